This is an optimization exercise on Yosys and OpenROAD, whose aim is small area, not a production implementation. At most, simulation tests tie the RTL to the original design; equivalence was not proved. Order is by start time. A run may have started before the one above it ended, and the first run may already hold edits. Not every run is shown, and edits may drop behaviour that the tests do not exercise. For runs 2 to 5 and 9, only the layout was checked, not whether the RTL still works.

===== flow/design.v =====
`timescale 1 ns / 1 ns
module alu_avr(
               alu_data_r_in, 
               alu_data_d_in, 
	       alu_c_flag_in, 
	       alu_z_flag_in, 
	       idc_add, 
	       idc_adc, 
	       idc_adiw, 
	       idc_sub, 
	       idc_subi, 
	       idc_sbc, 
	       idc_sbci, 
	       idc_sbiw, 
	       adiw_st, 
	       sbiw_st, 
	       idc_and, 
	       idc_andi, 
	       idc_or, 
	       idc_ori, 
	       idc_eor, 
	       idc_com, 
	       idc_neg, 
	       idc_inc, 
	       idc_dec, 
	       idc_cp, 
	       idc_cpc, 
	       idc_cpi, 
	       idc_cpse, 
	       idc_lsr, 
	       idc_ror, 
	       idc_asr, 
	       idc_swap, 
	       alu_data_out, 
	       alu_c_flag_out, 
	       alu_z_flag_out, 
	       alu_n_flag_out, 
	       alu_v_flag_out, 
	       alu_s_flag_out, 
	       alu_h_flag_out
	       );
   input [7:0]  alu_data_r_in;
   input [7:0]  alu_data_d_in;
   input        alu_c_flag_in;
   input        alu_z_flag_in;
   input        idc_add;
   input        idc_adc;
   input        idc_adiw;
   input        idc_sub;
   input        idc_subi;
   input        idc_sbc;
   input        idc_sbci;
   input        idc_sbiw;
   input        adiw_st;
   input        sbiw_st;
   input        idc_and;
   input        idc_andi;
   input        idc_or;
   input        idc_ori;
   input        idc_eor;
   input        idc_com;
   input        idc_neg;
   input        idc_inc;
   input        idc_dec;
   input        idc_cp;
   input        idc_cpc;
   input        idc_cpi;
   input        idc_cpse;
   input        idc_lsr;
   input        idc_ror;
   input        idc_asr;
   input        idc_swap;
   output [7:0] alu_data_out;
   output       alu_c_flag_out;
   output       alu_z_flag_out;
   output       alu_n_flag_out;
   output       alu_v_flag_out;
   output       alu_s_flag_out;
   output       alu_h_flag_out;
   wire [7:0]   alu_data_out_int;
   wire         alu_z_flag_out_int;
   wire         alu_c_flag_in_int;		 
   wire         alu_n_flag_out_int;
   wire         alu_v_flag_out_int;
   wire         alu_c_flag_out_int;
   wire         adder_nadd_sub;		 
   wire         adder_v_flag_out;
   wire [8:0]   adder_carry;
   wire [8:0]   adder_d_in;
   wire [8:0]   adder_r_in;
   wire [8:0]   adder_out;
   wire [8:0]   neg_op_carry;
   wire [8:0]   neg_op_out;
   wire [7:0]   incdec_op_carry;
   wire [7:0]   incdec_op_out;
   wire [7:0]   com_op_out;
   wire [7:0]   and_op_out;
   wire [7:0]   or_op_out;
   wire [7:0]   eor_op_out;
   wire [7:0]   right_shift_out;
   wire [7:0]   swap_out;
   assign adder_nadd_sub = (idc_sub | idc_subi | idc_sbc | idc_sbci | idc_sbiw | sbiw_st | idc_cp | idc_cpc | idc_cpi | idc_cpse);		 
   assign alu_c_flag_in_int = alu_c_flag_in & (idc_adc | adiw_st | idc_sbc | idc_sbci | sbiw_st | idc_cpc | idc_ror);
   assign alu_z_flag_out = (alu_z_flag_out_int & (~(adiw_st | sbiw_st | idc_cpc | idc_sbc | idc_sbci))) | ((alu_z_flag_in & alu_z_flag_out_int) & (adiw_st | sbiw_st)) | (alu_z_flag_in & alu_z_flag_out_int & (idc_cpc | idc_sbc | idc_sbci));		 
   assign alu_n_flag_out = alu_n_flag_out_int;
   assign alu_v_flag_out = alu_v_flag_out_int;
   assign alu_c_flag_out = alu_c_flag_out_int;
   assign alu_data_out = alu_data_out_int;
   assign adder_d_in = {1'b0, alu_data_d_in};
   assign adder_r_in = {1'b0, alu_data_r_in};
   assign adder_out[0]     = adder_d_in[0] ^ adder_r_in[0] ^ alu_c_flag_in_int;
   assign adder_carry[0]   = ((adder_d_in[0] ^ adder_nadd_sub) & adder_r_in[0]) | (((adder_d_in[0] ^ adder_nadd_sub) | adder_r_in[0]) & alu_c_flag_in_int);
   assign adder_out[8:1]   = adder_d_in[8:1] ^ adder_r_in[8:1] ^ adder_carry[7:0];
   assign adder_carry[8:1] = ((adder_d_in[8:1] ^ {8{adder_nadd_sub}}) & adder_r_in[8:1]) | (((adder_d_in[8:1] ^ {8{adder_nadd_sub}}) | adder_r_in[8:1]) & adder_carry[7:0]);
      assign adder_v_flag_out = (((adder_d_in[7] & adder_r_in[7] & (~adder_out[7])) | ((~adder_d_in[7]) & (~adder_r_in[7]) & adder_out[7])) & (~adder_nadd_sub)) | (((adder_d_in[7] & (~adder_r_in[7]) & (~adder_out[7])) | ((~adder_d_in[7]) & adder_r_in[7] & adder_out[7])) & adder_nadd_sub);		 
      assign neg_op_out[0]     = alu_data_d_in[0];
      assign neg_op_carry[0]   = ~alu_data_d_in[0];
      assign neg_op_out[7:1]   = (~alu_data_d_in[7:1]) ^ neg_op_carry[6:0];
      assign neg_op_carry[7:1] = (~alu_data_d_in[7:1]) & neg_op_carry[6:0];
         assign neg_op_out[8]   = ~neg_op_carry[7];
         assign neg_op_carry[8] = neg_op_carry[7];		 
         assign incdec_op_out[0]     = ~alu_data_d_in[0];
         assign incdec_op_carry[0]   = alu_data_d_in[0] ^ idc_dec;
         assign incdec_op_out[7:1]   = alu_data_d_in[7:1] ^ incdec_op_carry[6:0];
         assign incdec_op_carry[7:1] = (alu_data_d_in[7:1] ^ {7{idc_dec}}) & incdec_op_carry[6:0];
            assign com_op_out = (~alu_data_d_in);
            assign and_op_out = alu_data_d_in & alu_data_r_in;
            assign or_op_out = alu_data_d_in | alu_data_r_in;
            assign eor_op_out = alu_data_d_in ^ alu_data_r_in;
            assign right_shift_out[7] = (idc_ror & alu_c_flag_in_int) | (idc_asr & alu_data_d_in[7]);		 
	    assign right_shift_out[6:0] = alu_data_d_in[7:1];
                  assign swap_out = {alu_data_d_in[3:0] , alu_data_d_in[7:4]};		     
assign alu_data_out_int[7:0] = (adder_out[7:0]       & {8{(idc_add | idc_adc | (idc_adiw | adiw_st) | idc_sub | idc_subi | idc_sbc | idc_sbci | (idc_sbiw | sbiw_st) | idc_cpse | idc_cp | idc_cpc | idc_cpi)}}) | 
                               (neg_op_out[7:0]      & {8{idc_neg}}) |                           
			       (incdec_op_out[7:0]   & {8{(idc_inc | idc_dec)}}) | 	         
			       (com_op_out[7:0]      & {8{idc_com}}) |  		         
			       (and_op_out[7:0]      & {8{(idc_and | idc_andi)}}) | 	         
			       (or_op_out[7:0]       & {8{(idc_or | idc_ori)}}) | 	         
			       (eor_op_out[7:0]      & {8{idc_eor}}) |  		         
			       (right_shift_out[7:0] & {8{(idc_lsr | idc_ror | idc_asr)}}) |     
			       (swap_out[7:0]        & {8{idc_swap}});			         
 assign alu_h_flag_out = (adder_carry[3] & (idc_add | idc_adc | idc_sub | idc_subi | idc_sbc | idc_sbci | idc_cp | idc_cpc | idc_cpi)) | ((~neg_op_carry[3]) & idc_neg);	  
 assign alu_s_flag_out = alu_n_flag_out_int ^ alu_v_flag_out_int;
 assign alu_v_flag_out_int = (adder_v_flag_out & (idc_add | idc_adc | idc_sub | idc_subi | idc_sbc | idc_sbci | adiw_st | sbiw_st | idc_cp | idc_cpi | idc_cpc)) | ((alu_data_d_in[7] & neg_op_carry[6]) & idc_neg) | ((~alu_data_d_in[7]) & incdec_op_carry[6] & idc_inc) | (alu_data_d_in[7] & incdec_op_carry[6] & idc_dec) | ((alu_n_flag_out_int ^ alu_c_flag_out_int) & (idc_lsr | idc_ror | idc_asr));		  
 assign alu_n_flag_out_int = alu_data_out_int[7];
 assign alu_z_flag_out_int = ~(|alu_data_out_int);
 assign alu_c_flag_out_int = (adder_out[8] & (idc_add | idc_adc | (idc_adiw | adiw_st) | idc_sub | idc_subi | idc_sbc | idc_sbci | (idc_sbiw | sbiw_st) | idc_cp | idc_cpc | idc_cpi)) | ((~alu_z_flag_out_int) & idc_neg) | (alu_data_d_in[0] & (idc_lsr | idc_ror | idc_asr)) | idc_com;		  
endmodule  
`timescale 1 ns / 1 ns
module reg_file(
                cp2, 
		cp2en, 
		ireset, 
		reg_rd_in, 
		reg_rd_out, 
		reg_rd_adr, 
		reg_rr_out, 
		reg_rr_adr, 
		reg_rd_wr, 
		post_inc, 
		pre_dec, 
		reg_h_wr, 
		reg_h_out, 
		reg_h_adr, 
		reg_z_out, 
		w_op, 
		reg_rd_hb_in, 
		reg_rr_hb_out, 
		spm_out
		);
   parameter     use_rst = 1;  
   input         cp2;
   input         cp2en;
   input         ireset;
   input [7:0]   reg_rd_in;
   output [7:0]  reg_rd_out;
   input [4:0]   reg_rd_adr;
   output [7:0]  reg_rr_out;
   input [4:0]   reg_rr_adr;
   input         reg_rd_wr;
   input         post_inc;		 
   input         pre_dec;		 
   input         reg_h_wr;
   output [15:0] reg_h_out;
   input [2:0]   reg_h_adr;		 
   output [15:0] reg_z_out;		 
   input         w_op;
   input [7:0]   reg_rd_hb_in;
   output [7:0]  reg_rr_hb_out;
   output [15:0] spm_out;
   reg [7:0]     gprf_current[0:31];
   reg [7:0]     gprf_next[0:31];
   wire [15:0]   reg_h_in;
   wire [15:0]   sg_adr16_postinc;
   wire [15:0]   sg_adr16_predec;
   reg [15:0]    sg_tmp_h_data;
   localparam LP_GPRF_VECT_LEN = 8*32;
   reg [LP_GPRF_VECT_LEN-1:0]     gprf_current_vect;
   reg [LP_GPRF_VECT_LEN-1:0]     gprf_next_vect;   
   always@*
   begin : vec_array_cnv
   integer i;
   integer j;
   reg[7:0] tmp_rg_v2a;
   reg[7:0] tmp_rg_a2v;
    for(i = 0;i < 32;i = i + 1) begin
     tmp_rg_a2v = gprf_next[i];
     for(j = 0;j < 8;j = j + 1) begin
      gprf_next_vect[i*8+j] = tmp_rg_a2v[j];
      tmp_rg_v2a[j] = gprf_current_vect[i*8+j];
     end
      gprf_current[i] = tmp_rg_v2a; 
    end
   end  
   generate
    if (!use_rst)
     begin : impl_no_rst
      always @(posedge cp2)
      begin: gprf_seq
            gprf_current_vect <= gprf_next_vect;   
         end  
      end  
      else  
      begin : impl_rst
         always @(posedge cp2 or negedge ireset)
         begin: gprf_seq
            if (!ireset)
             gprf_current_vect <= {LP_GPRF_VECT_LEN{1'b0}};   
            else 
             gprf_current_vect <= gprf_next_vect;   
            end  
         end  
    endgenerate
         assign sg_adr16_postinc = sg_tmp_h_data + 1;		 
         assign sg_adr16_predec  = sg_tmp_h_data - 1;		 
         assign reg_h_out = ((pre_dec)) ? sg_adr16_predec : 		 
                            sg_tmp_h_data;		 
         assign reg_h_in = ((post_inc)) ? sg_adr16_postinc : 		 
                           sg_adr16_predec;		 
         always @(*)
         begin: hi_regs_mux_comb
            sg_tmp_h_data = {16{1'b0}};
            case (reg_h_adr)
               3'b001 :		 
                  sg_tmp_h_data = {gprf_current[27], gprf_current[26]};
               3'b010 :		 
                  sg_tmp_h_data = {gprf_current[29], gprf_current[28]};
               3'b100 :		 
                  sg_tmp_h_data = {gprf_current[31], gprf_current[30]};
               default :
                  sg_tmp_h_data = {16{1'b0}};
            endcase
            end  
            always @(*)
            begin: gprf_comb
               integer       i;
               for(i = 0; i < 32; i = i + 1) gprf_next[i] = gprf_current[i];		 
               if (cp2en)		 
               begin
                  if (reg_rd_wr)		 
                  begin
                     for (i = 0; i < 32; i = i + 1)
                        if ( reg_rd_adr == i[4:0])
                           gprf_next[i] = reg_rd_in;
                     if (w_op)		 
                        for (i = 0; i < 32; i = i + 1)
                         if ((reg_rd_adr[4:0] + 5'd1) == i[4:0])    
                              gprf_next[i] = reg_rd_hb_in;
                  end
                  else if (reg_h_wr)		 
                     case (reg_h_adr)
                        3'b001 :		 
                           begin
                              gprf_next[26] = reg_h_in[7:0];
                              gprf_next[27] = reg_h_in[15:8];
                           end
                        3'b010 :		 
                           begin
                              gprf_next[28] = reg_h_in[7:0];
                              gprf_next[29] = reg_h_in[15:8];
                           end
                        3'b100 :		 
                           begin
                              gprf_next[30] = reg_h_in[7:0];
                              gprf_next[31] = reg_h_in[15:8];
                           end
                        default : ;  
                     endcase
               end
               end   
               assign reg_rd_out = gprf_current[reg_rd_adr];
               assign reg_rr_out = gprf_current[reg_rr_adr];
               assign reg_z_out = {gprf_current[31], gprf_current[30]};
	       wire[4:0] reg_rr_hb_idx = (reg_rr_adr + 1);  
               assign reg_rr_hb_out = gprf_current[reg_rr_hb_idx];		 
               assign spm_out = {gprf_current[1], gprf_current[0]};
endmodule  
`timescale 1 ns / 1 ns
module io_reg_file(
                   cp2, 
		   cp2en, 
		   ireset, 
		   adr, 
		   iowe, 
		   dbusout, 
		   sreg_fl_in, 
		   sreg_out, 
		   sreg_fl_wr_en, 
		   spl_out, 
		   sph_out, 
		   sp_ndown_up, 
		   sp_en, 
		   rampz_out, 
		   eind_out
		   );
   parameter             pc22b = 0;
   parameter             eind_width = 1;
   parameter             rampz_width = 1;
   input                 cp2;
   input                 cp2en;
   input                 ireset;
   input [5:0]           adr;
   input                 iowe;
   input [7:0]           dbusout;
   input [7:0]           sreg_fl_in;
   output [7:0]          sreg_out;
   input [7:0]           sreg_fl_wr_en;		 
   output [7:0]          spl_out;
   output [7:0]          sph_out;
   input                 sp_ndown_up;		 
   input                 sp_en;		 
   output reg [7:0]      rampz_out;
   output [7:0]          eind_out;
   reg    [7:0]          eind_out;  
   reg [7:0]             spl_current;
   reg [7:0]             spl_next;
   reg [7:0]             sph_current;
   reg [7:0]             sph_next;
   reg [7:0]             sreg_current;
   reg [7:0]             sreg_next;
   reg [rampz_width-1:0] rampz_current;
   reg [rampz_width-1:0] rampz_next;
   reg [eind_width-1:0]  eind_current;
   reg [eind_width-1:0]  eind_next;
   wire [15:0]           sp_res;
parameter P_SPL_Address   = 6'h3D;  
parameter P_SPH_Address   = 6'h3E;  
parameter P_SREG_Address  = 6'h3F;  
parameter P_RAMPZ_Address = 6'h3B;  
parameter P_EIND_Address  = 6'h3C;  
   assign sp_res = (!sp_ndown_up) ? (({sph_current, spl_current}) - 16'd1) :    
                                    (({sph_current, spl_current}) + 16'd1);     
   always @(cp2en or adr or iowe or dbusout or sreg_fl_in or sreg_fl_wr_en or sp_res or sp_en or spl_current or sph_current or 
            sreg_current or rampz_current)
   begin: next_regs_comb
      integer               i;
      spl_next   = spl_current;
      sph_next   = sph_current;
      sreg_next  = sreg_current;
      rampz_next = rampz_current;
      if (cp2en)		 
      begin
         if (iowe)		 
         begin
            if (adr == P_SPL_Address)
               spl_next = dbusout;		 
            if (adr == P_SPH_Address)
               sph_next = dbusout;		 
         end
         else if (sp_en)		 
         begin
            spl_next = sp_res[7:0];
            sph_next = sp_res[15:8];
         end
         if (iowe)		 
         begin
            if (adr == P_SREG_Address)
               sreg_next = dbusout;		 
         end
         else 
	 begin
            for (i = 0; i < 8; i = i + 1)
             if (sreg_fl_wr_en[i])
                  sreg_next[i] = sreg_fl_in[i];
         end 
         if (iowe && adr == P_RAMPZ_Address)		 
            rampz_next = dbusout[rampz_width-1:0];
      end
      end  
      generate
        if (!pc22b)
         begin : no_eind
	  always @(*)  
           eind_out = {8{1'b0}};
         end
        else   
        begin : eind_is_impl
         always @(cp2en or adr or iowe or dbusout or eind_current)
          begin: next_eind_comb
           eind_next = eind_current;
           if (iowe && adr == P_EIND_Address)		 
            eind_next = dbusout[eind_width-1:0];
           end  
          always @(posedge cp2 or negedge ireset)
           begin: eind_seq
            if (!ireset)	    
             eind_current <= {eind_width{1'b0}};
            else	    
             eind_current <= eind_next;
            end  
           always @(eind_current)
            begin: eind_gen_comb
             integer i;
	     eind_out = {8{1'b0}};
             for (i = 0; i < 8; i = i + 1)
              if (i < eind_width)
               eind_out[i] = eind_current[i];
             end  
           end  
        endgenerate
  always @(posedge cp2 or negedge ireset)
  begin: regs_seq
     if (!ireset)	    
     begin
	spl_current   <= {8{1'b0}};
	sph_current   <= {8{1'b0}};
	sreg_current  <= {8{1'b0}};
	rampz_current <= {rampz_width{1'b0}};
     end
     else	    
     begin
	spl_current   <= spl_next;
	sph_current   <= sph_next;
	sreg_current  <= sreg_next;
	rampz_current <= rampz_next;
     end
     end  
     assign spl_out  = spl_current;
     assign sph_out  = sph_current;
     assign sreg_out = sreg_current;
     always @(rampz_current)
     begin: rampz_gen_comb
      integer i;
      rampz_out = {8{1'b0}};  
      for (i = 0; i < rampz_width; i = i + 1)
       rampz_out[i] = rampz_current[i];
     end  
endmodule  
`timescale 1 ns / 1 ns
module AluREG (
   input  wire       cp2,
   input  wire       cp2en,
   input  wire       ireset,
   input  wire [4:0] reg_rd_adr,
   input  wire [4:0] reg_rr_adr,
   input  wire       reg_rd_wr,
   input  wire [7:0] sreg_fl_wr_en,
   input  wire       idc_add,
   input  wire       idc_adc,
   input  wire       idc_adiw,
   input  wire       idc_sub,
   input  wire       idc_subi,
   input  wire       idc_sbc,
   input  wire       idc_sbci,
   input  wire       idc_sbiw,
   input  wire       adiw_st,
   input  wire       sbiw_st,
   input  wire       idc_and,
   input  wire       idc_andi,
   input  wire       idc_or,
   input  wire       idc_ori,
   input  wire       idc_eor,
   input  wire       idc_com,
   input  wire       idc_neg,
   input  wire       idc_inc,
   input  wire       idc_dec,
   input  wire       idc_cp,
   input  wire       idc_cpc,
   input  wire       idc_cpi,
   input  wire       idc_cpse,
   input  wire       idc_lsr,
   input  wire       idc_ror,
   input  wire       idc_asr,
   input  wire       idc_swap,
   input  wire       mc,
   input  wire       mz,
   output wire [7:0] alu_data_out,
   output wire [7:0] sreg_out
);
   parameter use_rst     = 1;
   parameter pc22b       = 0;
   parameter eind_width  = 1;
   parameter rampz_width = 1;
   wire [7:0]  reg_rd_out;
   wire [7:0]  reg_rr_out;
   wire [15:0] reg_h_out;
   wire [15:0] reg_z_out;
   wire [7:0]  reg_rr_hb_out;
   wire [15:0] spm_out;
   wire [7:0]  spl_out;
   wire [7:0]  sph_out;
   wire [7:0]  rampz_out;
   wire [7:0]  eind_out;
   wire        alu_c_flag_out;
   wire        alu_z_flag_out;
   wire        alu_n_flag_out;
   wire        alu_v_flag_out;
   wire        alu_s_flag_out;
   wire        alu_h_flag_out;
   reg_file #(.use_rst(use_rst))
   GPRF_Inst (.cp2           (cp2),
              .cp2en         (cp2en),
              .ireset        (ireset),
              .reg_rd_in     (alu_data_out),
              .reg_rd_out    (reg_rd_out),
              .reg_rd_adr    (reg_rd_adr),
              .reg_rr_out    (reg_rr_out),
              .reg_rr_adr    (reg_rr_adr),
              .reg_rd_wr     (reg_rd_wr),
              .post_inc      (1'b0),
              .pre_dec       (1'b0),
              .reg_h_wr      (1'b0),
              .reg_h_out     (reg_h_out),
              .reg_h_adr     (3'b000),
              .reg_z_out     (reg_z_out),
              .w_op          (1'b0),
              .reg_rd_hb_in  (8'h00),
              .reg_rr_hb_out (reg_rr_hb_out),
              .spm_out       (spm_out));
   io_reg_file #(.pc22b       (pc22b),
                 .eind_width  (eind_width),
                 .rampz_width (rampz_width))
   IORegs_Inst (.cp2           (cp2),
                .cp2en         (cp2en),
                .ireset        (ireset),
                .adr           (6'h00),
                .iowe          (1'b0),
                .dbusout       (8'h00),
                .sreg_fl_in    ({mz, mc, alu_h_flag_out, alu_s_flag_out, alu_v_flag_out,
                                 alu_n_flag_out, alu_z_flag_out, alu_c_flag_out}),
                .sreg_out      (sreg_out),
                .sreg_fl_wr_en (sreg_fl_wr_en),
                .spl_out       (spl_out),
                .sph_out       (sph_out),
                .sp_ndown_up   (1'b0),
                .sp_en         (1'b0),
                .rampz_out     (rampz_out),
                .eind_out      (eind_out));
   alu_avr
   ALU_Inst (.alu_data_r_in  (reg_rr_out),
             .alu_data_d_in  (reg_rd_out),
             .alu_c_flag_in  (sreg_out[0]),
             .alu_z_flag_in  (sreg_out[1]),
             .idc_add        (idc_add),
             .idc_adc        (idc_adc),
             .idc_adiw       (idc_adiw),
             .idc_sub        (idc_sub),
             .idc_subi       (idc_subi),
             .idc_sbc        (idc_sbc),
             .idc_sbci       (idc_sbci),
             .idc_sbiw       (idc_sbiw),
             .adiw_st        (adiw_st),
             .sbiw_st        (sbiw_st),
             .idc_and        (idc_and),
             .idc_andi       (idc_andi),
             .idc_or         (idc_or),
             .idc_ori        (idc_ori),
             .idc_eor        (idc_eor),
             .idc_com        (idc_com),
             .idc_neg        (idc_neg),
             .idc_inc        (idc_inc),
             .idc_dec        (idc_dec),
             .idc_cp         (idc_cp),
             .idc_cpc        (idc_cpc),
             .idc_cpi        (idc_cpi),
             .idc_cpse       (idc_cpse),
             .idc_lsr        (idc_lsr),
             .idc_ror        (idc_ror),
             .idc_asr        (idc_asr),
             .idc_swap       (idc_swap),
             .alu_data_out   (alu_data_out),
             .alu_c_flag_out (alu_c_flag_out),
             .alu_z_flag_out (alu_z_flag_out),
             .alu_n_flag_out (alu_n_flag_out),
             .alu_v_flag_out (alu_v_flag_out),
             .alu_s_flag_out (alu_s_flag_out),
             .alu_h_flag_out (alu_h_flag_out));
endmodule  

===== flow/run.sh =====
#!/bin/bash
# synth_recipe.tcl (not shown) runs the flow's synth.tcl, then flattens the netlist and writes it again
# the make line also repeats each setting of config.mk as NAME=value (left out here)
make -C /OpenROAD-flow-scripts/flow DESIGN_CONFIG=/design/flow/config.mk WORK_HOME=/design/flow/orfs CLKGATE_MAP_FILE= SYNTH_SCRIPT=/design/flow/synth_recipe.tcl finish

===== flow/config.mk =====
export PLATFORM = sky130hd
export DESIGN_NAME = AluREG
export DESIGN_NICKNAME = AluREG
export VERILOG_FILES = /design/flow/design.v
export SDC_FILE = /design/flow/constraint.sdc
export NUM_CORES = 4
export LEC_CHECK = 0
export CAP_MARGIN = 20
export CORE_MARGIN = 2
export CORE_UTILIZATION = 40
export SETUP_SLACK_MARGIN = 0.3
export SLEW_MARGIN = 20

===== flow/constraint.sdc =====
create_clock -name core_clock -period 7.2 [get_ports {cp2}]
set_input_delay 1.4400 -clock core_clock [delete_from_list [all_inputs] [get_ports {cp2}]]
set_output_delay 1.4400 -clock core_clock [all_outputs]
set_load 0.01 [all_outputs]

==> qor.csv, run 1 <==
stage,metric,value,unit
grt,GRT Total Usage,0.4186,
routing,Post-DRT Antenna Nets,0,
synthesis,asr flop ratio synth,1.000,
synthesis,top-area cell type share of the netlist area,0.4173,
worst_setup_path,R2R cell count,24,
synthesis,Post-Synth XOR/XNOR Area,0.009958,
worst_setup_path,slack of the worst reg-to-reg path,1.94,ns
grt,vias in the first global route,17100,
placed_design,dpl cells,2668,
worst_hold_path,Hold Crit Start,IORegs_Inst.sreg_current[7],
worst_setup_path,Crit path buffers/inverters,14,
routing,drt drc,0,
cts,TritonCTS Buffers,29,
die,Ports,67,
synthesis,Post-Synth Adder-Cell Area,0.02268,
synthesis,post-synthesis cell type count,94,
worst_hold_path,Worst Hold Class,reg2reg,
cts,Clock Tree Root,clkbuf_16,
worst_setup_path,CP top delay family,buffers and inverters,
die,initial core utilization,0.4077,
worst_setup_path,highest cell delay on the worst timing path,0.41,ns
cts,Max H-tree Level,1,
synthesis,syn avg cell area,8.498,sq um
finish,area grow syn2layout,39.56,%
synthesis,largest cells by area after synthesis,"dfrtp_1, a21oi_1, nor2_1",
timing,final hold viol count,0,
worst_setup_path,CP Data Required Time,5.76,ns
finish,antenna diode instance count,0,
timing,Worst Skew,0.01761,ns
worst_setup_path,Crit Path Class,in2out,
timing,min cycle time layout,6.886,ns
synthesis,Cells after Synth,1863,
synthesis,post-synthesis mux area share,0.02869,
finish,fin cells,2787,
cts,Sink Count,264,
synthesis,dominant synthesized flop cell,dfrtp_1,
routing,per-cell routed wire length,31.36,um
synthesis,simple logic cell fraction of the synthesized area,0.2265,
die,DIE WIDTH,202.9,um
timing,Setup TNS,0,ns
worst_hold_path,Hold Path Stages,1,
worst_setup_path,"most used cell, CP",buf_4,
finish,Final #Nets,2325,
routing,drt first pass iters,8,
run_status,status,timing/DRC/antenna clean,
grt,largest net degree at the start of global routing,174,
worst_setup_path,Worst R2R End,IORegs_Inst.sreg_current[4],
finish,fin util,0.5690,
die,Die Footprint,41190,sq um
timing,Relative slew margins,0.2424,
synthesis,most frequent cells after synthesis,"dfrtp_1, nor2_1, a21oi_1",
synthesis,complex-gate fraction of the synthesized area,0.2441,
job,Max-cap violations,0,
worst_setup_path,CP max FO,8,
synthesis,Syn Std Cell Area,15830,sq um
worst_setup_path,Worst Path Arrival,5.45,ns
worst_setup_path,FF-to-FF Start,GPRF_Inst.gprf_current_vect[208],
cts,Longest Clk Path Bufs,3,
die,Std-Cell Rows,72,
worst_setup_path,CP startpoint kind,input port,
synthesis,largest family of logic cells by synthesized area,compound AO/OA/AOI/OAI gates,
routing,routed wire length,87400,um
placed_design,DP Wirelength,67690,um
worst_setup_path,critical path's slowest cell,o32a_1,
synthesis,register area share after synthesis,0.4173,
grt,GRT overflow,0,
grt,global-route wire length before repair,123400,um
worst_setup_path,Setup crit end kind,output pin,
synthesis,"EDFF count, synth",0,
synthesis,Ys Warns,4,
cts,# hold bufs at CTS,0,
synthesis,"area leader, netlist",dfrtp_1,
routing,DRT iter0 DRCs,2319,
placed_design,port buffer count,66,
cts,clock slew at reported path FFs,0.06,ns
cts,clk latency of the worst-skew pair,0.60,ns
grt,initial antenna violation count,6,
cts,CTS tree,yes,
placed_design,placer congestion estimate,1.070,
routing,via count,17990,
finish,fraction of layout cells with a size suffix above 1,0.3067,
timing,Final setup viols,0,
worst_hold_path,Hold EP,IORegs_Inst.sreg_current[7],
die,core region area,38830,sq um
timing,fmax,145.2,MHz
synthesis,post-synthesis register bit count,264,
timing,unrepaired setup endpoints after global routing,yes,
timing,pins over their slew limit,0,
routing,vias per cell,6.454,
timing,Final Cycle Share,0.9564,
die,Die Y,202.9,um
timing,Worst-Margin Slew,1.133,ns
per-layer routing:
| layer | vias up | routed length, um | GRT usage |
|---|---|---|---|
| met4 | 4 | 5009 | 0.1903 |
| met5 | - | 20 | 0 |
| met1 | 8830 | 36550 | 0.5984 |
| li1 | 7621 | - | - |
| met2 | 1241 | 35990 | 0.6051 |
| met3 | 290 | 9821 | 0.08989 |
through the flow:
step                cell area [sq um]  hold slack, ns  worst slack, ns
finish                          22090          0.5127           0.3139
global route                    22090          0.5371           0.1147
CTS                             21470          0.5155           0.2311
detailed placement              19570          0.5015          -0.7499
global placement                19570          0.4864          -0.7046
floorplan                       15840          0.4595           0.3602
how the worst max path moves through the flow:
stage,from,to,slack (ns),depth (start not counted)
2_1_floorplan,reg_rd_adr[2],alu_data_out[6],0.36,24
3_3_place_gp,reg_rd_adr[0],alu_data_out[6],-0.70,24
3_5_place_dp,reg_rd_adr[0],alu_data_out[6],-0.75,25
4_1_cts,reg_rd_adr[1],alu_data_out[6],0.23,24
5_1_grt,reg_rd_adr[3],alu_data_out[6],0.11,25
6_report,reg_rd_adr[4],alu_data_out[7],0.31,27
cells in the final DEF (no fill, tap or decap), types with 8 or more instances in the layout:
| cell | synthesis | final |
|---|---|---|
| a21oi_1 | 212 | 205 |
| a221oi_1 | 20 | 13 |
| a221oi_2 | 2 | 9 |
| a222oi_1 | 10 | 10 |
| a22o_1 | 17 | 17 |
| a22oi_1 | 83 | 81 |
| a31oi_1 | 18 | 16 |
| a32oi_1 | 14 | 14 |
| and2_1 | 13 | 9 |
| and3_1 | 45 | 35 |
| and3_4 | 0 | 9 |
| buf_12 | 0 | 15 |
| buf_4 | 7 | 389 |
| buf_6 | 8 | 23 |
| clkbuf_16 | 0 | 29 |
| clkdlybuf4s50_1 | 0 | 47 |
| dfrtp_1 | 264 | 264 |
| ha_1 | 27 | 21 |
| inv_1 | 30 | 27 |
| mux2_2 | 10 | 10 |
| mux2i_1 | 33 | 32 |
| nand2_1 | 157 | 155 |
| nand3_1 | 60 | 59 |
| nand3b_1 | 16 | 16 |
| nand4_1 | 36 | 36 |
| nor2_1 | 264 | 241 |
| nor2_2 | 6 | 16 |
| nor2_4 | 1 | 14 |
| nor2b_1 | 10 | 9 |
| nor3_1 | 60 | 25 |
| nor3_2 | 3 | 29 |
| nor3_4 | 0 | 9 |
| nor3b_1 | 12 | 8 |
| o211ai_1 | 9 | 9 |
| o21ai_0 | 107 | 104 |
| xnor2_1 | 17 | 16 |
final cells by class:
type                       count  area, sq um
fill                        3545        16730
multi-input combinational   1421         9463
sequential                   264         6606
timing repair buffer         497         4249
clock buffer                  38        789.5
tap                          518        648.1
clock inverter                15        207.7
inverter                      34        130.1
state kept, by name, summed over array words and instances (netlist names):
name                         cells
GPRF_Inst.gprf_current_vect    256
IORegs_Inst.sreg_current         8
what timing repair did:
action	in CTS	in global routing
endpoints found under the setup margin	8	8
resized for setup	170	97
buffers inserted	31	30
pin swaps	42	36
cloned	4	1
hold endpoints to repair	0	0
logic make-up after synthesis:
logic type / count (synthesis)
mux: 44
simple gates: 741
flops: 264
buf+inv: 178
xor+xnor: 18
compound gates: 589
fa+ha+maj: 29
Power of run 1 is not shown: the default activity estimate is doubtful for this run.
==> inputs of run 2 (changes only) <==
==> flow/design.v (replaced) <==
`timescale 1 ns / 1 ns
module alu_avr (
   input  wire [7:0] alu_data_r_in,
   input  wire [7:0] alu_data_d_in,
   input  wire       alu_c_flag_in,
   input  wire       alu_z_flag_in,
   input  wire       idc_add,
   input  wire       idc_adc,
   input  wire       idc_adiw,
   input  wire       idc_sub,
   input  wire       idc_subi,
   input  wire       idc_sbc,
   input  wire       idc_sbci,
   input  wire       idc_sbiw,
   input  wire       adiw_st,
   input  wire       sbiw_st,
   input  wire       idc_and,
   input  wire       idc_andi,
   input  wire       idc_or,
   input  wire       idc_ori,
   input  wire       idc_eor,
   input  wire       idc_com,
   input  wire       idc_neg,
   input  wire       idc_inc,
   input  wire       idc_dec,
   input  wire       idc_cp,
   input  wire       idc_cpc,
   input  wire       idc_cpi,
   input  wire       idc_cpse,
   input  wire       idc_lsr,
   input  wire       idc_ror,
   input  wire       idc_asr,
   input  wire       idc_swap,
   output wire [7:0] alu_data_out,
   output wire       alu_c_flag_out,
   output wire       alu_z_flag_out,
   output wire       alu_n_flag_out,
   output wire       alu_v_flag_out,
   output wire       alu_s_flag_out,
   output wire       alu_h_flag_out
);
   wire [7:0] x = alu_data_d_in;
   wire [7:0] y = alu_data_r_in;
   wire op_hflag = idc_add | idc_adc | idc_sub | idc_subi | idc_sbc | idc_sbci |
                   idc_cp | idc_cpc | idc_cpi | idc_neg;
   wire op_vflag = idc_add | idc_adc | idc_sub | idc_subi | idc_sbc | idc_sbci |
                   adiw_st | sbiw_st | idc_cp | idc_cpi | idc_cpc |
                   idc_neg | idc_inc | idc_dec;
   wire op_cflag = idc_add | idc_adc | idc_adiw | adiw_st | idc_sub | idc_subi |
                   idc_sbc | idc_sbci | idc_sbiw | sbiw_st | idc_cp | idc_cpc |
                   idc_cpi | idc_neg;
   wire op_adder = op_cflag | idc_cpse | idc_inc | idc_dec | idc_com;
   wire op_sub   = idc_sub | idc_subi | idc_sbc | idc_sbci | idc_sbiw | sbiw_st |
                   idc_cp | idc_cpc | idc_cpi | idc_cpse | idc_neg | idc_com | idc_dec;
   wire op_cin   = idc_adc | adiw_st | idc_sbc | idc_sbci | sbiw_st | idc_cpc;
   wire op_zkeep = adiw_st | sbiw_st | idc_cpc | idc_sbc | idc_sbci;
   wire op_shift = idc_lsr | idc_ror | idc_asr;
   wire op_and   = idc_and | idc_andi;
   wire op_or    = idc_or | idc_ori;
   wire cin = (alu_c_flag_in & op_cin) | idc_inc | idc_dec | idc_com;
   wire [7:0] xs = x ^ {8{op_sub}};
   wire [7:0] gen = xs & y;
   wire [7:0] prp = xs | y;
   wire [7:0] c;
   assign c[0] = gen[0] | (prp[0] & cin);
   genvar k;
   generate
      for (k = 1; k < 8; k = k + 1) begin : cy
         assign c[k] = gen[k] | (prp[k] & c[k-1]);
      end
   endgenerate
   wire [7:0] sum = x ^ y ^ {c[6:0], cin};
   wire       v_add = (xs[7] ~^ y[7]) & (sum[7] ^ x[7]);
   wire [7:0] shr = {(idc_ror & alu_c_flag_in) | (idc_asr & x[7]), x[7:1]};
   wire [7:0] res = (sum & {8{op_adder}}) |
                    ((x & y) & {8{op_and}}) |
                    ((x | y) & {8{op_or}}) |
                    ((x ^ y) & {8{idc_eor}}) |
                    (shr & {8{op_shift}}) |
                    ({x[3:0], x[7:4]} & {8{idc_swap}});
   wire zero = ~(|res);
   assign alu_data_out   = res;
   assign alu_n_flag_out = res[7];
   assign alu_z_flag_out = zero & (~op_zkeep | alu_z_flag_in);
   assign alu_h_flag_out = c[3] & op_hflag;
   assign alu_c_flag_out = (c[7] & op_cflag) | (x[0] & op_shift) | idc_com;
   assign alu_v_flag_out = (v_add & op_vflag) | ((res[7] ^ x[0]) & op_shift);
   assign alu_s_flag_out = alu_n_flag_out ^ alu_v_flag_out;
endmodule  
`timescale 1 ns / 1 ns
module reg_file (
   input  wire       cp2,
   input  wire       cp2en,
   input  wire       ireset,
   input  wire [7:0] reg_rd_in,
   input  wire [4:0] reg_rd_adr,
   input  wire       reg_rd_wr,
   input  wire       rd_en,
   output reg  [7:0] reg_rd_out,
   input  wire [4:0] reg_rr_adr,
   input  wire       rr_en,
   output reg  [7:0] reg_rr_out
);
   reg  [255:0] gprf;
   wire [31:0]  rd_dec, rr_dec;
   wire         wr = cp2en & reg_rd_wr;
   genvar g;
   generate
      for (g = 0; g < 32; g = g + 1) begin : gpr
         assign rd_dec[g] = (reg_rd_adr == g);
         assign rr_dec[g] = rr_en & (reg_rr_adr == g);
         always @(posedge cp2 or negedge ireset)
            if (!ireset)
               gprf[g*8 +: 8] <= 8'h00;
            else if (wr & rd_dec[g])
               gprf[g*8 +: 8] <= reg_rd_in;
      end
   endgenerate
   always @(*) begin : rd_mux
      integer i;
      reg_rd_out = 8'h00;
      reg_rr_out = 8'h00;
      for (i = 0; i < 32; i = i + 1) begin
         reg_rd_out = reg_rd_out | (gprf[i*8 +: 8] & {8{rd_en & rd_dec[i]}});
         reg_rr_out = reg_rr_out | (gprf[i*8 +: 8] & {8{rr_dec[i]}});
      end
   end
endmodule  
`timescale 1 ns / 1 ns
module io_reg_file (
   input  wire       cp2,
   input  wire       cp2en,
   input  wire       ireset,
   input  wire [7:0] sreg_fl_in,
   input  wire [7:0] sreg_fl_wr_en,
   output reg  [7:0] sreg_out
);
   genvar g;
   generate
      for (g = 0; g < 8; g = g + 1) begin : fl
         always @(posedge cp2 or negedge ireset)
            if (!ireset)
               sreg_out[g] <= 1'b0;
            else if (cp2en && sreg_fl_wr_en[g])
               sreg_out[g] <= sreg_fl_in[g];
      end
   endgenerate
endmodule  
`timescale 1 ns / 1 ns
module AluREG (
   input  wire       cp2,
   input  wire       cp2en,
   input  wire       ireset,
   input  wire [4:0] reg_rd_adr,
   input  wire [4:0] reg_rr_adr,
   input  wire       reg_rd_wr,
   input  wire [7:0] sreg_fl_wr_en,
   input  wire       idc_add,
   input  wire       idc_adc,
   input  wire       idc_adiw,
   input  wire       idc_sub,
   input  wire       idc_subi,
   input  wire       idc_sbc,
   input  wire       idc_sbci,
   input  wire       idc_sbiw,
   input  wire       adiw_st,
   input  wire       sbiw_st,
   input  wire       idc_and,
   input  wire       idc_andi,
   input  wire       idc_or,
   input  wire       idc_ori,
   input  wire       idc_eor,
   input  wire       idc_com,
   input  wire       idc_neg,
   input  wire       idc_inc,
   input  wire       idc_dec,
   input  wire       idc_cp,
   input  wire       idc_cpc,
   input  wire       idc_cpi,
   input  wire       idc_cpse,
   input  wire       idc_lsr,
   input  wire       idc_ror,
   input  wire       idc_asr,
   input  wire       idc_swap,
   input  wire       mc,
   input  wire       mz,
   output wire [7:0] alu_data_out,
   output wire [7:0] sreg_out
);
   wire [7:0] reg_rd_out;
   wire [7:0] reg_rr_out;
   wire       alu_c_flag_out;
   wire       alu_z_flag_out;
   wire       alu_n_flag_out;
   wire       alu_v_flag_out;
   wire       alu_s_flag_out;
   wire       alu_h_flag_out;
   wire       neg_com = idc_neg | idc_com;
   wire       rd_en   = ~neg_com;
   wire       rr_en   = ~(idc_inc | idc_dec);
   wire [4:0] rr_adr  = neg_com ? reg_rd_adr : reg_rr_adr;
   reg_file GPRF_Inst (
      .cp2        (cp2),
      .cp2en      (cp2en),
      .ireset     (ireset),
      .reg_rd_in  (alu_data_out),
      .reg_rd_adr (reg_rd_adr),
      .reg_rd_wr  (reg_rd_wr),
      .rd_en      (rd_en),
      .reg_rd_out (reg_rd_out),
      .reg_rr_adr (rr_adr),
      .rr_en      (rr_en),
      .reg_rr_out (reg_rr_out));
   io_reg_file IORegs_Inst (
      .cp2           (cp2),
      .cp2en         (cp2en),
      .ireset        (ireset),
      .sreg_fl_in    ({mz, mc, alu_h_flag_out, alu_s_flag_out, alu_v_flag_out,
                       alu_n_flag_out, alu_z_flag_out, alu_c_flag_out}),
      .sreg_fl_wr_en (sreg_fl_wr_en),
      .sreg_out      (sreg_out));
   alu_avr ALU_Inst (
      .alu_data_r_in  (reg_rr_out),
      .alu_data_d_in  (reg_rd_out),
      .alu_c_flag_in  (sreg_out[0]),
      .alu_z_flag_in  (sreg_out[1]),
      .idc_add        (idc_add),
      .idc_adc        (idc_adc),
      .idc_adiw       (idc_adiw),
      .idc_sub        (idc_sub),
      .idc_subi       (idc_subi),
      .idc_sbc        (idc_sbc),
      .idc_sbci       (idc_sbci),
      .idc_sbiw       (idc_sbiw),
      .adiw_st        (adiw_st),
      .sbiw_st        (sbiw_st),
      .idc_and        (idc_and),
      .idc_andi       (idc_andi),
      .idc_or         (idc_or),
      .idc_ori        (idc_ori),
      .idc_eor        (idc_eor),
      .idc_com        (idc_com),
      .idc_neg        (idc_neg),
      .idc_inc        (idc_inc),
      .idc_dec        (idc_dec),
      .idc_cp         (idc_cp),
      .idc_cpc        (idc_cpc),
      .idc_cpi        (idc_cpi),
      .idc_cpse       (idc_cpse),
      .idc_lsr        (idc_lsr),
      .idc_ror        (idc_ror),
      .idc_asr        (idc_asr),
      .idc_swap       (idc_swap),
      .alu_data_out   (alu_data_out),
      .alu_c_flag_out (alu_c_flag_out),
      .alu_z_flag_out (alu_z_flag_out),
      .alu_n_flag_out (alu_n_flag_out),
      .alu_v_flag_out (alu_v_flag_out),
      .alu_s_flag_out (alu_s_flag_out),
      .alu_h_flag_out (alu_h_flag_out));
endmodule  
==> qor.csv, run 2 <==
stage,metric,value,unit,change
timing,Worst Skew,0.01058,ns,-0.007036 ns
timing,fmax,141.6,MHz,-2.5%
synthesis,post-synthesis mux area share,0.06565,,+0.03696
cts,Longest Clk Path Bufs,3,,unchanged
job,Max-cap violations,0,,unchanged
worst_setup_path,critical path's slowest cell,and2_1,,
routing,per-cell routed wire length,30.29,um,-3.4%
finish,biggest regs,"GPRF_Inst.gprf (256), IORegs_Inst.sreg_out (8)",,
routing,vias per cell,6.292,,-2.5%
grt,largest net degree at the start of global routing,161,,-7.5%
worst_setup_path,CP max FO,10,,+2
synthesis,register area share after synthesis,0.4360,,+0.01875
timing,Final setup viols,0,,unchanged
timing,Final Cycle Share,0.9805,,+0.02412
worst_setup_path,CP startpoint kind,input port,,
routing,routed wire length,77750,um,-11%
placed_design,dpl cell area,18920,sq um,-3.3%
grt,GRT overflow,0,,unchanged
worst_setup_path,CP top delay family,compound AO/OA/AOI/OAI gates,,
routing,Post-DRT Antenna Nets,0,,unchanged
finish,fin cells,2567,,-7.9%
synthesis,"area leader, netlist",dfrtp_1,,
finish,"commonest non-fill, non-tap cell in the layout",buf_4,,
synthesis,complex-gate fraction of the synthesized area,0.2468,,+0.002788
cts,CTS tree,yes,,
synthesis,top-area cell type share of the netlist area,0.4360,,+0.01875
placed_design,DP Wirelength,60490,um,-11%
cts,Sink Count,264,,unchanged
worst_setup_path,Crit path buffers/inverters,7,,-7
synthesis,most common cell in the netlist,nor2_1,,
worst_setup_path,"most used cell, CP",buf_4,,
finish,fraction of layout cells with a size suffix above 1,0.2904,,-0.01637
grt,GRT Total Usage,0.3981,,-0.02048
cts,Clock Tree Root,clkbuf_16,,
run_status,status,timing/DRC/antenna clean,,
timing,hold slack final,0.4903,ns,-0.02237 ns
finish,most frequent cells in the layout,"buf_4, nor2_1, dfrtp_1",,
cts,TritonCTS Buffers,30,,+3.4%
synthesis,dominant synthesized flop cell,dfrtp_1,,
cts,clk latency of the worst-skew pair,0.58,ns,-0.02 ns
finish,antenna diode instance count,0,,unchanged
grt,initial antenna violation count,0,,-6
grt,vias in the first global route,15520,,-9.3%
synthesis,post-synthesis cell type count,88,,-6.4%
worst_setup_path,CP Cell Sequence,"buf_6, buf_4, nor3_1, and2_1, a32o_1, o21ai_1, o211ai_1, buf_4, inv_1, a211o_1, a31oi_4, o221ai_4, o211ai_1, buf_4, nand4_1, xor2_2, a221oi_4, inv_1, buf_2",,
routing,DRT iter0 DRCs,2084,,-10%
synthesis,largest family of logic cells by synthesized area,compound AO/OA/AOI/OAI gates,,
die,Die Y,198.6,um,-2.1%
worst_setup_path,R2R cell count,18,,-25%
finish,fin area,20480,sq um,-7.3%
synthesis,Ys Warns,2,,-2
timing,Relative slew margins,0.2854,,+0.04304
worst_setup_path,slack of the worst reg-to-reg path,2.11,ns,+0.17 ns
die,DIE WIDTH,198.6,um,-2.1%
worst_setup_path,WP depth,19,,-30%
cts,clock slew at reported path FFs,0.06,ns,about the same
worst_setup_path,Worst Path Arrival,5.62,ns,+0.17 ns
synthesis,"EDFF count, synth",0,,unchanged
cts,Max H-tree Level,1,,unchanged
finish,max reg flops,256,,unchanged
synthesis,asr flop ratio synth,1.000,,unchanged
routing,via count,16150,,-10%
worst_hold_path,Worst Hold Class,reg2reg,,
synthesis,largest cells by area after synthesis,"dfrtp_1, a21oi_1, nor2_1",,
placed_design,dpl cells,2493,,-6.6%
synthesis,simple logic cell fraction of the synthesized area,0.1784,,-0.04813
finish,Final #Nets,2102,,-9.6%
cts,# hold bufs at CTS,0,,unchanged
die,Die Footprint,39450,sq um,-4.2%
synthesis,Syn Std Cell Area,15150,sq um,-4.3%
placed_design,port buffer count,66,,unchanged
worst_setup_path,highest cell delay on the worst timing path,0.55,ns,+0.14 ns
die,initial core utilization,0.4041,,-0.003595
timing,pins over their slew limit,0,,unchanged
timing,min cycle time layout,7.060,ns,+0.1737 ns
routing,drt first pass iters,8,,unchanged
die,core region area,37490,sq um,-3.4%
finish,Reg with most FFs,GPRF_Inst.gprf,,
worst_setup_path,Crit Path Class,in2out,,
worst_setup_path,Setup crit end kind,output pin,,
die,Ports,67,,unchanged
placed_design,placer congestion estimate,1.039,,-2.8%
synthesis,post-synthesis register bit count,264,,unchanged
finish,Filler cells,3502,,-1.2%
synthesis,Post-Synth Adder-Cell Area,0.01693,,-0.005753
die,Std-Cell Rows,71,,-1.4%
routing,drt drc,0,,unchanged
worst_hold_path,Hold Path Stages,2,,+1
finish,area grow syn2layout,35.15,%,
worst_setup_path,CP Data Required Time,5.76,ns,about the same
grt,global-route wire length before repair,112000,um,-9.2%
synthesis,Cells after Synth,1682,,-9.7%
timing,Worst-Margin Slew,1.071,ns,-0.06203 ns
timing,final hold viol count,0,,unchanged
synthesis,Post-Synth XOR/XNOR Area,0.009249,,-0.0007088
synthesis,syn avg cell area,9.008,sq um,+6.0%
synthesis,most frequent cells after synthesis,"nor2_1, dfrtp_1, a21oi_1",,
timing,unrepaired setup endpoints after global routing,yes,,
## run 2: cell count changes after synthesis, moves of 11 or more
cell       delta
a2111oi_0    -11
a22oi_1      +21
and3_1       -27
buf_2        -13
mux2_2       +43
nand2_1      -61
nand3_1      -21
nand3b_1     -13
nor2_1       +17
nor3_1       -32
o21ai_0      -53
o22ai_1      +14
## run 2: metrics by stage
stage	worst slack [ns]	utilization	TNS, ns
2_1_floorplan	0.3218	-	0
3_3_place_gp	-1.089	0.5046	-4.770
3_5_place_dp	-1.173	0.5046	-5.308
4_1_cts	0.1715	0.5417	0
5_1_grt	-0.002122	0.5462	-0.002122
6_report	0.1402	0.5462	0
## run 2: path summary, 6_finish.rpt
path | to | start
hold / removal | IORegs_Inst.sreg_out[5] | IORegs_Inst.sreg_out[5]
setup reg to reg | IORegs_Inst.sreg_out[1] | GPRF_Inst.gprf[72]
setup / recovery | alu_data_out[6] | reg_rd_adr[0]
max in group asynchronous | GPRF_Inst.gprf[204] | ireset
hold reg to reg | IORegs_Inst.sreg_out[5] | IORegs_Inst.sreg_out[5]
min in group asynchronous | GPRF_Inst.gprf[41] | ireset
## run 2: timing repair
| action | in CTS | in global routing |
|---|---|---|
| gates resized for setup | 102 | 39 |
| pin swaps | 19 | 22 |
| setup buffers | 11 | 7 |
| setup endpoints to repair | 8 | 6 |
| hold endpoints to repair | 0 | 0 |
| cloned | 1 | 0 |
## run 2: kinds of logic after synthesis
kind of cell,Yosys count
adder cells (fa/ha/maj),21
AND/OR/NAND/NOR,576
flip-flops,264
multiplexers,84
buffers and inverters,160
XOR/XNOR,16
AO/OA/AOI/OAI,561
## run 2: tightest hold or removal path, cell delays in order, from the launching register on
cell	delay, ns
dfrtp_1	0.35
nand2_1	0.05
o31ai_1	0.06
## run 2: layer usage
layer,GRT usage,up-vias,share of wire,routed length [um]
met1,0.5784,8027,0.44,34030
met3,0.08664,171,0.10,8000
met2,0.5958,985,0.43,33050
met5,0,-,0,0
li1,-,6969,-,-
met4,0.1106,0,0.034,2671
## run 2: final cells by class
class | count | area (sq um) | area share
Multi-Input combinational cell | 1258 | 8312 | 0.4059
Sequential cell | 264 | 6606 | 0.3226
Timing Repair Buffer | 447 | 3834 | 0.1872
Clock buffer | 42 | 835.8 | 0.04082
Tap cell | 511 | 639.4 | 0.03123
Inverter | 32 | 125.1 | 0.006111
Clock inverter | 13 | 123.9 | 0.006050
Power of run 2 is not shown: the default activity estimate is doubtful for this run.
==> inputs of run 3 (changes only) <==
--- a/flow/config.mk
+++ b/flow/config.mk
@@ -8,5 +8,7 @@
 export CAP_MARGIN = 20
 export CORE_MARGIN = 2
-export CORE_UTILIZATION = 40
-export SETUP_SLACK_MARGIN = 0.3
+export CORE_UTILIZATION = 60
+export CTS_BUF_LIST = sky130_fd_sc_hd__clkbuf_4
+export GPL_TIMING_DRIVEN = 0
+export SETUP_SLACK_MARGIN = 0
 export SLEW_MARGIN = 20
==> qor.csv, run 3 <==
stage,metric,value,unit,change
synthesis,"EDFF count, synth",0,,unchanged
placed_design,port buffer count,61,,-7.6%
cts,Clock Tree Root,clkbuf_4,,
die,Die Y,162.9,um,-18%
run_status,first error,[ERROR GRT-0232] Routing congestion too high. Check the congestion heatmap in the GUI.,,
grt,GRT Total Usage,0.7163,,
synthesis,Syn Std Cell Area,15150,sq um,unchanged
timing,worst_ep grt,alu_data_out[6],,
cts,Sink Count,264,,unchanged
placed_design,dpl cell area,16320,sq um,-14%
die,initial core utilization,0.6069,,+0.2028
die,DIE WIDTH,162.9,um,-18%
run_status,status,stopped before the end,,
synthesis,register area share after synthesis,0.4360,,unchanged
placed_design,pre-CTS setup slack,-2.153,ns,-0.9805 ns
placed_design,placer congestion estimate,1.175,,+13%
die,Std-Cell Rows,58,,-18%
grt,largest net degree at the start of global routing,109,,
cts,TritonCTS Buffers,69,,+130%
synthesis,post-synthesis register bit count,264,,unchanged
synthesis,"area leader, netlist",dfrtp_1,,
timing,Worst EP Category,top-level output,,
synthesis,Cells after Synth,1682,,unchanged
synthesis,most common cell in the netlist,nor2_1,,
synthesis,asr flop ratio synth,1.000,,unchanged
cts,Longest Clk Path Bufs,3,,unchanged
synthesis,top-area cell type share of the netlist area,0.4360,,unchanged
synthesis,syn avg cell area,9.008,sq um,unchanged
cts,# hold bufs at CTS,0,,unchanged
die,Ports,67,,unchanged
synthesis,post-synthesis cell type count,88,,unchanged
placed_design,DP Wirelength,55590,um,-8.1%
synthesis,most frequent cells after synthesis,"nor2_1, dfrtp_1, a21oi_1",,
cts,Max H-tree Level,3,,+2
synthesis,dominant synthesized flop cell,dfrtp_1,,
synthesis,largest cells by area after synthesis,"dfrtp_1, a21oi_1, nor2_1",,
run_status,stage where the run ended,global routing (5_1_grt),,
synthesis,Ys Warns,2,,unchanged
grt,GRT overflow,31,,
-- run 3: cell counts after synthesis --
Identical to the previous run, type by type.
-- run 3: metrics by stage --
stage	util	hold slack (ns)	cells
after CTS	0.7576	0.5156	2288
after detailed placement	0.6536	0.5000	2079
after global placement	0.6479	0.4679	2073
after floorplan	-	0.4586	1682
-- run 3: layer usage --
metal | GRT usage | GRT overflow
met4 | 0.6279 | 16
met1 | 0.7446 | 0
met3 | 0.5651 | 1
met2 | 0.8800 | 14
met5 | 0.3314 | 0
-- run 3: cells by family after synthesis --
kind of cell	after synthesis	share of synthesized area
fa+ha+maj	21	0.01693
mux	84	0.06565
flops	264	0.4360
xor+xnor	16	0.009249
buf+inv	160	0.04691
compound gates	561	0.2468
simple gates	576	0.1784
-- run 3: worst min-delay path by stage --
stage	startpoint	to	slack, ns	cells after the start
CTS	IORegs_Inst.sreg_out[6]	IORegs_Inst.sreg_out[6]	0.52	1
detailed placement	IORegs_Inst.sreg_out[6]	IORegs_Inst.sreg_out[6]	0.50	1
global placement	IORegs_Inst.sreg_out[5]	IORegs_Inst.sreg_out[5]	0.47	2
floorplan	GPRF_Inst.gprf[88]	GPRF_Inst.gprf[88]	0.46	2
-- run 3: what timing repair did --
item,CTS
gates resized for setup,278
endpoints found under the setup margin,8
buffers inserted,101
endpoints found under the hold margin,0
pin swaps,54
cloned,2
==> inputs of run 4 (changes only) <==
--- a/flow/design.v
+++ b/flow/design.v
@@ -42,4 +42,6 @@
    wire [7:0] x = alu_data_d_in;
    wire [7:0] y = alu_data_r_in;
+   wire op_subr  = idc_sub | idc_subi | idc_sbc | idc_sbci | idc_sbiw | sbiw_st |
+                   idc_cp | idc_cpc | idc_cpi | idc_cpse;
    wire op_hflag = idc_add | idc_adc | idc_sub | idc_subi | idc_sbc | idc_sbci |
                    idc_cp | idc_cpc | idc_cpi | idc_neg;
@@ -51,6 +53,4 @@
                    idc_cpi | idc_neg;
    wire op_adder = op_cflag | idc_cpse | idc_inc | idc_dec | idc_com;
-   wire op_sub   = idc_sub | idc_subi | idc_sbc | idc_sbci | idc_sbiw | sbiw_st |
-                   idc_cp | idc_cpc | idc_cpi | idc_cpse | idc_neg | idc_com | idc_dec;
    wire op_cin   = idc_adc | adiw_st | idc_sbc | idc_sbci | sbiw_st | idc_cpc;
    wire op_zkeep = adiw_st | sbiw_st | idc_cpc | idc_sbc | idc_sbci;
@@ -58,10 +58,14 @@
    wire op_and   = idc_and | idc_andi;
    wire op_or    = idc_or | idc_ori;
-   wire cin = (alu_c_flag_in & op_cin) | idc_inc | idc_dec | idc_com;
-   wire [7:0] xs = x ^ {8{op_sub}};
-   wire [7:0] gen = xs & y;
-   wire [7:0] prp = xs | y;
-   wire [7:0] c;
-   assign c[0] = gen[0] | (prp[0] & cin);
+   wire inv_a  = idc_neg | idc_com;             
+   wire inv_b  = op_subr | idc_dec;             
+   wire borrow = op_subr | idc_neg;             
+   wire ci     = ((alu_c_flag_in & op_cin) ^ op_subr) | idc_neg | idc_inc;
+   wire [7:0] a   = x ^ {8{inv_a}};
+   wire [7:0] b   = y ^ {8{inv_b}};
+   wire [7:0] gen = a & b;
+   wire [7:0] prp = a ^ b;
+   wire [7:0] c;                                 
+   assign c[0] = gen[0] | (prp[0] & ci);
    genvar k;
    generate
@@ -70,11 +74,11 @@
       end
    endgenerate
-   wire [7:0] sum = x ^ y ^ {c[6:0], cin};
-   wire       v_add = (xs[7] ~^ y[7]) & (sum[7] ^ x[7]);
+   wire [7:0] sum = prp ^ {c[6:0], ci};
+   wire       v_add = (a[7] ~^ b[7]) & (sum[7] ^ a[7]);
    wire [7:0] shr = {(idc_ror & alu_c_flag_in) | (idc_asr & x[7]), x[7:1]};
    wire [7:0] res = (sum & {8{op_adder}}) |
-                    ((x & y) & {8{op_and}}) |
-                    ((x | y) & {8{op_or}}) |
-                    ((x ^ y) & {8{idc_eor}}) |
+                    (gen & {8{op_and}}) |
+                    ((gen | prp) & {8{op_or}}) |
+                    (prp & {8{idc_eor}}) |
                     (shr & {8{op_shift}}) |
                     ({x[3:0], x[7:4]} & {8{idc_swap}});
@@ -83,6 +87,6 @@
    assign alu_n_flag_out = res[7];
    assign alu_z_flag_out = zero & (~op_zkeep | alu_z_flag_in);
-   assign alu_h_flag_out = c[3] & op_hflag;
-   assign alu_c_flag_out = (c[7] & op_cflag) | (x[0] & op_shift) | idc_com;
+   assign alu_h_flag_out = (c[3] ^ borrow) & op_hflag;
+   assign alu_c_flag_out = ((c[7] ^ borrow) & op_cflag) | (x[0] & op_shift) | idc_com;
    assign alu_v_flag_out = (v_add & op_vflag) | ((res[7] ^ x[0]) & op_shift);
    assign alu_s_flag_out = alu_n_flag_out ^ alu_v_flag_out;
@@ -96,33 +100,66 @@
    input  wire [4:0] reg_rd_adr,
    input  wire       reg_rd_wr,
-   input  wire       rd_en,
-   output reg  [7:0] reg_rd_out,
+   output wire [7:0] reg_rd_out,
    input  wire [4:0] reg_rr_adr,
    input  wire       rr_en,
-   output reg  [7:0] reg_rr_out
+   output wire [7:0] reg_rr_out
 );
    reg  [255:0] gprf;
-   wire [31:0]  rd_dec, rr_dec;
-   wire         wr = cp2en & reg_rd_wr;
+   reg  [31:0]  valid;
+   wire [31:0]  we, rd_sel, rr_sel;
+   rf_dec     wr_dec (.adr(reg_rd_adr), .en(cp2en & reg_rd_wr), .sel(we));
+   rf_dec_vld rd_dec (.adr(reg_rd_adr), .en(1'b1),  .vld(valid), .sel(rd_sel));
+   rf_dec_vld rr_dec (.adr(reg_rr_adr), .en(rr_en), .vld(valid), .sel(rr_sel));
+   rf_rd_mux  rd_mux (.data(gprf), .sel(rd_sel), .q(reg_rd_out));
+   rf_rd_mux  rr_mux (.data(gprf), .sel(rr_sel), .q(reg_rr_out));
    genvar g;
    generate
       for (g = 0; g < 32; g = g + 1) begin : gpr
-         assign rd_dec[g] = (reg_rd_adr == g);
-         assign rr_dec[g] = rr_en & (reg_rr_adr == g);
          always @(posedge cp2 or negedge ireset)
             if (!ireset)
-               gprf[g*8 +: 8] <= 8'h00;
-            else if (wr & rd_dec[g])
+               valid[g] <= 1'b0;
+            else if (we[g])
+               valid[g] <= 1'b1;
+         always @(posedge cp2)
+            if (we[g])
                gprf[g*8 +: 8] <= reg_rd_in;
       end
    endgenerate
-   always @(*) begin : rd_mux
+endmodule  
+module rf_dec (
+   input  wire [4:0]  adr,
+   input  wire        en,
+   output wire [31:0] sel
+);
+   genvar g;
+   generate
+      for (g = 0; g < 32; g = g + 1) begin : d
+         assign sel[g] = en & (adr == g);
+      end
+   endgenerate
+endmodule  
+module rf_dec_vld (
+   input  wire [4:0]  adr,
+   input  wire        en,
+   input  wire [31:0] vld,
+   output wire [31:0] sel
+);
+   genvar g;
+   generate
+      for (g = 0; g < 32; g = g + 1) begin : d
+         assign sel[g] = en & vld[g] & (adr == g);
+      end
+   endgenerate
+endmodule  
+module rf_rd_mux (
+   input  wire [255:0] data,
+   input  wire [31:0]  sel,
+   output reg  [7:0]   q
+);
+   always @(*) begin : ao
       integer i;
-      reg_rd_out = 8'h00;
-      reg_rr_out = 8'h00;
-      for (i = 0; i < 32; i = i + 1) begin
-         reg_rd_out = reg_rd_out | (gprf[i*8 +: 8] & {8{rd_en & rd_dec[i]}});
-         reg_rr_out = reg_rr_out | (gprf[i*8 +: 8] & {8{rr_dec[i]}});
-      end
+      q = 8'h00;
+      for (i = 0; i < 32; i = i + 1)
+         q = q | (data[i*8 +: 8] & {8{sel[i]}});
    end
 endmodule  
@@ -196,8 +233,5 @@
    wire       alu_s_flag_out;
    wire       alu_h_flag_out;
-   wire       neg_com = idc_neg | idc_com;
-   wire       rd_en   = ~neg_com;
-   wire       rr_en   = ~(idc_inc | idc_dec);
-   wire [4:0] rr_adr  = neg_com ? reg_rd_adr : reg_rr_adr;
+   wire       rr_en = ~(idc_neg | idc_com | idc_inc | idc_dec);
    reg_file GPRF_Inst (
       .cp2        (cp2),
@@ -207,7 +241,6 @@
       .reg_rd_adr (reg_rd_adr),
       .reg_rd_wr  (reg_rd_wr),
-      .rd_en      (rd_en),
       .reg_rd_out (reg_rd_out),
-      .reg_rr_adr (rr_adr),
+      .reg_rr_adr (reg_rr_adr),
       .rr_en      (rr_en),
       .reg_rr_out (reg_rr_out));
--- a/flow/config.mk
+++ b/flow/config.mk
@@ -8,7 +8,7 @@
 export CAP_MARGIN = 20
 export CORE_MARGIN = 2
-export CORE_UTILIZATION = 60
+export CORE_UTILIZATION = 50
 export CTS_BUF_LIST = sky130_fd_sc_hd__clkbuf_4
-export GPL_TIMING_DRIVEN = 0
 export SETUP_SLACK_MARGIN = 0
 export SLEW_MARGIN = 20
+export SYNTH_HIERARCHICAL = 1
==> qor.csv, run 4 <==
stage,metric,value,unit,change
synthesis,Ys Warns,9,,+7
cts,Clock Tree Root,clkbuf_4,,
routing,drt first pass iters,6,,
routing,vias per cell,6.400,,
worst_setup_path,FF-to-FF Start,GPRF_Inst.valid[2],,
timing,Relative slew margins,0.2629,,
cts,clock slew at reported path FFs,0.07,ns,
placed_design,port buffer count,66,,+8.2%
synthesis,"EDFF count, synth",256,,+256
cts,clk latency of the worst-skew pair,0.74,ns,
synthesis,top-area cell type share of the netlist area,0.5538,,+0.1177
timing,unrepaired setup endpoints after global routing,yes,,
routing,drt drc,0,,
synthesis,Syn Std Cell Area,13880,sq um,-8.4%
synthesis,"area leader, netlist",edfxtp_1,,
synthesis,Cells after Synth,1015,,-40%
timing,min cycle time layout,8.237,ns,
routing,per-cell routed wire length,27.43,um,
synthesis,register area share after synthesis,0.6259,,+0.1898
worst_setup_path,Worst Path Arrival,6.80,ns,
synthesis,most frequent cells after synthesis,"a22oi_1, edfxtp_1, nand4_1",,
synthesis,syn avg cell area,13.68,sq um,+52%
synthesis,largest cells by area after synthesis,"edfxtp_1, a22oi_1, dfrtp_1",,
timing,Worst-Margin Slew,1.102,ns,
run_status,SO Viols,negative setup slack,,
timing,Final setup viols,5,,
grt,GRT Total Usage,0.3287,,
placed_design,DP Wirelength,33810,um,-39%
worst_hold_path,Hold Crit Start,GPRF_Inst.valid[28],,
worst_setup_path,CP max FO,5,,
die,initial core utilization,0.5122,,-0.09467
worst_setup_path,R2R cell count,22,,
timing,fmax,121.4,MHz,
cts,CTS tree,yes,,
worst_hold_path,Hold Path Stages,1,,
finish,fin cells,1722,,
grt,GRT overflow,0,,
grt,initial antenna violation count,5,,
placed_design,pre-CTS setup slack,-1.968,ns,+0.1860 ns
finish,most frequent cells in the layout,"edfxtp_1, a22oi_1, buf_4",,
synthesis,dominant synthesized flop cell,edfxtp_1,,
worst_hold_path,Worst Hold Class,reg2reg,,
finish,biggest regs,"GPRF_Inst.gprf (256), GPRF_Inst.valid (32), IORegs_Inst.sreg_out (8)",,
synthesis,most common cell in the netlist,a22oi_1,,
worst_hold_path,Hold EP,GPRF_Inst.valid[28],,
routing,DRT iter0 DRCs,1331,,
die,Die Footprint,29110,sq um,
finish,Reg with most FFs,GPRF_Inst.gprf,,
timing,pins over their slew limit,0,,
job,Max-cap violations,0,,
timing,Final Cycle Share,1.144,,
grt,largest net degree at the start of global routing,41,,
run_status,status,finished with violations,,
synthesis,post-synthesis register bit count,296,,+12%
routing,via count,11020,,
die,Std-Cell Rows,60,,+3.4%
worst_setup_path,Setup crit end kind,output pin,,
die,Ports,67,,unchanged
finish,area grow syn2layout,26.37,%,
die,core region area,27100,sq um,
timing,Worst Skew,0.05097,ns,
finish,"commonest non-fill, non-tap cell in the layout",edfxtp_1,,
worst_setup_path,slack of the worst reg-to-reg path,0.81,ns,
routing,Post-DRT Antenna Nets,0,,
placed_design,dpl cells,1560,,-25%
finish,fin util,0.6473,,
die,DIE WIDTH,170.6,um,+4.7%
routing,routed wire length,47240,um,
worst_setup_path,CP startpoint kind,input port,,
finish,max reg flops,256,,
finish,Final #Nets,1359,,
cts,TritonCTS Buffers,77,,+12%
worst_setup_path,Worst R2R End,IORegs_Inst.sreg_out[1],,
worst_setup_path,Crit Path Class,in2out,,
finish,fraction of layout cells with a size suffix above 1,0.3249,,
cts,Sink Count,296,,+12%
cts,# hold bufs at CTS,0,,unchanged
grt,vias in the first global route,10870,,
placed_design,placer congestion estimate,0.9263,,-21%
worst_setup_path,CP Data Required Time,5.76,ns,
cts,Max H-tree Level,3,,unchanged
timing,PnR worst setup slack,-1.037,ns,
synthesis,post-synthesis cell type count,55,,-38%
synthesis,asr flop ratio synth,0.1351,,-0.8649
timing,hold slack final,0.4750,ns,
timing,final hold viol count,0,,
die,Die Y,170.6,um,+4.7%
cts,Longest Clk Path Bufs,3,,unchanged
grt,global-route wire length before repair,68610,um,
[run 4: changes by cell type after synthesis, sizes merged, moves of 47 or more]
cell,delta
edfxtp,+256
nand2,-85
o21ai,-47
dfrtp,-224
clkbuf,-58
a21oi,-219
a22oi,+158
nor2,-242
[run 4: logic make-up (layout without fill, tap and decap cells)]
group,after synthesis,after routing,share of synthesized area
AO/OA/AOI/OAI,293,293,0.1591
AND/OR/NAND/NOR,279,279,0.1298
multiplexers,9,9,0.009374
flip-flops,296,296,0.6259
XOR/XNOR,21,21,0.01325
adder cells (fa/ha/maj),24,24,0.02596
other,1,10,0.0002701
buffers and inverters,92,418,0.03641
[run 4: repair_timing]
item	in CTS	in global routing
endpoints found under the setup margin	10	8
gates resized for setup	143	10
gates cloned	2	0
pin swaps	42	21
buffers inserted	14	2
[run 4: per-layer routing]
layer | track usage | vias up | wire length, um
met5 | 0 | - | 39
met4 | 0.1579 | 6 | 2399
met3 | 0.08374 | 134 | 4666
met2 | 0.5080 | 662 | 21260
met1 | 0.4360 | 5469 | 18870
li1 | - | 4750 | -
[run 4: area by class of cell]
class / instances / area (sq um)
fillers: 2087 / 9558
flip-flops and latches: 296 / 8688
well taps: 372 / 465.4
clock inverters: 32 / 178.9
diodes: 2 / 5.005
inverters: 19 / 73.82
clock buffers: 111 / 833.3
repair buffers: 256 / 2160
multi-input cells: 634 / 5139
[run 4: per-module statistics from Yosys (local to each module, per instance)]
module | times used | flops+latches | cells inside
alu_avr | 1 | 0 | 132
io_reg_file | 1 | 8 | 25
rf_dec_vld | 2 | 0 | 44
AluREG | 1 | 0 | 1
rf_dec | 1 | 0 | 47
reg_file | 1 | 288 | 322
rf_rd_mux | 2 | 0 | 200
[run 4: worst max path at each step]
| stage | from | end | cells past startpoint |
|---|---|---|---|
| after floorplan | reg_rd_adr[2] | alu_data_out[7] | 21 |
| after global placement | reg_rr_adr[0] | alu_data_out[7] | 22 |
| after detailed placement | reg_rr_adr[1] | alu_data_out[7] | 22 |
| after CTS | idc_inc | alu_data_out[7] | 23 |
| after global routing | idc_com | alu_data_out[7] | 23 |
| final | reg_rd_adr[1] | alu_data_out[7] | 22 |
[run 4: worst max-delay path, stage by stage]
cell and delay (ns):
clkdlybuf4s15_2 0.27, nor2_1 0.11, buf_4 0.17, and3_1 0.22, a22oi_2 0.20, nand4_1 0.14, or4_4 0.60, xnor2_4 0.17
inv_2 0.07, fa_2 0.38, fa_2 0.35, fa_2 0.36, fa_2 0.39, fa_2 0.35, fa_2 0.36, fa_2 0.35
inv_2 0.06, fa_1 0.42, inv_1 0.08, o21ba_4 0.16, inv_4 0.03, buf_6 0.11
[run 4: per-stage QoR]
stage	cell area, sq um	TNS (ns)
6_report	17540	-2.779
5_1_grt	17540	-3.590
4_1_cts	17480	-2.907
3_5_place_dp	16120	-44.28
3_3_place_gp	16120	-45.13
2_1_floorplan	14080	-2.129
Power of run 4 is not shown: the default activity estimate is doubtful for this run.
==> inputs of run 5 (changes only) <==
--- a/flow/config.mk
+++ b/flow/config.mk
@@ -8,7 +8,6 @@
 export CAP_MARGIN = 20
 export CORE_MARGIN = 2
-export CORE_UTILIZATION = 50
-export CTS_BUF_LIST = sky130_fd_sc_hd__clkbuf_4
-export SETUP_SLACK_MARGIN = 0
+export CORE_UTILIZATION = 40
+export SETUP_SLACK_MARGIN = 0.3
 export SLEW_MARGIN = 20
 export SYNTH_HIERARCHICAL = 1
==> qor.csv, run 5 <==
stage,metric,value,unit,change
routing,routed wire length,47750,um,+1.1%
cts,Clock Tree Root,clkbuf_16,,
worst_setup_path,critical path's slowest cell,or4_4,,
grt,vias in the first global route,10940,,+0.62%
worst_setup_path,CP Data Required Time,5.76,ns,about the same
routing,DRT iter0 DRCs,1483,,+11%
die,core region area,34370,sq um,+27%
job,Max-cap violations,0,,unchanged
synthesis,most frequent cells after synthesis,"a22oi_1, edfxtp_1, nand4_1",,
synthesis,asr flop ratio synth,0.1351,,unchanged
finish,Filler cells,2918,,+40%
routing,vias per cell,6.194,,-3.2%
routing,via count,10750,,-2.4%
synthesis,most common cell in the netlist,a22oi_1,,
run_status,SO Viols,negative setup slack,,
synthesis,post-synthesis cell type count,55,,unchanged
timing,final hold viol count,0,,unchanged
timing,Relative slew margins,0.2629,,about the same
worst_setup_path,CP max FO,5,,unchanged
finish,area grow syn2layout,29.30,%,
cts,Longest Clk Path Bufs,3,,unchanged
worst_setup_path,CP startpoint kind,input port,,
die,Ports,67,,unchanged
die,Die Footprint,36210,sq um,+24%
worst_setup_path,CP Cell Sequence,"buf_8, buf_6, buf_6, and4b_2, and3_4, a22oi_2, nand4_1, or4_4, xnor2_4, inv_2, fa_2, fa_2, fa_2, fa_2, fa_2, fa_2, fa_2, inv_2, fa_1, inv_1, o21ba_4, inv_4, buf_6",,
grt,largest net degree at the start of global routing,41,,unchanged
grt,GRT overflow,0,,unchanged
run_status,status,finished with violations,,
timing,unrepaired setup endpoints after global routing,yes,,
timing,PnR worst setup slack,-1.077,ns,-0.04002 ns
worst_hold_path,Worst Hold Class,reg2reg,,
worst_setup_path,slack of the worst reg-to-reg path,0.58,ns,-0.23 ns
placed_design,port buffer count,66,,unchanged
die,DIE WIDTH,190.3,um,+12%
finish,"commonest non-fill, non-tap cell in the layout",edfxtp_1,,
timing,Worst-Margin Slew,1.102,ns,+0.000001550 ns
finish,max reg flops,256,,unchanged
cts,TritonCTS Buffers,31,,-60%
routing,Post-DRT Antenna Nets,0,,unchanged
worst_hold_path,Hold Path Stages,1,,unchanged
cts,Sink Count,296,,unchanged
cts,clk latency of the worst-skew pair,0.59,ns,-0.15 ns
routing,drt first pass iters,5,,-1
worst_setup_path,Crit Path Class,in2out,,
timing,Worst Skew,0.02819,ns,-0.02277 ns
timing,Setup TNS,-2.580,ns,+0.1987 ns
worst_hold_path,Hold EP,GPRF_Inst.valid[29],,
finish,biggest regs,"GPRF_Inst.gprf (256), GPRF_Inst.valid (32), IORegs_Inst.sreg_out (8)",,
worst_setup_path,Worst Path Arrival,6.84,ns,+0.04 ns
placed_design,placer congestion estimate,0.9181,,-0.89%
worst_setup_path,"most used cell, CP",fa_2,,
timing,Final setup viols,4,,-1
routing,per-cell routed wire length,27.50,um,+0.26%
placed_design,DP Wirelength,33820,um,about the same
die,initial core utilization,0.4039,,-0.1084
cts,CTS tree,yes,,
finish,antenna diode instance count,0,,-2
die,Std-Cell Rows,68,,+13%
grt,initial antenna violation count,1,,-4
synthesis,register area share after synthesis,0.6259,,unchanged
synthesis,"area leader, netlist",edfxtp_1,,
timing,pins over their slew limit,0,,unchanged
finish,Final #Nets,1332,,-2.0%
synthesis,syn avg cell area,13.68,sq um,unchanged
grt,GRT Total Usage,0.2617,,-0.06702
synthesis,top-area cell type share of the netlist area,0.5538,,unchanged
finish,fraction of layout cells with a size suffix above 1,0.3091,,-0.01579
routing,drt drc,0,,unchanged
synthesis,"EDFF count, synth",256,,unchanged
worst_setup_path,Setup crit end kind,output pin,,
cts,# hold bufs at CTS,0,,unchanged
timing,Final Cycle Share,1.150,,+0.005558
finish,Reg with most FFs,GPRF_Inst.gprf,,
worst_hold_path,Hold Crit Start,GPRF_Inst.valid[29],,
die,Die Y,190.3,um,+12%
worst_setup_path,highest cell delay on the worst timing path,0.60,ns,about the same
worst_setup_path,Worst R2R End,IORegs_Inst.sreg_out[1],,
synthesis,dominant synthesized flop cell,edfxtp_1,,
synthesis,Ys Warns,9,,unchanged
synthesis,Cells after Synth,1015,,unchanged
synthesis,post-synthesis register bit count,296,,unchanged
cts,Max H-tree Level,1,,-2
synthesis,Syn Std Cell Area,13880,sq um,unchanged
cts,clock slew at reported path FFs,0.07,ns,about the same
synthesis,largest cells by area after synthesis,"edfxtp_1, a22oi_1, dfrtp_1",,
timing,fmax,120.8,MHz,-0.48%
worst_setup_path,FF-to-FF Start,GPRF_Inst.valid[24],,
worst_setup_path,R2R cell count,25,,+14%
placed_design,pre-CTS setup slack,-1.983,ns,-0.01530 ns
timing,min cycle time layout,8.277,ns,+0.04002 ns
grt,global-route wire length before repair,70060,um,+2.1%
finish,most frequent cells in the layout,"edfxtp_1, a22oi_1, buf_4",,
## run 5: cell counts after synthesis
No cell type changed its count.
## run 5: layout make-up
type,instances,area [sq um],area share
inverter,19,73.82,0.004113
sequential,296,8688,0.4840
multi-input combinational,634,5214,0.2905
tap,455,569.3,0.03172
clock buffer,36,794.5,0.04426
timing repair buffer,275,2344,0.1306
clock inverter,21,266.5,0.01485
## run 5: timing repair
item,in CTS,in global routing
pin swaps,51,20
hold endpoints to repair,0,0
gates cloned,3,3
buffers inserted,14,7
setup endpoints to repair,76,42
resized for setup,165,25
## run 5: worst max-delay path by stage
stage	start	endpoint	depth (start not counted)
after CTS	reg_rd_adr[3]	alu_data_out[7]	22
final	reg_rd_adr[2]	alu_data_out[7]	23
after floorplan	reg_rd_adr[2]	alu_data_out[7]	21
after global placement	idc_com	alu_data_out[7]	22
after detailed placement	reg_rr_adr[2]	alu_data_out[7]	21
after global routing	reg_rd_adr[2]	alu_data_out[7]	23
## run 5: layer usage
| layer | global-route usage | vias to the layer above | part of all wire |
|---|---|---|---|
| met1 | 0.3505 | 5373 | 0.41 |
| met4 | 0.09600 | 2 | 0.041 |
| met3 | 0.05521 | 118 | 0.092 |
| met2 | 0.4206 | 619 | 0.46 |
| li1 | - | 4641 | - |
| met5 | 0 | - | 0.00027 |
## run 5: cell families after synthesis
| kind of cell | Yosys count | synth area share |
|---|---|---|
| adders and majority gates | 24 | 0.02596 |
| xor gates and xnor gates | 21 | 0.01325 |
| muxes | 9 | 0.009374 |
| buffers and inverters | 92 | 0.03641 |
| and+or+nand+nor | 279 | 0.1298 |
| DFF | 296 | 0.6259 |
| other | 1 | 0.0002701 |
| AOI/OAI and AO/OA | 293 | 0.1591 |
## run 5: per-stage QoR
step | cells | area [sq um] | hold WS, ns | util
floorplan | 1022 | 14090 | 0.4393 | -
global placement | 1652 | 16270 | 0.4535 | 0.4735
detailed placement | 1652 | 16270 | 0.4595 | 0.4735
CTS | 1726 | 17730 | 0.4773 | 0.5159
global route | 1736 | 17950 | 0.5069 | 0.5222
finish | 1736 | 17950 | 0.4798 | 0.5222
## run 5: critical path: cells and delay by family
kind | cells | cell delay, ns
compound gates | 2 | 0.33
xor+xnor | 1 | 0.17
buf+inv | 8 | 0.70
fa+ha+maj | 8 | 2.97
simple gates | 4 | 1.21
## run 5: modules after synthesis (local to each module, per instance)
| module | times used | flip-flops and latches | cells |
|---|---|---|---|
| AluREG | 1 | 0 | 1 |
| alu_avr | 1 | 0 | 132 |
| io_reg_file | 1 | 8 | 25 |
| reg_file | 1 | 288 | 322 |
| rf_dec | 1 | 0 | 47 |
| rf_dec_vld | 2 | 0 | 44 |
| rf_rd_mux | 2 | 0 | 200 |
Power of run 5 is not shown: the default activity estimate is doubtful for this run.
==> inputs of run 6 (changes only) <==
--- a/flow/design.v
+++ b/flow/design.v
@@ -66,12 +66,11 @@
    wire [7:0] gen = a & b;
    wire [7:0] prp = a ^ b;
-   wire [7:0] c;                                 
-   assign c[0] = gen[0] | (prp[0] & ci);
-   genvar k;
-   generate
-      for (k = 1; k < 8; k = k + 1) begin : cy
-         assign c[k] = gen[k] | (prp[k] & c[k-1]);
-      end
-   endgenerate
+   wire [7:0] g0 = {gen[7:1], gen[0] | (prp[0] & ci)};
+   wire [7:0] p0 = prp;
+   wire [7:0] g1 = g0 | ({p0[7:1], 1'b0} & {g0[6:0], 1'b0});
+   wire [7:0] p1 = {p0[7:1] & p0[6:0], p0[0]};
+   wire [7:0] g2 = g1 | ({p1[7:2], 2'b0} & {g1[5:0], 2'b0});
+   wire [7:0] p2 = {p1[7:2] & p1[5:0], p1[1:0]};
+   wire [7:0] c  = g2 | ({p2[7:4], 4'b0} & {g2[3:0], 4'b0});
    wire [7:0] sum = prp ^ {c[6:0], ci};
    wire       v_add = (a[7] ~^ b[7]) & (sum[7] ^ a[7]);
==> qor.csv, run 6 <==
stage,metric,value,unit,change
synthesis,dominant synthesized flop cell,edfxtp_1,,
synthesis,register area share after synthesis,0.6212,,-0.004647
worst_setup_path,CP Data Required Time,5.76,ns,about the same
routing,wire length on met3,3264,um,-26%
routing,routed wire length,47950,um,+0.43%
worst_setup_path,R2R cell count,16,,-36%
routing,via count,10790,,+0.33%
placed_design,port buffer count,66,,unchanged
finish,most frequent cells in the layout,"edfxtp_1, a22oi_1, buf_4",,
grt,largest net degree at the start of global routing,41,,unchanged
run_status,status,timing/DRC/antenna clean,,
worst_setup_path,Crit Path Class,in2out,,
cts,# hold bufs at CTS,0,,unchanged
cts,Sink Count,296,,unchanged
synthesis,largest cells by area after synthesis,"edfxtp_1, a22oi_1, dfrtp_1",,
finish,Final #Nets,1340,,+0.60%
worst_setup_path,CP max FO,7,,+2
timing,pins over their slew limit,0,,unchanged
cts,CTS tree,yes,,
timing,fmax,147.0,MHz,+22%
placed_design,placer congestion estimate,1.030,,+12%
finish,fin cells,1750,,+0.81%
timing,final hold viol count,0,,unchanged
worst_setup_path,Setup crit end kind,output pin,,
worst_hold_path,Worst Hold Class,reg2reg,,
synthesis,most frequent cells after synthesis,"a22oi_1, edfxtp_1, nand4_1",,
timing,Worst Skew,0.01892,ns,-0.009275 ns
synthesis,post-synthesis register bit count,296,,unchanged
synthesis,most common cell in the netlist,a22oi_1,,
die,Std-Cell Rows,68,,unchanged
timing,unrepaired setup endpoints after global routing,no,,
cts,Clock Tree Root,clkbuf_16,,
grt,GRT overflow,0,,unchanged
routing,Top Layer Used,met4,,
routing,drt drc,0,,unchanged
cts,TritonCTS Buffers,35,,+13%
finish,area grow syn2layout,30.76,%,
synthesis,Syn Std Cell Area,13990,sq um,+0.75%
timing,min cycle time layout,6.803,ns,-1.474 ns
synthesis,Ys Warns,9,,unchanged
grt,GRT Total Usage,0.2656,,+0.003947
finish,biggest regs,"GPRF_Inst.gprf (256), GPRF_Inst.valid (32), IORegs_Inst.sreg_out (8)",,
die,Die Y,191.0,um,+0.37%
routing,Post-DRT Antenna Nets,0,,unchanged
synthesis,top-area cell type share of the netlist area,0.5497,,-0.004112
timing,Final setup viols,0,,-4
placed_design,dpl cells,1677,,+1.5%
routing,met1 wire length,19630,um,+0.46%
routing,per-cell routed wire length,27.40,um,-0.37%
die,Die Footprint,36480,sq um,+0.73%
routing,metal2 WL,22760,um,+4.2%
die,core region area,34460,sq um,+0.25%
finish,Reg with most FFs,GPRF_Inst.gprf,,
timing,Final Cycle Share,0.9448,,-0.2047
die,Ports,67,,unchanged
cts,Longest Clk Path Bufs,3,,unchanged
worst_hold_path,Hold Path Stages,1,,unchanged
finish,fin util,0.5307,,+0.008515
synthesis,"area leader, netlist",edfxtp_1,,
finish,"commonest non-fill, non-tap cell in the layout",edfxtp_1,,
grt,vias in the first global route,11090,,+1.4%
synthesis,post-synthesis cell type count,62,,+13%
synthesis,asr flop ratio synth,0.1351,,unchanged
worst_setup_path,Worst Path Arrival,5.36,ns,-1.48 ns
cts,clock slew at reported path FFs,0.06,ns,about the same
finish,max reg flops,256,,unchanged
synthesis,Cells after Synth,1047,,+3.2%
synthesis,"EDFF count, synth",256,,unchanged
routing,vias per cell,6.165,,-0.48%
cts,clk latency of the worst-skew pair,0.53,ns,-0.06 ns
finish,fraction of layout cells with a size suffix above 1,0.3236,,+0.01442
grt,initial antenna violation count,1,,unchanged
routing,drt first pass iters,8,,+3
timing,Worst-Margin Slew,1.093,ns,-0.008870 ns
die,DIE WIDTH,191.0,um,+0.37%
finish,antenna diode instance count,0,,unchanged
placed_design,DP Wirelength,34820,um,+3.0%
finish,Filler cells,2911,,-0.24%
synthesis,syn avg cell area,13.36,sq um,-2.3%
job,Max-cap violations,0,,unchanged
grt,global-route wire length before repair,70890,um,+1.2%
cts,Max H-tree Level,2,,+1
routing,DRT iter0 DRCs,1081,,-27%
timing,Relative slew margins,0.2688,,+0.005935
die,initial core utilization,0.4059,,+0.002017
worst_setup_path,CP startpoint kind,input port,,
## run 6: cell count changes after synthesis, moves of 3 or more
| cell | previous run | this run |
|---|---|---|
| a22o_1 | 3 | 0 |
| a21o_1 | 1 | 7 |
| a222oi_1 | 0 | 3 |
| xor2_1 | 1 | 6 |
| nor2_1 | 41 | 51 |
| fa_1 | 8 | 2 |
| a221o_1 | 1 | 4 |
| a21oi_1 | 1 | 6 |
| a221oi_1 | 7 | 0 |
## run 6: repair_timing
item | 4_1_cts | 5_1_grt
buffers inserted | 9 | 0
endpoints found under the setup margin | 8 | 8
resized for setup | 145 | 82
pin swaps | 55 | 47
gates cloned | 3 | 0
## run 6: layout make-up
cell class / count / area [sq um] / area share
flip-flops and latches: 296 / 8688 / 0.4751
multi-input cells: 666 / 5579 / 0.3051
clock buffers: 53 / 1046 / 0.05720
clock inverters: 8 / 117.6 / 0.006431
well taps: 455 / 569.3 / 0.03113
repair buffers: 253 / 2213 / 0.1210
inverters: 19 / 73.82 / 0.004037
## run 6: worst paths after layout
path,startpoint,to,slack [ns]
max in group asynchronous,ireset,GPRF_Inst.valid[11],5.72
min in group asynchronous,ireset,IORegs_Inst.sreg_out[5],1.02
min,GPRF_Inst.valid[3],GPRF_Inst.valid[3],0.48
max reg2reg,GPRF_Inst.valid[9],IORegs_Inst.sreg_out[4],2.41
min reg2reg,GPRF_Inst.valid[3],GPRF_Inst.valid[3],0.48
max,reg_rd_adr[2],alu_data_out[7],0.40
## run 6: metal layers
metal / global-route usage / up-vias
met3: 0.04388 / 122
met2: 0.4352 / 523
met5: 0 / -
met1: 0.3458 / 5427
li1: - / 4716
met4: 0.1216 / 0
## run 6: cell families (layout without fill, tap and decap cells)
family | Yosys count | count (layout) | share of synthesized area
flops | 296 | 296 | 0.6212
simple gates | 299 | 299 | 0.1343
buf+inv | 92 | 333 | 0.03659
fa+ha+maj | 18 | 18 | 0.01718
compound gates | 307 | 307 | 0.1652
mux | 10 | 10 | 0.01020
other cells | 1 | 8 | 0.0002681
xor+xnor | 24 | 24 | 0.01503
## run 6: per-module statistics from Yosys (local to each module, per instance)
module,cell area (sq um),times used
rf_dec,234.0,1
rf_dec_vld,314.1,2
rf_rd_mux,1420,2
AluREG,12.51,1
io_reg_file,361.6,1
reg_file,8698,1
alu_avr,1211,1
## run 6: worst max-delay path: stages
cell      delay (ns)
clkbuf_2        0.13
buf_6           0.13
and4bb_2        0.28
and3_1          0.20
buf_4           0.17
a22oi_1         0.32
nand4_1         0.31
or4_4           0.57
xnor2_1         0.16
ha_1            0.21
or2_1           0.24
or4_4           0.43
o32a_4          0.21
a31oi_4         0.30
inv_4           0.10
buf_6           0.13
## run 6: per-stage QoR
stage	setup TNS, ns	area (sq um)	setup WS (ns)	hold slack [ns]
after detailed placement	-2.593	16320	-0.5905	0.4614
after global routing	0	18290	0.3305	0.4985
after floorplan	0	14010	0.5394	0.4393
after global placement	-2.548	16320	-0.5414	0.4534
final	0	18290	0.3974	0.4765
after CTS	0	18070	0.3129	0.4742
Power of run 6 is not shown: the default activity estimate is doubtful for this run.
==> inputs of run 7 (changes only) <==
--- a/flow/design.v
+++ b/flow/design.v
@@ -64,13 +64,7 @@
    wire [7:0] a   = x ^ {8{inv_a}};
    wire [7:0] b   = y ^ {8{inv_b}};
-   wire [7:0] gen = a & b;
-   wire [7:0] prp = a ^ b;
-   wire [7:0] g0 = {gen[7:1], gen[0] | (prp[0] & ci)};
-   wire [7:0] p0 = prp;
-   wire [7:0] g1 = g0 | ({p0[7:1], 1'b0} & {g0[6:0], 1'b0});
-   wire [7:0] p1 = {p0[7:1] & p0[6:0], p0[0]};
-   wire [7:0] g2 = g1 | ({p1[7:2], 2'b0} & {g1[5:0], 2'b0});
-   wire [7:0] p2 = {p1[7:2] & p1[5:0], p1[1:0]};
-   wire [7:0] c  = g2 | ({p2[7:4], 4'b0} & {g2[3:0], 4'b0});
+   wire [7:0] gen, prp, c;                       
+   alu_pg  u_pg  (.a(a), .b(b), .g(gen), .p(prp));
+   alu_cla u_cla (.g(gen), .p(prp), .ci(ci), .c(c));
    wire [7:0] sum = prp ^ {c[6:0], ci};
    wire       v_add = (a[7] ~^ b[7]) & (sum[7] ^ a[7]);
@@ -91,4 +85,26 @@
    assign alu_s_flag_out = alu_n_flag_out ^ alu_v_flag_out;
 endmodule  
+module alu_pg (
+   input  wire [7:0] a,
+   input  wire [7:0] b,
+   output wire [7:0] g,
+   output wire [7:0] p
+);
+   assign g = a & b;
+   assign p = a ^ b;
+endmodule  
+module alu_cla (
+   input  wire [7:0] g,
+   input  wire [7:0] p,
+   input  wire       ci,
+   output wire [7:0] c
+);
+   wire [7:0] g0 = {g[7:1], g[0] | (p[0] & ci)};
+   wire [7:0] g1 = g0 | ({p[7:1], 1'b0} & {g0[6:0], 1'b0});
+   wire [7:0] p1 = {p[7:1] & p[6:0], p[0]};
+   wire [7:0] g2 = g1 | ({p1[7:2], 2'b0} & {g1[5:0], 2'b0});
+   wire [7:0] p2 = {p1[7:2] & p1[5:0], p1[1:0]};
+   assign c = g2 | ({p2[7:4], 4'b0} & {g2[3:0], 4'b0});
+endmodule  
 `timescale 1 ns / 1 ns
 module reg_file (
@@ -107,7 +123,12 @@
    reg  [31:0]  valid;
    wire [31:0]  we, rd_sel, rr_sel;
-   rf_dec     wr_dec (.adr(reg_rd_adr), .en(cp2en & reg_rd_wr), .sel(we));
-   rf_dec_vld rd_dec (.adr(reg_rd_adr), .en(1'b1),  .vld(valid), .sel(rd_sel));
-   rf_dec_vld rr_dec (.adr(reg_rr_adr), .en(rr_en), .vld(valid), .sel(rr_sel));
+   wire [3:0] rd_lo, rd_lo_n, rr_lo;
+   wire [7:0] rd_hi, wr_hi_n, rr_hi;
+   rf_pre2    rd_pre_lo  (.a(reg_rd_adr[1:0]), .y(rd_lo));
+   rf_pre2_n  rd_pre_lon (.a(reg_rd_adr[1:0]), .y_n(rd_lo_n));
+   rf_pre3    rd_pre_hi  (.a(reg_rd_adr[4:2]), .y(rd_hi));
+   rf_pre3e_n wr_pre_hin (.a(reg_rd_adr[4:2]), .en(cp2en & reg_rd_wr), .y_n(wr_hi_n));
+   rf_pre2    rr_pre_lo  (.a(reg_rr_adr[1:0]), .y(rr_lo));
+   rf_pre3e   rr_pre_hi  (.a(reg_rr_adr[4:2]), .en(rr_en), .y(rr_hi));
    rf_rd_mux  rd_mux (.data(gprf), .sel(rd_sel), .q(reg_rd_out));
    rf_rd_mux  rr_mux (.data(gprf), .sel(rr_sel), .q(reg_rr_out));
@@ -115,4 +136,7 @@
    generate
       for (g = 0; g < 32; g = g + 1) begin : gpr
+         rf_nor2 we_g (.a(rd_lo_n[g % 4]), .b(wr_hi_n[g / 4]), .y(we[g]));
+         rf_and3 rd_g (.a(rd_lo[g % 4]), .b(rd_hi[g / 4]), .c(valid[g]), .y(rd_sel[g]));
+         rf_and3 rr_g (.a(rr_lo[g % 4]), .b(rr_hi[g / 4]), .c(valid[g]), .y(rr_sel[g]));
          always @(posedge cp2 or negedge ireset)
             if (!ireset)
@@ -126,41 +150,78 @@
    endgenerate
 endmodule  
-module rf_dec (
-   input  wire [4:0]  adr,
-   input  wire        en,
-   output wire [31:0] sel
-);
-   genvar g;
+module rf_pre2 (input wire [1:0] a, output wire [3:0] y);
+   assign y = {a[1] & a[0], a[1] & ~a[0], ~a[1] & a[0], ~a[1] & ~a[0]};
+endmodule
+module rf_pre2_n (input wire [1:0] a, output wire [3:0] y_n);
+   assign y_n = ~{a[1] & a[0], a[1] & ~a[0], ~a[1] & a[0], ~a[1] & ~a[0]};
+endmodule
+module rf_pre3 (input wire [2:0] a, output wire [7:0] y);
+   genvar k;
    generate
-      for (g = 0; g < 32; g = g + 1) begin : d
-         assign sel[g] = en & (adr == g);
+      for (k = 0; k < 8; k = k + 1) begin : d
+         assign y[k] = (a == k);
       end
    endgenerate
-endmodule  
-module rf_dec_vld (
-   input  wire [4:0]  adr,
-   input  wire        en,
-   input  wire [31:0] vld,
-   output wire [31:0] sel
-);
-   genvar g;
+endmodule
+module rf_pre3e (input wire [2:0] a, input wire en, output wire [7:0] y);
+   genvar k;
    generate
-      for (g = 0; g < 32; g = g + 1) begin : d
-         assign sel[g] = en & vld[g] & (adr == g);
+      for (k = 0; k < 8; k = k + 1) begin : d
+         assign y[k] = en & (a == k);
       end
    endgenerate
-endmodule  
+endmodule
+module rf_pre3e_n (input wire [2:0] a, input wire en, output wire [7:0] y_n);
+   genvar k;
+   generate
+      for (k = 0; k < 8; k = k + 1) begin : d
+         assign y_n[k] = ~(en & (a == k));
+      end
+   endgenerate
+endmodule
 module rf_rd_mux (
    input  wire [255:0] data,
    input  wire [31:0]  sel,
-   output reg  [7:0]   q
+   output wire [7:0]   q
 );
-   always @(*) begin : ao
-      integer i;
-      q = 8'h00;
-      for (i = 0; i < 32; i = i + 1)
-         q = q | (data[i*8 +: 8] & {8{sel[i]}});
-   end
+   genvar b, k;
+   generate
+      for (b = 0; b < 8; b = b + 1) begin : bit_
+         wire [10:0] t;
+         wire [2:0]  p;
+         for (k = 0; k < 10; k = k + 1) begin : ao3
+            rf_a222oi u (.a1(data[(3*k)*8+b]),   .a2(sel[3*k]),
+                         .b1(data[(3*k+1)*8+b]), .b2(sel[3*k+1]),
+                         .c1(data[(3*k+2)*8+b]), .c2(sel[3*k+2]), .y(t[k]));
+         end
+         rf_a22oi  u30 (.a1(data[30*8+b]), .a2(sel[30]), .b1(data[31*8+b]), .b2(sel[31]), .y(t[10]));
+         rf_nand4  n0  (.a(t[0]), .b(t[1]), .c(t[2]), .d(t[3]), .y(p[0]));
+         rf_nand4  n1  (.a(t[4]), .b(t[5]), .c(t[6]), .d(t[7]), .y(p[1]));
+         rf_nand3  n2  (.a(t[8]), .b(t[9]), .c(t[10]), .y(p[2]));
+         rf_or3    o   (.a(p[0]), .b(p[1]), .c(p[2]), .y(q[b]));
+      end
+   endgenerate
 endmodule  
+module rf_a222oi (input wire a1, a2, b1, b2, c1, c2, output wire y);
+   assign y = ~((a1 & a2) | (b1 & b2) | (c1 & c2));
+endmodule
+module rf_a22oi (input wire a1, a2, b1, b2, output wire y);
+   assign y = ~((a1 & a2) | (b1 & b2));
+endmodule
+module rf_nand4 (input wire a, b, c, d, output wire y);
+   assign y = ~(a & b & c & d);
+endmodule
+module rf_nand3 (input wire a, b, c, output wire y);
+   assign y = ~(a & b & c);
+endmodule
+module rf_or3 (input wire a, b, c, output wire y);
+   assign y = a | b | c;
+endmodule
+module rf_and3 (input wire a, b, c, output wire y);
+   assign y = a & b & c;
+endmodule
+module rf_nor2 (input wire a, b, output wire y);
+   assign y = ~(a | b);
+endmodule
 `timescale 1 ns / 1 ns
 module io_reg_file (
==> flow/flow/run.sh (new file) <==
#!/bin/bash
# Standard ORFS layout (standard.sh) with two changes:
#  - ports are buffered with buf_2 instead of the default delay-cell buffer;
#  - clock tree synthesis without dummy loads.
# make's full output goes to run_make.log in the work folder; ORFS writes each
# step's log under orfs/logs/.
set -euo pipefail
bash standard.sh \
  "BUFFER_PORTS_ARGS=-buffer_cell sky130_fd_sc_hd__buf_2" \
  "CTS_ARGS=-sink_clustering_enable -repair_clock_nets -dont_use_dummy_load -sink_clustering_size 20 -sink_clustering_max_diameter 80 -buf_list sky130_fd_sc_hd__clkbuf_16" \
  finish > run_make.log 2>&1
==> flow/standard.sh (new file) <==
#!/bin/bash
# synth_recipe.tcl (not shown) runs the flow's synth.tcl, then flattens the netlist and writes it again
# the make line also repeats each setting of config.mk as NAME=value (left out here)
make -C /OpenROAD-flow-scripts/flow DESIGN_CONFIG=/design/flow/config.mk WORK_HOME=/design/flow/orfs CLKGATE_MAP_FILE= SYNTH_SCRIPT=/design/flow/synth_recipe.tcl "${@:-finish}"
--- a/flow/config.mk
+++ b/flow/config.mk
@@ -8,6 +8,9 @@
 export CAP_MARGIN = 20
 export CORE_MARGIN = 2
-export CORE_UTILIZATION = 40
-export SETUP_SLACK_MARGIN = 0.3
+export CORE_UTILIZATION = 50
+export CTS_BUF_LIST = sky130_fd_sc_hd__clkbuf_16
+export CTS_CLUSTER_DIAMETER = 80
+export CTS_CLUSTER_SIZE = 20
+export SETUP_SLACK_MARGIN = 0.1
 export SLEW_MARGIN = 20
 export SYNTH_HIERARCHICAL = 1
removed: flow/run.sh
==> qor.csv, run 7 <==
stage,metric,value,unit,change
finish,antenna diode instance count,0,,unchanged
worst_hold_path,Worst Hold Class,reg2reg,,
synthesis,most common cell in the netlist,edfxtp_1,,
cts,Sink Count,296,,unchanged
synthesis,Syn Std Cell Area,13200,sq um,-5.6%
timing,Relative slew margins,0.2328,,-0.03601
cts,clock slew at reported path FFs,0.08,ns,+0.02 ns
die,Std-Cell Rows,59,,-13%
timing,final hold viol count,0,,unchanged
finish,Filler cells,2108,,-28%
cts,TritonCTS Buffers,19,,-46%
synthesis,"EDFF count, synth",256,,unchanged
finish,Final #Nets,1055,,-21%
cts,Clock Tree Root,clkbuf_16,,
routing,drt first pass iters,14,,+6
synthesis,Ys Warns,8,,-1
worst_setup_path,CP startpoint kind,input port,,
timing,Final setup viols,0,,unchanged
routing,via count,10160,,-5.8%
timing,Worst Skew,0.04261,ns,+0.02369 ns
routing,drt drc,0,,unchanged
cts,clk latency of the worst-skew pair,0.54,ns,about the same
synthesis,asr flop ratio synth,0.1351,,unchanged
placed_design,port buffer count,66,,unchanged
worst_setup_path,CP max FO,8,,+1
cts,Longest Clk Path Bufs,3,,unchanged
worst_setup_path,Crit Path Class,in2out,,
die,Die Footprint,27710,sq um,-24%
finish,most frequent cells in the layout,"edfxtp_1, a222oi_1, buf_2",,
timing,unrepaired setup endpoints after global routing,yes,,
finish,Reg with most FFs,GPRF_Inst.gprf,,
timing,min cycle time layout,7.068,ns,+0.2649 ns
finish,area grow syn2layout,12.10,%,
synthesis,top-area cell type share of the netlist area,0.5825,,+0.03288
grt,met2 Usage GRT,0.4951,,+0.05995
routing,routed wire length,44330,um,-7.5%
grt,grt peak-use layer,met2,,
worst_setup_path,Setup crit end kind,output pin,,
finish,max reg flops,256,,unchanged
placed_design,DP Wirelength,31700,um,-9.0%
grt,GR Layer Usage met1,0.4511,,+0.1054
cts,Max H-tree Level,1,,-1
job,Max-cap violations,0,,unchanged
grt,global-route wire length before repair,63900,um,-9.9%
die,core region area,25980,sq um,-25%
synthesis,syn avg cell area,15.12,sq um,+13%
worst_setup_path,Worst Path Arrival,5.63,ns,+0.27 ns
routing,DRT iter0 DRCs,2480,,+130%
grt,largest net degree at the start of global routing,41,,unchanged
routing,Post-DRT Antenna Nets,0,,unchanged
synthesis,complex-gate fraction of the synthesized area,0.1672,,+0.001921
finish,Reg area,8688,sq um,unchanged
grt,GRT overflow,0,,unchanged
grt,initial antenna violation count,1,,unchanged
synthesis,most frequent cells after synthesis,"edfxtp_1, a222oi_1, and3_1",,
synthesis,Post-Synth XOR/XNOR Area,0.01517,,+0.0001407
synthesis,largest family of logic cells by synthesized area,compound AO/OA/AOI/OAI gates,,
grt,vias in the first global route,9519,,-14%
die,initial core utilization,0.5078,,+0.1020
cts,CTS tree,yes,,
placed_design,placer congestion estimate,0.9892,,-3.9%
synthesis,simple logic cell fraction of the synthesized area,0.1367,,+0.002440
timing,Worst-Margin Slew,1.148,ns,+0.05569 ns
synthesis,post-synthesis mux area share,0.01071,,+0.0005153
synthesis,Post-Synth Adder-Cell Area,0.007585,,-0.009592
die,DIE WIDTH,166.5,um,-13%
routing,vias per cell,7.646,,+24%
finish,fraction of layout cells with a size suffix above 1,0.2042,,-0.1193
die,Ports,67,,unchanged
synthesis,"area leader, netlist",edfxtp_1,,
worst_setup_path,CP Data Required Time,5.76,ns,about the same
synthesis,post-synthesis register bit count,296,,unchanged
timing,pins over their slew limit,0,,unchanged
grt,GRT Total Usage,0.3105,,+0.04486
finish,biggest regs,"GPRF_Inst.gprf (256), GPRF_Inst.valid (32), IORegs_Inst.sreg_out (8)",,
grt,M3 GR Usage,0.04563,,+0.001750
routing,per-cell routed wire length,33.36,um,+22%
timing,Final Cycle Share,0.9816,,+0.03679
timing,fmax,141.5,MHz,-3.7%
finish,multi-input logic area,4543,sq um,-19%
synthesis,register area share after synthesis,0.6584,,+0.03717
timing,Setup TNS,0,ns,unchanged
cts,# hold bufs at CTS,0,,unchanged
finish,fin util,0.5693,,+0.03857
synthesis,dominant synthesized flop cell,edfxtp_1,,
synthesis,largest cells by area after synthesis,"edfxtp_1, a222oi_1, dfrtp_1",,
run_status,status,timing/DRC/antenna clean,,
die,Die Y,166.5,um,-13%
finish,"commonest non-fill, non-tap cell in the layout",edfxtp_1,,
synthesis,post-synthesis cell type count,70,,+13%
synthesis,Cells after Synth,873,,-17%
run 7: cell count changes after synthesis, sizes merged, moves of 18 or more:
cell | before | now
nand4 | 66 | 36
a22oi | 262 | 22
a222oi | 3 | 163
nand3 | 2 | 21
clkbuf | 22 | 4
or3 | 4 | 22
buf | 51 | 3
run 7: worst paths after layout:
path                                           from                 endpoint  slack, ns  depth (start not counted)
worst max register to register   GPRF_Inst.valid[9]  IORegs_Inst.sreg_out[1]       2.01                         16
worst max-delay path                        idc_neg          alu_data_out[5]       0.13                         17
worst min-delay path            GPRF_Inst.valid[28]      GPRF_Inst.valid[28]       0.48                          1
max in group asynchronous                    ireset      GPRF_Inst.valid[24]       5.82                          1
worst min register to register  GPRF_Inst.valid[28]      GPRF_Inst.valid[28]       0.48                          1
min in group asynchronous                    ireset  IORegs_Inst.sreg_out[5]       0.94                          1
run 7: Yosys stat by module, one instance, submodules excluded, a selection:
module | flip-flops and latches | cells | area, sq um
rf_pre2_n | 0 | 4 | 22.52
alu_cla | 0 | 16 | 118.9
rf_pre3e_n | 0 | 8 | 76.32
rf_or3 | 0 | 1 | 6.256
io_reg_file | 8 | 25 | 361.6
alu_avr | 0 | 130 | 893.4
rf_nand3 | 0 | 1 | 5.005
rf_and3 | 0 | 1 | 6.256
AluREG | 0 | 1 | 12.51
rf_nor2 | 0 | 1 | 3.754
rf_pre3e | 0 | 8 | 96.34
rf_pre3 | 0 | 8 | 65.06
rf_a22oi | 0 | 1 | 12.51
run 7: metrics by stage:
step	cell area [sq um]	cells	worst slack, ns	hold WS, ns
floorplan	13200	873	0.1113	0.4417
global placement	14190	1304	0.08517	0.4583
detailed placement	14190	1304	0.03478	0.4606
CTS	14690	1323	0.1042	0.4812
global route	14790	1329	0.09551	0.5017
finish	14790	1329	0.1325	0.4806
run 7: cell type report:
cell class,count,share of cell area
Inverter,3,0.0007612
Timing Repair Buffer,109,0.04432
Tap cell,335,0.02833
Sequential cell,296,0.5873
Clock buffer,19,0.03214
Multi-Input combinational cell,567,0.3071
run 7: worst max-delay path, stage by stage:
cell and delay, ns:
buf_2 0.15, nor4_2 0.06, buf_4 0.17, and4bb_2 0.28, and3_2 0.26, a222oi_1 0.53, nand4_1 0.32, or3_1 0.43
xor2_1 0.17, ha_1 0.37, a21oi_2 0.21, nand2_1 0.12, a21o_1 0.20, a31o_2 0.26, xnor2_1 0.15, o21bai_2 0.30
buf_2 0.19
run 7: timing repair:
item	CTS	global route
setup endpoints to repair	2	4
pin swaps	2	17
buffers inserted	0	6
resized for setup	3	19
gates cloned	0	0
run 7: layer usage:
metal | part of all wire | vias up
li1 | - | 4155
met1 | 0.39 | 5085
met2 | 0.46 | 825
met3 | 0.12 | 96
met4 | 0.030 | 0
met5 | 0 | -
run 7: kinds of logic (layout without fill, tap and decap cells):
logic type	count (synthesis)	after routing
DFF	296	296
buffers and inverters	10	131
AOI/OAI and AO/OA	231	231
and+or+nand+nor	296	296
muxes	10	10
adders and majority gates	8	8
xor gates and xnor gates	22	22
Power of run 7 is not shown: the default activity estimate is doubtful for this run.
==> inputs of run 8 (changes only) <==
--- a/flow/design.v
+++ b/flow/design.v
@@ -122,19 +122,20 @@
    reg  [255:0] gprf;
    reg  [31:0]  valid;
-   wire [31:0]  we, rd_sel, rr_sel;
-   wire [3:0] rd_lo, rd_lo_n, rr_lo;
-   wire [7:0] rd_hi, wr_hi_n, rr_hi;
+   wire [31:0]  we_n, rd_sel, rr_sel;
+   wire [3:0] rd_lo, rr_lo;
+   wire [7:0] rd_hi, wr_hi, rr_hi;
    rf_pre2    rd_pre_lo  (.a(reg_rd_adr[1:0]), .y(rd_lo));
-   rf_pre2_n  rd_pre_lon (.a(reg_rd_adr[1:0]), .y_n(rd_lo_n));
    rf_pre3    rd_pre_hi  (.a(reg_rd_adr[4:2]), .y(rd_hi));
-   rf_pre3e_n wr_pre_hin (.a(reg_rd_adr[4:2]), .en(cp2en & reg_rd_wr), .y_n(wr_hi_n));
+   rf_pre3e   wr_pre_hi  (.a(reg_rd_adr[4:2]), .en(cp2en & reg_rd_wr), .y(wr_hi));
    rf_pre2    rr_pre_lo  (.a(reg_rr_adr[1:0]), .y(rr_lo));
    rf_pre3e   rr_pre_hi  (.a(reg_rr_adr[4:2]), .en(rr_en), .y(rr_hi));
    rf_rd_mux  rd_mux (.data(gprf), .sel(rd_sel), .q(reg_rd_out));
    rf_rd_mux  rr_mux (.data(gprf), .sel(rr_sel), .q(reg_rr_out));
-   genvar g;
+   wire [255:0] gprf_d;
+   wire [7:0]   din_n = ~reg_rd_in;
+   genvar g, b;
    generate
       for (g = 0; g < 32; g = g + 1) begin : gpr
-         rf_nor2 we_g (.a(rd_lo_n[g % 4]), .b(wr_hi_n[g / 4]), .y(we[g]));
+         rf_nand2 we_g (.a(rd_lo[g % 4]), .b(wr_hi[g / 4]), .y(we_n[g]));
          rf_and3 rd_g (.a(rd_lo[g % 4]), .b(rd_hi[g / 4]), .c(valid[g]), .y(rd_sel[g]));
          rf_and3 rr_g (.a(rr_lo[g % 4]), .b(rr_hi[g / 4]), .c(valid[g]), .y(rr_sel[g]));
@@ -142,9 +143,13 @@
             if (!ireset)
                valid[g] <= 1'b0;
-            else if (we[g])
+            else if (!we_n[g])
                valid[g] <= 1'b1;
+         for (b = 0; b < 8; b = b + 1) begin : bit_
+            wire hold_n;
+            rf_nand2 h_g (.a(gprf[g*8+b]), .b(we_n[g]), .y(hold_n));
+            rf_o21ai d_g (.a1(we_n[g]), .a2(din_n[b]), .b1(hold_n), .y(gprf_d[g*8+b]));
+         end
          always @(posedge cp2)
-            if (we[g])
-               gprf[g*8 +: 8] <= reg_rd_in;
+            gprf[g*8 +: 8] <= gprf_d[g*8 +: 8];
       end
    endgenerate
@@ -153,7 +158,4 @@
    assign y = {a[1] & a[0], a[1] & ~a[0], ~a[1] & a[0], ~a[1] & ~a[0]};
 endmodule
-module rf_pre2_n (input wire [1:0] a, output wire [3:0] y_n);
-   assign y_n = ~{a[1] & a[0], a[1] & ~a[0], ~a[1] & a[0], ~a[1] & ~a[0]};
-endmodule
 module rf_pre3 (input wire [2:0] a, output wire [7:0] y);
    genvar k;
@@ -172,12 +174,4 @@
    endgenerate
 endmodule
-module rf_pre3e_n (input wire [2:0] a, input wire en, output wire [7:0] y_n);
-   genvar k;
-   generate
-      for (k = 0; k < 8; k = k + 1) begin : d
-         assign y_n[k] = ~(en & (a == k));
-      end
-   endgenerate
-endmodule
 module rf_rd_mux (
    input  wire [255:0] data,
@@ -221,6 +215,9 @@
    assign y = a & b & c;
 endmodule
-module rf_nor2 (input wire a, b, output wire y);
-   assign y = ~(a | b);
+module rf_o21ai (input wire a1, a2, b1, output wire y);
+   assign y = ~((a1 | a2) & b1);
+endmodule
+module rf_nand2 (input wire a, b, output wire y);
+   assign y = ~(a & b);
 endmodule
 `timescale 1 ns / 1 ns
==> qor.csv, run 8 <==
stage,metric,value,unit,change
run_status,status,timing/DRC/antenna clean,,
grt,initial antenna violation count,1,,unchanged
worst_setup_path,CP max FO,16,,+8
routing,via count,12260,,+21%
routing,routed wire length,45420,um,+2.5%
grt,largest net degree at the start of global routing,41,,unchanged
synthesis,post-synthesis cell type count,68,,-2.9%
finish,Reg with most FFs,GPRF_Inst.gprf,,
synthesis,Syn Std Cell Area,12900,sq um,-2.2%
finish,Final #Nets,1562,,+48%
grt,GRT overflow,0,,unchanged
timing,unrepaired setup endpoints after global routing,no,,
finish,fraction of layout cells with a size suffix above 1,0.1259,,-0.07831
grt,GRT Total Usage,0.3303,,+0.01979
routing,vias per cell,6.694,,-12%
routing,drt drc,0,,unchanged
synthesis,post-synthesis register bit count,296,,unchanged
synthesis,most common cell in the netlist,nand2_1,,
synthesis,most frequent cells after synthesis,"nand2_1, dfxtp_1, o21ai_1",,
finish,fin cells,1831,,+38%
die,initial core utilization,0.5109,,+0.003101
cts,TritonCTS Buffers,19,,unchanged
cts,Longest Clk Path Bufs,3,,unchanged
timing,PnR worst setup slack,0.2178,ns,+0.08534 ns
synthesis,syn avg cell area,9.290,sq um,-39%
placed_design,DP Wirelength,32210,um,+1.6%
worst_setup_path,CP Data Required Time,5.76,ns,about the same
routing,drt first pass iters,14,,unchanged
placed_design,port buffer count,66,,unchanged
worst_setup_path,slack of the worst reg-to-reg path,2.24,ns,+0.23 ns
placed_design,pre-CTS setup slack,0.2613,ns,+0.2265 ns
placed_design,dpl cells,1811,,+39%
cts,clk latency of the worst-skew pair,0.54,ns,about the same
synthesis,Cells after Synth,1389,,+59%
synthesis,"area leader, netlist",dfxtp_1,,
timing,Final Cycle Share,0.9697,,-0.01185
die,DIE WIDTH,164.6,um,-1.1%
die,core region area,25250,sq um,-2.8%
cts,# hold bufs at CTS,0,,unchanged
worst_setup_path,highest cell delay on the worst timing path,0.60,ns,+0.07 ns
cts,Sink Count,296,,unchanged
finish,Filler cells,2369,,+12%
finish,most frequent cells in the layout,"nand2_1, dfxtp_1, o21ai_1",,
synthesis,largest cells by area after synthesis,"dfxtp_1, a222oi_1, o21ai_1",,
timing,pins over their slew limit,0,,unchanged
worst_setup_path,Crit Path Class,in2out,,
die,Die Footprint,27110,sq um,-2.2%
die,Ports,67,,unchanged
worst_setup_path,Worst Path Arrival,5.54,ns,-0.09 ns
routing,per-cell routed wire length,24.81,um,-26%
finish,"commonest non-fill, non-tap cell in the layout",nand2_1,,
die,Std-Cell Rows,58,,-1.7%
finish,max reg flops,256,,unchanged
timing,min cycle time layout,6.982,ns,-0.08534 ns
synthesis,asr flop ratio synth,0.1351,,unchanged
worst_setup_path,critical path's slowest cell,a222oi_1,,
routing,DRT iter0 DRCs,1846,,-26%
grt,vias in the first global route,11140,,+17%
grt,global-route wire length before repair,68110,um,+6.6%
cts,Max H-tree Level,1,,unchanged
cts,Clock Tree Root,clkbuf_16,,
synthesis,top-area cell type share of the netlist area,0.3972,,-0.1854
finish,antenna diode instance count,0,,unchanged
cts,clock slew at reported path FFs,0.08,ns,about the same
synthesis,register area share after synthesis,0.4747,,-0.1836
timing,Relative slew margins,0.1850,,-0.04782
finish,biggest regs,"GPRF_Inst.gprf (256), GPRF_Inst.valid (32), IORegs_Inst.sreg_out (8)",,
timing,Final setup viols,0,,unchanged
finish,area grow syn2layout,11.63,%,
job,Max-cap violations,0,,unchanged
timing,Worst-Margin Slew,1.220,ns,+0.07159 ns
routing,Post-DRT Antenna Nets,0,,unchanged
die,Die Y,164.6,um,-1.1%
timing,Worst Skew,0.05530,ns,+0.01269 ns
worst_setup_path,"most used cell, CP",buf_2,,
cts,CTS tree,yes,,
worst_setup_path,CP startpoint kind,input port,,
synthesis,dominant synthesized flop cell,dfxtp_1,,
worst_setup_path,CP Cell Sequence,"buf_2, and2_2, and3_1, a222oi_1, nand4_1, or3_1, xnor2_1, ha_1, and4_1, a211oi_2, nand2b_2, a21o_2, xor2_2, a21oi_2, inv_1, buf_2",,
timing,final hold viol count,0,,unchanged
worst_setup_path,Setup crit end kind,output pin,,
synthesis,Ys Warns,8,,unchanged
worst_hold_path,Worst Hold Class,reg2reg,,
placed_design,placer congestion estimate,0.9835,,-0.58%
timing,fmax,143.2,MHz,+1.2%
synthesis,"EDFF count, synth",0,,-100%
[run 8: what timing repair did]
item	CTS	global route
buffers inserted	0	1
endpoints found under the setup margin	0	2
gates resized for setup	0	7
[run 8: cell type report]
type                    instances  area [sq um]  share of cell area
repair buffers                100         625.6             0.04343
inverters                      11         41.29            0.002867
multi-input cells            1075          6723              0.4667
flip-flops and latches        296          6126              0.4253
well taps                     330         412.9             0.02867
clock buffers                  19         475.5             0.03301
[run 8: per-module statistics from Yosys (local to each module, per instance), excerpt]
| module | flops+latches | cells inside | area, sq um |
|---|---|---|---|
| reg_file | 288 | 329 | 6162 |
| io_reg_file | 8 | 25 | 361.6 |
| rf_pre3e | 0 | 8 | 96.34 |
| rf_a22oi | 0 | 1 | 12.51 |
| rf_and3 | 0 | 1 | 6.256 |
| rf_nand2 | 0 | 1 | 3.754 |
[run 8: per-stage QoR]
step	utilization	hold WS, ns	TNS [ns]	cell area, sq um
global placement	0.5495	0.4579	-0.2539	13880
CTS	0.5687	0.4761	0	14360
global route	0.5704	0.4906	0	14400
finish	0.5704	0.4751	0	14400
detailed placement	0.5498	0.4602	0	13890
floorplan	-	0.4427	0	12900
[run 8: metal layers]
layer / vias to the layer above / track usage / share of wire
met4: 2 / 0.1146 / 0.038
met5: - / 0 / 0.00018
met2: 709 / 0.4874 / 0.41
met3: 101 / 0.06554 / 0.10
li1: 5720 / - / -
met1: 5725 / 0.4809 / 0.45
[run 8: kinds of logic (layout without fill, tap and decap cells)]
kind of cell	count (synthesis)	count (layout)	share of synthesized area
flip-flops	296	296	0.4747
adder cells (fa/ha/maj)	8	8	0.007758
AND/OR/NAND/NOR	548	548	0.2141
multiplexers	10	10	0.01096
buffers and inverters	18	130	0.006690
XOR/XNOR	22	22	0.01551
AO/OA/AOI/OAI	487	487	0.2702
[run 8: path summary, 6_finish.rpt]
path,startpoint,end,cells past startpoint
max,reg_rd_adr[0],alu_data_out[7],16
min,GPRF_Inst.gprf[206],GPRF_Inst.gprf[206],2
max reg2reg,GPRF_Inst.valid[9],IORegs_Inst.sreg_out[1],16
min reg2reg,GPRF_Inst.gprf[206],GPRF_Inst.gprf[206],2
max in group asynchronous,ireset,IORegs_Inst.sreg_out[1],2
min in group asynchronous,ireset,GPRF_Inst.valid[30],2
[run 8: worst max-delay path: cells and delay by family]
family / cells / cell delay (ns)
AOI/OAI and AO/OA: 4 / 1.24
adders and majority gates: 1 / 0.32
and+or+nand+nor: 6 / 1.82
xor gates and xnor gates: 2 / 0.36
buffers and inverters: 3 / 0.35
Power of run 8 is not shown: the default activity estimate is doubtful for this run.
==> inputs of run 9 (changes only) <==
--- a/flow/design.v
+++ b/flow/design.v
@@ -230,12 +230,17 @@
    output reg  [7:0] sreg_out
 );
+   wire [7:0] fl_n = ~sreg_fl_in;
+   wire [7:0] en_n, hold_n, d;
    genvar g;
    generate
       for (g = 0; g < 8; g = g + 1) begin : fl
+         rf_nand2 en_g (.a(cp2en), .b(sreg_fl_wr_en[g]), .y(en_n[g]));
+         rf_nand2 h_g  (.a(sreg_out[g]), .b(en_n[g]), .y(hold_n[g]));
+         rf_o21ai d_g  (.a1(en_n[g]), .a2(fl_n[g]), .b1(hold_n[g]), .y(d[g]));
          always @(posedge cp2 or negedge ireset)
             if (!ireset)
                sreg_out[g] <= 1'b0;
-            else if (cp2en && sreg_fl_wr_en[g])
-               sreg_out[g] <= sreg_fl_in[g];
+            else
+               sreg_out[g] <= d[g];
       end
    endgenerate
==> flow/flow/run.sh (replaced) <==
#!/bin/bash
# Standard ORFS layout (standard.sh) with two changes:
#  - ports are buffered with buf_1 instead of the default delay-cell buffer;
#  - clock tree synthesis without dummy loads.
# make's full output goes to run_make.log in the work folder; ORFS writes each
# step's log under orfs/logs/.
set -euo pipefail
bash standard.sh \
  "BUFFER_PORTS_ARGS=-buffer_cell sky130_fd_sc_hd__buf_1" \
  "CTS_ARGS=-sink_clustering_enable -repair_clock_nets -dont_use_dummy_load -sink_clustering_size 30 -sink_clustering_max_diameter 120 -buf_list sky130_fd_sc_hd__clkbuf_16" \
  finish > run_make.log 2>&1
--- a/flow/config.mk
+++ b/flow/config.mk
@@ -8,5 +8,5 @@
 export CAP_MARGIN = 20
 export CORE_MARGIN = 2
-export CORE_UTILIZATION = 50
+export CORE_UTILIZATION = 45
 export CTS_BUF_LIST = sky130_fd_sc_hd__clkbuf_16
 export CTS_CLUSTER_DIAMETER = 80
==> qor.csv, run 9 <==
stage,metric,value,unit,change
worst_setup_path,Worst Path Arrival,5.52,ns,-0.02 ns
grt,global-route wire length before repair,70080,um,+2.9%
worst_setup_path,CP max FO,11,,-5
synthesis,Cells after Synth,1404,,+1.1%
synthesis,Syn Std Cell Area,12870,sq um,-0.24%
timing,Relative slew margins,0.3701,,+0.1851
routing,per-cell routed wire length,24.54,um,-1.1%
worst_setup_path,slack of the worst reg-to-reg path,2.58,ns,+0.34 ns
finish,biggest regs,"GPRF_Inst.gprf (256), GPRF_Inst.valid (32), IORegs_Inst.sreg_out (8)",,
routing,DRT iter0 DRCs,2239,,+21%
finish,Reg with most FFs,GPRF_Inst.gprf,,
synthesis,register area share after synthesis,0.4759,,+0.001154
cts,Max H-tree Level,1,,unchanged
synthesis,dominant synthesized flop cell,dfxtp_1,,
cts,# hold bufs at CTS,0,,unchanged
finish,max reg flops,256,,unchanged
finish,Final #Nets,1582,,+1.3%
synthesis,most common cell in the netlist,nand2_1,,
cts,clk latency of the worst-skew pair,0.53,ns,about the same
worst_setup_path,Crit Path Class,in2out,,
cts,TritonCTS Buffers,13,,-6
timing,fmax,143.6,MHz,+0.26%
worst_setup_path,CP startpoint kind,input port,,
die,Die Footprint,29970,sq um,+11%
cts,Longest Clk Path Bufs,3,,unchanged
routing,Top Layer Used,met5,,
die,Die Y,173.1,um,+5.2%
synthesis,asr flop ratio synth,0.1351,,unchanged
cts,CTS tree,yes,,
die,core region area,28010,sq um,+11%
worst_hold_path,Hold Path Stages,2,,unchanged
die,DIE WIDTH,173.1,um,+5.2%
placed_design,port buffer count,66,,unchanged
job,Max-cap violations,0,,unchanged
placed_design,pre-CTS setup slack,-0.001812,ns,-0.2631 ns
synthesis,syn avg cell area,9.168,sq um,-1.3%
synthesis,"area leader, netlist",dfxtp_1,,
cts,clock slew at reported path FFs,0.10,ns,+0.02 ns
finish,fraction of layout cells with a size suffix above 1,0.08087,,-0.04505
finish,"commonest non-fill, non-tap cell in the layout",nand2_1,,
worst_hold_path,Hold Crit Start,GPRF_Inst.gprf[161],,
worst_setup_path,FF-to-FF Start,GPRF_Inst.valid[20],,
finish,Filler cells,2749,,+16%
routing,metal2 WL,19570,um,+4.9%
finish,antenna diode instance count,0,,unchanged
routing,met1 wire length,20840,um,+2.5%
die,Std-Cell Rows,61,,+5.2%
finish,area grow syn2layout,11.06,%,
synthesis,post-synthesis register bit count,296,,unchanged
grt,GRT Total Usage,0.3010,,-0.02924
routing,drt first pass iters,12,,-2
routing,wire length on met3,4358,um,-7.2%
timing,unrepaired setup endpoints after global routing,no,,
grt,GRT overflow,0,,unchanged
cts,Sink Count,296,,unchanged
worst_setup_path,Worst R2R End,IORegs_Inst.sreg_out[1],,
timing,PnR worst setup slack,0.2362,ns,+0.01835 ns
routing,vias per cell,6.526,,-2.5%
worst_hold_path,Worst Hold Class,reg2reg,,
run_status,status,timing/DRC/antenna clean,,
timing,Worst-Margin Slew,0.9429,ns,-0.2771 ns
timing,final hold viol count,0,,unchanged
grt,largest net degree at the start of global routing,41,,unchanged
die,initial core utilization,0.4596,,-0.05140
placed_design,placer congestion estimate,0.9276,,-5.7%
synthesis,most frequent cells after synthesis,"nand2_1, o21ai_1, dfxtp_1",,
die,Ports,67,,unchanged
worst_setup_path,R2R cell count,17,,+1
timing,hold slack final,0.4832,ns,+0.008154 ns
cts,Clock Tree Root,clkbuf_16,,
synthesis,post-synthesis cell type count,67,,-1.5%
worst_setup_path,Setup crit end kind,output pin,,
synthesis,top-area cell type share of the netlist area,0.3981,,+0.0009651
grt,vias in the first global route,11380,,+2.2%
timing,pins over their slew limit,0,,unchanged
routing,routed wire length,46610,um,+2.6%
finish,most frequent cells in the layout,"nand2_1, o21ai_1, dfxtp_1",,
grt,initial antenna violation count,1,,unchanged
worst_setup_path,CP Data Required Time,5.76,ns,about the same
routing,Post-DRT Antenna Nets,0,,unchanged
synthesis,"EDFF count, synth",0,,unchanged
placed_design,DP Wirelength,34230,um,+6.3%
routing,via count,12390,,+1.1%
timing,Final setup viols,0,,unchanged
timing,Worst Skew,0.05898,ns,+0.003686 ns
worst_hold_path,Hold EP,GPRF_Inst.gprf[161],,
routing,drt drc,0,,unchanged
timing,min cycle time layout,6.964,ns,-0.01835 ns
synthesis,Ys Warns,8,,unchanged
timing,Final Cycle Share,0.9672,,-0.002549
synthesis,largest cells by area after synthesis,"dfxtp_1, a222oi_1, o21ai_1",,
## run 9: cell types whose count changed in the layout (fill, tap and decap cells not counted), sizes merged
cell    change
o21ai       +8
nand2       +8
buf         +6
mux2        -8
inv         +8
clkbuf      -2
## run 9: worst max-delay path by stage
stage	slack [ns]	cells past startpoint	endpoint	start
after floorplan	1.09	15	alu_data_out[7]	reg_rd_adr[1]
after global placement	0.02	17	alu_data_out[7]	reg_rd_adr[3]
after detailed placement	-0.002	17	alu_data_out[7]	reg_rd_adr[3]
after CTS	0.11	15	alu_data_out[4]	reg_rd_adr[4]
after global routing	0.11	17	alu_data_out[7]	reg_rd_adr[4]
final	0.24	17	alu_data_out[7]	reg_rd_adr[4]
## run 9: repair_timing
item / in CTS / in global routing
endpoints found under the setup margin: 2 / 5
hold endpoints to repair: 0 / 0
setup buffers: 0 / 2
gates resized for setup: 1 / 11
pin swaps: 0 / 6
## run 9: through the flow
stage / instance area, sq um / TNS [ns] / instances / util
detailed placement: 13930 / -0.001812 / 1884 / 0.4972
floorplan: 12870 / 0 / 1404 / -
global placement: 13930 / 0 / 1884 / 0.4972
finish: 14300 / 0 / 1899 / 0.5104
global route: 14300 / 0 / 1899 / 0.5104
CTS: 14250 / 0 / 1897 / 0.5088
## run 9: area by class of cell
class                   count  area (sq um)  area share
multi-input cells        1083          6665      0.4662
flip-flops and latches    296          6126      0.4285
repair buffers            110         635.6     0.04446
well taps                 378         473.0     0.03308
clock buffers              13         325.3     0.02276
inverters                  19         71.32    0.004989
## run 9: routing by layer
| layer | GRT usage | vias up |
|---|---|---|
| met5 | 0 | - |
| met2 | 0.4470 | 688 |
| met1 | 0.4390 | 5831 |
| li1 | - | 5779 |
| met4 | 0.1236 | 2 |
| met3 | 0.04156 | 93 |
## run 9: worst max-delay path, cell delays in order
cell and delay, ns:
clkbuf_2 0.23, buf_4 0.23, and3b_2 0.23, and3_1 0.26
a222oi_1 0.45, nand4_1 0.26, or3_4 0.47, xnor2_1 0.14
ha_1 0.37, a21o_1 0.22, a211oi_2 0.25, nand2b_2 0.12
a21o_2 0.25, xor2_1 0.23, a21oi_2 0.10, inv_1 0.11
buf_1 0.16
## run 9: cells by family (layout without fill, tap and decap cells)
| logic type | after synthesis | after routing | synth area share |
|---|---|---|---|
| XOR/XNOR | 22 | 22 | 0.01555 |
| AND/OR/NAND/NOR | 556 | 556 | 0.2170 |
| buffers and inverters | 25 | 142 | 0.008165 |
| AO/OA/AOI/OAI | 495 | 495 | 0.2740 |
| flip-flops | 296 | 296 | 0.4759 |
| adder cells (fa/ha/maj) | 8 | 8 | 0.007776 |
| multiplexers | 2 | 2 | 0.001652 |
## run 9: modules after synthesis, one instance, submodules excluded, a selection
module	cell area (sq um)	copies in the design	cells	flip-flops and latches
rf_or3	6.256	16	1	0
rf_nand4	6.256	32	1	0
alu_cla	118.9	1	16	0
rf_a22oi	12.51	16	1	0
rf_o21ai	5.005	264	1	0
rf_pre2	26.28	2	4	0
rf_nand3	5.005	16	1	0
Power of run 9 is not shown: the default activity estimate is doubtful for this run.
==> inputs of run 10 (changes only) <==
--- a/flow/design.v
+++ b/flow/design.v
@@ -42,36 +42,27 @@
    wire [7:0] x = alu_data_d_in;
    wire [7:0] y = alu_data_r_in;
-   wire op_subr  = idc_sub | idc_subi | idc_sbc | idc_sbci | idc_sbiw | sbiw_st |
-                   idc_cp | idc_cpc | idc_cpi | idc_cpse;
-   wire op_hflag = idc_add | idc_adc | idc_sub | idc_subi | idc_sbc | idc_sbci |
-                   idc_cp | idc_cpc | idc_cpi | idc_neg;
-   wire op_vflag = idc_add | idc_adc | idc_sub | idc_subi | idc_sbc | idc_sbci |
-                   adiw_st | sbiw_st | idc_cp | idc_cpi | idc_cpc |
-                   idc_neg | idc_inc | idc_dec;
-   wire op_cflag = idc_add | idc_adc | idc_adiw | adiw_st | idc_sub | idc_subi |
-                   idc_sbc | idc_sbci | idc_sbiw | sbiw_st | idc_cp | idc_cpc |
-                   idc_cpi | idc_neg;
-   wire op_adder = op_cflag | idc_cpse | idc_inc | idc_dec | idc_com;
-   wire op_cin   = idc_adc | adiw_st | idc_sbc | idc_sbci | sbiw_st | idc_cpc;
-   wire op_zkeep = adiw_st | sbiw_st | idc_cpc | idc_sbc | idc_sbci;
-   wire op_shift = idc_lsr | idc_ror | idc_asr;
-   wire op_and   = idc_and | idc_andi;
-   wire op_or    = idc_or | idc_ori;
-   wire inv_a  = idc_neg | idc_com;             
-   wire inv_b  = op_subr | idc_dec;             
-   wire borrow = op_subr | idc_neg;             
-   wire ci     = ((alu_c_flag_in & op_cin) ^ op_subr) | idc_neg | idc_inc;
-   wire [7:0] a   = x ^ {8{inv_a}};
+   wire op_subr, op_hflag, op_vflag, op_cflag, op_arith, op_logic, op_cin, op_zkeep;
+   wire op_shift, op_and, op_andor, inv_b, borrow, ci_set;
+   alu_dec u_dec (
+      .idc_add (idc_add),  .idc_adc (idc_adc),  .idc_adiw (idc_adiw), .idc_sub (idc_sub),
+      .idc_subi(idc_subi), .idc_sbc (idc_sbc),  .idc_sbci (idc_sbci), .idc_sbiw(idc_sbiw),
+      .adiw_st (adiw_st),  .sbiw_st (sbiw_st),  .idc_and  (idc_and),  .idc_andi(idc_andi),
+      .idc_or  (idc_or),   .idc_ori (idc_ori),  .idc_eor  (idc_eor),  .idc_com (idc_com),
+      .idc_neg (idc_neg),  .idc_inc (idc_inc),  .idc_dec  (idc_dec),  .idc_cp  (idc_cp),
+      .idc_cpc (idc_cpc),  .idc_cpi (idc_cpi),  .idc_cpse (idc_cpse), .idc_lsr (idc_lsr),
+      .idc_ror (idc_ror),  .idc_asr (idc_asr),
+      .op_subr (op_subr),  .op_hflag(op_hflag), .op_vflag (op_vflag), .op_cflag(op_cflag),
+      .op_arith(op_arith), .op_logic(op_logic), .op_cin   (op_cin),   .op_zkeep(op_zkeep),
+      .op_shift(op_shift), .op_and  (op_and),   .op_andor (op_andor), .inv_b   (inv_b),
+      .borrow  (borrow),   .ci_set  (ci_set));
+   wire ci     = ((alu_c_flag_in & op_cin) ^ op_subr) | ci_set;
    wire [7:0] b   = y ^ {8{inv_b}};
    wire [7:0] gen, prp, c;                       
-   alu_pg  u_pg  (.a(a), .b(b), .g(gen), .p(prp));
+   alu_pg  u_pg  (.a(x), .b(b), .kill(idc_neg), .g(gen), .p(prp));
    alu_cla u_cla (.g(gen), .p(prp), .ci(ci), .c(c));
-   wire [7:0] sum = prp ^ {c[6:0], ci};
-   wire       v_add = (a[7] ~^ b[7]) & (sum[7] ^ a[7]);
+   wire [7:0] m   = ({c[6:0], ci} & {8{op_arith}}) | (gen & {8{op_andor}}) | (prp & {8{op_and}});
+   wire [7:0] sum = (prp ^ m) & {8{op_arith | op_logic}};
    wire [7:0] shr = {(idc_ror & alu_c_flag_in) | (idc_asr & x[7]), x[7:1]};
-   wire [7:0] res = (sum & {8{op_adder}}) |
-                    (gen & {8{op_and}}) |
-                    ((gen | prp) & {8{op_or}}) |
-                    (prp & {8{idc_eor}}) |
+   wire [7:0] res = sum |
                     (shr & {8{op_shift}}) |
                     ({x[3:0], x[7:4]} & {8{idc_swap}});
@@ -82,14 +73,44 @@
    assign alu_h_flag_out = (c[3] ^ borrow) & op_hflag;
    assign alu_c_flag_out = ((c[7] ^ borrow) & op_cflag) | (x[0] & op_shift) | idc_com;
-   assign alu_v_flag_out = (v_add & op_vflag) | ((res[7] ^ x[0]) & op_shift);
+   assign alu_v_flag_out = ((c[6] ^ c[7]) & op_vflag) | ((res[7] ^ x[0]) & op_shift);
    assign alu_s_flag_out = alu_n_flag_out ^ alu_v_flag_out;
 endmodule  
+module alu_dec (
+   input  wire idc_add, idc_adc, idc_adiw, idc_sub, idc_subi, idc_sbc, idc_sbci, idc_sbiw,
+   input  wire adiw_st, sbiw_st, idc_and, idc_andi, idc_or, idc_ori, idc_eor, idc_com,
+   input  wire idc_neg, idc_inc, idc_dec, idc_cp, idc_cpc, idc_cpi, idc_cpse, idc_lsr,
+   input  wire idc_ror, idc_asr,
+   output wire op_subr, op_hflag, op_vflag, op_cflag, op_arith, op_logic, op_cin, op_zkeep,
+   output wire op_shift, op_and, op_andor, inv_b, borrow, ci_set
+);
+   assign op_subr  = idc_sub | idc_subi | idc_sbc | idc_sbci | idc_sbiw | sbiw_st |
+                     idc_cp | idc_cpc | idc_cpi | idc_cpse;
+   assign op_hflag = idc_add | idc_adc | idc_sub | idc_subi | idc_sbc | idc_sbci |
+                     idc_cp | idc_cpc | idc_cpi | idc_neg;
+   assign op_vflag = idc_add | idc_adc | idc_sub | idc_subi | idc_sbc | idc_sbci |
+                     adiw_st | sbiw_st | idc_cp | idc_cpi | idc_cpc |
+                     idc_neg | idc_inc | idc_dec;
+   assign op_cflag = idc_add | idc_adc | idc_adiw | adiw_st | idc_sub | idc_subi |
+                     idc_sbc | idc_sbci | idc_sbiw | sbiw_st | idc_cp | idc_cpc |
+                     idc_cpi | idc_neg;
+   assign op_arith = op_cflag | idc_cpse | idc_inc | idc_dec;
+   assign op_logic = idc_and | idc_andi | idc_or | idc_ori | idc_eor | idc_com;
+   assign op_cin   = idc_adc | adiw_st | idc_sbc | idc_sbci | sbiw_st | idc_cpc;
+   assign op_zkeep = adiw_st | sbiw_st | idc_cpc | idc_sbc | idc_sbci;
+   assign op_shift = idc_lsr | idc_ror | idc_asr;
+   assign op_and   = idc_and | idc_andi;
+   assign op_andor = idc_and | idc_andi | idc_or | idc_ori;
+   assign inv_b    = op_subr | idc_dec | idc_neg | idc_com;    
+   assign borrow   = op_subr | idc_neg;                        
+   assign ci_set   = idc_inc | idc_neg;
+endmodule  
 module alu_pg (
    input  wire [7:0] a,
    input  wire [7:0] b,
+   input  wire       kill,
    output wire [7:0] g,
    output wire [7:0] p
 );
-   assign g = a & b;
+   assign g = a & b & {8{~kill}};
    assign p = a ^ b;
 endmodule  
@@ -127,7 +148,7 @@
    rf_pre2    rd_pre_lo  (.a(reg_rd_adr[1:0]), .y(rd_lo));
    rf_pre3    rd_pre_hi  (.a(reg_rd_adr[4:2]), .y(rd_hi));
-   rf_pre3e   wr_pre_hi  (.a(reg_rd_adr[4:2]), .en(cp2en & reg_rd_wr), .y(wr_hi));
-   rf_pre2    rr_pre_lo  (.a(reg_rr_adr[1:0]), .y(rr_lo));
-   rf_pre3e   rr_pre_hi  (.a(reg_rr_adr[4:2]), .en(rr_en), .y(rr_hi));
+   wire       wr = cp2en & reg_rd_wr;
+   rf_pre2e   rr_pre_lo  (.a(reg_rr_adr[1:0]), .en(rr_en), .y(rr_lo));
+   rf_pre3    rr_pre_hi  (.a(reg_rr_adr[4:2]), .y(rr_hi));
    rf_rd_mux  rd_mux (.data(gprf), .sel(rd_sel), .q(reg_rd_out));
    rf_rd_mux  rr_mux (.data(gprf), .sel(rr_sel), .q(reg_rr_out));
@@ -136,4 +157,7 @@
    genvar g, b;
    generate
+      for (g = 0; g < 8; g = g + 1) begin : wrh
+         rf_and2 wh_g (.a(rd_hi[g]), .b(wr), .y(wr_hi[g]));
+      end
       for (g = 0; g < 32; g = g + 1) begin : gpr
          rf_nand2 we_g (.a(rd_lo[g % 4]), .b(wr_hi[g / 4]), .y(we_n[g]));
@@ -158,4 +182,7 @@
    assign y = {a[1] & a[0], a[1] & ~a[0], ~a[1] & a[0], ~a[1] & ~a[0]};
 endmodule
+module rf_pre2e (input wire [1:0] a, input wire en, output wire [3:0] y);
+   assign y = {4{en}} & {a[1] & a[0], a[1] & ~a[0], ~a[1] & a[0], ~a[1] & ~a[0]};
+endmodule
 module rf_pre3 (input wire [2:0] a, output wire [7:0] y);
    genvar k;
@@ -166,12 +193,4 @@
    endgenerate
 endmodule
-module rf_pre3e (input wire [2:0] a, input wire en, output wire [7:0] y);
-   genvar k;
-   generate
-      for (k = 0; k < 8; k = k + 1) begin : d
-         assign y[k] = en & (a == k);
-      end
-   endgenerate
-endmodule
 module rf_rd_mux (
    input  wire [255:0] data,
@@ -218,4 +237,7 @@
    assign y = ~((a1 | a2) & b1);
 endmodule
+module rf_and2 (input wire a, b, output wire y);
+   assign y = a & b;
+endmodule
 module rf_nand2 (input wire a, b, output wire y);
    assign y = ~(a & b);
--- a/flow/flow/run.sh
+++ b/flow/flow/run.sh
@@ -8,4 +8,4 @@
 bash standard.sh \
   "BUFFER_PORTS_ARGS=-buffer_cell sky130_fd_sc_hd__buf_1" \
-  "CTS_ARGS=-sink_clustering_enable -repair_clock_nets -dont_use_dummy_load -sink_clustering_size 30 -sink_clustering_max_diameter 120 -buf_list sky130_fd_sc_hd__clkbuf_16" \
+  "CTS_ARGS=-sink_clustering_enable -repair_clock_nets -dont_use_dummy_load -sink_clustering_size 25 -sink_clustering_max_diameter 100 -buf_list sky130_fd_sc_hd__clkbuf_16" \
   finish > run_make.log 2>&1
--- a/flow/config.mk
+++ b/flow/config.mk
@@ -9,8 +9,6 @@
 export CORE_MARGIN = 2
 export CORE_UTILIZATION = 45
-export CTS_BUF_LIST = sky130_fd_sc_hd__clkbuf_16
-export CTS_CLUSTER_DIAMETER = 80
-export CTS_CLUSTER_SIZE = 20
-export SETUP_SLACK_MARGIN = 0.1
+export GPL_TIMING_DRIVEN = 0
+export SETUP_SLACK_MARGIN = 0.05
 export SLEW_MARGIN = 20
 export SYNTH_HIERARCHICAL = 1
==> qor.csv, run 10 <==
stage,metric,value,unit,change
synthesis,dominant synthesized flop cell,dfxtp_1,,
die,Std-Cell Rows,61,,unchanged
worst_setup_path,CP Cell Sequence,"buf_1, and3b_2, and3_1, a222oi_1, nand4_1, or3_1, xor2_1, ha_1, a21oi_2, nand2_1, a21o_1, a31o_2, a21o_1, a2bb2oi_1, o221ai_1, buf_1",,
grt,global-route wire length before repair,63670,um,-9.1%
timing,pins over their slew limit,0,,unchanged
synthesis,post-synthesis register bit count,296,,unchanged
routing,via count,11970,,-3.4%
worst_setup_path,CP startpoint kind,input port,,
cts,Clock Tree Root,clkbuf_16,,
timing,Setup TNS,0,ns,unchanged
finish,area grow syn2layout,11.07,%,about the same
finish,Final #Nets,1551,,-2.0%
worst_hold_path,Worst Hold Class,reg2reg,,
finish,Filler cells,2762,,+0.47%
finish,most frequent cells in the layout,"nand2_1, o21ai_1, dfxtp_1",,
synthesis,"area leader, netlist",dfxtp_1,,
synthesis,register area share after synthesis,0.4819,,+0.006043
synthesis,"EDFF count, synth",0,,unchanged
grt,initial antenna violation count,5,,+4
worst_setup_path,CP top delay family,compound AO/OA/AOI/OAI gates,,
cts,CTS tree,yes,,
placed_design,port buffer count,65,,-1.5%
worst_setup_path,critical path's slowest cell,or3_1,,
routing,routed wire length,42420,um,-9.0%
die,Die Footprint,29610,sq um,-1.2%
finish,max reg flops,256,,unchanged
synthesis,syn avg cell area,9.125,sq um,-0.47%
worst_setup_path,CP Data Required Time,5.76,ns,about the same
synthesis,Cells after Synth,1393,,-0.78%
timing,Final setup viols,0,,unchanged
timing,unrepaired setup endpoints after global routing,yes,,
timing,Worst Skew,0.03254,ns,-0.02644 ns
grt,largest net degree at the start of global routing,33,,-20%
cts,clk latency of the worst-skew pair,0.51,ns,-0.02 ns
worst_setup_path,highest cell delay on the worst timing path,0.46,ns,about the same
die,Die Y,172.1,um,-0.62%
routing,vias per cell,6.385,,-2.2%
die,DIE WIDTH,172.1,um,-0.62%
worst_setup_path,Crit path buffers/inverters,2,,-2
routing,DRT iter0 DRCs,1889,,-16%
synthesis,most frequent cells after synthesis,"nand2_1, o21ai_1, dfxtp_1",,
job,Max-cap violations,0,,unchanged
timing,PnR worst setup slack,0.1179,ns,-0.1183 ns
placed_design,placer congestion estimate,0.9391,,+1.2%
synthesis,top-area cell type share of the netlist area,0.4032,,+0.005056
timing,final hold viol count,0,,unchanged
cts,TritonCTS Buffers,16,,+3
die,core region area,27780,sq um,-0.82%
grt,vias in the first global route,10740,,-5.6%
finish,"commonest non-fill, non-tap cell in the layout",nand2_1,,
timing,hold slack final,0.4761,ns,-0.007171 ns
synthesis,largest cells by area after synthesis,"dfxtp_1, a222oi_1, o21ai_1",,
routing,drt drc,0,,unchanged
timing,Relative slew margins,0.4405,,+0.07039
grt,GRT Total Usage,0.2814,,-0.01960
cts,Longest Clk Path Bufs,3,,unchanged
synthesis,asr flop ratio synth,0.1351,,unchanged
cts,Max H-tree Level,1,,unchanged
worst_setup_path,Setup crit end kind,output pin,,
run_status,status,timing/DRC/antenna clean,,
finish,fraction of layout cells with a size suffix above 1,0.07785,,-0.003016
routing,per-cell routed wire length,22.64,um,-7.8%
synthesis,post-synthesis cell type count,60,,-10%
finish,biggest regs,"GPRF_Inst.gprf (256), GPRF_Inst.valid (32), IORegs_Inst.sreg_out (8)",,
worst_setup_path,Crit Path Class,in2out,,
synthesis,most common cell in the netlist,nand2_1,,
grt,GRT overflow,0,,unchanged
die,Ports,67,,unchanged
cts,Sink Count,296,,unchanged
worst_setup_path,CP max FO,8,,-3
routing,drt first pass iters,9,,-3
die,initial core utilization,0.4575,,-0.002022
timing,Final Cycle Share,0.9836,,+0.01643
cts,# hold bufs at CTS,0,,unchanged
worst_setup_path,Worst Path Arrival,5.64,ns,+0.12 ns
routing,Post-DRT Antenna Nets,0,,unchanged
placed_design,DP Wirelength,29470,um,-14%
finish,Reg with most FFs,GPRF_Inst.gprf,,
synthesis,Syn Std Cell Area,12710,sq um,-1.3%
timing,fmax,141.2,MHz,-1.7%
placed_design,pre-CTS setup slack,-0.6739,ns,-0.6721 ns
timing,min cycle time layout,7.082,ns,+0.1183 ns
timing,Worst-Margin Slew,0.8355,ns,-0.1074 ns
cts,clock slew at reported path FFs,0.07,ns,-0.03 ns
synthesis,Ys Warns,8,,unchanged
-- run 10: per-module statistics from Yosys (local to each module, per instance), excerpt --
module	times used	flops+latches
rf_pre3	2	0
alu_pg	1	0
rf_and3	64	0
alu_cla	1	0
io_reg_file	1	8
rf_and2	8	0
rf_pre2e	1	0
alu_dec	1	0
rf_pre2	1	0
alu_avr	1	0
rf_nand2	304	0
rf_or3	16	0
-- run 10: routing by layer --
| layer | track usage | vias up | part of all wire |
|---|---|---|---|
| met2 | 0.4325 | 594 | 0.43 |
| met1 | 0.4023 | 5634 | 0.45 |
| li1 | - | 5661 | - |
| met4 | 0.09207 | 2 | 0.033 |
| met5 | 0 | - | 0.00026 |
| met3 | 0.04761 | 75 | 0.091 |
-- run 10: final timing paths --
path	startpoint	cells after the start	slack, ns	endpoint
setup / recovery	reg_rr_adr[0]	16	0.12	alu_data_out[5]
hold / removal	GPRF_Inst.gprf[190]	2	0.48	GPRF_Inst.gprf[190]
setup reg to reg	GPRF_Inst.valid[11]	18	2.16	IORegs_Inst.sreg_out[1]
hold reg to reg	GPRF_Inst.gprf[190]	2	0.48	GPRF_Inst.gprf[190]
max in group asynchronous	ireset	2	5.83	GPRF_Inst.valid[12]
min in group asynchronous	ireset	1	0.86	IORegs_Inst.sreg_out[0]
-- run 10: layout make-up --
class / count / area (sq um) / share of cell area
buffer: 6 / 25.02 / 0.001772
inverter: 22 / 82.58 / 0.005849
timing repair buffer: 82 / 436.7 / 0.03093
clock buffer: 16 / 400.4 / 0.02836
antenna: 6 / 15.01 / 0.001063
sequential: 296 / 6126 / 0.4339
multi-input combinational: 1068 / 6560 / 0.4646
tap: 378 / 473.0 / 0.03350
-- run 10: timing repair --
item / 4_1_cts / 5_1_grt
buffers inserted: 8 / 8
pin swaps: 22 / 22
resized for setup: 25 / 24
gates cloned: 0 / 0
setup endpoints to repair: 7 / 6
-- run 10: cell families (layout without fill, tap and decap cells) --
kind of cell    count (synthesis)  after routing  share of synthesized area
fa+ha+maj                       8              8                   0.007875
compound gates                481            481                     0.2716
simple gates                  560            560                     0.2157
flops                         296            296                     0.4819
buf+inv                        29            126                   0.009055
mux                             7              7                   0.005611
other cells                     0              6                          0
xor+xnor                       12             12                   0.008268
-- run 10: stage by stage --
| step | util | cell area (sq um) | std cells |
|---|---|---|---|
| 6_report | 0.5082 | 14120 | 1874 |
| 3_3_place_gp | 0.4833 | 13430 | 1836 |
| 2_1_floorplan | - | 12710 | 1393 |
| 4_1_cts | 0.5035 | 13990 | 1861 |
| 5_1_grt | 0.5077 | 14110 | 1869 |
| 3_5_place_dp | 0.4843 | 13450 | 1837 |
-- run 10: worst min-delay path: cells and delay by family (launching register included) --
| kind | cells | cell delay, ns |
|---|---|---|
| simple gates | 1 | 0.06 |
| compound gates | 1 | 0.05 |
| flops | 1 | 0.32 |
Power of run 10 is not shown: the default activity estimate is doubtful for this run.
==> inputs of run 11 (changes only) <==
==> flow/flow/run.sh (replaced) <==
#!/bin/bash
# Standard ORFS layout (standard.sh) with two changes:
#  - ports are buffered with buf_2 instead of the default delay-cell buffer;
#  - clock tree synthesis without dummy loads.
# make's full output goes to run_make.log in the work folder; ORFS writes each
# step's log under orfs/logs/.
set -euo pipefail
bash standard.sh \
  "BUFFER_PORTS_ARGS=-buffer_cell sky130_fd_sc_hd__buf_2" \
  "CTS_ARGS=-sink_clustering_enable -repair_clock_nets -dont_use_dummy_load -sink_clustering_size 25 -sink_clustering_max_diameter 100 -buf_list sky130_fd_sc_hd__clkbuf_16" \
  finish > run_make.log 2>&1
==> qor.csv, run 11 <==
stage,metric,value,unit,change
timing,hold slack final,0.4781,ns,+0.002054 ns
synthesis,register area share after synthesis,0.4819,,unchanged
worst_setup_path,CP top delay family,simple AND/OR/NAND/NOR gates,,
synthesis,Syn Std Cell Area,12710,sq um,unchanged
run_status,status,timing/DRC/antenna clean,,
synthesis,largest cells by area after synthesis,"dfxtp_1, a222oi_1, o21ai_1",,
routing,vias per cell,6.395,,+0.15%
worst_hold_path,Hold Crit Start,GPRF_Inst.gprf[37],,
worst_setup_path,slack of the worst reg-to-reg path,2.07,ns,-0.09 ns
cts,Longest Clk Path Bufs,3,,unchanged
finish,antenna diode instance count,0,,-6
timing,Worst Skew,0.06468,ns,+0.03214 ns
worst_setup_path,highest cell delay on the worst timing path,0.52,ns,+0.06 ns
synthesis,Ys Warns,8,,unchanged
die,DIE WIDTH,172.1,um,unchanged
timing,final hold viol count,0,,unchanged
finish,Reg with most FFs,GPRF_Inst.gprf,,
finish,multi-input logic area,6560,sq um,unchanged
die,Std-Cell Rows,61,,unchanged
cts,Sink Count,296,,unchanged
worst_setup_path,CP Cell Sequence,"buf_12, nor4_4, and3b_2, and3_4, a222oi_1, nand4_1, or3_1, xor2_1, ha_2, nor2b_2, a21o_1, a211oi_2, nand2b_4, a22oi_1, mux2i_1, a222oi_1, inv_1, buf_2",,
finish,max reg flops,256,,unchanged
finish,most frequent cells in the layout,"nand2_1, o21ai_1, dfxtp_1",,
routing,per-cell routed wire length,22.65,um,about the same
timing,Final setup viols,0,,unchanged
grt,vias in the first global route,10630,,-1.1%
synthesis,syn avg cell area,9.125,sq um,unchanged
finish,area grow syn2layout,11.52,%,
timing,fmax,141.0,MHz,-0.14%
timing,min cycle time layout,7.092,ns,+0.009669 ns
die,initial core utilization,0.4575,,unchanged
worst_setup_path,critical path's slowest cell,a222oi_1,,
worst_setup_path,Crit path buffers/inverters,3,,+1
synthesis,post-synthesis register bit count,296,,unchanged
synthesis,"EDFF count, synth",0,,unchanged
cts,clk latency of the worst-skew pair,0.53,ns,+0.02 ns
synthesis,most common cell in the netlist,nand2_1,,
placed_design,pre-CTS setup slack,-0.3491,ns,+0.3248 ns
cts,Max H-tree Level,1,,unchanged
synthesis,top-area cell type share of the netlist area,0.4032,,unchanged
cts,Clock Tree Root,clkbuf_16,,
die,Ports,67,,unchanged
finish,Final #Nets,1551,,unchanged
worst_setup_path,CP startpoint kind,input port,,
finish,Filler cells,2729,,-1.2%
routing,via count,11950,,-0.18%
cts,CTS tree,yes,,
timing,unrepaired setup endpoints after global routing,yes,,
placed_design,DP Wirelength,29440,um,about the same
worst_setup_path,CP max FO,12,,+4
synthesis,dominant synthesized flop cell,dfxtp_1,,
timing,pins over their slew limit,0,,unchanged
placed_design,placer congestion estimate,0.9349,,-0.45%
worst_setup_path,Setup crit end kind,output pin,,
grt,GRT overflow,0,,unchanged
cts,# hold bufs at CTS,0,,unchanged
timing,Setup TNS,0,ns,unchanged
synthesis,"area leader, netlist",dfxtp_1,,
grt,GRT Total Usage,0.2814,,about the same
finish,fraction of layout cells with a size suffix above 1,0.1141,,+0.03624
die,core region area,27780,sq um,unchanged
timing,Worst-Margin Slew,0.8880,ns,+0.05247 ns
routing,routed wire length,42320,um,-0.23%
worst_setup_path,Worst Path Arrival,5.65,ns,about the same
routing,drt drc,0,,unchanged
worst_setup_path,worst setup path start,idc_neg,,
worst_setup_path,Crit Path Class,in2out,,
die,Die Footprint,29610,sq um,unchanged
finish,Reg area,6126,sq um,unchanged
die,Die Y,172.1,um,unchanged
worst_setup_path,FF-to-FF Start,GPRF_Inst.valid[18],,
grt,global-route wire length before repair,63650,um,about the same
grt,initial antenna violation count,1,,-4
cts,TritonCTS Buffers,16,,unchanged
timing,Relative slew margins,0.4053,,-0.03514
synthesis,most frequent cells after synthesis,"nand2_1, o21ai_1, dfxtp_1",,
routing,Post-DRT Antenna Nets,0,,unchanged
routing,DRT iter0 DRCs,1841,,-2.5%
synthesis,post-synthesis cell type count,60,,unchanged
finish,biggest regs,"GPRF_Inst.gprf (256), GPRF_Inst.valid (32), IORegs_Inst.sreg_out (8)",,
finish,"commonest non-fill, non-tap cell in the layout",nand2_1,,
worst_hold_path,Worst Hold Class,reg2reg,,
job,Max-cap violations,0,,unchanged
routing,drt first pass iters,10,,+1
placed_design,port buffer count,65,,unchanged
timing,PnR worst setup slack,0.1082,ns,-0.009669 ns
worst_setup_path,"most used cell, CP",a222oi_1,,
grt,largest net degree at the start of global routing,41,,+24%
timing,Final Cycle Share,0.9850,,+0.001343
cts,clock slew at reported path FFs,0.09,ns,+0.02 ns
synthesis,Cells after Synth,1393,,unchanged
worst_setup_path,CP Data Required Time,5.76,ns,about the same
synthesis,asr flop ratio synth,0.1351,,unchanged
[run 11: final cells by class]
type                            count  area share
Multi-Input combinational cell   1068      0.4628
Sequential cell                   296      0.4322
Timing Repair Buffer               82     0.03584
Tap cell                          378     0.03337
Clock buffer                       16     0.02825
Inverter                           22    0.005826
Buffer                              6    0.001765
[run 11: final timing paths]
kind,end,cells past startpoint
max,alu_data_out[6],18
min,GPRF_Inst.gprf[37],2
max reg2reg,IORegs_Inst.sreg_out[1],17
min reg2reg,GPRF_Inst.gprf[37],2
max in group asynchronous,IORegs_Inst.sreg_out[5],1
min in group asynchronous,GPRF_Inst.valid[21],1
[run 11: what timing repair did]
item	CTS	global route
endpoints found under the setup margin	5	6
resized for setup	16	21
pin swaps	15	28
buffers inserted	8	7
[run 11: stage by stage]
| stage | std cells | instance area [sq um] | utilization |
|---|---|---|---|
| final | 1868 | 14170 | 0.5102 |
| after global routing | 1868 | 14170 | 0.5102 |
| after CTS | 1862 | 14060 | 0.5060 |
| after detailed placement | 1838 | 13550 | 0.4876 |
| after global placement | 1836 | 13510 | 0.4863 |
| after floorplan | 1393 | 12710 | - |
[run 11: cells by family after synthesis]
family	count (synthesis)	share of synthesized area
muxes	7	0.005611
and+or+nand+nor	560	0.2157
DFF	296	0.4819
adders and majority gates	8	0.007875
AOI/OAI and AO/OA	481	0.2716
xor gates and xnor gates	12	0.008268
buffers and inverters	29	0.009055
[run 11: worst min-delay path, stage by stage, from the launching register on]
cell and delay (ns):
dfxtp_1 0.33, nand2_1 0.06, o21ai_1 0.05
[run 11: modules after synthesis (local to each module, per instance), a selection]
module     times used  cells  cell area [sq um]  flops+latches
reg_file            1    329               6162            288
alu_cla             1     16              118.9              0
rf_pre2             1      4              26.28              0
AluREG              1      1              12.51              0
rf_a222oi         160      1              10.01              0
rf_and2             8      1              6.256              0
rf_nand4           32      1              6.256              0
rf_o21ai          264      1              5.005              0
rf_nand3           16      1              5.005              0
rf_nand2          304      1              3.754              0
[run 11: per-layer routing]
layer,vias up,wire [um],global-route usage
li1,5659,-,-
met1,5614,18990,0.4069
met2,605,17690,0.4240
met3,65,4302,0.05699
met4,2,1323,0.08257
met5,-,12,0
Power of run 11 is not shown: the default activity estimate is doubtful for this run.
==> inputs of run 12 (changes only) <==
==> flow/flow/run.sh (replaced) <==
#!/bin/bash
# Standard ORFS layout (standard.sh) with two changes:
#  - ports are buffered with buf_1 instead of the default delay-cell buffer
#    (every input and output port still gets its own buffer);
#  - clock tree synthesis without dummy loads, with sink clusters of up to 25
#    flip-flops within 100 um, each driven by a clkbuf_16.
# make's full output goes to run_make.log in the work folder; ORFS writes each
# step's log under orfs/logs/.
set -euo pipefail
bash standard.sh \
  "BUFFER_PORTS_ARGS=-buffer_cell sky130_fd_sc_hd__buf_1" \
  "CTS_ARGS=-sink_clustering_enable -repair_clock_nets -dont_use_dummy_load -sink_clustering_size 25 -sink_clustering_max_diameter 100 -buf_list sky130_fd_sc_hd__clkbuf_16" \
  finish > run_make.log 2>&1
==> qor.csv, run 12 <==
stage,metric,value,unit,change
synthesis,most common cell in the netlist,nand2_1,,
worst_setup_path,Worst R2R End,IORegs_Inst.sreg_out[1],,
die,core region area,27780,sq um,unchanged
finish,fraction of layout cells with a size suffix above 1,0.07785,,-0.03624
worst_setup_path,WP depth,16,,-2
grt,GRT Total Usage,0.2814,,about the same
finish,Filler cells,2762,,+1.2%
timing,Worst Skew,0.03254,ns,-0.03214 ns
placed_design,DP Wirelength,29470,um,about the same
cts,clock slew at reported path FFs,0.07,ns,-0.02 ns
run_status,status,timing/DRC/antenna clean,,
worst_hold_path,Worst Hold Class,reg2reg,,
routing,Post-DRT Antenna Nets,0,,unchanged
worst_setup_path,CP Data Required Time,5.76,ns,about the same
die,initial core utilization,0.4575,,unchanged
grt,GRT overflow,0,,unchanged
synthesis,top-area cell type share of the netlist area,0.4032,,unchanged
cts,Longest Clk Path Bufs,3,,unchanged
worst_hold_path,Hold Crit Start,GPRF_Inst.gprf[190],,
finish,max reg flops,256,,unchanged
timing,min cycle time layout,7.082,ns,-0.009669 ns
cts,TritonCTS Buffers,16,,unchanged
worst_setup_path,CP max FO,8,,-4
synthesis,post-synthesis cell type count,60,,unchanged
worst_setup_path,slack of the worst reg-to-reg path,2.16,ns,+0.09 ns
die,Std-Cell Rows,61,,unchanged
timing,Final Cycle Share,0.9836,,-0.001343
synthesis,Cells after Synth,1393,,unchanged
worst_setup_path,Crit path buffers/inverters,2,,-1
finish,biggest regs,"GPRF_Inst.gprf (256), GPRF_Inst.valid (32), IORegs_Inst.sreg_out (8)",,
worst_setup_path,R2R cell count,18,,+1
routing,via count,11970,,+0.18%
timing,fmax,141.2,MHz,+0.14%
routing,DRT iter0 DRCs,1889,,+2.6%
grt,global-route wire length before repair,63670,um,about the same
finish,"commonest non-fill, non-tap cell in the layout",nand2_1,,
worst_setup_path,Worst Path Arrival,5.64,ns,about the same
grt,vias in the first global route,10740,,+1.1%
finish,Reg with most FFs,GPRF_Inst.gprf,,
synthesis,Ys Warns,8,,unchanged
cts,clk latency of the worst-skew pair,0.51,ns,-0.02 ns
cts,Clock Tree Root,clkbuf_16,,
die,Die Y,172.1,um,unchanged
worst_setup_path,Crit Path Class,in2out,,
synthesis,dominant synthesized flop cell,dfxtp_1,,
timing,Worst-Margin Slew,0.8355,ns,-0.05247 ns
worst_setup_path,worst setup path start,reg_rr_adr[0],,
synthesis,most frequent cells after synthesis,"nand2_1, o21ai_1, dfxtp_1",,
grt,largest net degree at the start of global routing,33,,-20%
routing,drt first pass iters,9,,-1
routing,vias per cell,6.385,,-0.14%
job,Max-cap violations,0,,unchanged
cts,# hold bufs at CTS,0,,unchanged
timing,PnR worst setup slack,0.1179,ns,+0.009669 ns
placed_design,pre-CTS setup slack,-0.6739,ns,-0.3248 ns
synthesis,"area leader, netlist",dfxtp_1,,
timing,Final setup viols,0,,unchanged
routing,drt drc,0,,unchanged
routing,per-cell routed wire length,22.64,um,about the same
worst_setup_path,worst setup path end,alu_data_out[5],,
cts,Sink Count,296,,unchanged
die,Die Footprint,29610,sq um,unchanged
timing,final hold viol count,0,,unchanged
timing,pins over their slew limit,0,,unchanged
placed_design,placer congestion estimate,0.9391,,+0.45%
synthesis,asr flop ratio synth,0.1351,,unchanged
timing,unrepaired setup endpoints after global routing,yes,,
routing,routed wire length,42420,um,+0.23%
die,DIE WIDTH,172.1,um,unchanged
die,Ports,67,,unchanged
synthesis,largest cells by area after synthesis,"dfxtp_1, a222oi_1, o21ai_1",,
cts,CTS tree,yes,,
worst_setup_path,FF-to-FF Start,GPRF_Inst.valid[11],,
timing,Relative slew margins,0.4405,,+0.03514
cts,Max H-tree Level,1,,unchanged
worst_setup_path,CP startpoint kind,input port,,
synthesis,Syn Std Cell Area,12710,sq um,unchanged
synthesis,"EDFF count, synth",0,,unchanged
worst_setup_path,highest cell delay on the worst timing path,0.46,ns,-0.06 ns
worst_setup_path,CP top delay family,compound AO/OA/AOI/OAI gates,,
grt,initial antenna violation count,5,,+4
worst_setup_path,CP Cell Sequence,"buf_1, and3b_2, and3_1, a222oi_1, nand4_1, or3_1, xor2_1, ha_1, a21oi_2, nand2_1, a21o_1, a31o_2, a21o_1, a2bb2oi_1, o221ai_1, buf_1",,
synthesis,syn avg cell area,9.125,sq um,unchanged
worst_setup_path,critical path's slowest cell,or3_1,,
finish,most frequent cells in the layout,"nand2_1, o21ai_1, dfxtp_1",,
synthesis,post-synthesis register bit count,296,,unchanged
finish,area grow syn2layout,11.07,%,
placed_design,port buffer count,65,,unchanged
synthesis,register area share after synthesis,0.4819,,unchanged
finish,Final #Nets,1551,,unchanged
worst_setup_path,Setup crit end kind,output pin,,
[run 12: changes by cell type in the layout (fill, tap and decap cells not counted), moves of 2 or more]
cell      before  now
buf_4         18   16
clkbuf_2       1    4
buf_2         62    2
buf_6          0    2
and3_4         7    5
diode_2        0    6
buf_1          1   58
and3_2         8   11
[run 12: per-layer routing]
metal | GRT usage | up-vias | routed length, um
li1 | - | 5661 | -
met1 | 0.4023 | 5634 | 19110
met2 | 0.4325 | 594 | 18040
met3 | 0.04761 | 75 | 3841
met4 | 0.09207 | 2 | 1414
met5 | 0 | - | 11
[run 12: kinds of logic after synthesis]
kind of cell / share of synthesized area
AOI/OAI and AO/OA: 0.2716
and+or+nand+nor: 0.2157
buffers and inverters: 0.009055
muxes: 0.005611
adders and majority gates: 0.007875
xor gates and xnor gates: 0.008268
DFF: 0.4819
[run 12: worst register-to-register path, stage by stage, from the launching register on]
cell	delay (ns)
dfrtp_1	0.40
and3_2	0.30
a222oi_1	0.57
nand4_1	0.26
or3_1	0.41
xor2_1	0.16
ha_1	0.37
and4_1	0.23
a211oi_2	0.21
nand2b_2	0.11
a21o_4	0.22
a22oi_2	0.16
mux2i_1	0.09
a221o_1	0.39
buf_4	0.19
or4_1	0.54
nor3_2	0.14
inv_1	0.06
o21ai_1	0.15
[run 12: layout make-up]
cell class	count	area (sq um)	share of cell area
multi-input combinational	1068	6560	0.4646
antenna	6	15.01	0.001063
inverter	22	82.58	0.005849
tap	378	473.0	0.03350
clock buffer	16	400.4	0.02836
timing repair buffer	82	436.7	0.03093
buffer	6	25.02	0.001772
sequential	296	6126	0.4339
[run 12: worst min-delay path by stage]
stage / endpoint / slack (ns) / depth (start not counted)
after floorplan: GPRF_Inst.valid[0] / 0.44 / 1
after global placement: GPRF_Inst.gprf[230] / 0.46 / 2
after detailed placement: GPRF_Inst.valid[8] / 0.46 / 1
after CTS: GPRF_Inst.gprf[132] / 0.48 / 2
after global routing: GPRF_Inst.gprf[162] / 0.50 / 2
final: GPRF_Inst.gprf[190] / 0.48 / 2
[run 12: stage by stage]
stage | util | instances | hold slack (ns) | setup TNS [ns] | area (sq um)
after floorplan | - | 1393 | 0.4427 | 0 | 12710
after global placement | 0.4833 | 1836 | 0.4578 | -25.61 | 13430
after detailed placement | 0.4843 | 1837 | 0.4617 | -2.756 | 13450
after CTS | 0.5035 | 1861 | 0.4770 | 0 | 13990
after global routing | 0.5077 | 1869 | 0.4982 | 0 | 14110
final | 0.5082 | 1874 | 0.4761 | 0 | 14120
[run 12: timing repair]
item / 4_1_cts / 5_1_grt
setup buffers: 8 / 8
endpoints found under the setup margin: 7 / 6
resized for setup: 25 / 24
pin swaps: 22 / 22
[run 12: Yosys stat by module, one instance, submodules excluded, excerpt]
module / cell area (sq um) / cells inside / copies in the design / flip-flops and latches
reg_file: 6162 / 329 / 1 / 288
rf_a22oi: 12.51 / 1 / 16 / 0
rf_nand2: 3.754 / 1 / 304 / 0
rf_a222oi: 10.01 / 1 / 160 / 0
rf_and2: 6.256 / 1 / 8 / 0
rf_or3: 6.256 / 1 / 16 / 0
alu_cla: 118.9 / 16 / 1 / 0
rf_pre2e: 37.54 / 4 / 1 / 0
rf_pre2: 26.28 / 4 / 1 / 0
rf_nand3: 5.005 / 1 / 16 / 0
alu_avr: 604.3 / 85 / 1 / 0
rf_o21ai: 5.005 / 1 / 264 / 0
alu_dec: 143.9 / 26 / 1 / 0
Power of run 12 is not shown: the default activity estimate is doubtful for this run.
==> inputs of run 13 (changes only) <==
--- a/flow/config.mk
+++ b/flow/config.mk
@@ -10,5 +10,5 @@
 export CORE_UTILIZATION = 45
 export GPL_TIMING_DRIVEN = 0
-export SETUP_SLACK_MARGIN = 0.05
+export SETUP_SLACK_MARGIN = 0.1
 export SLEW_MARGIN = 20
 export SYNTH_HIERARCHICAL = 1
==> qor.csv, run 13 <==
stage,metric,value,unit,change
run_status,status,timing/DRC/antenna clean,,
worst_setup_path,CP Data Required Time,5.76,ns,about the same
grt,global-route wire length before repair,63730,um,about the same
placed_design,pre-CTS setup slack,-0.6739,ns,unchanged
timing,Relative slew margins,0.4292,,-0.01126
die,initial core utilization,0.4575,,unchanged
synthesis,Post-Synth XOR/XNOR Area,0.008269,,unchanged
worst_setup_path,Crit Path Class,in2out,,
synthesis,syn avg cell area,9.125,sq um,unchanged
worst_setup_path,CP max FO,8,,unchanged
cts,clock slew at reported path FFs,0.07,ns,about the same
placed_design,port buffer count,65,,unchanged
die,Ports,67,,unchanged
die,DIE WIDTH,172.1,um,unchanged
timing,PnR worst setup slack,0.1319,ns,+0.01400 ns
job,Max-cap violations,0,,unchanged
routing,vias per cell,6.321,,-1.0%
synthesis,dominant synthesized flop cell,dfxtp_1,,
cts,TritonCTS Buffers,16,,unchanged
worst_hold_path,Worst Hold Class,reg2reg,,
die,Std-Cell Rows,61,,unchanged
timing,unrepaired setup endpoints after global routing,no,,
routing,via count,11880,,-0.74%
routing,Top Layer Used,met5,,
worst_setup_path,Worst Path Arrival,5.63,ns,about the same
synthesis,Ys Warns,8,,unchanged
synthesis,"EDFF count, synth",0,,unchanged
finish,Final #Nets,1556,,+0.32%
finish,biggest regs,"GPRF_Inst.gprf (256), GPRF_Inst.valid (32), IORegs_Inst.sreg_out (8)",,
finish,"commonest non-fill, non-tap cell in the layout",nand2_1,,
finish,most frequent cells in the layout,"nand2_1, o21ai_1, dfxtp_1",,
grt,GRT Total Usage,0.2817,,about the same
cts,Longest Clk Path Bufs,3,,unchanged
timing,Final setup viols,0,,unchanged
synthesis,most frequent cells after synthesis,"nand2_1, o21ai_1, dfxtp_1",,
cts,clk latency of the worst-skew pair,0.51,ns,about the same
synthesis,Syn Std Cell Area,12710,sq um,unchanged
synthesis,post-synthesis mux area share,0.005611,,unchanged
finish,Reg area,6126,sq um,unchanged
synthesis,largest cells by area after synthesis,"dfxtp_1, a222oi_1, o21ai_1",,
synthesis,most common cell in the netlist,nand2_1,,
routing,per-cell routed wire length,22.59,um,-0.22%
die,Die Y,172.1,um,unchanged
worst_setup_path,Setup crit end kind,output pin,,
cts,Sink Count,296,,unchanged
grt,largest net degree at the start of global routing,33,,unchanged
timing,fmax,141.5,MHz,+0.20%
finish,Filler cells,2752,,-0.36%
synthesis,asr flop ratio synth,0.1351,,unchanged
synthesis,Post-Synth Adder-Cell Area,0.007875,,unchanged
routing,wire length on met3,4135,um,+7.7%
cts,Max H-tree Level,1,,unchanged
synthesis,"area leader, netlist",dfxtp_1,,
routing,drt first pass iters,10,,+1
finish,fraction of layout cells with a size suffix above 1,0.08495,,+0.007097
synthesis,top-area cell type share of the netlist area,0.4032,,unchanged
routing,drt drc,0,,unchanged
finish,area grow syn2layout,11.81,%,
timing,Worst-Margin Slew,0.8523,ns,+0.01682 ns
routing,met1 wire length,18740,um,-1.9%
cts,Clock Tree Root,clkbuf_16,,
routing,routed wire length,42440,um,about the same
finish,Reg with most FFs,GPRF_Inst.gprf,,
timing,Setup TNS,0,ns,unchanged
routing,metal2 WL,18230,um,+1.0%
timing,hold slack final,0.4771,ns,+0.001036 ns
grt,GRT overflow,0,,unchanged
synthesis,register area share after synthesis,0.4819,,unchanged
synthesis,Cells after Synth,1393,,unchanged
grt,initial antenna violation count,5,,unchanged
routing,Post-DRT Antenna Nets,0,,unchanged
routing,DRT iter0 DRCs,1891,,+0.11%
grt,vias in the first global route,10750,,+0.065%
timing,pins over their slew limit,0,,unchanged
worst_setup_path,CP startpoint kind,input port,,
finish,multi-input logic area,6573,sq um,+0.19%
die,Die Footprint,29610,sq um,unchanged
die,core region area,27780,sq um,unchanged
placed_design,placer congestion estimate,0.9391,,unchanged
synthesis,post-synthesis register bit count,296,,unchanged
finish,max reg flops,256,,unchanged
timing,Final Cycle Share,0.9817,,-0.001945
timing,Worst Skew,0.02969,ns,-0.002851 ns
synthesis,largest family of logic cells by synthesized area,compound AO/OA/AOI/OAI gates,,
placed_design,DP Wirelength,29470,um,unchanged
cts,CTS tree,yes,,
timing,min cycle time layout,7.068,ns,-0.01401 ns
synthesis,post-synthesis cell type count,60,,unchanged
synthesis,simple logic cell fraction of the synthesized area,0.2157,,unchanged
timing,final hold viol count,0,,unchanged
synthesis,complex-gate fraction of the synthesized area,0.2716,,unchanged
## run 13: cell counts after synthesis
No cell type changed its count.
## run 13: worst paths after layout
check                               startpoint                       to  slack, ns  cells after the start
min in group asynchronous               ireset  IORegs_Inst.sreg_out[0]       0.85                      1
min                        GPRF_Inst.gprf[190]      GPRF_Inst.gprf[190]       0.48                      2
max reg2reg                GPRF_Inst.valid[11]  IORegs_Inst.sreg_out[1]       2.18                     18
min reg2reg                GPRF_Inst.gprf[190]      GPRF_Inst.gprf[190]       0.48                      2
max                                    idc_com          alu_data_out[7]       0.13                     19
max in group asynchronous               ireset      GPRF_Inst.valid[12]       5.83                      2
## run 13: modules after synthesis (local to each module, per instance), a selection
module | copies in the design | cells inside | flip-flops and latches
AluREG | 1 | 1 | 0
alu_cla | 1 | 16 | 0
alu_dec | 1 | 26 | 0
alu_pg | 1 | 16 | 0
reg_file | 1 | 329 | 288
rf_a22oi | 16 | 1 | 0
rf_and2 | 8 | 1 | 0
rf_and3 | 64 | 1 | 0
rf_nand2 | 304 | 1 | 0
rf_nand3 | 16 | 1 | 0
rf_nand4 | 32 | 1 | 0
rf_o21ai | 264 | 1 | 0
rf_pre2 | 1 | 4 | 0
rf_pre2e | 1 | 4 | 0
rf_pre3 | 2 | 8 | 0
## run 13: worst max-delay path, stage by stage
cell	delay, ns
buf_8	0.09
nor4_4	0.05
and3b_2	0.25
buf_6	0.15
and3_4	0.20
a222oi_1	0.62
nand4_1	0.25
or3_1	0.40
xor2_1	0.16
ha_1	0.37
and4_1	0.23
a211oi_2	0.21
nand2b_2	0.11
a21o_4	0.22
a22oi_2	0.17
mux2i_1	0.09
a221o_1	0.37
buf_6	0.14
buf_6	0.11
## run 13: layout make-up
type,instances,share of cell area
inverter,22,0.005810
antenna,6,0.001056
buffer,7,0.002553
sequential,296,0.4310
clock buffer,16,0.02817
tap,378,0.03328
timing repair buffer,86,0.03565
multi-input combinational,1068,0.4625
## run 13: logic make-up after synthesis
group / Yosys count
and+or+nand+nor: 560
AOI/OAI and AO/OA: 481
DFF: 296
buffers and inverters: 29
xor gates and xnor gates: 12
adders and majority gates: 8
muxes: 7
## run 13: per-stage QoR
| step | cell area (sq um) | cells | util |
|---|---|---|---|
| after CTS | 14000 | 1861 | 0.5040 |
| final | 14210 | 1879 | 0.5116 |
| after detailed placement | 13450 | 1837 | 0.4843 |
| after global routing | 14200 | 1874 | 0.5111 |
| after global placement | 13430 | 1836 | 0.4833 |
| after floorplan | 12710 | 1393 | - |
## run 13: routing by layer
layer / global-route usage / vias up
met5: 0 / -
met4: 0.09207 / 2
met1: 0.4029 / 5589
met2: 0.4327 / 567
li1: - / 5652
met3: 0.04761 / 67
## run 13: what timing repair did
action                                  CTS  global route
buffers inserted                          8            12
pin swaps                                24            29
gates resized for setup                  31            37
endpoints found under the setup margin    8             5
hold buffers                              0             0
Power of run 13 is not shown: the default activity estimate is doubtful for this run.
==> inputs of run 14 (changes only) <==
==> flow/flow/run.sh (replaced) <==
#!/bin/bash
# Standard ORFS layout (standard.sh) with two changes:
#  - ports are buffered with buf_1 instead of the default delay-cell buffer
#    (every input and output port still gets its own buffer);
#  - clock tree synthesis without dummy loads, with sink clusters of up to 10
#    flip-flops within 50 um, each driven by a clkbuf_4 (clkbuf_16 at the root).
# make's full output goes to run_make.log in the work folder; ORFS writes each
# step's log under orfs/logs/.
set -euo pipefail
bash standard.sh \
  "BUFFER_PORTS_ARGS=-buffer_cell sky130_fd_sc_hd__buf_1" \
  "CTS_ARGS=-sink_clustering_enable -repair_clock_nets -dont_use_dummy_load -sink_clustering_size 10 -sink_clustering_max_diameter 50 -buf_list sky130_fd_sc_hd__clkbuf_4 -root_buf sky130_fd_sc_hd__clkbuf_16" \
  finish > run_make.log 2>&1
--- a/flow/config.mk
+++ b/flow/config.mk
@@ -10,5 +10,5 @@
 export CORE_UTILIZATION = 45
 export GPL_TIMING_DRIVEN = 0
-export SETUP_SLACK_MARGIN = 0.1
+export SETUP_SLACK_MARGIN = 0.05
 export SLEW_MARGIN = 20
 export SYNTH_HIERARCHICAL = 1
==> qor.csv, run 14 <==
stage,metric,value,unit,change
die,initial core utilization,0.4575,,unchanged
routing,via count,12100,,+1.9%
placed_design,port buffer count,65,,unchanged
synthesis,simple logic cell fraction of the synthesized area,0.2157,,unchanged
cts,Longest Clk Path Bufs,3,,unchanged
cts,Sink Count,296,,unchanged
die,Die Y,172.1,um,unchanged
die,Std-Cell Rows,61,,unchanged
finish,most frequent cells in the layout,"nand2_1, o21ai_1, dfxtp_1",,
synthesis,largest family of logic cells by synthesized area,compound AO/OA/AOI/OAI gates,,
routing,Post-DRT Antenna Nets,0,,unchanged
finish,"commonest non-fill, non-tap cell in the layout",nand2_1,,
timing,PnR worst setup slack,0.1381,ns,+0.006173 ns
grt,GRT overflow,0,,unchanged
timing,min cycle time layout,7.062,ns,-0.006173 ns
timing,final hold viol count,0,,unchanged
worst_setup_path,Crit path buffers/inverters,3,,-1
grt,vias in the first global route,10960,,+2.0%
worst_setup_path,highest cell delay on the worst timing path,0.58,ns,-0.04 ns
synthesis,post-synthesis register bit count,296,,unchanged
cts,CTS tree,yes,,
run_status,status,timing/DRC/antenna clean,,
timing,pins over their slew limit,0,,unchanged
synthesis,complex-gate fraction of the synthesized area,0.2716,,unchanged
cts,Max H-tree Level,2,,+1
job,Max-cap violations,0,,unchanged
synthesis,Post-Synth Adder-Cell Area,0.007875,,unchanged
timing,Relative slew margins,0.4460,,+0.01683
synthesis,dominant synthesized flop cell,dfxtp_1,,
cts,# hold bufs at CTS,0,,unchanged
worst_setup_path,Worst Path Arrival,5.62,ns,about the same
timing,Final setup viols,0,,unchanged
routing,vias per cell,6.387,,+1.0%
cts,clock slew at reported path FFs,0.10,ns,+0.03 ns
finish,fin area,14100,sq um,-0.77%
finish,biggest regs,"GPRF_Inst.gprf (256), GPRF_Inst.valid (32), IORegs_Inst.sreg_out (8)",,
timing,Setup TNS,0,ns,unchanged
placed_design,dpl cell area,13450,sq um,unchanged
worst_setup_path,critical path's slowest cell,a222oi_1,,
routing,drt first pass iters,10,,unchanged
worst_setup_path,Setup crit end kind,output pin,,
placed_design,placer congestion estimate,0.9391,,unchanged
finish,Reg with most FFs,GPRF_Inst.gprf,,
die,DIE WIDTH,172.1,um,unchanged
routing,drt drc,0,,unchanged
synthesis,Cells after Synth,1393,,unchanged
synthesis,"area leader, netlist",dfxtp_1,,
routing,per-cell routed wire length,22.76,um,+0.78%
synthesis,most common cell in the netlist,nand2_1,,
synthesis,Syn Std Cell Area,12710,sq um,unchanged
timing,unrepaired setup endpoints after global routing,yes,,
routing,routed wire length,43130,um,+1.6%
worst_hold_path,Worst Hold Class,reg2reg,,
worst_setup_path,CP Cell Sequence,"buf_12, nor4_4, and3b_2, buf_6, and3_4, a222oi_1, nand4_1, or3_1, xor2_1, ha_1, a21oi_2, nand2_1, a21o_1, a31o_2, a21o_1, a2bb2oi_1, o221ai_1, buf_1",,
grt,largest net degree at the start of global routing,33,,unchanged
routing,DRT iter0 DRCs,1818,,-3.9%
synthesis,post-synthesis mux area share,0.005611,,unchanged
synthesis,Ys Warns,8,,unchanged
placed_design,pre-CTS setup slack,-0.6739,ns,unchanged
finish,Final #Nets,1576,,+1.3%
synthesis,"EDFF count, synth",0,,unchanged
finish,fraction of layout cells with a size suffix above 1,0.09373,,+0.008780
die,core region area,27780,sq um,unchanged
worst_setup_path,Crit Path Class,in2out,,
synthesis,largest cells by area after synthesis,"dfxtp_1, a222oi_1, o21ai_1",,
worst_setup_path,CP Data Required Time,5.76,ns,about the same
timing,Worst Skew,0.06765,ns,+0.03796 ns
synthesis,asr flop ratio synth,0.1351,,unchanged
worst_setup_path,CP max FO,12,,+4
grt,GRT Total Usage,0.2862,,+0.004560
die,Ports,67,,unchanged
cts,clk latency of the worst-skew pair,0.51,ns,about the same
synthesis,post-synthesis cell type count,60,,unchanged
synthesis,syn avg cell area,9.125,sq um,unchanged
worst_setup_path,"most used cell, CP",a21o_1,,
worst_setup_path,CP startpoint kind,input port,,
finish,max reg flops,256,,unchanged
cts,TritonCTS Buffers,40,,+24
synthesis,Post-Synth XOR/XNOR Area,0.008269,,unchanged
grt,global-route wire length before repair,64460,um,+1.1%
worst_setup_path,CP top delay family,compound AO/OA/AOI/OAI gates,,
synthesis,top-area cell type share of the netlist area,0.4032,,unchanged
synthesis,most frequent cells after synthesis,"nand2_1, o21ai_1, dfxtp_1",,
die,Die Footprint,29610,sq um,unchanged
timing,Final Cycle Share,0.9808,,about the same
timing,hold slack final,0.4785,ns,+0.001426 ns
synthesis,register area share after synthesis,0.4819,,unchanged
grt,initial antenna violation count,4,,-1
cts,Clock Tree Root,clkbuf_16,,
placed_design,DP Wirelength,29470,um,unchanged
finish,area grow syn2layout,10.96,%,
timing,fmax,141.6,MHz,about the same
timing,Worst-Margin Slew,0.8301,ns,-0.02228 ns
==> run 14: cell types whose count changed in the layout (fill, tap and decap cells not counted), sizes merged <==
cell and delta:
buf -5, clkbuf +25, diode -4
==> run 14: final timing paths <==
path,start,to,slack (ns),cells past startpoint
min reg2reg,GPRF_Inst.gprf[10],GPRF_Inst.gprf[10],0.48,2
min in group asynchronous,ireset,IORegs_Inst.sreg_out[5],0.84,1
max reg2reg,GPRF_Inst.valid[11],IORegs_Inst.sreg_out[1],2.19,19
max,idc_neg,alu_data_out[5],0.14,18
min,GPRF_Inst.gprf[10],GPRF_Inst.gprf[10],0.48,2
max in group asynchronous,ireset,GPRF_Inst.valid[24],5.82,2
==> run 14: cell type report <==
class	count	area [sq um]
multi-input combinational	1068	6558
antenna	2	5.005
tap	378	473.0
sequential	296	6126
fill	2792	13680
buffer	6	25.02
clock buffer	40	387.9
inverter	22	82.58
timing repair buffer	83	446.7
==> run 14: logic make-up (layout without fill, tap and decap cells) <==
group                      after synthesis  count (layout)
AOI/OAI and AO/OA                      481             481
xor gates and xnor gates                12              12
muxes                                    7               7
other                                    0               2
DFF                                    296             296
and+or+nand+nor                        560             560
adders and majority gates                8               8
buffers and inverters                   29             151
==> run 14: timing repair <==
item	CTS	global route
setup endpoints to repair	7	6
gates resized for setup	25	26
setup buffers	8	9
pin swaps	22	30
==> run 14: stage by stage <==
stage                 util  instances
floorplan                -       1393
global placement    0.4833       1836
detailed placement  0.4843       1837
CTS                 0.5031       1885
global route        0.5075       1893
finish              0.5077       1895
==> run 14: Yosys stat by module, one instance, submodules excluded, a selection <==
module / times used / flops+latches
rf_a222oi: 160 / 0
rf_nand2: 304 / 0
rf_nand3: 16 / 0
rf_a22oi: 16 / 0
alu_pg: 1 / 0
io_reg_file: 1 / 8
rf_and2: 8 / 0
rf_pre3: 2 / 0
rf_pre2e: 1 / 0
rf_pre2: 1 / 0
reg_file: 1 / 288
rf_nand4: 32 / 0
alu_dec: 1 / 0
rf_or3: 16 / 0
==> run 14: tightest hold or removal path: stages (launching register included) <==
cell and delay, ns:
dfxtp_1 0.33, nand2_1 0.06, o21ai_1 0.05
==> run 14: layer usage <==
layer | GRT usage | part of all wire | vias up
met1 | 0.4009 | 0.44 | 5712
met5 | 0 | 0.00051 | -
met2 | 0.4390 | 0.43 | 606
li1 | - | - | 5703
met3 | 0.05905 | 0.10 | 78
met4 | 0.09938 | 0.031 | 4
Power of run 14 is not shown: the default activity estimate is doubtful for this run.
==> inputs of run 15 (changes only) <==
==> flow/flow/run.sh (replaced) <==
#!/bin/bash
# Standard ORFS layout (standard.sh) with two changes:
#  - ports are buffered with buf_1 instead of the default delay-cell buffer
#    (every input and output port still gets its own buffer);
#  - clock tree synthesis without dummy loads, with sink clusters of up to 16
#    flip-flops within 70 um, each driven by a clkbuf_8 (clkbuf_16 at the root).
# make's full output goes to run_make.log in the work folder; ORFS writes each
# step's log under orfs/logs/.
set -euo pipefail
bash standard.sh \
  "BUFFER_PORTS_ARGS=-buffer_cell sky130_fd_sc_hd__buf_1" \
  "CTS_ARGS=-sink_clustering_enable -repair_clock_nets -dont_use_dummy_load -sink_clustering_size 16 -sink_clustering_max_diameter 70 -buf_list sky130_fd_sc_hd__clkbuf_8 -root_buf sky130_fd_sc_hd__clkbuf_16" \
  finish > run_make.log 2>&1
==> qor.csv, run 15 <==
stage,metric,value,unit,change
run_status,status,timing/DRC/antenna clean,,
finish,Final #Nets,1559,,-1.1%
timing,Final setup viols,0,,unchanged
routing,routed wire length,42820,um,-0.72%
grt,global-route wire length before repair,64340,um,-0.19%
synthesis,post-synthesis cell type count,60,,unchanged
synthesis,"area leader, netlist",dfxtp_1,,
timing,pins over their slew limit,0,,unchanged
cts,Max H-tree Level,1,,-1
worst_setup_path,CP startpoint kind,input port,,
finish,most frequent cells in the layout,"nand2_1, o21ai_1, dfxtp_1",,
synthesis,top-area cell type share of the netlist area,0.4032,,unchanged
die,Die Y,172.1,um,unchanged
finish,Reg with most FFs,GPRF_Inst.gprf,,
worst_setup_path,critical path's slowest cell,a222oi_1,,
cts,CTS tree,yes,,
worst_setup_path,CP Cell Sequence,"buf_12, nor4_4, and3b_2, buf_4, and3_4, a222oi_1, nand4_1, or3_1, xor2_1, ha_1, nor2b_1, a21oi_2, nand2_1, a21o_1, a31o_2, a21o_1, a2bb2oi_1, o221ai_1, buf_1",,
timing,min cycle time layout,7.038,ns,-0.02409 ns
placed_design,placer congestion estimate,0.9391,,unchanged
synthesis,Cells after Synth,1393,,unchanged
die,Std-Cell Rows,61,,unchanged
synthesis,dominant synthesized flop cell,dfxtp_1,,
timing,Worst-Margin Slew,0.8086,ns,-0.02150 ns
synthesis,Post-Synth Adder-Cell Area,0.007875,,unchanged
synthesis,syn avg cell area,9.125,sq um,unchanged
synthesis,post-synthesis mux area share,0.005611,,unchanged
timing,unrepaired setup endpoints after global routing,yes,,
worst_hold_path,Hold Crit Start,GPRF_Inst.gprf[214],,
cts,clk latency of the worst-skew pair,0.53,ns,+0.02 ns
grt,vias in the first global route,10950,,-0.16%
grt,grt peak-use layer,met2,,
timing,fmax,142.1,MHz,+0.34%
worst_setup_path,Setup crit end kind,output pin,,
synthesis,largest family of logic cells by synthesized area,compound AO/OA/AOI/OAI gates,,
worst_setup_path,worst setup path start,idc_neg,,
finish,fraction of layout cells with a size suffix above 1,0.08545,,-0.008282
routing,vias per cell,6.360,,-0.42%
synthesis,"EDFF count, synth",0,,unchanged
worst_setup_path,Worst Path Arrival,5.60,ns,-0.02 ns
worst_setup_path,"most used cell, CP",a21o_1,,
finish,max reg flops,256,,unchanged
finish,area grow syn2layout,10.82,%,
cts,Sink Count,296,,unchanged
synthesis,complex-gate fraction of the synthesized area,0.2716,,unchanged
grt,M3 GR Usage,0.05333,,-0.005722
synthesis,Post-Synth XOR/XNOR Area,0.008269,,unchanged
synthesis,Syn Std Cell Area,12710,sq um,unchanged
worst_setup_path,CP max FO,12,,unchanged
finish,biggest regs,"GPRF_Inst.gprf (256), GPRF_Inst.valid (32), IORegs_Inst.sreg_out (8)",,
worst_setup_path,Crit Path Class,in2out,,
routing,via count,11960,,-1.2%
finish,fin util,0.5070,,-0.0006300
finish,Filler cells,2775,,-0.61%
finish,fin cells,1881,,-0.74%
timing,Worst Skew,0.05328,ns,-0.01437 ns
synthesis,Ys Warns,8,,unchanged
grt,met2 Usage GRT,0.4336,,-0.005413
placed_design,port buffer count,65,,unchanged
routing,DRT iter0 DRCs,1774,,-2.4%
cts,clock slew at reported path FFs,0.06,ns,-0.04 ns
routing,Post-DRT Antenna Nets,0,,unchanged
worst_setup_path,FF-to-FF Start,GPRF_Inst.valid[3],,
grt,initial antenna violation count,6,,+2
die,Ports,67,,unchanged
grt,GRT Total Usage,0.2844,,-0.001869
synthesis,largest cells by area after synthesis,"dfxtp_1, a222oi_1, o21ai_1",,
synthesis,register area share after synthesis,0.4819,,unchanged
die,initial core utilization,0.4575,,unchanged
timing,final hold viol count,0,,unchanged
worst_hold_path,Worst Hold Class,reg2reg,,
timing,Final Cycle Share,0.9775,,-0.003346
routing,drt drc,0,,unchanged
routing,drt first pass iters,8,,-2
placed_design,dpl cells,1837,,unchanged
job,Max-cap violations,0,,unchanged
die,core region area,27780,sq um,unchanged
cts,TritonCTS Buffers,24,,-40%
cts,Longest Clk Path Bufs,3,,unchanged
die,DIE WIDTH,172.1,um,unchanged
worst_setup_path,CP Data Required Time,5.76,ns,about the same
grt,GR Layer Usage met1,0.4014,,+0.0004333
routing,per-cell routed wire length,22.77,um,about the same
synthesis,post-synthesis register bit count,296,,unchanged
grt,largest net degree at the start of global routing,33,,unchanged
grt,GRT overflow,0,,unchanged
synthesis,simple logic cell fraction of the synthesized area,0.2157,,unchanged
die,Die Footprint,29610,sq um,unchanged
finish,"commonest non-fill, non-tap cell in the layout",nand2_1,,
cts,Clock Tree Root,clkbuf_16,,
worst_setup_path,highest cell delay on the worst timing path,0.57,ns,about the same
synthesis,asr flop ratio synth,0.1351,,unchanged
timing,Relative slew margins,0.4585,,+0.01249
synthesis,most common cell in the netlist,nand2_1,,
placed_design,DP Wirelength,29470,um,unchanged
synthesis,most frequent cells after synthesis,"nand2_1, o21ai_1, dfxtp_1",,
[run 15: layer usage]
layer  vias to the layer above  part of all wire
li1                       5664                 -
met1                      5646              0.45
met2                       580              0.43
met3                        71             0.089
met4                         2             0.035
met5                         -           0.00030
[run 15: final cells by class]
type	instances	area (sq um)	share of cell area
antenna	5	12.51	0.0008883
buffer	6	25.02	0.001777
clock buffer	24	364.1	0.02585
inverter	22	82.58	0.005863
multi-input combinational	1068	6561	0.4658
sequential	296	6126	0.4349
tap	378	473.0	0.03358
timing repair buffer	82	441.7	0.03136
[run 15: cells by family (layout without fill, tap and decap cells)]
family | count (synthesis) | in the layout
AOI/OAI and AO/OA | 481 | 481
DFF | 296 | 296
buffers and inverters | 29 | 134
xor gates and xnor gates | 12 | 12
other | 0 | 5
muxes | 7 | 7
and+or+nand+nor | 560 | 560
adders and majority gates | 8 | 8
[run 15: path summary, 6_finish.rpt]
path	end	slack, ns	cells past startpoint
worst max-delay path	alu_data_out[5]	0.16	19
worst min-delay path	GPRF_Inst.gprf[214]	0.48	2
worst max register to register	IORegs_Inst.sreg_out[1]	2.22	18
worst min register to register	GPRF_Inst.gprf[214]	0.48	2
max in group asynchronous	GPRF_Inst.valid[12]	5.85	2
min in group asynchronous	IORegs_Inst.sreg_out[0]	0.82	1
[run 15: stage by stage]
step | cell area [sq um] | setup TNS (ns) | hold WS (ns) | worst slack (ns)
6_report | 14090 | 0 | 0.4762 | 0.1622
5_1_grt | 14080 | 0 | 0.4992 | 0.02516
4_1_cts | 13950 | 0 | 0.4749 | 0.05516
3_5_place_dp | 13450 | -2.756 | 0.4617 | -0.6739
3_3_place_gp | 13430 | -25.61 | 0.4578 | -0.6170
2_1_floorplan | 12710 | 0 | 0.4427 | 0.9875
[run 15: repair_timing]
| action | 4_1_cts | 5_1_grt |
|---|---|---|
| pin swaps | 22 | 40 |
| setup endpoints to repair | 7 | 6 |
| hold buffers | 0 | 0 |
| cloned | 0 | 0 |
| resized for setup | 25 | 29 |
| buffers inserted | 8 | 8 |
[run 15: critical path, delay by kind of cell]
kind                     cells  cell delay [ns]
AO/OA/AOI/OAI                7             1.75
XOR/XNOR                     1             0.15
AND/OR/NAND/NOR              7             1.57
adder cells (fa/ha/maj)      1             0.19
buffers and inverters        3             0.49
[run 15: per-module statistics from Yosys (local to each module, per instance), excerpt]
| module | area (sq um) | copies in the design |
|---|---|---|
| alu_avr | 604.3 | 1 |
| io_reg_file | 230.2 | 1 |
| alu_dec | 143.9 | 1 |
| alu_cla | 118.9 | 1 |
| rf_a22oi | 12.51 | 16 |
| rf_a222oi | 10.01 | 160 |
| rf_or3 | 6.256 | 16 |
| rf_o21ai | 5.005 | 264 |
Power of run 15 is not shown: the default activity estimate is doubtful for this run.
==> inputs of run 16 (changes only) <==
--- a/flow/config.mk
+++ b/flow/config.mk
@@ -8,5 +8,5 @@
 export CAP_MARGIN = 20
 export CORE_MARGIN = 2
-export CORE_UTILIZATION = 45
+export CORE_UTILIZATION = 50
 export GPL_TIMING_DRIVEN = 0
 export SETUP_SLACK_MARGIN = 0.05
==> qor.csv, run 16 <==
stage,metric,value,unit,change
die,Die Y,163.4,um,-5.0%
timing,Worst Skew,0.06448,ns,+0.01120 ns
synthesis,Syn Std Cell Area,12710,sq um,unchanged
worst_setup_path,Crit Path Class,in2out,,
die,initial core utilization,0.5077,,+0.05017
synthesis,most frequent cells after synthesis,"nand2_1, o21ai_1, dfxtp_1",,
finish,biggest regs,"GPRF_Inst.gprf (256), GPRF_Inst.valid (32), IORegs_Inst.sreg_out (8)",,
synthesis,most common cell in the netlist,nand2_1,,
finish,Reg with most FFs,GPRF_Inst.gprf,,
routing,routed wire length,42880,um,+0.13%
synthesis,top-area cell type share of the netlist area,0.4032,,unchanged
placed_design,placer congestion estimate,0.8997,,-4.2%
worst_setup_path,CP max FO,12,,unchanged
cts,CTS tree,yes,,
synthesis,Cells after Synth,1393,,unchanged
timing,Final Cycle Share,0.9844,,+0.006940
timing,Setup TNS,0,ns,unchanged
grt,global-route wire length before repair,64540,um,+0.32%
finish,most frequent cells in the layout,"nand2_1, o21ai_1, dfxtp_1",,
routing,vias per cell,6.615,,+4.0%
worst_setup_path,CP top delay family,simple AND/OR/NAND/NOR gates,,
grt,GRT overflow,0,,unchanged
timing,pins over their slew limit,0,,unchanged
synthesis,post-synthesis register bit count,296,,unchanged
synthesis,post-synthesis cell type count,60,,unchanged
worst_hold_path,Worst Hold Class,reg2reg,,
grt,grt peak-use layer,met2,,
job,Max-cap violations,0,,unchanged
timing,fmax,141.1,MHz,-0.71%
cts,clock slew at reported path FFs,0.10,ns,+0.04 ns
die,Std-Cell Rows,58,,-4.9%
cts,Longest Clk Path Bufs,3,,unchanged
synthesis,syn avg cell area,9.125,sq um,unchanged
synthesis,asr flop ratio synth,0.1351,,unchanged
timing,final hold viol count,0,,unchanged
placed_design,port buffer count,65,,unchanged
die,DIE WIDTH,163.4,um,-5.0%
finish,area grow syn2layout,10.46,%,
cts,clk latency of the worst-skew pair,0.52,ns,about the same
routing,drt drc,0,,unchanged
synthesis,Ys Warns,8,,unchanged
grt,GR Layer Usage met1,0.4685,,+0.06714
routing,Post-DRT Antenna Nets,0,,unchanged
grt,M3 GR Usage,0.03631,,-0.01702
synthesis,register area share after synthesis,0.4819,,unchanged
grt,largest net degree at the start of global routing,33,,unchanged
synthesis,"area leader, netlist",dfxtp_1,,
worst_setup_path,Worst Path Arrival,5.65,ns,+0.05 ns
finish,max reg flops,256,,unchanged
worst_setup_path,highest cell delay on the worst timing path,0.50,ns,-0.07 ns
run_status,status,timing/DRC/antenna clean,,
worst_setup_path,CP Data Required Time,5.76,ns,about the same
routing,via count,12070,,+0.92%
cts,Sink Count,296,,unchanged
finish,fraction of layout cells with a size suffix above 1,0.08701,,+0.001567
worst_setup_path,CP Cell Sequence,"buf_12, nor4_4, and3b_2, and3_1, a222oi_1, nand4_1, or3_1, xor2_1, ha_1, nor2b_1, and4_1, a211oi_2, nand2b_4, a21o_4, a22oi_2, mux2i_1, a221o_1, clkbuf_2",,
synthesis,largest cells by area after synthesis,"dfxtp_1, a222oi_1, o21ai_1",,
timing,Relative slew margins,0.3803,,-0.07824
finish,"commonest non-fill, non-tap cell in the layout",nand2_1,,
grt,vias in the first global route,10820,,-1.2%
routing,per-cell routed wire length,23.50,um,+3.2%
grt,initial antenna violation count,1,,-5
cts,Clock Tree Root,clkbuf_16,,
synthesis,dominant synthesized flop cell,dfxtp_1,,
grt,met2 Usage GRT,0.4804,,+0.04688
routing,drt first pass iters,9,,+1
die,Die Footprint,26710,sq um,-9.8%
timing,Worst-Margin Slew,0.9254,ns,+0.1168 ns
die,Ports,67,,unchanged
placed_design,DP Wirelength,29190,um,-0.94%
worst_setup_path,Crit path buffers/inverters,2,,-1
timing,Final setup viols,0,,unchanged
worst_setup_path,Setup crit end kind,output pin,,
synthesis,"EDFF count, synth",0,,unchanged
cts,Max H-tree Level,1,,unchanged
grt,GRT Total Usage,0.3144,,+0.03006
cts,TritonCTS Buffers,24,,unchanged
timing,unrepaired setup endpoints after global routing,no,,
worst_setup_path,CP startpoint kind,input port,,
worst_setup_path,critical path's slowest cell,or3_1,,
die,core region area,25040,sq um,-9.9%
routing,DRT iter0 DRCs,1763,,-0.62%
timing,min cycle time layout,7.088,ns,+0.04997 ns
finish,Final #Nets,1555,,-0.26%
run 16: area by class of cell:
cell class              instances  area [sq um]
diodes                          1         2.502
plain buffers                   6         25.02
clock buffers                  24         364.1
fillers                      2397         11000
inverters                      22         82.58
multi-input cells            1068          6601
flip-flops and latches        296          6126
well taps                     330         412.9
repair buffers                 78         426.7
run 16: worst paths after layout:
path / startpoint / endpoint / slack (ns) / depth (start not counted)
worst min register to register: GPRF_Inst.gprf[156] / GPRF_Inst.gprf[156] / 0.48 / 2
worst max-delay path: idc_neg / alu_data_out[7] / 0.11 / 18
max in group asynchronous: ireset / GPRF_Inst.valid[3] / 5.65 / 2
min in group asynchronous: ireset / IORegs_Inst.sreg_out[4] / 0.98 / 1
worst max register to register: GPRF_Inst.valid[15] / IORegs_Inst.sreg_out[1] / 2.07 / 19
worst min-delay path: GPRF_Inst.gprf[156] / GPRF_Inst.gprf[156] / 0.48 / 2
run 16: layer usage:
metal | share of wire | vias to the layer above
met5 | 0 | -
met4 | 0.027 | 0
met3 | 0.092 | 76
met2 | 0.43 | 622
met1 | 0.45 | 5714
li1 | - | 5661
run 16: worst register-to-register path, stage by stage, from the launching register on:
cell	delay (ns)
dfrtp_1	0.41
and3_1	0.30
a222oi_1	0.50
nand4_1	0.31
or3_4	0.49
xor2_1	0.16
ha_2	0.19
nor2b_2	0.16
a21o_1	0.20
a211oi_2	0.27
nand2b_4	0.10
a21o_4	0.22
a22oi_2	0.16
mux2i_1	0.09
a221o_1	0.40
buf_4	0.19
or4_1	0.53
nor3_2	0.16
inv_1	0.06
o21ai_1	0.12
run 16: per-module statistics from Yosys, one instance, submodules excluded, excerpt:
module,times used,cell area [sq um],cells,flops+latches
alu_avr,1,604.3,85,0
alu_pg,1,150.1,16,0
alu_dec,1,143.9,26,0
alu_cla,1,118.9,16,0
rf_pre2e,1,37.54,4,0
rf_a222oi,160,10.01,1,0
rf_and3,64,6.256,1,0
rf_nand4,32,6.256,1,0
rf_nand3,16,5.005,1,0
rf_o21ai,264,5.005,1,0
rf_nand2,304,3.754,1,0
run 16: timing repair:
action,in CTS,in global routing
resized for setup,33,27
pin swaps,24,34
setup endpoints to repair,8,5
buffers inserted,8,4
hold buffers,0,0
run 16: through the flow:
step / std cells / hold slack (ns) / setup slack [ns] / cell area, sq um / utilization
floorplan: 1393 / 0.4427 / 0.9875 / 12710 / -
global placement: 1788 / 0.4567 / -0.9142 / 13370 / 0.5339
detailed placement: 1789 / 0.4619 / -0.8467 / 13400 / 0.5353
CTS: 1821 / 0.4785 / 0.05496 / 13940 / 0.5567
global route: 1824 / 0.4943 / 0.07012 / 14040 / 0.5607
finish: 1825 / 0.4773 / 0.1122 / 14040 / 0.5608
run 16: kinds of logic (layout without fill, tap and decap cells):
family,Yosys count,count (layout),share of synthesized area
XOR/XNOR,12,12,0.008268
AND/OR/NAND/NOR,560,560,0.2157
buffers and inverters,29,130,0.009055
other,0,1,0
flip-flops,296,296,0.4819
multiplexers,7,7,0.005611
AO/OA/AOI/OAI,481,481,0.2716
adder cells (fa/ha/maj),8,8,0.007875
Power of run 16 is not shown: the default activity estimate is doubtful for this run.
==> inputs of run 17 (changes only) <==
--- a/flow/config.mk
+++ b/flow/config.mk
@@ -8,7 +8,7 @@
 export CAP_MARGIN = 20
 export CORE_MARGIN = 2
-export CORE_UTILIZATION = 50
+export CORE_UTILIZATION = 45
 export GPL_TIMING_DRIVEN = 0
-export SETUP_SLACK_MARGIN = 0.05
+export SETUP_SLACK_MARGIN = 0
 export SLEW_MARGIN = 20
 export SYNTH_HIERARCHICAL = 1
==> qor.csv, run 17 <==
stage,metric,value,unit,change
finish,Final #Nets,1558,,+0.19%
worst_setup_path,CP max FO,16,,+4
synthesis,complex-gate fraction of the synthesized area,0.2716,,unchanged
synthesis,Post-Synth XOR/XNOR Area,0.008269,,unchanged
worst_setup_path,CP startpoint kind,input port,,
timing,Worst Skew,0.05951,ns,-0.004976 ns
die,Die Footprint,29610,sq um,+11%
synthesis,most frequent cells after synthesis,"nand2_1, o21ai_1, dfxtp_1",,
timing,Worst-Margin Slew,0.8521,ns,-0.07330 ns
synthesis,post-synthesis register bit count,296,,unchanged
synthesis,"EDFF count, synth",0,,unchanged
worst_hold_path,Worst Hold Class,reg2reg,,
cts,CTS tree,yes,,
worst_setup_path,Crit path buffers/inverters,3,,+1
grt,GRT overflow,0,,unchanged
grt,GRT Total Usage,0.2842,,-0.03021
die,Die Y,172.1,um,+5.3%
die,DIE WIDTH,172.1,um,+5.3%
synthesis,"area leader, netlist",dfxtp_1,,
routing,vias per cell,6.351,,-4.0%
routing,per-cell routed wire length,22.70,um,-3.4%
die,core region area,27780,sq um,+11%
finish,area grow syn2layout,10.67,%,
finish,most frequent cells in the layout,"nand2_1, o21ai_1, dfxtp_1",,
synthesis,post-synthesis cell type count,60,,unchanged
routing,drt drc,0,,unchanged
synthesis,Ys Warns,8,,unchanged
cts,clock slew at reported path FFs,0.07,ns,-0.03 ns
routing,drt first pass iters,9,,unchanged
grt,initial antenna violation count,6,,+5
synthesis,simple logic cell fraction of the synthesized area,0.2157,,unchanged
routing,DRT iter0 DRCs,1852,,+5.0%
die,initial core utilization,0.4575,,-0.05017
routing,via count,11940,,-1.1%
synthesis,dominant synthesized flop cell,dfxtp_1,,
cts,Max H-tree Level,1,,unchanged
die,Std-Cell Rows,61,,+5.2%
finish,max reg flops,256,,unchanged
worst_setup_path,critical path's slowest cell,a222oi_1,,
placed_design,DP Wirelength,29470,um,+0.95%
grt,vias in the first global route,10930,,+1.0%
timing,Relative slew margins,0.4294,,+0.04909
run_status,status,timing/DRC/antenna clean,,
grt,largest net degree at the start of global routing,33,,unchanged
grt,global-route wire length before repair,64300,um,-0.37%
cts,TritonCTS Buffers,24,,unchanged
routing,routed wire length,42670,um,-0.49%
timing,pins over their slew limit,0,,unchanged
worst_setup_path,CP Data Required Time,5.76,ns,about the same
finish,fraction of layout cells with a size suffix above 1,0.08216,,-0.004850
cts,clk latency of the worst-skew pair,0.54,ns,+0.02 ns
worst_setup_path,CP Cell Sequence,"buf_1, and2_2, and3_1, a222oi_1, nand4_1, or3_4, ha_1, nor2b_1, a21oi_2, a21oi_1, nand2b_2, a21o_4, a22oi_2, mux2i_1, a221o_1, buf_4, clkbuf_2",,
cts,Sink Count,296,,unchanged
timing,final hold viol count,0,,unchanged
synthesis,largest family of logic cells by synthesized area,compound AO/OA/AOI/OAI gates,,
placed_design,dpl cells,1837,,+2.7%
synthesis,most common cell in the netlist,nand2_1,,
synthesis,Cells after Synth,1393,,unchanged
synthesis,largest cells by area after synthesis,"dfxtp_1, a222oi_1, o21ai_1",,
timing,fmax,139.2,MHz,-1.4%
worst_setup_path,Crit Path Class,in2out,,
timing,Final Cycle Share,0.9980,,+0.01357
synthesis,Syn Std Cell Area,12710,sq um,unchanged
worst_setup_path,highest cell delay on the worst timing path,0.63,ns,+0.13 ns
placed_design,placer congestion estimate,0.9391,,+4.4%
cts,Clock Tree Root,clkbuf_16,,
timing,min cycle time layout,7.186,ns,+0.09774 ns
worst_setup_path,Worst Path Arrival,5.75,ns,+0.10 ns
finish,Reg with most FFs,GPRF_Inst.gprf,,
cts,# hold bufs at CTS,0,,unchanged
synthesis,register area share after synthesis,0.4819,,unchanged
finish,"commonest non-fill, non-tap cell in the layout",nand2_1,,
finish,fin cells,1880,,+3.0%
synthesis,asr flop ratio synth,0.1351,,unchanged
timing,Final setup viols,0,,unchanged
synthesis,Post-Synth Adder-Cell Area,0.007875,,unchanged
finish,biggest regs,"GPRF_Inst.gprf (256), GPRF_Inst.valid (32), IORegs_Inst.sreg_out (8)",,
placed_design,port buffer count,65,,unchanged
worst_setup_path,CP top delay family,simple AND/OR/NAND/NOR gates,,
synthesis,syn avg cell area,9.125,sq um,unchanged
synthesis,post-synthesis mux area share,0.005611,,unchanged
worst_setup_path,Setup crit end kind,output pin,,
synthesis,top-area cell type share of the netlist area,0.4032,,unchanged
routing,Post-DRT Antenna Nets,0,,unchanged
job,Max-cap violations,0,,unchanged
cts,Longest Clk Path Bufs,3,,unchanged
die,Ports,67,,unchanged
-- run 17: cell types whose count changed in the layout (fill, tap and decap cells not counted), sizes merged --
cell | previous run | this run
buf | 75 | 78
diode | 1 | 5
-- run 17: stage by stage --
stage               instance area (sq um)  setup slack, ns  hold slack, ns  utilization  setup TNS (ns)
floorplan                           12710           0.9875          0.4427            -               0
global placement                    13430          -0.6170          0.4578       0.4833          -25.61
detailed placement                  13450          -0.6739          0.4617       0.4843          -2.756
CTS                                 13930          0.01614          0.4749       0.5014               0
global route                        14060         -0.01035          0.4992       0.5061        -0.01784
finish                              14070          0.01445          0.4757       0.5064               0
-- run 17: layout make-up --
| class | count | area, sq um |
|---|---|---|
| Fill cell | 2777 | 13710 |
| Multi-Input combinational cell | 1068 | 6551 |
| Sequential cell | 296 | 6126 |
| Tap cell | 378 | 473.0 |
| Timing Repair Buffer | 80 | 425.4 |
| Clock buffer | 24 | 364.1 |
| Inverter | 22 | 82.58 |
| Buffer | 7 | 32.53 |
| Antenna cell | 5 | 12.51 |
-- run 17: logic make-up after synthesis --
family,Yosys count
flip-flops,296
AO/OA/AOI/OAI,481
AND/OR/NAND/NOR,560
buffers and inverters,29
multiplexers,7
XOR/XNOR,12
adder cells (fa/ha/maj),8
-- run 17: repair_timing --
action,in CTS,in global routing
resized for setup,22,21
cloned,0,0
pin swaps,18,37
endpoints found under the setup margin,7,5
buffers inserted,6,8
-- run 17: tightest hold or removal path, cell delays in order, from the launching register on --
cell and delay, ns:
dfxtp_1 0.32, nand2_1 0.06, o21ai_1 0.05
-- run 17: final timing paths --
check / startpoint / to / slack [ns] / depth (start not counted)
worst min-delay path: GPRF_Inst.gprf[190] / GPRF_Inst.gprf[190] / 0.48 / 2
max in group asynchronous: ireset / GPRF_Inst.valid[12] / 5.85 / 2
worst min register to register: GPRF_Inst.gprf[190] / GPRF_Inst.gprf[190] / 0.48 / 2
min in group asynchronous: ireset / IORegs_Inst.sreg_out[0] / 0.82 / 1
worst max-delay path: reg_rd_adr[0] / alu_data_out[7] / 0.01 / 17
worst max register to register: GPRF_Inst.valid[21] / IORegs_Inst.sreg_out[1] / 2.21 / 18
-- run 17: Yosys stat by module, one instance, submodules excluded, excerpt --
module,cells,times used,flops+latches,area [sq um]
reg_file,329,1,288,6162
alu_avr,85,1,0,604.3
io_reg_file,16,1,8,230.2
alu_pg,16,1,0,150.1
alu_dec,26,1,0,143.9
alu_cla,16,1,0,118.9
rf_pre2,4,1,0,26.28
AluREG,1,1,0,12.51
rf_a22oi,1,16,0,12.51
rf_a222oi,1,160,0,10.01
rf_nand4,1,32,0,6.256
rf_and3,1,64,0,6.256
rf_or3,1,16,0,6.256
rf_and2,1,8,0,6.256
rf_o21ai,1,264,0,5.005
rf_nand2,1,304,0,3.754
-- run 17: layer usage --
layer / wire length [um] / vias up / track usage
met2: 18140 / 581 / 0.4337
met4: 1529 / 2 / 0.1038
met1: 18960 / 5628 / 0.4012
li1: - / 5652 / -
met5: 13 / - / 0
met3: 4025 / 76 / 0.05333
Power of run 17 is not shown: the default activity estimate is doubtful for this run.
==> inputs of run 18 (changes only) <==
--- a/flow/config.mk
+++ b/flow/config.mk
@@ -6,9 +6,9 @@
 export NUM_CORES = 4
 export LEC_CHECK = 0
-export CAP_MARGIN = 20
+export CAP_MARGIN = 10
 export CORE_MARGIN = 2
 export CORE_UTILIZATION = 45
 export GPL_TIMING_DRIVEN = 0
-export SETUP_SLACK_MARGIN = 0
-export SLEW_MARGIN = 20
+export SETUP_SLACK_MARGIN = 0.05
+export SLEW_MARGIN = 10
 export SYNTH_HIERARCHICAL = 1
==> qor.csv, run 18 <==
stage,metric,value,unit,change
worst_setup_path,worst setup path start,idc_inc,,
finish,"commonest non-fill, non-tap cell in the layout",nand2_1,,
worst_setup_path,Setup crit end kind,output pin,,
routing,metal2 WL,18340,um,+1.1%
worst_setup_path,Worst R2R End,GPRF_Inst.gprf[103],,
worst_setup_path,CP max FO,8,,-8
timing,fmax,141.3,MHz,+1.5%
routing,Post-DRT Antenna Nets,0,,unchanged
die,Ports,67,,unchanged
finish,area grow syn2layout,11.93,%,
placed_design,port buffer count,65,,unchanged
die,core region area,27780,sq um,unchanged
timing,Setup TNS,0,ns,unchanged
synthesis,top-area cell type share of the netlist area,0.4032,,unchanged
timing,Worst-Margin Slew,0.8544,ns,+0.002333 ns
finish,Reg with most FFs,GPRF_Inst.gprf,,
routing,routed wire length,43190,um,+1.2%
run_status,status,timing/DRC/antenna clean,,
cts,Max H-tree Level,1,,unchanged
finish,biggest regs,"GPRF_Inst.gprf (256), GPRF_Inst.valid (32), IORegs_Inst.sreg_out (8)",,
synthesis,register area share after synthesis,0.4819,,unchanged
synthesis,"area leader, netlist",dfxtp_1,,
timing,pins over their slew limit,0,,unchanged
routing,Top Layer Used,met5,,
worst_setup_path,CP top delay family,compound AO/OA/AOI/OAI gates,,
synthesis,Ys Warns,8,,unchanged
finish,max reg flops,256,,unchanged
timing,final hold viol count,0,,unchanged
timing,Relative slew margins,0.4278,,-0.001563
worst_setup_path,CP Cell Sequence,"clkbuf_2, nor4_4, and3b_2, and3_4, buf_4, a222oi_1, nand4_1, or3_1, xor2_1, ha_1, a21oi_2, a21oi_1, nand2b_2, a21o_4, a22oi_2, mux2i_1, a221o_1, buf_4, clkbuf_2",,
job,Max-cap violations,0,,unchanged
cts,clock slew at reported path FFs,0.07,ns,about the same
synthesis,most frequent cells after synthesis,"nand2_1, o21ai_1, dfxtp_1",,
synthesis,Cells after Synth,1393,,unchanged
synthesis,dominant synthesized flop cell,dfxtp_1,,
worst_setup_path,CP startpoint kind,input port,,
cts,Clock Tree Root,clkbuf_16,,
worst_setup_path,R2R cell count,17,,-1
cts,CTS tree,yes,,
synthesis,"EDFF count, synth",0,,unchanged
cts,TritonCTS Buffers,25,,+4.2%
finish,Final #Nets,1563,,+0.32%
synthesis,syn avg cell area,9.125,sq um,unchanged
grt,GRT overflow,0,,unchanged
timing,min cycle time layout,7.077,ns,-0.1086 ns
placed_design,placer congestion estimate,0.9391,,unchanged
routing,wire length on met3,4345,um,+8.0%
worst_setup_path,worst setup path end,alu_data_out[7],,
routing,vias per cell,6.379,,+0.44%
grt,largest net degree at the start of global routing,33,,unchanged
worst_setup_path,Crit path buffers/inverters,4,,+1
die,Die Y,172.1,um,unchanged
routing,DRT iter0 DRCs,1859,,+0.38%
routing,drt first pass iters,9,,unchanged
synthesis,post-synthesis register bit count,296,,unchanged
die,Die Footprint,29610,sq um,unchanged
placed_design,DP Wirelength,30000,um,+1.8%
die,Std-Cell Rows,61,,unchanged
die,initial core utilization,0.4575,,unchanged
die,DIE WIDTH,172.1,um,unchanged
grt,GRT Total Usage,0.2860,,+0.001771
finish,fraction of layout cells with a size suffix above 1,0.08788,,+0.005718
worst_setup_path,FF-to-FF Start,GPRF_Inst.valid[23],,
worst_setup_path,Worst Path Arrival,5.64,ns,-0.11 ns
worst_hold_path,Worst Hold Class,reg2reg,,
timing,hold slack final,0.4750,ns,-0.0006910 ns
routing,met1 wire length,18700,um,-1.4%
worst_setup_path,WP depth,19,,+2
finish,most frequent cells in the layout,"nand2_1, o21ai_1, dfxtp_1",,
synthesis,Syn Std Cell Area,12710,sq um,unchanged
cts,clk latency of the worst-skew pair,0.53,ns,about the same
worst_setup_path,critical path's slowest cell,a222oi_1,,
synthesis,most common cell in the netlist,nand2_1,,
cts,# hold bufs at CTS,0,,unchanged
timing,Final Cycle Share,0.9829,,-0.01508
worst_setup_path,Crit Path Class,in2out,,
worst_setup_path,slack of the worst reg-to-reg path,2.24,ns,+0.03 ns
cts,Longest Clk Path Bufs,3,,unchanged
grt,vias in the first global route,11030,,+0.93%
timing,Worst Skew,0.04253,ns,-0.01698 ns
timing,Final setup viols,0,,unchanged
finish,fin util,0.5121,,+0.005765
grt,global-route wire length before repair,64720,um,+0.64%
synthesis,post-synthesis cell type count,60,,unchanged
routing,drt drc,0,,unchanged
timing,unrepaired setup endpoints after global routing,no,,
grt,initial antenna violation count,5,,-1
synthesis,asr flop ratio synth,0.1351,,unchanged
cts,Sink Count,296,,unchanged
routing,via count,12010,,+0.60%
synthesis,largest cells by area after synthesis,"dfxtp_1, a222oi_1, o21ai_1",,
worst_setup_path,CP Data Required Time,5.76,ns,about the same
routing,per-cell routed wire length,22.94,um,+1.1%
worst_setup_path,highest cell delay on the worst timing path,0.56,ns,-0.07 ns
-- run 18: cell counts after synthesis --
Identical to the previous run, type by type.
-- run 18: how the worst min path moves through the flow --
| stage | from | end | cells after the start | slack, ns |
|---|---|---|---|---|
| global route | GPRF_Inst.gprf[193] | GPRF_Inst.gprf[193] | 2 | 0.50 |
| global placement | GPRF_Inst.gprf[230] | GPRF_Inst.gprf[230] | 2 | 0.46 |
| floorplan | GPRF_Inst.valid[0] | GPRF_Inst.valid[0] | 1 | 0.44 |
| finish | GPRF_Inst.gprf[183] | GPRF_Inst.gprf[183] | 2 | 0.48 |
| CTS | GPRF_Inst.gprf[131] | GPRF_Inst.gprf[131] | 2 | 0.48 |
| detailed placement | GPRF_Inst.valid[20] | GPRF_Inst.valid[20] | 1 | 0.46 |
-- run 18: metrics by stage --
stage / worst slack, ns / area, sq um / std cells
floorplan: 0.9875 / 12710 / 1393
global placement: -0.6170 / 13430 / 1836
detailed placement: -0.6531 / 13560 / 1841
CTS: 0.07784 / 14050 / 1872
global route: 0.02852 / 14220 / 1881
finish: 0.1231 / 14230 / 1883
-- run 18: area by class of cell --
| cell class | count | area, sq um |
|---|---|---|
| multi-input combinational | 1068 | 6593 |
| antenna | 3 | 7.507 |
| buffer | 7 | 32.53 |
| fill | 2733 | 13550 |
| tap | 378 | 473.0 |
| timing repair buffer | 84 | 535.5 |
| clock buffer | 25 | 377.9 |
| inverter | 22 | 82.58 |
| sequential | 296 | 6126 |
-- run 18: kinds of logic after synthesis --
family	after synthesis	share of synthesized area
xor gates and xnor gates	12	0.008268
buffers and inverters	29	0.009055
AOI/OAI and AO/OA	481	0.2716
muxes	7	0.005611
adders and majority gates	8	0.007875
DFF	296	0.4819
and+or+nand+nor	560	0.2157
-- run 18: metal layers --
metal,GRT usage,vias up
met5,0,-
met1,0.4006,5622
met4,0.1063,2
met3,0.05722,96
met2,0.4365,625
li1,-,5666
-- run 18: worst reg2reg max path, stage by stage (launching register included) --
cell	delay (ns)
dfrtp_1	0.40
and3_2	0.30
a222oi_1	0.53
nand4_1	0.34
or3_1	0.41
xor2_1	0.15
ha_1	0.34
and4_1	0.21
a211oi_2	0.21
nand2b_2	0.11
a21o_4	0.23
a22oi_2	0.17
mux2i_1	0.09
a221o_1	0.37
buf_4	0.15
inv_1	0.45
buf_16	0.24
o21ai_1	0.11
-- run 18: Yosys stat by module (local to each module, per instance), a selection --
| module | cell area (sq um) | cells inside | copies in the design | flip-flops and latches |
|---|---|---|---|---|
| rf_nand3 | 5.005 | 1 | 16 | 0 |
| rf_a22oi | 12.51 | 1 | 16 | 0 |
| rf_and2 | 6.256 | 1 | 8 | 0 |
| rf_pre2e | 37.54 | 4 | 1 | 0 |
| reg_file | 6162 | 329 | 1 | 288 |
| rf_nand2 | 3.754 | 1 | 304 | 0 |
| rf_nand4 | 6.256 | 1 | 32 | 0 |
| alu_dec | 143.9 | 26 | 1 | 0 |
| AluREG | 12.51 | 1 | 1 | 0 |
| rf_o21ai | 5.005 | 1 | 264 | 0 |
-- run 18: timing repair --
action | CTS | global route
endpoints found under the setup margin | 7 | 5
resized for setup | 22 | 35
pin swaps | 17 | 40
buffers inserted | 6 | 8
Power of run 18 is not shown: the default activity estimate is doubtful for this run.
==> inputs of run 19 (changes only) <==
==> flow/flow/run.sh (replaced) <==
#!/bin/bash
# Standard ORFS layout (standard.sh) with two changes:
#  - ports are buffered with buf_1 instead of the default delay-cell buffer
#    (every input and output port still gets its own buffer);
#  - clock tree synthesis without dummy loads, with sink clusters of up to 18
#    flip-flops within 75 um, each driven by a clkbuf_8 (clkbuf_16 at the root).
# make's full output goes to run_make.log in the work folder; ORFS writes each
# step's log under orfs/logs/.
set -euo pipefail
bash standard.sh \
  "BUFFER_PORTS_ARGS=-buffer_cell sky130_fd_sc_hd__buf_1" \
  "CTS_ARGS=-sink_clustering_enable -repair_clock_nets -dont_use_dummy_load -sink_clustering_size 18 -sink_clustering_max_diameter 75 -buf_list sky130_fd_sc_hd__clkbuf_8 -root_buf sky130_fd_sc_hd__clkbuf_16" \
  finish > run_make.log 2>&1
--- a/flow/config.mk
+++ b/flow/config.mk
@@ -6,9 +6,9 @@
 export NUM_CORES = 4
 export LEC_CHECK = 0
-export CAP_MARGIN = 10
+export CAP_MARGIN = 20
 export CORE_MARGIN = 2
 export CORE_UTILIZATION = 45
 export GPL_TIMING_DRIVEN = 0
 export SETUP_SLACK_MARGIN = 0.05
-export SLEW_MARGIN = 10
+export SLEW_MARGIN = 20
 export SYNTH_HIERARCHICAL = 1
==> qor.csv, run 19 <==
stage,metric,value,unit,change
synthesis,"EDFF count, synth",0,,unchanged
placed_design,DP Wirelength,29470,um,-1.8%
grt,global-route wire length before repair,64040,um,-1.0%
finish,fraction of layout cells with a size suffix above 1,0.07831,,-0.009570
worst_setup_path,CP startpoint kind,input port,,
timing,Final Cycle Share,0.9797,,-0.003209
routing,routed wire length,42640,um,-1.3%
worst_hold_path,Hold Path Stages,2,,unchanged
worst_setup_path,highest cell delay on the worst timing path,0.62,ns,+0.06 ns
timing,Setup TNS,0,ns,unchanged
synthesis,asr flop ratio synth,0.1351,,unchanged
routing,Post-DRT Antenna Nets,0,,unchanged
die,core region area,27780,sq um,unchanged
finish,Reg with most FFs,GPRF_Inst.gprf,,
timing,min cycle time layout,7.054,ns,-0.02310 ns
placed_design,dpl cell area,13450,sq um,-0.79%
die,initial core utilization,0.4575,,unchanged
timing,Worst Skew,0.05568,ns,+0.01315 ns
worst_hold_path,Hold EP,GPRF_Inst.gprf[170],,
timing,final hold viol count,0,,unchanged
synthesis,dominant synthesized flop cell,dfxtp_1,,
cts,Clock Tree Root,clkbuf_16,,
timing,fmax,141.8,MHz,+0.33%
placed_design,port buffer count,65,,unchanged
worst_setup_path,Crit Path Class,in2out,,
synthesis,largest cells by area after synthesis,"dfxtp_1, a222oi_1, o21ai_1",,
grt,GRT overflow,0,,unchanged
finish,area grow syn2layout,10.30,%,
worst_setup_path,CP max FO,8,,unchanged
routing,vias per cell,6.414,,+0.55%
timing,Relative slew margins,0.4334,,+0.005560
timing,unrepaired setup endpoints after global routing,yes,,
routing,DRT iter0 DRCs,1819,,-2.2%
worst_setup_path,Crit path buffers/inverters,4,,unchanged
worst_setup_path,critical path's slowest cell,a222oi_1,,
worst_hold_path,Hold Crit Start,GPRF_Inst.gprf[170],,
routing,per-cell routed wire length,22.74,um,-0.84%
routing,via count,12030,,+0.12%
worst_setup_path,Setup crit end kind,output pin,,
cts,CTS tree,yes,,
timing,Final setup viols,0,,unchanged
synthesis,syn avg cell area,9.125,sq um,unchanged
synthesis,post-synthesis register bit count,296,,unchanged
timing,Worst-Margin Slew,0.8461,ns,-0.008303 ns
worst_setup_path,CP Cell Sequence,"buf_1, and3b_2, buf_6, and3_4, a222oi_1, nand4_1, or3_1, xor2_1, ha_1, and4_1, a211oi_2, nand2b_2, a22oi_1, mux2i_1, a222oi_1, inv_1, buf_1",,
finish,fin area,14020,sq um,-1.5%
synthesis,most frequent cells after synthesis,"nand2_1, o21ai_1, dfxtp_1",,
worst_setup_path,CP Data Required Time,5.76,ns,about the same
die,Die Y,172.1,um,unchanged
worst_setup_path,R2R cell count,18,,+1
grt,GRT Total Usage,0.2833,,-0.002677
grt,largest net degree at the start of global routing,33,,unchanged
worst_setup_path,Worst Path Arrival,5.61,ns,-0.03 ns
routing,drt drc,0,,unchanged
finish,most frequent cells in the layout,"nand2_1, o21ai_1, dfxtp_1",,
run_status,status,timing/DRC/antenna clean,,
synthesis,top-area cell type share of the netlist area,0.4032,,unchanged
grt,initial antenna violation count,4,,-1
synthesis,most common cell in the netlist,nand2_1,,
die,DIE WIDTH,172.1,um,unchanged
cts,# hold bufs at CTS,0,,unchanged
worst_setup_path,CP top delay family,simple AND/OR/NAND/NOR gates,,
placed_design,placer congestion estimate,0.9391,,unchanged
worst_setup_path,FF-to-FF Start,GPRF_Inst.valid[11],,
cts,clk latency of the worst-skew pair,0.53,ns,about the same
cts,clock slew at reported path FFs,0.10,ns,+0.03 ns
finish,max reg flops,256,,unchanged
synthesis,Syn Std Cell Area,12710,sq um,unchanged
grt,vias in the first global route,10850,,-1.6%
cts,TritonCTS Buffers,21,,-16%
synthesis,register area share after synthesis,0.4819,,unchanged
timing,pins over their slew limit,0,,unchanged
synthesis,Cells after Synth,1393,,unchanged
synthesis,"area leader, netlist",dfxtp_1,,
job,Max-cap violations,0,,unchanged
die,Std-Cell Rows,61,,unchanged
worst_setup_path,Worst R2R End,IORegs_Inst.sreg_out[1],,
synthesis,Ys Warns,8,,unchanged
placed_design,pre-CTS setup slack,-0.6739,ns,-0.02085 ns
finish,biggest regs,"GPRF_Inst.gprf (256), GPRF_Inst.valid (32), IORegs_Inst.sreg_out (8)",,
worst_setup_path,slack of the worst reg-to-reg path,2.15,ns,-0.09 ns
cts,Max H-tree Level,1,,unchanged
worst_hold_path,Worst Hold Class,reg2reg,,
routing,drt first pass iters,10,,+1
finish,"commonest non-fill, non-tap cell in the layout",nand2_1,,
synthesis,post-synthesis cell type count,60,,unchanged
timing,PnR worst setup slack,0.1462,ns,+0.02310 ns
cts,Sink Count,296,,unchanged
die,Die Footprint,29610,sq um,unchanged
die,Ports,67,,unchanged
cts,Longest Clk Path Bufs,3,,unchanged
finish,Final #Nets,1555,,-0.51%
-- run 19: cell types whose count changed in the layout (fill, tap and decap cells not counted), sizes merged --
| cell | delta |
|---|---|
| buf | -1 |
| clkbuf | -7 |
-- run 19: metrics by stage --
step	hold WS, ns	utilization	std cells
final	0.4809	0.5046	1875
after global routing	0.5007	0.5044	1872
after CTS	0.4793	0.5007	1866
after detailed placement	0.4617	0.4843	1837
after global placement	0.4578	0.4833	1836
after floorplan	0.4427	-	1393
-- run 19: logic make-up (layout without fill, tap and decap cells) --
logic type | count (synthesis) | count (layout) | synth area share
adders and majority gates | 8 | 8 | 0.007875
AOI/OAI and AO/OA | 481 | 481 | 0.2716
and+or+nand+nor | 560 | 560 | 0.2157
other | 0 | 3 | 0
xor gates and xnor gates | 12 | 12 | 0.008268
muxes | 7 | 7 | 0.005611
DFF | 296 | 296 | 0.4819
buffers and inverters | 29 | 130 | 0.009055
-- run 19: worst max-delay path by stage --
stage	start	endpoint	slack (ns)	cells past startpoint
after floorplan	idc_dec	alu_data_out[7]	0.99	16
after global placement	idc_neg	alu_data_out[7]	-0.62	18
after detailed placement	idc_neg	alu_data_out[7]	-0.67	18
after CTS	idc_neg	alu_data_out[7]	0.06	19
after global routing	idc_neg	alu_data_out[3]	0.04	19
final	reg_rr_adr[0]	alu_data_out[6]	0.15	17
-- run 19: layer usage --
metal	track usage	wire (um)	up-vias
met4	0.09682	1528	2
met5	0	11	-
met3	0.04967	4010	80
met2	0.4350	18210	595
li1	-	-	5656
met1	0.4026	18880	5693
-- run 19: timing repair --
action                     in CTS  in global routing
setup endpoints to repair       7                  5
setup buffers                   8                  7
gates resized for setup        25                 22
pin swaps                      24                 26
-- run 19: final cells by class --
type | count | area (sq um)
plain buffers | 6 | 25.02
inverters | 22 | 82.58
clock buffers | 21 | 322.8
well taps | 378 | 473.0
multi-input cells | 1068 | 6553
flip-flops and latches | 296 | 6126
repair buffers | 81 | 430.4
fillers | 2778 | 13760
diodes | 3 | 7.507
-- run 19: modules after synthesis (local to each module, per instance), a selection --
module       cells inside  copies in the design
alu_cla                16                     1
io_reg_file            16                     1
rf_a222oi               1                   160
rf_and2                 1                     8
rf_nand3                1                    16
rf_nand4                1                    32
rf_o21ai                1                   264
rf_pre3                 8                     2
-- run 19: tightest hold or removal path, delay by kind of cell (launching register included) --
family,cells,cell delay [ns]
DFF,1,0.34
AOI/OAI and AO/OA,1,0.05
and+or+nand+nor,1,0.06
Power of run 19 is not shown: the default activity estimate is doubtful for this run.

what the ideal ports hide:
Ports are ideal in the flow. The routed layouts listed here were re-timed in OpenROAD. Step 1 (the two cells are an assumption about what drives the block):
set clk [get_ports {cp2}]
set_driving_cell -lib_cell sky130_fd_sc_hd__clkbuf_16 $clk
set_driving_cell -lib_cell sky130_fd_sc_hd__buf_2 [delete_from_list [all_inputs] $clk]
Step 2 moves the port delays by t, midway between the first and last clock arrival at a register: inputs arrive t later, outputs are due t later. That takes back most of the time a late clock gives input paths. a / b / c = ideal ports / drivers / drivers and shift; a / b = the first two.
run	shift t [ns]	slack for setup (ns)	latest minus earliest clock arrival (ns)	slew at the worst register clock pin (ns)	cell pins on the clock port's net
run 1	0.648	0.314 / 0.283 / 0.283	0.018 / 0.018	0.07 / 0.07	1
run 2	0.625	0.140 / 0.108 / 0.108	0.010 / 0.011	0.07 / 0.07	1
run 4	0.758	-1.037 / -1.065 / -1.065	0.051 / 0.051	0.08 / 0.08	1
run 5	0.629	-1.077 / -1.132 / -1.132	0.028 / 0.028	0.07 / 0.07	1
run 6	0.566	0.397 / 0.371 / 0.371	0.019 / 0.019	0.06 / 0.06	1
run 7	0.564	0.132 / 0.109 / 0.109	0.042 / 0.043	0.09 / 0.09	1
run 8	0.560	0.218 / 0.198 / 0.198	0.055 / 0.056	0.09 / 0.09	1
run 9	0.546	0.236 / 0.185 / 0.185	0.059 / 0.059	0.12 / 0.12	1
run 10	0.544	0.118 / 0.069 / 0.069	0.032 / 0.033	0.10 / 0.10	1
run 11	0.554	0.108 / 0.042 / 0.042	0.065 / 0.064	0.10 / 0.10	1
run 12	0.544	0.118 / 0.069 / 0.069	0.032 / 0.033	0.10 / 0.10	1
run 13	0.545	0.132 / 0.070 / 0.070	0.029 / 0.030	0.11 / 0.11	1
run 14	0.529	0.138 / 0.072 / 0.072	0.068 / 0.067	0.11 / 0.11	1
run 15	0.552	0.162 / 0.096 / 0.096	0.053 / 0.053	0.11 / 0.11	1
run 16	0.541	0.112 / 0.047 / 0.047	0.065 / 0.065	0.11 / 0.11	1
run 17	0.554	0.014 / -0.047 / -0.047	0.059 / 0.060	0.11 / 0.11	1
run 18	0.557	0.123 / 0.070 / 0.070	0.042 / 0.042	0.10 / 0.10	1
run 19	0.550	0.146 / 0.085 / 0.085	0.055 / 0.056	0.12 / 0.12	1
With both steps, setup timing fails in run 17, where it was met with ideal ports.
